Source: an optimization exercise on an open RTL-to-GDS flow (aim: small area). Production flows keep margins and buffers that such runs may drop. At most, simulation tests tie the RTL to the original design; equivalence was not proved. Runs are listed by start time; runs that overlapped did not see each other's results, and the first one shown may already differ from the original design. Not every run is shown, and edits may drop behaviour that the tests do not exercise. The RTL of runs 5 and 6 was laid out without a check of its function. No driver is modelled on the clock port, so clocking that relies on it looks cheaper here than on a real chip. Power and IR drop assume default switching activity.

`flow/design.v`:
```
module axi_stream_insert_header #(
    parameter DATA_WD = 32,
    parameter DATA_BYTE_WD = DATA_WD / 8,
    parameter BYTE_CNT_WD = $clog2(DATA_BYTE_WD)
) (
    input clk,
    input rst_n,
    input valid_in,
    input [DATA_WD-1 : 0] data_in,
    input [DATA_BYTE_WD-1 : 0] keep_in,
    input last_in,
    output ready_in,
    output valid_out,
    output [DATA_WD-1 : 0] data_out,
    output [DATA_BYTE_WD-1 : 0] keep_out,
    output last_out,
    input ready_out,
    input valid_insert,
    input [DATA_WD-1 : 0] header_insert,
    input [DATA_BYTE_WD-1 : 0] keep_insert,
    input [BYTE_CNT_WD : 0] byte_insert_cnt,
    output ready_insert
);
function [BYTE_CNT_WD:0]count_1;
    input [DATA_BYTE_WD-1:0] data_in;
    reg [BYTE_CNT_WD:0]cnt,n;
begin
    cnt=0;
    for (n=0;n<DATA_BYTE_WD; n=n+1) begin
        if(data_in[n])
            cnt = cnt+1'b1; 
            count_1 =cnt;
    end
end
endfunction
localparam IDEL = 4'b0001;
localparam HAEDER_INSERT = 4'b0010;
localparam WAIT = 4'b0100;
localparam IN_OUT = 4'b1000;
reg [3:0] current_state;
reg [3:0] next_state;
reg [BYTE_CNT_WD : 0] byte_insert_cnt_temp;
reg [DATA_BYTE_WD-1 : 0] keep_insert_temp;
reg [DATA_WD-1:0] mem [0:4];
reg [1:0] addr_in;
reg [1:0] addr_out;
reg[4:0] cnt_temp;
reg [DATA_BYTE_WD-1 : 0] keepin_last;
wire [BYTE_CNT_WD:0] keepin_last_count;
wire [4:0] out_cnt ;
reg [2*DATA_WD-1 : 0] data_out_reg;
reg [2*DATA_BYTE_WD-1 : 0] keep_out_reg;
reg last_out_reg;
reg [4:0]cnt_out_temp;
    assign keepin_last_count = count_1(keepin_last); 
    assign ready_in = (current_state == HAEDER_INSERT || current_state==IN_OUT)?1'b1:1'b0;
    assign ready_insert = (current_state == IDEL)?1'b1:1'b0;
    assign valid_out = (current_state == IN_OUT)?1'b1:1'b0;
    assign out_cnt = (keepin_last_count+byte_insert_cnt_temp>DATA_BYTE_WD)?cnt_temp+1'b1:cnt_temp; 
    always @(posedge clk or negedge rst_n) begin
        if(!rst_n)begin
            current_state <= IDEL;
        end else begin
            current_state <= next_state;
        end
    end
    always @(*) begin
        next_state = IDEL;
        case (current_state)
            IDEL:begin
                if(valid_insert && ready_insert) 
                    next_state = HAEDER_INSERT;
                else 
                    next_state = IDEL;     
            end
            HAEDER_INSERT:begin
                if(ready_out && addr_in == 2'd3) 
                    next_state = IN_OUT;
                else if(addr_in == 2'd3)
                    next_state = WAIT; 
                else
                    next_state = HAEDER_INSERT;     
            end
            WAIT:begin
                if(valid_in && ready_out) 
                    next_state = IN_OUT;
                else 
                    next_state = WAIT;     
            end
            IN_OUT:begin
                if(last_out) 
                    next_state = IDEL;
                else 
                    next_state = IN_OUT;     
            end
            default: next_state = IDEL;
        endcase    
    end
    always @(posedge clk or negedge rst_n) begin
        if(!rst_n)begin
            byte_insert_cnt_temp <= 'b0;
            keep_insert_temp <= 'b0;
        end else if(valid_insert && ready_insert) begin
            byte_insert_cnt_temp <= byte_insert_cnt; 
            keep_insert_temp <= keep_insert;
        end else begin
            byte_insert_cnt_temp <= byte_insert_cnt_temp;
            keep_insert_temp <= keep_insert_temp;
        end
    end
    integer k;
    always @(posedge clk or negedge rst_n) begin
        if(!rst_n)begin
            addr_in <= 2'd0;
            cnt_temp <= 5'b0;
            keepin_last <= 'b0; 
            for(k=0;k<=4;k=k+1) 
               mem[k] <= 32'b0;        
        end else if(valid_insert && ready_insert && addr_in==2'd0) begin 
            addr_in <= addr_in + 1'b1;
            mem[addr_in] <= header_insert;
            cnt_temp <= 5'b0;
            keepin_last <= 'b0;
        end else if (valid_in && ready_in && last_in) begin 
            addr_in <= addr_in + 1'b1;
            mem[addr_in] <= data_in;
            cnt_temp <= cnt_temp + 1'b1;
            keepin_last <= keep_in;
        end else if (valid_in && ready_in) begin 
            addr_in <= addr_in + 1'b1;
            mem[addr_in] <= data_in;
            cnt_temp <= cnt_temp + 1'b1;
            keepin_last <= keepin_last;
        end else begin
            addr_in <= addr_in;
            cnt_temp <= cnt_temp;
            keepin_last <= keepin_last;
        end
    end
    always @(posedge clk or negedge rst_n) begin
        if(!rst_n)begin
            data_out_reg <= 'b0;
            keep_out_reg <= 'b0;
            last_out_reg <= 1'b0;
            addr_out <= 'b0;
            cnt_out_temp <= 'b0;
        end else if((current_state==HAEDER_INSERT || current_state==WAIT) && next_state == IN_OUT) begin 
            data_out_reg <= {mem[addr_out],mem[addr_out+1]} << (DATA_BYTE_WD - byte_insert_cnt)*8;
            keep_out_reg <= {DATA_BYTE_WD{1'b1}};
            last_out_reg <= 1'b0;
            addr_out <= addr_out + 1'b1;
            cnt_out_temp <= cnt_out_temp+1'b1;
        end else if (valid_out && ready_out) begin
            data_out_reg <= {mem[addr_out],mem[addr_out+1]} << (DATA_BYTE_WD - byte_insert_cnt)*8; 
            addr_out <= addr_out + 1'b1;
            cnt_out_temp <= cnt_out_temp+1'b1;
            if (cnt_out_temp == out_cnt-1'b1) begin
            last_out_reg <= 1'b1;
            keep_out_reg <= {keep_insert_temp,keepin_last} << (DATA_BYTE_WD - byte_insert_cnt);            
            end else begin                                                                                                                                           
            last_out_reg <= 1'b0;
            keep_out_reg <= {DATA_BYTE_WD{1'b1}};               
            end
        end else begin
            data_out_reg <= data_out_reg;
            keep_out_reg <= keep_out_reg;
            last_out_reg <= 1'b0;
            addr_out <= 'b0;
            cnt_out_temp <= 'b0;
        end
    end
    assign data_out = data_out_reg[2*DATA_WD-1:DATA_WD];
    assign keep_out = (out_cnt == cnt_temp)?keep_out_reg[2*DATA_BYTE_WD-1:DATA_BYTE_WD]:keep_out_reg[DATA_BYTE_WD-1:0];
    assign last_out = last_out_reg;
endmodule
```
`flow/config.mk`:
```
export PLATFORM = sky130hd
export DESIGN_NAME = axi_stream_insert_header
export DESIGN_NICKNAME = axi_stream_insert_header
export VERILOG_FILES = /design/flow/design.v
export SDC_FILE = /design/flow/constraint.sdc
export NUM_CORES = 4
export LEC_CHECK = 0
export CAP_MARGIN = 20
export CORE_MARGIN = 2
export CORE_UTILIZATION = 40
export PLACE_DENSITY = 0.6
export SLEW_MARGIN = 20
```
`flow/constraint.sdc`:
```
create_clock -name core_clock -period 5.5 [get_ports {clk}]
set_input_delay 1.1000 -clock core_clock [delete_from_list [all_inputs] [get_ports {clk}]]
set_output_delay 1.1000 -clock core_clock [all_outputs]
set_load 0.01 [all_outputs]
```
`flow/run.sh`:
```
#!/bin/bash
# synth_recipe.tcl (not shown) runs the flow's synth.tcl, then flattens the netlist and writes it again
# the make line also repeats each setting of config.mk as NAME=value (left out here)
make -C /OpenROAD-flow-scripts/flow DESIGN_CONFIG=/design/flow/config.mk WORK_HOME=/design/flow/orfs CLKGATE_MAP_FILE= SYNTH_SCRIPT=/design/flow/synth_recipe.tcl finish
```
==> summary.txt, run 1 <==
worst-skew pair later-pin latency = 0.45 ns
Post-synth ARST share = 100%
die area = 31100 um^2
max-slew violations = 0
Clock Skew = 0.0176 ns
synth warn = 2
per-cell routed wire length = 21.5 um
row cnt = 63
fin crit period = 5.32 ns
#FFs+latches synth = 198
Max-cap violations = 0
critical path type = reg2out
Post-CTS Setup Repair Bufs = 0
number of port buffers = 120
Seq pwr share = 38.2%
TritonCTS clock tree = yes
hpwl dp = 26500 um
count of cell types in the netlist = 82
Post-Route WL = 38700 um
DP Worst Slack = 0.608 ns
Final Hold Viols = 0
RePlAce Congestion = 0.925
commonest cells after routing, fill and taps aside = nand2_1 (238), dfrtp_1 (197), o21ai_0 (175)
share of cells above drive strength 1 = 8.23%
core box area = 29500 um^2
hold_buf cts = 0
CTS resizes = 0
CTS Buf Count = 17
CP Capture Type = primary output
top cells by area, synth = dfrtp_1 (41%), nand2_1 (7.6%), o21ai_0 (7.4%)
Initial Utilization = 40.3%
Clk pwr share = 18.4%
antenna violations before repair = 0
maximum number of pins on one net before global-route repair = 109
Worst-path clk slew = 0.08 ns
clk buf depth = 2
# DRC = 0
# diodes = 0
Net Sw Frac = 41.8%
width of the die = 176 um
H-tree lvl count = 4
Peak VDD IR = 0.000258 V
Syn Nets = 1447
startpoint types = flop
vias after detailed routing = 10900
all-layer global routing usage = 25.0%
clk root buf = clkbuf_16
Cells after Synth = 1345
Avg Vias per Cell = 6.05
Total Power = 7.01 mW
Placed Area = 13300 um^2
Post-synth EDFFs = 0
Synth Flop Type = dfrtp_1
drt pass-1 iters = 6
syn_area_per_cell = 8.84 um^2
Critical Path RT = 4.40 ns
Leakage = 5.70 nW
class of the worst hold path = reg2reg
Yosys top cell by area = dfrtp_1
maximum clock frequency = 188 MHz
PnR worst setup slack = 0.180 ns
Die Y-Extent = 176 um
final setup violation count = 0
combinational share of power = 43.4%
Area Overhead vs Synth = 17.2%
clk sink count = 198
grt total ovfl = 0
I/O Pins = 121
Int Pwr = 4.08 mW
vias in the first global route = 10300
mapped cell area = 11900 um^2
Setup Total Neg Slack = 0 ns
Yosys top cell area share = 41.4%
DRT iter0 DRCs = 1462
crit path DAT = 4.22 ns
pwr dens = 503 nW/um^2
fin nets = 1499
Routed Antenna Nets = 0
sequential area share after synthesis = 41.7%
Final period util = 96.7%
max FFs per register = 128
fin area = 13900 um^2
most common cell after layout, fill and taps aside = nand2_1
Slew HR = 19.6%
first-pass GRT wire length = 59900 um
Critical Path Fanout Max = 8
Net Sw Power = 2.93 mW
outcome = complete, no violations
worst slew pin tran = 1.20 ns
==> stage by stage <==
step	hold WS (ns)	instances	util, %
floorplan	0.450	1345	-
global placement	0.465	1768	45.2
detailed placement	0.474	1768	45.2
CTS	0.492	1800	47.3
global route	0.524	1800	47.3
finish	0.493	1800	47.3
==> power groups by stage <==
stage                     clock (mW)  sequential, mW  combinational, mW
after global routing            1.37            2.77               3.36
after CTS                       1.32            2.67               2.98
after detailed placement           0            2.70               2.97
after global placement             0            2.67               2.90
final                           1.29            2.68               3.04
after floorplan                    0            2.52               1.94
==> cells by family (layout without fill, tap and decap cells) <==
| kind of cell | count (synthesis) | count (layout) | synth area share, % |
|---|---|---|---|
| xor+xnor | 15 | 15 | 1.10 |
| fa+ha+maj | 21 | 21 | 2.27 |
| buf+inv | 141 | 206 | 5.20 |
| compound gates | 471 | 471 | 27.1 |
| flops | 198 | 198 | 41.7 |
| simple gates | 426 | 426 | 15.7 |
| mux | 73 | 73 | 6.96 |
==> worst max-delay path: stages, from the launching register on <==
cell and delay (ns):
dfrtp_1 0.51, inv_1 0.08, ha_1 0.33, xor2_1 0.23
xor2_1 0.22, ha_1 0.21, inv_1 0.06, fa_1 0.50
or2b_2 0.35, a221oi_4 0.42, mux2_2 0.39, clkdlybuf4s50_1 0.48
==> worst paths after layout <==
| check | endpoint | cells after the start | start | slack, ns |
|---|---|---|---|---|
| worst max-delay path | keep_out[3] | 11 | keepin_last[0]$_DFFE_PN0P_ | 0.18 |
| worst min-delay path | data_out_reg[38]$_DFFE_PN0P_ | 2 | data_out_reg[38]$_DFFE_PN0P_ | 0.49 |
| worst max register to register | keep_out_reg[6]$_DFFE_PN0P_ | 14 | keepin_last[0]$_DFFE_PN0P_ | 1.10 |
| worst min register to register | data_out_reg[38]$_DFFE_PN0P_ | 2 | data_out_reg[38]$_DFFE_PN0P_ | 0.49 |
| max in group asynchronous | mem[0][6]$_DFFE_PN0P_ | 2 | rst_n | 3.51 |
| min in group asynchronous | cnt_temp[1]$_DFFE_PN0P_ | 1 | rst_n | 0.73 |
==> cell type report <==
cell class	count	area (um^2)
inverters	26	97.6
well taps	390	488
flip-flops and latches	198	4960
clock inverters	14	176
clock buffers	18	439
multi-input cells	1006	6380
repair buffers	148	1410
fillers	2861	15500
==> per-layer routing <==
metal | global-route usage (%) | vias to the layer above | wire length (um)
li1 | - | 5095 | -
met2 | 37.8 | 500 | 17000
met1 | 34.7 | 5197 | 17100
met5 | 0.321 | - | 0
met3 | 5.04 | 95 | 2950
met4 | 11.2 | 0 | 1620
==> cells in the mapped netlist, types with 20 or more instances <==
cell type / instances
a21oi_1: 67
buf_2: 20
mux2i_1: 49
nand3_1: 23
nor2_1: 77
a222oi_1: 62
inv_1: 24
nand2_1: 242
nor2b_1: 22
ha_1: 20
clkbuf_1: 78
dfrtp_1: 197
o21ai_0: 175
==> inputs of run 2 (changes only) <==
==> flow/design.v (replaced) <==
module axi_stream_insert_header #(
    parameter DATA_WD = 32,
    parameter DATA_BYTE_WD = DATA_WD / 8,
    parameter BYTE_CNT_WD = $clog2(DATA_BYTE_WD)
) (
    input clk,
    input rst_n,
    input valid_in,
    input [DATA_WD-1 : 0] data_in,
    input [DATA_BYTE_WD-1 : 0] keep_in,
    input last_in,
    output ready_in,
    output valid_out,
    output [DATA_WD-1 : 0] data_out,
    output [DATA_BYTE_WD-1 : 0] keep_out,
    output last_out,
    input ready_out,
    input valid_insert,
    input [DATA_WD-1 : 0] header_insert,
    input [DATA_BYTE_WD-1 : 0] keep_insert,
    input [BYTE_CNT_WD : 0] byte_insert_cnt,
    output ready_insert
);
reg  [1:0] st;
wire s_idle = ~st[1] & ~st[0];
wire s_hdr  = ~st[1] &  st[0];
wire s_io   =  st[1] &  st[0];
wire s_wait =  st[1] & ~st[0];
reg  [1:0] addr_in;
reg        v3;
reg  [31:0] mem0, mem1, mem2, mem3;
reg  [4:0] cnt_in;
reg  [4:0] cnt_out;
reg  [2:0] bict;
reg  [3:0] kit;
reg  [3:0] kl;
reg  [31:0] dreg;
reg  [7:0] kreg;
reg        lreg;
assign ready_in     = st[0];
assign ready_insert = s_idle;
assign valid_out    = s_io;
assign data_out     = dreg;
assign last_out     = lreg;
wire ain0 = (addr_in == 2'd0);
wire ain3 = (addr_in == 2'd3);
wire hacc = valid_insert & s_idle;
wire hs   = hacc & ain0;
wire we   = valid_in & st[0];
wire load = ready_out & (s_io | (s_hdr & ain3) | (s_wait & valid_in));
wire [2:0] klc = {1'b0, kl[0]} + {1'b0, kl[1]} + {1'b0, kl[2]} + {1'b0, kl[3]};
wire [3:0] ksum = {1'b0, klc} + {1'b0, bict};
wire inc = ksum > 4'd4;
wire [4:0] cnt_out_p1 = cnt_out + 5'd1;
wire match = inc ? (cnt_out == cnt_in) : (cnt_out_p1 == cnt_in);
wire last_nx = s_io & ready_out & match;
wire [2:0] s = byte_insert_cnt;
wire s_big = s[2] & (s[1] | s[0]);
reg  [7:0] kshift;
always @(*) begin
    case (s)
        3'd0: kshift = {kl, 4'b0000};
        3'd1: kshift = {kit[0], kl, 3'b000};
        3'd2: kshift = {kit[1:0], kl, 2'b00};
        3'd3: kshift = {kit[2:0], kl, 1'b0};
        3'd4: kshift = {kit, kl};
        default: kshift = 8'h00;
    endcase
end
assign keep_out = inc ? kreg[3:0] : kreg[7:4];
wire [1:0] a = cnt_out[1:0];
wire sz = (s == 3'd0);
wire [2:0] q = {1'b0, a} + {2'b00, sz};
wire [1:0] r = {s[1] ^ s[0], s[0]};
wire q0 = (q == 3'd0);
wire q1 = (q == 3'd1);
wire q2 = (q == 3'd2);
wire q3 = (q == 3'd3);
wire [31:0] wlo = ({32{q0}} & mem0) | ({32{q1}} & mem1) | ({32{q2}} & mem2) | ({32{q3}} & mem3);
wire [23:0] whi = ({24{q0}} & mem1[31:8]) | ({24{q1}} & mem2[31:8]) | ({24{~q0 & ~q1}} & mem3[31:8]);
wire vlo = ~s_big & (q0 | q1 | q2 | (q3 & v3));
wire vhi = ~s_big & (q0 | q1 | (q2 & v3));
wire [55:0] t = {wlo, whi};
wire [3:0] rs = {r == 2'd3, r == 2'd2, r == 2'd1, r == 2'd0};
reg  [31:0] dnx;
integer i, k;
always @(*) begin
    for (i = 0; i < 4; i = i + 1) begin
        dnx[31-8*i -: 8] = {8{~load}} & dreg[31-8*i -: 8];
        for (k = 0; k < 4; k = k + 1)
            dnx[31-8*i -: 8] = dnx[31-8*i -: 8] |
                ({8{load & rs[k] & ((i + k < 4) ? vlo : vhi)}} & t[55-8*(i+k) -: 8]);
    end
end
always @(posedge clk or negedge rst_n) begin
    if (!rst_n) begin
        st <= 2'b00;
        addr_in <= 2'd0;
        v3 <= 1'b0;
    end else begin
        case (st)
            2'b00: st <= valid_insert ? 2'b01 : 2'b00;
            2'b01: st <= ain3 ? (ready_out ? 2'b11 : 2'b10) : 2'b01;
            2'b10: st <= (valid_in & ready_out) ? 2'b11 : 2'b10;
            default: st <= lreg ? 2'b00 : 2'b11;
        endcase
        if (hs | we)
            addr_in <= addr_in + 2'd1;
        if (we & ain3)
            v3 <= 1'b1;
    end
end
always @(posedge clk) begin
    if (hs)
        mem0 <= header_insert;
    else if (we & ain0)
        mem0 <= data_in;
    if (we & (addr_in == 2'd1))
        mem1 <= data_in;
    if (we & (addr_in == 2'd2))
        mem2 <= data_in;
    if (we & ain3)
        mem3 <= data_in;
    if (hs)
        cnt_in <= 5'd0;
    else if (we)
        cnt_in <= cnt_in + 5'd1;
    if (hs)
        kl <= 4'd0;
    else if (we & last_in)
        kl <= keep_in;
    if (hacc) begin
        bict <= byte_insert_cnt;
        kit <= keep_insert;
    end
    cnt_out <= load ? cnt_out_p1 : 5'd0;
    lreg <= last_nx;
    dreg <= dnx;
    if (load)
        kreg <= last_nx ? kshift : 8'h0F;
end
endmodule
==> summary.txt, run 2 <==
first-pass GRT wire length = 36800 um (-39%)
commonest cells after routing, fill and taps aside = edfxtp_1 (143), clkdlybuf4s50_1 (120), nand2_1 (89)
Initial Utilization = 40.5% (+0.19 points)
critical path type = reg2out
Worst path slowest cell = o22ai_1
per-cell routed wire length = 21.3 um (-0.92%)
grt total ovfl = 0 (unchanged)
RePlAce Congestion = 0.841 (-9.1%)
CP max stage delay = 0.63 ns (+0.12 ns)
die area = 24100 um^2 (-23%)
max-slew violations = 0 (unchanged)
row cnt = 55 (-13%)
DRT iter0 DRCs = 652 (-55%)
Leakage = 3.86 nW (-32%)
setup slack, reg-to-reg = 1.36 ns (+0.26 ns)
synth warn = 1 (-1)
startpoint types = flop
class of the worst hold path = reg2reg
Syn Nets = 804 (-44%)
core box area = 22600 um^2 (-23%)
Final period util = 91.7% (-5.1 points)
# DRC = 0 (unchanged)
maximum clock frequency = 198 MHz (+5.5%)
top cells by area, synth = edfxtp_1 (47%), dfxtp_1 (10%), mux4_2 (5.9%)
outcome = complete, no violations
Avg Vias per Cell = 5.72 (-5.4%)
most common cell in the netlist = edfxtp_1
TritonCTS clock tree = yes
Synth Flop Type = edfxtp_1
maximum number of pins on one net before global-route repair = 47 (-57%)
CP Depth = 8 (-3)
vias after detailed routing = 6387 (-41%)
CP top delay family = adder cells
RSZ-0062 raised after global routing = false
CTS resizes = 0 (unchanged)
hpwl dp = 16000 um (-40%)
worst slew pin tran = 1.04 ns (-0.155 ns)
Slew HR = 30.6% (+11 points)
# diodes = 0 (unchanged)
Post-synth EDFFs = 143 (+143)
RR Endpoint = kreg[2]$_SDFFCE_PN1P_
CTS Buf Count = 17 (unchanged)
mapped cell area = 9150 um^2 (-23%)
CP bufs+invs = 2 (-1)
WHS Endpoint = dreg[5]$_DFF_P_
R2R depth = 10 (-4)
vias in the first global route = 6418 (-38%)
Max-cap violations = 0 (unchanged)
fin crit period = 5.04 ns (-0.278 ns)
all-layer global routing usage = 20.1% (-4.9 points)
Post-synth ARST share = 2.56% (-97 points)
Cells after Synth = 712 (-47%)
Post-Route WL = 23800 um (-39%)
Total Power = 5.44 mW (-22%)
antenna violations before repair = 0 (unchanged)
CP dominant cell by count = fa_1
fin area = 11100 um^2 (-20%)
crit path DAT = 3.94 ns (-0.28 ns)
Clock Skew = 0.00756 ns (-0.0100 ns)
clk root buf = clkbuf_16
post-layout util = 49.4% (+2.1 points)
Worst Hold Launch = dreg[5]$_DFF_P_
Synth top cells by count = edfxtp_1 (143), nand2_1 (89), dfxtp_1 (47), nand3_1 (39), mux2_2 (38)
hold_buf cts = 0 (unchanged)
#FFs+latches synth = 195 (-1.5%)
Critical Path Fanout Max = 7 (-1)
count of cell types in the netlist = 57 (-30%)
most common cell after layout, fill and taps aside = edfxtp_1
Critical Path RT = 4.40 ns (about the same)
width of the die = 155 um (-12%)
number of port buffers = 120 (unchanged)
Post-CTS Setup Repair Bufs = 0 (unchanged)
Final Hold Viols = 0 (unchanged)
Area Overhead vs Synth = 21.8%
crit path cell chain = fa_1, fa_1, inv_1, fa_1, nor2b_1, o22ai_1, mux2_2, clkdlybuf4s50_1
sequential area share after synthesis = 58.6% (+17 points)
Yosys top cell by area = edfxtp_1
share of cells above drive strength 1 = 14.9% (+6.7 points)
drt pass-1 iters = 5 (-1)
Min Hold Slack = 0.496 ns (+0.00228 ns)
worst-skew pair later-pin latency = 0.43 ns (-0.02 ns)
Yosys top cell area share = 46.9% (+5.5 points)
clk sink count = 195 (-1.5%)
Setup Total Neg Slack = 0 ns (unchanged)
I/O Pins = 121 (unchanged)
pwr dens = 488 nW/um^2 (-3.0%)
CP Capture Type = primary output
reg-to-reg startpoint = kl[0]$_SDFFE_PP0P_
fin nets = 910 (-39%)
H-tree lvl count = 4 (unchanged)
Worst-path clk slew = 0.07 ns (about the same)
Peak VDD IR = 0.000193 V (-25%)
Routed Antenna Nets = 0 (unchanged)
Die Y-Extent = 155 um (-12%)
clk buf depth = 2 (unchanged)
final setup violation count = 0 (unchanged)
syn_area_per_cell = 12.9 um^2 (+45%)
hold depth = 2 (unchanged)
Placed Area = 10600 um^2 (-20%)
==> run 2: cell count changes in the layout (fill, tap and decap cells not counted), sizes merged, moves of 19 or more <==
| cell | change |
|---|---|
| mux2 | +20 |
| o21ai | -167 |
| a22oi | +32 |
| a222oi | -59 |
| a21oi | -61 |
| mux2i | -26 |
| dfrtp | -192 |
| dfxtp | +47 |
| mux4 | +19 |
| nand2 | -152 |
| edfxtp | +143 |
| nor2 | -46 |
==> run 2: report_power, final <==
part	internal, mW	total (mW)	leakage, nW	switching, mW
sequential	1.94	2.18	1.74	0.243
combinational	0.978	2.09	1.85	1.11
clock	0.593	1.17	0.274	0.573
==> run 2: cell families (layout without fill, tap and decap cells) <==
| group | count (synthesis) | in the layout | synth area share, % |
|---|---|---|---|
| AND/OR/NAND/NOR | 218 | 218 | 11.3 |
| flip-flops | 195 | 195 | 58.6 |
| adder cells (fa/ha/maj) | 11 | 11 | 1.75 |
| multiplexers | 86 | 86 | 13.4 |
| AO/OA/AOI/OAI | 132 | 132 | 10.8 |
| buffers and inverters | 55 | 174 | 2.72 |
| XOR/XNOR | 15 | 15 | 1.44 |
==> run 2: metal layers <==
metal,wire length (um),vias to the layer above,part of all wire [%],global-route usage [%]
li1,-,2947,-,-
met1,10300,3152,44,26.9
met2,11500,253,48,32.9
met3,1220,35,5.1,2.98
met4,711,0,3.0,8.74
met5,0,-,0,0
==> run 2: per-stage QoR <==
stage	std cells	setup slack, ns
6_report	1116	0.458
5_1_grt	1116	0.241
4_1_cts	1116	0.439
3_5_place_dp	1084	0.820
3_3_place_gp	1084	0.975
2_1_floorplan	712	1.68
==> run 2: how the worst max path moves through the flow <==
stage	from	end	slack (ns)
2_1_floorplan	bict[0]$_DFFE_PP_	keep_out[0]	1.68
3_3_place_gp	kl[0]$_SDFFE_PP0P_	keep_out[2]	0.98
3_5_place_dp	byte_insert_cnt[1]	dreg[22]$_DFF_P_	0.82
4_1_cts	kl[0]$_SDFFE_PP0P_	keep_out[2]	0.44
5_1_grt	kl[0]$_SDFFE_PP0P_	keep_out[2]	0.24
6_report	kl[0]$_SDFFE_PP0P_	keep_out[2]	0.46
==> run 2: area by class of cell <==
type	instances	area (um^2)
timing repair buffer	131	1280
inverter	11	41.3
tap	285	357
multi-input combinational	462	3560
clock inverter	15	123
fill	1983	11400
clock buffer	17	425
sequential	195	5360
==> run 2: worst reg2reg max path, stage by stage (launching register included) <==
cell	delay [ns]
dfxtp_1	0.48
fa_1	0.48
fa_1	0.40
inv_1	0.09
fa_1	0.41
nor2b_1	0.14
o22ai_1	0.63
mux2i_1	0.31
xnor2_1	0.10
nor4_2	0.66
o211ai_1	0.16
==> inputs of run 3 (changes only) <==
--- a/flow/design.v
+++ b/flow/design.v
@@ -76,22 +76,42 @@
 wire q1 = (q == 3'd1);
 wire q2 = (q == 3'd2);
 wire q3 = (q == 3'd3);
-wire [31:0] wlo = ({32{q0}} & mem0) | ({32{q1}} & mem1) | ({32{q2}} & mem2) | ({32{q3}} & mem3);
-wire [23:0] whi = ({24{q0}} & mem1[31:8]) | ({24{q1}} & mem2[31:8]) | ({24{~q0 & ~q1}} & mem3[31:8]);
 wire vlo = ~s_big & (q0 | q1 | q2 | (q3 & v3));
 wire vhi = ~s_big & (q0 | q1 | (q2 & v3));
+wire [3:0] rs = {r == 2'd3, r == 2'd2, r == 2'd1, r == 2'd0};
+wire [31:0] wlo;
+wire [23:0] whi;
 wire [55:0] t = {wlo, whi};
-wire [3:0] rs = {r == 2'd3, r == 2'd2, r == 2'd1, r == 2'd0};
-reg  [31:0] dnx;
-integer i, k;
-always @(*) begin
-    for (i = 0; i < 4; i = i + 1) begin
-        dnx[31-8*i -: 8] = {8{~load}} & dreg[31-8*i -: 8];
-        for (k = 0; k < 4; k = k + 1)
-            dnx[31-8*i -: 8] = dnx[31-8*i -: 8] |
-                ({8{load & rs[k] & ((i + k < 4) ? vlo : vhi)}} & t[55-8*(i+k) -: 8]);
+wire [31:0] dnx;
+wire we0 = we & ain0;
+wire we1 = we & (addr_in == 2'd1);
+wire we2 = we & (addr_in == 2'd2);
+wire we3 = we & ain3;
+wire [31:0] mem0_d, mem1_d, mem2_d, mem3_d;
+genvar b, i, k;
+generate
+    for (b = 0; b < 32; b = b + 1) begin : g_bit
+        aoi_sel4 u_lo (.e({q3, q2, q1, q0}), .d({mem3[b], mem2[b], mem1[b], mem0[b]}), .y(wlo[b]));
+        aoi_sel3 u_w0 (.e({hs, we0, ~(hs | we0)}), .d({header_insert[b], data_in[b], mem0[b]}), .y(mem0_d[b]));
+        aoi_sel2 u_w1 (.e({we1, ~we1}), .d({data_in[b], mem1[b]}), .y(mem1_d[b]));
+        aoi_sel2 u_w2 (.e({we2, ~we2}), .d({data_in[b], mem2[b]}), .y(mem2_d[b]));
+        aoi_sel2 u_w3 (.e({we3, ~we3}), .d({data_in[b], mem3[b]}), .y(mem3_d[b]));
     end
-end
+    for (b = 8; b < 32; b = b + 1) begin : g_hi
+        aoi_sel3 u_hi (.e({~q0 & ~q1, q1, q0}), .d({mem3[b], mem2[b], mem1[b]}), .y(whi[b-8]));
+    end
+    for (i = 0; i < 4; i = i + 1) begin : g_out
+        wire [3:0] e;
+        for (k = 0; k < 4; k = k + 1) begin : g_sel
+            assign e[k] = load & rs[k] & ((i + k < 4) ? vlo : vhi);
+        end
+        for (b = 0; b < 8; b = b + 1) begin : g_ob
+            aoi_sel5 u_o (.e({~load, e}),
+                          .d({dreg[31-8*i-b], t[55-8*(i+3)-b], t[55-8*(i+2)-b], t[55-8*(i+1)-b], t[55-8*i-b]}),
+                          .y(dnx[31-8*i-b]));
+        end
+    end
+endgenerate
 always @(posedge clk or negedge rst_n) begin
     if (!rst_n) begin
         st <= 2'b00;
@@ -111,16 +131,10 @@
     end
 end
 always @(posedge clk) begin
-    if (hs)
-        mem0 <= header_insert;
-    else if (we & ain0)
-        mem0 <= data_in;
-    if (we & (addr_in == 2'd1))
-        mem1 <= data_in;
-    if (we & (addr_in == 2'd2))
-        mem2 <= data_in;
-    if (we & ain3)
-        mem3 <= data_in;
+    mem0 <= mem0_d;
+    mem1 <= mem1_d;
+    mem2 <= mem2_d;
+    mem3 <= mem3_d;
     if (hs)
         cnt_in <= 5'd0;
     else if (we)
@@ -140,3 +154,15 @@
         kreg <= last_nx ? kshift : 8'h0F;
 end
 endmodule
+module aoi_sel2 (input [1:0] e, input [1:0] d, output y);
+    assign y = |(e & d);
+endmodule
+module aoi_sel3 (input [2:0] e, input [2:0] d, output y);
+    assign y = |(e & d);
+endmodule
+module aoi_sel4 (input [3:0] e, input [3:0] d, output y);
+    assign y = |(e & d);
+endmodule
+module aoi_sel5 (input [4:0] e, input [4:0] d, output y);
+    assign y = |(e & d);
+endmodule
--- a/flow/config.mk
+++ b/flow/config.mk
@@ -10,3 +10,5 @@
 export CORE_UTILIZATION = 40
 export PLACE_DENSITY = 0.6
 export SLEW_MARGIN = 20
+export SYNTH_HIERARCHICAL = 1
+export SYNTH_MINIMUM_KEEP_SIZE = 0
==> summary.txt, run 3 <==
outcome = complete, no violations
Initial Utilization = 40.7% (+0.20 points)
CP dominant cell by count = fa_1
Net Sw Power = 2.48 mW (+29%)
die area = 21800 um^2 (-9.7%)
Post-synth ARST share = 2.56% (unchanged)
hpwl dp = 16000 um (-0.34%)
Net Sw Frac = 38.4% (+3.0 points)
Post-Route WL = 26000 um (+9.3%)
hold_buf cts = 0 (unchanged)
crit path cell chain = fa_1, fa_1, inv_1, fa_1, nor2b_1, o22ai_1, nand2_1, nand2_1, clkdlybuf4s50_1
grt total ovfl = 0 (unchanged)
Slew HR = 46.5% (+16 points)
Most Used Layer, Global Route = met2
Synth Flop Type = dfxtp_1
startpoint types = flop
I/O Pins = 121 (unchanged)
max-slew violations = 0 (unchanged)
CTS resizes = 0 (unchanged)
fin area = 10600 um^2 (-5.4%)
Avg Vias per Cell = 6.15 (+7.4%)
Worst-path clk slew = 0.07 ns (about the same)
count of cell types in the netlist = 46 (-19%)
Yosys top cell by area = dfxtp_1
DP Worst Slack = 0.986 ns (+0.166 ns)
Die Y-Extent = 148 um (-5.0%)
Post-CTS Setup Repair Bufs = 0 (unchanged)
Setup Total Neg Slack = 0 ns (unchanged)
Placed Area = 9980 um^2 (-5.8%)
CTS Buf Count = 17 (unchanged)
Critical Path RT = 4.40 ns (about the same)
vias after detailed routing = 7573 (+19%)
fin crit period = 4.59 ns (-0.451 ns)
most common cell after layout, fill and taps aside = dfxtp_1
Int Pwr = 3.97 mW (+13%)
class of the worst hold path = reg2reg
top cells by area, synth = dfxtp_1 (43%), a222oi_1 (11%), a22o_1 (10%)
core box area = 20200 um^2 (-10%)
Max-cap violations = 0 (unchanged)
number of port buffers = 120 (unchanged)
clk buf depth = 2 (unchanged)
all-layer global routing usage = 23.8% (+3.6 points)
share of cells above drive strength 1 = 7.69% (-7.2 points)
post-layout util = 52.1% (+2.7 points)
drt pass-1 iters = 7 (+2)
row cnt = 52 (-5.5%)
commonest cells after routing, fill and taps aside = dfxtp_1 (175), clkdlybuf4s50_1 (120), a22oi_1 (99)
crit path DAT = 3.49 ns (-0.45 ns)
sequential area share after synthesis = 49.5% (-9.1 points)
Critical Path Fanout Max = 7 (unchanged)
setup slack, reg-to-reg = 2.12 ns (+0.76 ns)
TritonCTS clock tree = yes
most common cell in the netlist = dfxtp_1
met3 usage = 4.41% (+1.4 points)
combinational share of power = 41.4% (+3.0 points)
synth warn = 7 (+6)
mapped cell area = 8240 um^2 (-9.9%)
Worst path slowest cell = clkdlybuf4s50_1
clk root buf = clkbuf_16
CP Capture Type = primary output
Final Hold Viols = 0 (unchanged)
met2 Usage GRT = 39.2% (+6.3 points)
H-tree lvl count = 4 (unchanged)
clk sink count = 195 (unchanged)
width of the die = 148 um (-5.0%)
Clk pwr share = 19.0% (-2.4 points)
Cells after Synth = 796 (+12%)
fin nets = 1043 (+15%)
Leakage = 4.42 nW (+14%)
Routed Antenna Nets = 0 (unchanged)
syn_area_per_cell = 10.4 um^2 (-19%)
vias in the first global route = 7220 (+12%)
maximum number of pins on one net before global-route repair = 43 (-8.5%)
RSZ-0062 raised after global routing = false
#FFs+latches synth = 195 (unchanged)
RePlAce Congestion = 0.838 (-0.30%)
DRT iter0 DRCs = 999 (+53%)
Area Overhead vs Synth = 28.0%
first-pass GRT wire length = 40700 um (+11%)
Seq pwr share = 39.6% (-0.6 points)
critical path type = reg2out
maximum clock frequency = 218 MHz (+9.8%)
pwr dens = 612 nW/um^2 (+25%)
CP max stage delay = 0.53 ns (-0.10 ns)
Final period util = 83.5% (-8.2 points)
antenna violations before repair = 0 (unchanged)
PnR worst setup slack = 0.909 ns (+0.451 ns)
worst-skew pair later-pin latency = 0.44 ns (about the same)
Synth top cells by count = dfxtp_1 (175), a22oi_1 (99), a22o_1 (97), nand2_1 (97), a222oi_1 (88)
met1 Usage GRT = 31.5% (+4.6 points)
Post-synth EDFFs = 15 (-90%)
Clock Skew = 0.0116 ns (+0.00399 ns)
per-cell routed wire length = 21.1 um (-1.0%)
# DRC = 0 (unchanged)
# diodes = 0 (unchanged)
Peak VDD IR = 0.000294 V (+53%)
Min Hold Slack = 0.456 ns (-0.0392 ns)
final setup violation count = 0 (unchanged)
Yosys top cell area share = 42.5% (-4.4 points)
worst slew pin tran = 0.801 ns (-0.241 ns)
Syn Nets = 889 (+11%)
-- run 3: changes by cell type in the layout (fill, tap and decap cells not counted), sizes merged, moves of 14 or more --
cell,before,now
a222oi,3,88
edfxtp,143,15
nand3,39,9
a2bb2oi,18,0
buf,11,25
inv,18,75
a22oi,36,99
mux2,38,1
mux2i,23,7
o211ai,18,0
mux4,25,0
dfxtp,47,175
a22o,1,97
-- run 3: worst paths after layout --
kind | start | cells past startpoint | endpoint
worst max-delay path | kl[0]$_SDFFE_PP0P_ | 9 | keep_out[3]
worst min-delay path | lreg$_DFF_P_ | 1 | st[1]$_DFF_PN0_
worst max register to register | kl[0]$_SDFFE_PP0P_ | 9 | kreg[2]$_SDFFCE_PN1P_
worst min register to register | lreg$_DFF_P_ | 1 | st[1]$_DFF_PN0_
max in group asynchronous | rst_n | 1 | v3$_DFFE_PN0P_
min in group asynchronous | rst_n | 1 | st[1]$_DFF_PN0_
-- run 3: power by group through the flow --
stage          sequential [mW]  combinational (mW)  clock, mW
2_1_floorplan             2.45                1.71          0
3_3_place_gp              2.58                2.61          0
3_5_place_dp              2.56                2.65          0
4_1_cts                   2.55                2.66       1.25
5_1_grt                   2.63                2.93       1.30
6_report                  2.56                2.67       1.22
-- run 3: per-layer routing --
layer  vias to the layer above  part of all wire, %
met5                         -                    0
met3                        33                  7.3
met1                      3681                   44
met2                       351                   47
met4                         0                  1.8
li1                       3508                    -
-- run 3: worst max-delay path, delay by kind of cell (launching register included) --
family	cells	cell delay (ns)
compound gates	1	0.36
fa+ha+maj	3	1.26
buf+inv	2	0.61
flops	1	0.49
simple gates	3	0.33
-- run 3: stage by stage --
step                cells  power [mW]
floorplan             796        4.17
global placement     1201        5.19
detailed placement   1201        5.22
CTS                  1232        6.45
global route         1232        6.85
finish               1232        6.46
-- run 3: modules after synthesis, one instance, submodules excluded --
module / cell area, um^2 / cells inside / copies in the design
axi_stream_insert_header: 5350 / 396 / 1
aoi_sel5: 21.3 / 3 / 32
aoi_sel4: 18.8 / 3 / 32
aoi_sel3: 13.8 / 2 / 56
aoi_sel2: 8.76 / 1 / 96
-- run 3: cell families (layout without fill, tap and decap cells) --
family	count (synthesis)	in the layout	synth area share, %
mux	8	8	0.987
xor+xnor	15	15	1.85
fa+ha+maj	12	12	2.09
flops	195	195	49.5
simple gates	173	173	9.26
buf+inv	77	243	3.67
compound gates	316	316	32.7
-- run 3: area by class of cell --
cell class	instances	area, um^2
Clock inverter	14	141
Fill cell	1870	9680
Tap cell	270	338
Sequential cell	195	4080
Clock buffer	17	425
Multi-Input combinational cell	524	3910
Inverter	67	251
Timing Repair Buffer	145	1400
==> inputs of run 4 (changes only) <==
==> flow/flow/run.sh (new file) <==
#!/bin/bash
# Standard ORFS layout, with plain buf_1 cells on the ports and no CTS dummy loads.
set -uo pipefail
export BUFFER_PORTS_ARGS="-buffer_cell sky130_fd_sc_hd__buf_1"
export CTS_ARGS="-sink_clustering_enable -repair_clock_nets -dont_use_dummy_load"
bash standard.sh finish > flow.log 2>&1
==> flow/standard.sh (new file) <==
#!/bin/bash
# synth_recipe.tcl (not shown) runs the flow's synth.tcl, then flattens the netlist and writes it again
# the make line also repeats each setting of config.mk as NAME=value (left out here)
make -C /OpenROAD-flow-scripts/flow DESIGN_CONFIG=/design/flow/config.mk WORK_HOME=/design/flow/orfs CLKGATE_MAP_FILE= SYNTH_SCRIPT=/design/flow/synth_recipe.tcl "${@:-finish}"
removed: flow/run.sh
==> summary.txt, run 4 <==
outcome = complete, no violations
per-cell routed wire length = 21.0 um (-0.23%)
die area = 21800 um^2 (unchanged)
setup slack, reg-to-reg = 2.11 ns (about the same)
Worst-path clk slew = 0.06 ns (about the same)
Yosys top cell area share = 42.5% (unchanged)
CTS resizes = 0 (unchanged)
share of cells above drive strength 1 = 6.23% (-1.5 points)
# DRC = 0 (unchanged)
Cells after Synth = 796 (unchanged)
CP Capture Type = primary output
pwr dens = 627 nW/um^2 (+2.5%)
number of port buffers = 120 (unchanged)
Final period util = 76.9% (-6.5 points)
Critical Path RT = 4.40 ns (about the same)
Avg Vias per Cell = 6.14 (about the same)
fin nets = 1042 (-0.096%)
maximum clock frequency = 236 MHz (+8.5%)
Min Hold Slack = 0.456 ns (+0.0000220 ns)
RSZ-0062 raised after global routing = false
maximum number of pins on one net before global-route repair = 43 (unchanged)
Initial Utilization = 40.7% (unchanged)
syn_area_per_cell = 10.4 um^2 (unchanged)
fin crit period = 4.23 ns (-0.360 ns)
RePlAce Congestion = 0.816 (-2.6%)
worst-skew pair later-pin latency = 0.44 ns (about the same)
most common cell in the netlist = dfxtp_1
Post-CTS Setup Repair Bufs = 0 (unchanged)
all-layer global routing usage = 23.5% (-0.31 points)
grt total ovfl = 0 (unchanged)
final setup violation count = 0 (unchanged)
Post-Route WL = 25600 um (-1.4%)
Setup Total Neg Slack = 0 ns (unchanged)
class of the worst hold path = reg2reg
Max-cap violations = 0 (unchanged)
hpwl dp = 16000 um (+0.39%)
#FFs+latches synth = 195 (unchanged)
Synth top cells by count = dfxtp_1 (175), a22oi_1 (99), a22o_1 (97), nand2_1 (97), a222oi_1 (88)
top cells by area, synth = dfxtp_1 (43%), a222oi_1 (11%), a22o_1 (10%)
Slew HR = 35.8% (-11 points)
most common cell after layout, fill and taps aside = dfxtp_1
Clock Skew = 0.0317 ns (+0.0201 ns)
mapped cell area = 8240 um^2 (unchanged)
synth warn = 7 (unchanged)
commonest cells after routing, fill and taps aside = dfxtp_1 (175), buf_1 (120), a22oi_1 (99)
critical path type = reg2out
vias in the first global route = 7166 (-0.75%)
R2R depth = 9 (unchanged)
Post-synth ARST share = 2.56% (unchanged)
TritonCTS clock tree = yes
Placed Area = 9210 um^2 (-7.7%)
RR Endpoint = kreg[2]$_SDFFCE_PN1P_
reg-to-reg startpoint = kl[0]$_SDFFE_PP0P_
H-tree lvl count = 4 (unchanged)
clk buf depth = 2 (unchanged)
# diodes = 0 (unchanged)
max-slew violations = 0 (unchanged)
drt pass-1 iters = 10 (+3)
count of cell types in the netlist = 46 (unchanged)
Syn Nets = 889 (unchanged)
Die Y-Extent = 148 um (unchanged)
Synth Flop Type = dfxtp_1
crit path DAT = 3.13 ns (-0.36 ns)
WHS Endpoint = st[1]$_DFF_PN0_
antenna violations before repair = 0 (unchanged)
Routed Antenna Nets = 0 (unchanged)
CTS Buf Count = 17 (unchanged)
Final Hold Viols = 0 (unchanged)
clk root buf = clkbuf_16
Leakage = 4.03 nW (-8.8%)
I/O Pins = 121 (unchanged)
Total Power = 6.04 mW (-6.4%)
DRT iter0 DRCs = 966 (-3.3%)
hold depth = 1 (unchanged)
Critical Path Fanout Max = 7 (unchanged)
worst slew pin tran = 0.960 ns (+0.159 ns)
Area Overhead vs Synth = 16.9%
core box area = 20200 um^2 (unchanged)
hold_buf cts = 0 (unchanged)
startpoint types = flop
Yosys top cell by area = dfxtp_1
fin area = 9640 um^2 (-8.6%)
width of the die = 148 um (unchanged)
first-pass GRT wire length = 40200 um (-1.3%)
vias after detailed routing = 7474 (-1.3%)
Post-synth EDFFs = 15 (unchanged)
sequential area share after synthesis = 49.5% (unchanged)
row cnt = 52 (unchanged)
clk sink count = 195 (unchanged)
Peak VDD IR = 0.000269 V (-8.5%)
Worst Hold Launch = lreg$_DFF_P_
## run 4: cell count changes in the layout (fill, tap and decap cells not counted)
| cell | delta |
|---|---|
| buf_1 | +120 |
| buf_12 | -1 |
| bufinv_16 | -1 |
| clkdlybuf4s50_1 | -120 |
| clkinv_2 | -1 |
| clkinv_4 | -1 |
| clkinvlp_4 | -3 |
| inv_6 | -6 |
| inv_8 | -2 |
## run 4: per-module statistics from Yosys (local to each module, per instance)
module | copies in the design | cells
axi_stream_insert_header | 1 | 396
aoi_sel3 | 56 | 2
aoi_sel2 | 96 | 1
aoi_sel5 | 32 | 3
aoi_sel4 | 32 | 3
## run 4: per-stage QoR
step / util, % / instances / setup WS (ns)
global placement: 45.5 / 1200 / 1.24
floorplan: - / 796 / 0.278
finish: 47.6 / 1217 / 1.27
global route: 47.6 / 1217 / 1.10
CTS: 47.6 / 1217 / 1.23
detailed placement: 45.5 / 1200 / 1.12
## run 4: worst max path at each step
| stage | startpoint | end | cells past startpoint |
|---|---|---|---|
| finish | kl[0]$_SDFFE_PP0P_ | keep_out[0] | 9 |
| global route | kl[0]$_SDFFE_PP0P_ | keep_out[0] | 9 |
| CTS | kl[0]$_SDFFE_PP0P_ | keep_out[0] | 9 |
| detailed placement | byte_insert_cnt[2] | dreg[7]$_DFF_P_ | 11 |
| global placement | byte_insert_cnt[2] | dreg[7]$_DFF_P_ | 11 |
| floorplan | byte_insert_cnt[1] | dreg[0]$_DFF_P_ | 11 |
## run 4: kinds of logic after synthesis
group	after synthesis	synth area share, %
AO/OA/AOI/OAI	316	32.7
flip-flops	195	49.5
AND/OR/NAND/NOR	173	9.26
buffers and inverters	77	3.67
XOR/XNOR	15	1.85
adder cells (fa/ha/maj)	12	2.09
multiplexers	8	0.987
## run 4: cell type report
class	instances	area [um^2]
Sequential cell	195	4080
Multi-Input combinational cell	524	3910
Fill cell	2003	10600
Timing Repair Buffer	144	631
Clock buffer	17	425
Inverter	67	251
Tap cell	270	338
## run 4: power breakdown
| group | internal [mW] | leakage [nW] | switching [mW] |
|---|---|---|---|
| Sequential | 2.07 | 1.64 | 0.513 |
| Combinational | 1.05 | 2.17 | 1.39 |
| Clock | 0.538 | 0.209 | 0.485 |
| Total | 3.66 | 4.03 | 2.39 |
## run 4: worst max-delay path: stages, from the launching register on
cell     delay (ns)
dfxtp_1        0.49
fa_1           0.49
fa_1           0.39
inv_1          0.08
fa_1           0.40
nor2b_1        0.16
o22ai_1        0.36
nand2_1        0.11
nand2_1        0.08
buf_1          0.14
## run 4: layer usage
metal | track usage (%) | share of wire [%] | up-vias | routed length (um)
li1 | - | - | 3496 | -
met1 | 31.4 | 44 | 3628 | 11200
met2 | 38.7 | 47 | 325 | 12100
met3 | 4.75 | 7.6 | 25 | 1950
met4 | 6.44 | 1.3 | 0 | 339
met5 | 0 | 0 | - | 0
==> inputs of run 5 (changes only) <==
--- a/flow/design.v
+++ b/flow/design.v
@@ -35,7 +35,7 @@
 reg  [3:0] kit;
 reg  [3:0] kl;
 reg  [31:0] dreg;
-reg  [7:0] kreg;
+reg  [3:0] kreg;
 reg        lreg;
 assign ready_in     = st[0];
 assign ready_insert = s_idle;
@@ -67,7 +67,10 @@
         default: kshift = 8'h00;
     endcase
 end
-assign keep_out = inc ? kreg[3:0] : kreg[7:4];
+wire [3:0] kl_nx = (we & last_in) ? keep_in : kl;
+wire [2:0] klc_nx = {1'b0, kl_nx[0]} + {1'b0, kl_nx[1]} + {1'b0, kl_nx[2]} + {1'b0, kl_nx[3]};
+wire inc_nx = ({1'b0, klc_nx} + {1'b0, bict}) > 4'd4;
+assign keep_out = lreg ? kreg : {4{inc}};
 wire [1:0] a = cnt_out[1:0];
 wire sz = (s == 3'd0);
 wire [2:0] q = {1'b0, a} + {2'b00, sz};
@@ -150,8 +153,8 @@
     cnt_out <= load ? cnt_out_p1 : 5'd0;
     lreg <= last_nx;
     dreg <= dnx;
-    if (load)
-        kreg <= last_nx ? kshift : 8'h0F;
+    if (last_nx)
+        kreg <= inc_nx ? kshift[3:0] : kshift[7:4];
 end
 endmodule
 module aoi_sel2 (input [1:0] e, input [1:0] d, output y);
==> flow/run.sh (new file) <==
#!/bin/bash
# synth_recipe.tcl (not shown) runs the flow's synth.tcl, then flattens the netlist and writes it again
# the make line also repeats each setting of config.mk as NAME=value (left out here)
make -C /OpenROAD-flow-scripts/flow DESIGN_CONFIG=/design/flow/config.mk WORK_HOME=/design/flow/orfs CLKGATE_MAP_FILE= SYNTH_SCRIPT=/design/flow/synth_recipe.tcl finish
--- a/flow/config.mk
+++ b/flow/config.mk
@@ -5,10 +5,11 @@
 export SDC_FILE = /design/flow/constraint.sdc
 export NUM_CORES = 4
 export LEC_CHECK = 0
-export CAP_MARGIN = 20
+export CAP_MARGIN = 0
 export CORE_MARGIN = 2
 export CORE_UTILIZATION = 40
+export CTS_BUF_LIST = sky130_fd_sc_hd__clkbuf_8
 export PLACE_DENSITY = 0.6
-export SLEW_MARGIN = 20
+export SLEW_MARGIN = 0
 export SYNTH_HIERARCHICAL = 1
 export SYNTH_MINIMUM_KEEP_SIZE = 0
removed: flow/flow/run.sh
removed: flow/standard.sh
==> summary.txt, run 5 <==
outcome = complete, no violations
Peak VDD IR = 0.000296 V (+10%)
hpwl dp = 15500 um (-3.6%)
# DRC = 0 (unchanged)
Setup Total Neg Slack = 0 ns (unchanged)
max-slew violations = 0 (unchanged)
drt pass-1 iters = 6 (-4)
CP max stage delay = 0.55 ns (+0.06 ns)
clk root buf = clkbuf_8
row cnt = 52 (unchanged)
crit path cell chain = fa_1, fa_1, inv_1, fa_1, inv_1, o22ai_1, o22ai_1, nor2_1, a21oi_1, clkdlybuf4s50_1
CP top delay family = adder cells
antenna violations before repair = 0 (unchanged)
Post-CTS Setup Repair Bufs = 0 (unchanged)
most common cell after layout, fill and taps aside = dfxtp_1
placed insts = 1189 (-0.92%)
met3 WL = 2050 um (+5.0%)
CTS Buf Count = 17 (unchanged)
# diodes = 0 (unchanged)
Post-synth EDFFs = 11 (-4)
per-cell routed wire length = 21.0 um (-0.11%)
TritonCTS clock tree = yes
clk buf depth = 2 (unchanged)
number of port buffers = 120 (unchanged)
final setup violation count = 0 (unchanged)
most common cell in the netlist = dfxtp_1
Die Y-Extent = 147 um (-0.40%)
Yosys top cell area share = 42.9% (+0.35 points)
final cell count without fillers = 1220 (+0.25%)
DP Worst Slack = 0.637 ns (-0.487 ns)
Initial Utilization = 40.5% (-0.20 points)
Critical Path RT = 4.40 ns (about the same)
Synth Flop Type = dfxtp_1
fin crit period = 4.62 ns (+0.394 ns)
Avg Vias per Cell = 6.04 (-1.7%)
clk sink count = 191 (-2.1%)
critical path type = reg2out
crit path DAT = 3.52 ns (+0.39 ns)
hold_buf cts = 0 (unchanged)
first-pass GRT wire length = 40400 um (+0.58%)
I/O Pins = 121 (unchanged)
synth warn = 7 (unchanged)
Final period util = 84.1% (+7.2 points)
Post-Route WL = 25600 um (+0.14%)
mapped cell area = 8180 um^2 (-0.82%)
all-layer global routing usage = 23.8% (+0.34 points)
H-tree lvl count = 4 (unchanged)
worst slew pin tran = 0.863 ns (-0.0970 ns)
sequential area share after synthesis = 48.4% (-1.1 points)
CP bufs+invs = 3 (+1)
RePlAce Congestion = 0.791 (-3.0%)
CP Capture Type = primary output
count of cell types in the netlist = 54 (+17%)
Worst-path clk slew = 0.10 ns (+0.04 ns)
Routed Antenna Nets = 0 (unchanged)
Synth top cells by count = dfxtp_1 (175), a22oi_1 (97), a22o_1 (96), a222oi_1 (88)
Post-synth ARST share = 2.62% (+0.054 points)
met2 WL = 11800 um (-2.4%)
maximum number of pins on one net before global-route repair = 57 (+33%)
top cells by area, synth = dfxtp_1 (43%), a222oi_1 (11%), a22o_1 (10%)
DRT iter0 DRCs = 860 (-11%)
Worst path slowest cell = clkdlybuf4s50_1
PnR worst setup slack = 0.875 ns (-0.394 ns)
die area = 21600 um^2 (-0.80%)
Final Hold Viols = 0 (unchanged)
pwr dens = 614 nW/um^2 (-2.1%)
vias after detailed routing = 7365 (-1.5%)
share of cells above drive strength 1 = 8.11% (+1.9 points)
routed length on met1 = 11600 um (+3.1%)
fin nets = 1035 (-0.67%)
syn_area_per_cell = 10.4 um^2 (+0.70%)
RSZ-0062 raised after global routing = false
Total Power = 6.33 mW (+4.7%)
width of the die = 147 um (-0.40%)
CTS resizes = 0 (unchanged)
Syn Nets = 881 (-0.90%)
Max-cap violations = 0 (unchanged)
top routing layer in use = met4
commonest cells after routing, fill and taps aside = dfxtp_1 (175), clkdlybuf4s50_1 (120), a22oi_1 (97)
Area Overhead vs Synth = 26.0%
maximum clock frequency = 216 MHz (-8.5%)
core box area = 20200 um^2 (-0.32%)
startpoint types = flop
vias in the first global route = 7047 (-1.7%)
Cells after Synth = 784 (-1.5%)
CP dominant cell by count = fa_1
Clock Skew = 0.0138 ns (-0.0179 ns)
Leakage = 4.37 nW (+8.6%)
Critical Path Fanout Max = 7 (unchanged)
grt total ovfl = 0 (unchanged)
Slew HR = 42.4% (+6.6 points)
Yosys top cell by area = dfxtp_1
worst-skew pair later-pin latency = 0.48 ns (+0.04 ns)
#FFs+latches synth = 191 (-2.1%)
class of the worst hold path = reg2reg
run 5: cell types whose count changed after synthesis, moves of 3 or more:
cell	previous run	this run
o22a_1	4	0
nor3_1	9	5
o21ai_0	6	3
nand2_1	97	79
xnor2_1	5	8
mux2_2	1	4
nand3_1	8	2
fa_1	3	6
a21boi_0	0	3
buf_4	1	4
edfxtp_1	15	11
inv_1	67	79
nor2b_1	11	2
run 5: per-layer routing:
layer | vias to the layer above | GRT usage, %
met5 | - | 0
met4 | 0 | 5.53
met3 | 21 | 5.22
met2 | 307 | 37.3
met1 | 3569 | 33.8
li1 | 3468 | -
run 5: area by class of cell:
type	instances	area, um^2
well taps	270	338
repair buffers	145	1400
fillers	1878	9860
clock inverters	12	138
multi-input cells	504	3910
clock buffers	19	262
flip-flops and latches	191	3960
inverters	79	297
run 5: worst reg2reg max path, stage by stage (launching register included):
cell and delay (ns):
dfrtp_1 0.53, and2_1 0.25, nand2_4 0.09, mux2i_1 0.15, fa_1 0.52, inv_1 0.05, fa_1 0.39, inv_1 0.08
fa_1 0.45, nand2b_4 0.10, a221oi_2 0.06, o2bb2ai_2 0.34, mux2_4 0.33, a31o_1 0.21
run 5: cells by family after synthesis:
kind of cell | share of synthesized area, %
compound gates | 33.3
flops | 48.4
simple gates | 7.73
buf+inv | 4.30
fa+ha+maj | 3.00
xor+xnor | 1.61
mux | 1.59
run 5: through the flow:
stage	area [um^2]	hold WS [ns]	utilization [%]
floorplan	8180	0.450	-
global placement	9910	0.462	49.1
detailed placement	9910	0.464	49.1
CTS	10300	0.489	51.1
global route	10300	0.509	51.1
finish	10300	0.484	51.1
run 5: per-module statistics from Yosys (local to each module, per instance):
| module | cells | flip-flops and latches | cell area, um^2 | copies in the design |
|---|---|---|---|---|
| axi_stream_insert_header | 384 | 191 | 5280 | 1 |
| aoi_sel5 | 3 | 0 | 21.3 | 32 |
| aoi_sel4 | 3 | 0 | 18.8 | 32 |
| aoi_sel3 | 2 | 0 | 13.8 | 56 |
| aoi_sel2 | 1 | 0 | 8.76 | 96 |
run 5: path summary, 6_finish.rpt:
| check | from | end | slack, ns | cells past startpoint |
|---|---|---|---|---|
| max in group asynchronous | rst_n | addr_in[0]$_DFFE_PN0P_ | 4.42 | 1 |
| worst min register to register | dreg[4]$_DFF_P_ | dreg[4]$_DFF_P_ | 0.48 | 2 |
| worst max register to register | st[0]$_DFF_PN0_ | kreg[0]$_DFFE_PP_ | 1.71 | 13 |
| worst max-delay path | kl[0]$_SDFF_PP0_ | keep_out[0] | 0.88 | 10 |
| min in group asynchronous | rst_n | v3$_DFFE_PN0P_ | 0.86 | 1 |
| worst min-delay path | dreg[4]$_DFF_P_ | dreg[4]$_DFF_P_ | 0.48 | 2 |
run 5: where the power goes:
part	internal [mW]	switching (mW)	total, mW
combinational	1.38	1.51	2.89
sequential	2.01	0.476	2.49
clock	0.430	0.515	0.945
total	3.83	2.50	6.33
==> inputs of run 6 (changes only) <==
==> flow/flow/run.sh (new file) <==
#!/bin/bash
# Standard ORFS layout, with plain buf_1 cells on the ports and no CTS dummy loads.
set -uo pipefail
export BUFFER_PORTS_ARGS="-buffer_cell sky130_fd_sc_hd__buf_1"
export CTS_ARGS="-sink_clustering_enable -repair_clock_nets -dont_use_dummy_load"
bash standard.sh finish > flow.log 2>&1
==> flow/standard.sh (new file) <==
#!/bin/bash
# synth_recipe.tcl (not shown) runs the flow's synth.tcl, then flattens the netlist and writes it again
# the make line also repeats each setting of config.mk as NAME=value (left out here)
make -C /OpenROAD-flow-scripts/flow DESIGN_CONFIG=/design/flow/config.mk WORK_HOME=/design/flow/orfs CLKGATE_MAP_FILE= SYNTH_SCRIPT=/design/flow/synth_recipe.tcl "${@:-finish}"
--- a/flow/config.mk
+++ b/flow/config.mk
@@ -7,9 +7,9 @@
 export LEC_CHECK = 0
 export CAP_MARGIN = 0
 export CORE_MARGIN = 2
-export CORE_UTILIZATION = 40
+export CORE_UTILIZATION = 65
 export CTS_BUF_LIST = sky130_fd_sc_hd__clkbuf_8
-export PLACE_DENSITY = 0.6
+export PLACE_DENSITY = 0.8
 export SLEW_MARGIN = 0
 export SYNTH_HIERARCHICAL = 1
 export SYNTH_MINIMUM_KEEP_SIZE = 0
removed: flow/run.sh
==> summary.txt, run 6 <==
sequential area share after synthesis = 48.4% (unchanged)
Post-synth EDFFs = 11 (unchanged)
DRT iter0 DRCs = 1547 (+80%)
RePlAce Congestion = 0.868 (+9.7%)
fin nets = 1031 (-0.39%)
reg-to-reg startpoint = st[0]$_DFF_PN0_
Slew HR = 19.9% (-23 points)
Die Y-Extent = 116 um (-21%)
Avg Vias per Cell = 7.17 (+19%)
Post-CTS Setup Repair Bufs = 0 (unchanged)
share of cells above drive strength 1 = 6.44% (-1.7 points)
Worst Hold Launch = mem2[1]$_DFF_P_
#FFs+latches synth = 191 (unchanged)
outcome = complete, no violations
Syn Nets = 881 (unchanged)
count of cell types in the netlist = 54 (unchanged)
# diodes = 0 (unchanged)
width of the die = 116 um (-21%)
fin crit period = 4.42 ns (-0.207 ns)
vias in the first global route = 7583 (+7.6%)
Critical Path Fanout Max = 10 (+3)
DP Worst Slack = 0.688 ns (+0.0512 ns)
Leakage = 4.04 nW (-7.6%)
Total Power = 6.24 mW (-1.4%)
grt total ovfl = 0 (unchanged)
die area = 13500 um^2 (-38%)
hold_buf cts = 0 (unchanged)
Post-synth ARST share = 2.62% (unchanged)
number of port buffers = 120 (unchanged)
Critical Path RT = 5.67 ns (+1.27 ns)
class of the worst hold path = reg2reg
fin area = 9410 um^2 (-8.7%)
synth warn = 7 (unchanged)
maximum clock frequency = 226 MHz (+4.7%)
Final Hold Viols = 0 (unchanged)
worst-skew pair later-pin latency = 0.43 ns (-0.05 ns)
all-layer global routing usage = 37.3% (+14 points)
maximum number of pins on one net before global-route repair = 57 (unchanged)
Yosys top cell area share = 42.9% (unchanged)
clk root buf = clkbuf_16
antenna violations before repair = 0 (unchanged)
Synth Flop Type = dfxtp_1
final setup violation count = 0 (unchanged)
R2R depth = 13 (unchanged)
pwr dens = 663 nW/um^2 (+8.0%)
TritonCTS clock tree = yes
clk buf depth = 2 (unchanged)
drt pass-1 iters = 10 (+4)
Max-cap violations = 0 (unchanged)
Post-Route WL = 25200 um (-1.7%)
worst slew pin tran = 1.20 ns (+0.337 ns)
vias after detailed routing = 7892 (+7.2%)
crit path DAT = 4.58 ns (+1.06 ns)
Worst-path clk slew = 0.06 ns (-0.04 ns)
mapped cell area = 8180 um^2 (unchanged)
Synth top cells by count = dfxtp_1 (175), a22oi_1 (97), a22o_1 (96), a222oi_1 (88)
Worst setup startpoint = valid_in
CTS resizes = 0 (unchanged)
Setup Total Neg Slack = 0 ns (unchanged)
clk sink count = 191 (unchanged)
top cells by area, synth = dfxtp_1 (43%), a222oi_1 (11%), a22o_1 (10%)
PnR worst setup slack = 1.08 ns (+0.207 ns)
hpwl dp = 14800 um (-4.1%)
Area Overhead vs Synth = 15.1%
Yosys top cell by area = dfxtp_1
Clock Skew = 0.0193 ns (+0.00549 ns)
I/O Pins = 121 (unchanged)
commonest cells after routing, fill and taps aside = dfxtp_1 (175), buf_1 (120), a22oi_1 (97)
Final period util = 80.3% (-3.8 points)
Cells after Synth = 784 (unchanged)
H-tree lvl count = 4 (unchanged)
RSZ-0062 raised after global routing = false
core box area = 12200 um^2 (-40%)
Routed Antenna Nets = 0 (unchanged)
max-slew violations = 0 (unchanged)
CP Capture Type = flop
hold depth = 1 (-1)
CTS Buf Count = 17 (unchanged)
critical path type = in2reg
per-cell routed wire length = 22.9 um (+9.1%)
most common cell after layout, fill and taps aside = dfxtp_1
# DRC = 0 (unchanged)
Peak VDD IR = 0.000356 V (+20%)
startpoint types = input pin
most common cell in the netlist = dfxtp_1
syn_area_per_cell = 10.4 um^2 (unchanged)
Initial Utilization = 67.2% (+27 points)
Placed Area = 8980 um^2 (-9.3%)
first-pass GRT wire length = 38700 um (-4.1%)
row cnt = 40 (-23%)
[run 6: cell counts after synthesis]
Identical to the previous run, type by type.
[run 6: logic make-up after synthesis]
group           after synthesis  synth area share (%)
compound gates              321                  33.3
flops                       191                  48.4
simple gates                140                  7.73
buf+inv                      89                  4.30
fa+ha+maj                    16                  3.00
xor+xnor                     15                  1.61
mux                          12                  1.59
[run 6: per-layer routing]
metal,vias to the layer above,track usage [%],part of all wire [%],wire length [um]
met5,-,0,0,0
met4,0,16.8,3.5,875
met3,96,8.87,12,3130
met2,611,62.1,47,11800
met1,3738,46.3,37,9340
li1,3447,-,-,-
[run 6: critical path: stages]
cell       delay (ns)
buf_1            0.14
and2_1           0.43
nand2_4          0.13
mux2i_1          0.18
fa_1             0.52
inv_1            0.05
fa_1             0.39
inv_1            0.09
fa_1             0.45
nand2b_4         0.11
a221oi_2         0.06
o2bb2ai_2        0.37
mux2_4           0.34
a31o_1           0.22
[run 6: path summary, 6_finish.rpt]
path,to,slack (ns)
max in group asynchronous,st[1]$_DFF_PN0_,4.72
worst min register to register,mem2[1]$_DFF_P_,0.48
worst max-delay path,kreg[0]$_DFFE_PP_,1.08
worst max register to register,kreg[0]$_DFFE_PP_,1.35
min in group asynchronous,addr_in[1]$_DFFE_PN0P_,0.53
worst min-delay path,mem2[1]$_DFF_P_,0.48
[run 6: area by class of cell]
cell class                      instances  area [um^2]
Inverter                               79          297
Timing Repair Buffer                  141          608
Clock buffer                           17          425
Multi-Input combinational cell        504         3910
Sequential cell                       191         3960
Fill cell                             867         2750
Tap cell                              168          210
[run 6: per-module statistics from Yosys (local to each module, per instance)]
| module | area, um^2 | copies in the design | cells inside | flops+latches |
|---|---|---|---|---|
| axi_stream_insert_header | 5280 | 1 | 384 | 191 |
| aoi_sel3 | 13.8 | 56 | 2 | 0 |
| aoi_sel2 | 8.76 | 96 | 1 | 0 |
| aoi_sel5 | 21.3 | 32 | 3 | 0 |
| aoi_sel4 | 18.8 | 32 | 3 | 0 |
[run 6: stage by stage]
| step | hold WS (ns) | cells | util [%] |
|---|---|---|---|
| 3_5_place_dp | 0.461 | 1083 | 73.9 |
| 2_1_floorplan | 0.450 | 784 | - |
| 5_1_grt | 0.492 | 1100 | 77.4 |
| 3_3_place_gp | 0.451 | 1083 | 73.9 |
| 6_report | 0.482 | 1100 | 77.4 |
| 4_1_cts | 0.480 | 1100 | 77.4 |
[run 6: power by group]
part	internal [mW]	switching, mW	total [mW]
Sequential	2.02	0.471	2.49
Clock	0.537	0.456	0.993
Combinational	1.16	1.60	2.76
Total	3.72	2.52	6.24
==> inputs of run 7 (changes only) <==
--- a/flow/design.v
+++ b/flow/design.v
@@ -48,40 +48,53 @@
 wire hs   = hacc & ain0;
 wire we   = valid_in & st[0];
 wire load = ready_out & (s_io | (s_hdr & ain3) | (s_wait & valid_in));
-wire [2:0] klc = {1'b0, kl[0]} + {1'b0, kl[1]} + {1'b0, kl[2]} + {1'b0, kl[3]};
-wire [3:0] ksum = {1'b0, klc} + {1'b0, bict};
-wire inc = ksum > 4'd4;
+function incf;
+    input [3:0] k;
+    input [2:0] c;
+    reg t1, t2, t3, t4;
+begin
+    t1 = k[0] | k[1] | k[2] | k[3];
+    t2 = (k[0] & (k[1] | k[2] | k[3])) | (k[1] & (k[2] | k[3])) | (k[2] & k[3]);
+    t3 = (k[0] & k[1] & (k[2] | k[3])) | (k[2] & k[3] & (k[0] | k[1]));
+    t4 = k[0] & k[1] & k[2] & k[3];
+    case (c)
+        3'd0: incf = 1'b0;
+        3'd1: incf = t4;
+        3'd2: incf = t3;
+        3'd3: incf = t2;
+        3'd4: incf = t1;
+        default: incf = 1'b1;
+    endcase
+end
+endfunction
+wire inc = incf(kl, bict);
 wire [4:0] cnt_out_p1 = cnt_out + 5'd1;
 wire match = inc ? (cnt_out == cnt_in) : (cnt_out_p1 == cnt_in);
 wire last_nx = s_io & ready_out & match;
 wire [2:0] s = byte_insert_cnt;
-wire s_big = s[2] & (s[1] | s[0]);
-reg  [7:0] kshift;
-always @(*) begin
-    case (s)
-        3'd0: kshift = {kl, 4'b0000};
-        3'd1: kshift = {kit[0], kl, 3'b000};
-        3'd2: kshift = {kit[1:0], kl, 2'b00};
-        3'd3: kshift = {kit[2:0], kl, 1'b0};
-        3'd4: kshift = {kit, kl};
-        default: kshift = 8'h00;
-    endcase
-end
+wire [4:0] sd = {s == 3'd4, s == 3'd3, s == 3'd2, s == 3'd1, s == 3'd0};
+wire s_big = ~|sd;
 wire [3:0] kl_nx = (we & last_in) ? keep_in : kl;
-wire [2:0] klc_nx = {1'b0, kl_nx[0]} + {1'b0, kl_nx[1]} + {1'b0, kl_nx[2]} + {1'b0, kl_nx[3]};
-wire inc_nx = ({1'b0, klc_nx} + {1'b0, bict}) > 4'd4;
+wire inc_nx = incf(kl_nx, bict);
+wire [7:0] kw = inc_nx ? {kl, 4'b0000} : {kit, kl};
+wire [3:0] kwin;
+genvar b, i, k;
+generate
+    for (b = 0; b < 4; b = b + 1) begin : g_kw
+        aoi_sel5 u_kw (.e(sd), .d(kw[b+4:b]), .y(kwin[b]));
+    end
+endgenerate
 assign keep_out = lreg ? kreg : {4{inc}};
 wire [1:0] a = cnt_out[1:0];
-wire sz = (s == 3'd0);
+wire sz = sd[0];
 wire [2:0] q = {1'b0, a} + {2'b00, sz};
-wire [1:0] r = {s[1] ^ s[0], s[0]};
 wire q0 = (q == 3'd0);
 wire q1 = (q == 3'd1);
 wire q2 = (q == 3'd2);
 wire q3 = (q == 3'd3);
 wire vlo = ~s_big & (q0 | q1 | q2 | (q3 & v3));
 wire vhi = ~s_big & (q0 | q1 | (q2 & v3));
-wire [3:0] rs = {r == 2'd3, r == 2'd2, r == 2'd1, r == 2'd0};
+wire [3:0] rs = {sd[1], sd[2], sd[3], sd[0] | sd[4]};
 wire [31:0] wlo;
 wire [23:0] whi;
 wire [55:0] t = {wlo, whi};
@@ -91,7 +104,6 @@
 wire we2 = we & (addr_in == 2'd2);
 wire we3 = we & ain3;
 wire [31:0] mem0_d, mem1_d, mem2_d, mem3_d;
-genvar b, i, k;
 generate
     for (b = 0; b < 32; b = b + 1) begin : g_bit
         aoi_sel4 u_lo (.e({q3, q2, q1, q0}), .d({mem3[b], mem2[b], mem1[b], mem0[b]}), .y(wlo[b]));
@@ -154,7 +166,7 @@
     lreg <= last_nx;
     dreg <= dnx;
     if (last_nx)
-        kreg <= inc_nx ? kshift[3:0] : kshift[7:4];
+        kreg <= kwin;
 end
 endmodule
 module aoi_sel2 (input [1:0] e, input [1:0] d, output y);
==> flow/flow/run.sh (replaced) <==
#!/bin/bash
# Standard ORFS layout, with plain buf_1 cells on the ports, no CTS dummy
# loads, and a power-recovery resize after CTS (downsizes cells with slack).
set -uo pipefail
here=$(pwd)
export BUFFER_PORTS_ARGS="-buffer_cell sky130_fd_sc_hd__buf_1"
export CTS_ARGS="-sink_clustering_enable -repair_clock_nets -dont_use_dummy_load"
export POST_CTS_TCL="$here/flow/post_cts.tcl"
bash standard.sh finish > flow.log 2>&1
==> flow/flow/post_cts.tcl (new file) <==
# Downsize cells that have timing slack to spare, then re-legalize.
log_cmd repair_timing -recover_power 100 -verbose
log_cmd detailed_placement
check_placement -verbose
--- a/flow/config.mk
+++ b/flow/config.mk
@@ -7,9 +7,9 @@
 export LEC_CHECK = 0
 export CAP_MARGIN = 0
 export CORE_MARGIN = 2
-export CORE_UTILIZATION = 65
+export CORE_UTILIZATION = 50
 export CTS_BUF_LIST = sky130_fd_sc_hd__clkbuf_8
-export PLACE_DENSITY = 0.8
+export PLACE_DENSITY = 0.65
 export SLEW_MARGIN = 0
 export SYNTH_HIERARCHICAL = 1
 export SYNTH_MINIMUM_KEEP_SIZE = 0
==> summary.txt, run 7 <==
Setup Total Neg Slack = 0 ns (unchanged)
final setup violation count = 0 (unchanged)
commonest cells after routing, fill and taps aside = dfxtp_1 (175), buf_1 (116), a22oi_1 (100)
largest family of logic cells by synthesized area = compound AO/OA/AOI/OAI gates
Post-Synth Simple-Gate Area = 9.33% (+1.6 points)
Slew HR = 3.68% (-16 points)
class of the worst hold path = reg2reg
CP bufs+invs = 3 (unchanged)
drt pass-1 iters = 9 (-1)
Final Hold Viols = 0 (unchanged)
Cells after Synth = 791 (+0.89%)
crit path cell chain = buf_1, and2_0, nand2_2, inv_1, clkbuf_1, a22o_1
Worst path slowest cell = clkbuf_1
CP Capture Type = flop
per-cell routed wire length = 22.3 um (-2.4%)
crit path DAT = 4.56 ns (-0.02 ns)
mux cell area share after synthesis = 1.48% (-0.12 points)
Synth Flop Type = dfxtp_1
first-pass GRT wire length = 40800 um (+5.2%)
DRT iter0 DRCs = 916 (-41%)
most common cell in the netlist = dfxtp_1
final cell count without fillers = 1152 (+4.7%)
row cnt = 46 (+15%)
hpwl dp = 15800 um (+6.9%)
die area = 17300 um^2 (+28%)
Post-Route WL = 25700 um (+2.2%)
top cells by area, synth = dfxtp_1 (43%), a222oi_1 (11%), a22o_1 (10%)
Initial Utilization = 51.2% (-16 points)
RePlAce Congestion = 0.859 (-1.1%)
Synth top cells by count = dfxtp_1 (175), a22oi_1 (100), a22o_1 (97), nand2_1 (97), a222oi_1 (92)
antenna violations before repair = 0 (unchanged)
count of cell types in the netlist = 52 (-3.7%)
Routed Antenna Nets = 0 (unchanged)
all-layer global routing usage = 29.5% (-7.8 points)
Area Overhead vs Synth = 15.3%
Post-synth EDFFs = 11 (unchanged)
mapped cell area = 8140 um^2 (-0.44%)
critical path type = in2reg
max-slew violations = 0 (unchanged)
number of port buffers = 120 (unchanged)
maximum number of pins on one net before global-route repair = 57 (unchanged)
Syn Nets = 880 (-0.11%)
pwr dens = 626 nW/um^2 (-5.6%)
CP top delay family = buffers and inverters
syn_area_per_cell = 10.3 um^2 (-1.3%)
Max-cap violations = 0 (unchanged)
clk sink count = 191 (unchanged)
grt total ovfl = 0 (unchanged)
fin nets = 1027 (-0.39%)
#FFs+latches synth = 191 (unchanged)
sequential area share after synthesis = 48.6% (+0.22 points)
Post-synth ARST share = 2.62% (unchanged)
fin crit period = 4.20 ns (-0.220 ns)
width of the die = 132 um (+13%)
Worst-path clk slew = 0.06 ns (about the same)
TritonCTS clock tree = yes
I/O Pins = 121 (unchanged)
Critical Path RT = 5.86 ns (+0.19 ns)
outcome = complete, no violations
RSZ-0062 raised after global routing = false
Final period util = 76.3% (-4.0 points)
Die Y-Extent = 132 um (+13%)
# diodes = 0 (unchanged)
synth warn = 7 (unchanged)
CP max stage delay = 1.11 ns (+0.59 ns)
vias in the first global route = 7545 (-0.50%)
vias after detailed routing = 7665 (-2.9%)
# DRC = 0 (unchanged)
Peak VDD IR = 0.000294 V (-18%)
placed insts = 1134 (+4.7%)
core box area = 15900 um^2 (+31%)
worst-skew pair later-pin latency = 0.44 ns (about the same)
Yosys top cell by area = dfxtp_1
Total Power = 5.87 mW (-5.9%)
Synth Area in Compound Gates = 33.9% (+0.53 points)
maximum clock frequency = 238 MHz (+5.2%)
post-synthesis xor/xnor area fraction = 1.58% (-0.024 points)
worst slew pin tran = 1.44 ns (+0.244 ns)
Yosys top cell area share = 43.0% (+0.19 points)
Leakage = 3.97 nW (-1.6%)
Critical Path Fanout Max = 33 (+23)
Clock Skew = 0.0260 ns (+0.00667 ns)
startpoint types = input pin
most common cell after layout, fill and taps aside = dfxtp_1
Synth Area in Adders = 1.35% (-1.6 points)
share of cells above drive strength 1 = 6.41% (-0.028 points)
Avg Vias per Cell = 6.65 (-7.3%)
-- run 7: Yosys stat by module (local to each module, per instance) --
module / area [um^2] / copies in the design / flip-flops and latches / cells
axi_stream_insert_header: 5160 / 1 / 191 / 379
aoi_sel5: 21.3 / 36 / 0 / 3
aoi_sel4: 18.8 / 32 / 0 / 3
aoi_sel2: 8.76 / 96 / 0 / 1
aoi_sel3: 13.8 / 56 / 0 / 2
-- run 7: worst min-delay path, delay by kind of cell, from the launching register on --
family / cells / cell delay (ns)
simple gates: 1 / 0.05
compound gates: 1 / 0.06
flops: 1 / 0.33
-- run 7: cells by family (layout without fill, tap and decap cells) --
logic type	count (synthesis)	count (layout)
buf+inv	77	222
xor+xnor	13	13
simple gates	169	169
mux	11	11
flops	191	191
compound gates	321	321
fa+ha+maj	9	9
-- run 7: final cells by class --
| type | instances | area [um^2] |
|---|---|---|
| fill | 1434 | 6500 |
| sequential | 191 | 3960 |
| multi-input combinational | 523 | 3890 |
| timing repair buffer | 140 | 599 |
| clock buffer | 17 | 425 |
| tap | 216 | 270 |
| inverter | 65 | 244 |
-- run 7: metal layers --
metal	vias up	global-route usage, %	share of wire (%)
li1	3495	-	-
met1	3685	38.1	41
met2	418	48.4	48
met3	67	6.52	8.8
met4	0	10.9	2.7
met5	-	0	0
-- run 7: power by group --
part	switching [mW]	total, mW	internal, mW
Clock	0.461	0.999	0.538
Sequential	0.506	2.54	2.03
Combinational	1.33	2.34	1.00
Total	2.30	5.87	3.57
-- run 7: final timing paths --
path / slack [ns] / startpoint / end / cells after the start
max in group asynchronous: 4.69 / rst_n / v3$_DFFE_PN0P_ / 1
worst max register to register: 1.61 / st[0]$_DFF_PN0_ / mem2[27]$_DFF_P_ / 5
worst min-delay path: 0.48 / dreg[7]$_DFF_P_ / dreg[7]$_DFF_P_ / 2
worst max-delay path: 1.30 / valid_in / mem2[27]$_DFF_P_ / 6
worst min register to register: 0.48 / dreg[7]$_DFF_P_ / dreg[7]$_DFF_P_ / 2
min in group asynchronous: 0.54 / rst_n / st[0]$_DFF_PN0_ / 1
-- run 7: metrics by stage --
step	area [um^2]	util, %	setup WS (ns)	hold WS (ns)
global route	9390	59.1	1.13	0.494
detailed placement	8980	56.5	0.993	0.462
floorplan	8140	-	0.306	0.450
global placement	8980	56.5	1.18	0.463
finish	9390	59.1	1.30	0.477
==> inputs of run 8 (changes only) <==
==> flow/flow/run.sh (replaced) <==
#!/bin/bash
# Standard ORFS layout (standard.sh, standard synthesis) with:
#  - plain buf_1 cells as the port buffers,
#  - CTS with clkbuf_8 and no dummy loads,
#  - a power-recovery resize after CTS (downsizes cells that have slack).
set -uo pipefail
here=$(pwd)
export BUFFER_PORTS_ARGS="-buffer_cell sky130_fd_sc_hd__buf_1"
export CTS_ARGS="-sink_clustering_enable -repair_clock_nets -dont_use_dummy_load -buf_list sky130_fd_sc_hd__clkbuf_8"
export POST_CTS_TCL="$here/flow/post_cts.tcl"
bash standard.sh finish > flow.log 2>&1
--- a/flow/config.mk
+++ b/flow/config.mk
@@ -8,7 +8,6 @@
 export CAP_MARGIN = 0
 export CORE_MARGIN = 2
 export CORE_UTILIZATION = 50
-export CTS_BUF_LIST = sky130_fd_sc_hd__clkbuf_8
 export PLACE_DENSITY = 0.65
 export SLEW_MARGIN = 0
 export SYNTH_HIERARCHICAL = 1
==> summary.txt, run 8 <==
outcome = complete, no violations
vias in the first global route = 7533 (-0.16%)
sequential area share after synthesis = 48.6% (unchanged)
DP Worst Slack = 0.993 ns (unchanged)
all-layer global routing usage = 29.3% (-0.24 points)
clk sink count = 191 (unchanged)
Seq pwr share = 45.4% (+2.2 points)
Worst Hold Launch = dreg[7]$_DFF_P_
hpwl dp = 15800 um (unchanged)
max-slew violations = 0 (unchanged)
Max-cap violations = 0 (unchanged)
Net Sw Power = 2.26 mW (-1.6%)
number of port buffers = 120 (unchanged)
Synth top cells by count = dfxtp_1 (175), a22oi_1 (100), a22o_1 (97), nand2_1 (97), a222oi_1 (92)
per-cell routed wire length = 22.4 um (+0.17%)
Area Overhead vs Synth = 13.0%
Yosys top cell area share = 43.0% (unchanged)
count of cell types in the netlist = 52 (unchanged)
Critical Path Fanout Max = 27 (-18%)
vias after detailed routing = 7751 (+1.1%)
Critical Path RT = 5.81 ns (-0.05 ns)
Avg Vias per Cell = 6.73 (+1.1%)
maximum clock frequency = 238 MHz (+0.12%)
Synth Area in Compound Gates = 33.9% (unchanged)
Min Hold Slack = 0.486 ns (+0.00899 ns)
CP top delay family = simple AND/OR/NAND/NOR gates
Synth Flop Type = dfxtp_1
Die Y-Extent = 132 um (unchanged)
reg-to-reg startpoint = addr_in[0]$_DFFE_PN0P_
share of cells above drive strength 1 = 6.52% (+0.11 points)
Peak VDD IR = 0.000243 V (-17%)
RSZ-0062 raised after global routing = false
fin crit period = 4.19 ns (-0.00523 ns)
drt pass-1 iters = 9 (unchanged)
most common cell after layout, fill and taps aside = dfxtp_1
Post-Synth Simple-Gate Area = 9.33% (unchanged)
Final Hold Viols = 0 (unchanged)
placed insts = 1134 (unchanged)
CP Capture Type = flop
Post-synth EDFFs = 11 (unchanged)
Slew HR = 20.1% (+16 points)
class of the worst hold path = reg2reg
Leakage = 3.89 nW (-2.1%)
grt total ovfl = 0 (unchanged)
crit path DAT = 4.50 ns (-0.06 ns)
maximum number of pins on one net before global-route repair = 57 (unchanged)
post-synthesis xor/xnor area fraction = 1.58% (unchanged)
RePlAce Congestion = 0.859 (unchanged)
Int Pwr = 3.31 mW (-7.4%)
top cells by area, synth = dfxtp_1 (43%), a222oi_1 (11%), a22o_1 (10%)
# diodes = 0 (unchanged)
Routed Antenna Nets = 0 (unchanged)
width of the die = 132 um (unchanged)
Worst-path clk slew = 0.08 ns (+0.02 ns)
synth warn = 7 (unchanged)
Post-Route WL = 25800 um (+0.17%)
Synth Area in Adders = 1.35% (unchanged)
row cnt = 46 (unchanged)
final cell count without fillers = 1152 (unchanged)
mux cell area share after synthesis = 1.48% (unchanged)
core box area = 15900 um^2 (unchanged)
Total Power = 5.57 mW (-5.1%)
PnR worst setup slack = 1.31 ns (+0.00523 ns)
Clock Skew = 0.0438 ns (+0.0178 ns)
TritonCTS clock tree = yes
Net Sw Frac = 40.7% (+1.5 points)
combinational share of power = 42.0% (+2.2 points)
Worst path slowest cell = or2_2
critical path type = in2reg
crit path cell chain = clkbuf_1, nor3_1, ha_1, ha_1, or2_2, nor2_4, buf_4, a222oi_1, inv_1, a222oi_1, nand2_1
#FFs+latches synth = 191 (unchanged)
startpoint types = input pin
Initial Utilization = 51.2% (unchanged)
Final period util = 76.2% (-0.095 points)
Worst setup startpoint = byte_insert_cnt[1]
commonest cells after routing, fill and taps aside = dfxtp_1 (175), buf_1 (116), a22oi_1 (100)
Syn Nets = 880 (unchanged)
CP bufs+invs = 3 (unchanged)
antenna violations before repair = 0 (unchanged)
DRT iter0 DRCs = 948 (+3.5%)
worst-skew pair later-pin latency = 0.47 ns (+0.03 ns)
mapped cell area = 8140 um^2 (unchanged)
die area = 17300 um^2 (unchanged)
Post-synth ARST share = 2.62% (unchanged)
worst slew pin tran = 1.20 ns (-0.249 ns)
I/O Pins = 121 (unchanged)
Yosys top cell by area = dfxtp_1
first-pass GRT wire length = 40500 um (-0.63%)
Setup Total Neg Slack = 0 ns (unchanged)
pwr dens = 606 nW/um^2 (-3.2%)
# DRC = 0 (unchanged)
CP max stage delay = 0.66 ns (-0.45 ns)
fin nets = 1027 (unchanged)
Clk pwr share = 12.6% (-4.4 points)
largest family of logic cells by synthesized area = compound AO/OA/AOI/OAI gates
Cells after Synth = 791 (unchanged)
most common cell in the netlist = dfxtp_1
final setup violation count = 0 (unchanged)
syn_area_per_cell = 10.3 um^2 (unchanged)
[run 8: modules after synthesis (local to each module, per instance)]
module,flops+latches,area (um^2),cells inside,times used
axi_stream_insert_header,191,5160,379,1
aoi_sel5,0,21.3,3,36
aoi_sel4,0,18.8,3,32
aoi_sel3,0,13.8,2,56
aoi_sel2,0,8.76,1,96
[run 8: cell type report]
type	instances	area, um^2
fillers	1465	6690
flip-flops and latches	191	3960
well taps	216	270
clock buffers	17	234
inverters	65	244
multi-input cells	523	3890
repair buffers	140	603
[run 8: per-layer routing]
metal / track usage, % / part of all wire, % / vias up
met1: 37.7 / 40 / 3741
met5: 0 / 0 / -
li1: - / - / 3489
met3: 5.59 / 9.7 / 52
met4: 11.5 / 2.4 / 0
met2: 48.5 / 48 / 469
[run 8: cells by family (layout without fill, tap and decap cells)]
kind of cell	after synthesis	after routing
AO/OA/AOI/OAI	321	321
flip-flops	191	191
AND/OR/NAND/NOR	169	169
buffers and inverters	77	222
XOR/XNOR	13	13
multiplexers	11	11
adder cells (fa/ha/maj)	9	9
[run 8: tightest hold or removal path: stages (launching register included)]
cell and delay, ns:
dfxtp_1 0.34, a222oi_1 0.06, nand2_1 0.05
[run 8: through the flow]
stage,area [um^2],util (%)
2_1_floorplan,8140,-
3_3_place_gp,8980,56.5
3_5_place_dp,8980,56.5
5_1_grt,9200,57.9
6_report,9200,57.9
[run 8: worst paths after layout]
path	end	depth (start not counted)	slack, ns
setup / recovery	dreg[18]$_DFF_P_	11	1.31
hold / removal	dreg[7]$_DFF_P_	2	0.49
setup reg to reg	dreg[19]$_DFF_P_	10	1.87
hold reg to reg	dreg[7]$_DFF_P_	2	0.49
max in group asynchronous	v3$_DFFE_PN0P_	1	4.71
min in group asynchronous	st[0]$_DFF_PN0_	1	0.52
[run 8: power by group through the flow]
stage | Sequential [mW] | Clock (mW) | Combinational (mW)
5_1_grt | 2.60 | 0.757 | 2.57
3_3_place_gp | 2.52 | 0 | 2.23
2_1_floorplan | 2.40 | 0 | 1.66
3_5_place_dp | 2.54 | 0 | 2.32
6_report | 2.53 | 0.700 | 2.34
==> inputs of run 9 (changes only) <==
--- a/flow/design.v
+++ b/flow/design.v
@@ -74,13 +74,14 @@
 wire [2:0] s = byte_insert_cnt;
 wire [4:0] sd = {s == 3'd4, s == 3'd3, s == 3'd2, s == 3'd1, s == 3'd0};
 wire s_big = ~|sd;
-wire [3:0] kl_nx = (we & last_in) ? keep_in : kl;
-wire inc_nx = incf(kl_nx, bict);
-wire [7:0] kw = inc_nx ? {kl, 4'b0000} : {kit, kl};
+wire inc_nx = (we & last_in) ? incf(keep_in, bict) : inc;
+wire [7:0] kw;
+assign kw[3:0] = kl & {4{~inc_nx}};
 wire [3:0] kwin;
 genvar b, i, k;
 generate
     for (b = 0; b < 4; b = b + 1) begin : g_kw
+        aoi_sel2 u_kh (.e({inc_nx, ~inc_nx}), .d({kl[b], kit[b]}), .y(kw[b+4]));
         aoi_sel5 u_kw (.e(sd), .d(kw[b+4:b]), .y(kwin[b]));
     end
 endgenerate
--- a/flow/flow/run.sh
+++ b/flow/flow/run.sh
@@ -6,6 +6,6 @@
 set -uo pipefail
 here=$(pwd)
 export BUFFER_PORTS_ARGS="-buffer_cell sky130_fd_sc_hd__buf_1"
-export CTS_ARGS="-sink_clustering_enable -repair_clock_nets -dont_use_dummy_load -buf_list sky130_fd_sc_hd__clkbuf_8"
+export CTS_ARGS="-sink_clustering_enable -repair_clock_nets -dont_use_dummy_load -buf_list sky130_fd_sc_hd__clkbuf_8 -sink_clustering_size 24 -sink_clustering_max_diameter 100"
 export POST_CTS_TCL="$here/flow/post_cts.tcl"
 bash standard.sh finish > flow.log 2>&1
--- a/flow/config.mk
+++ b/flow/config.mk
@@ -7,8 +7,8 @@
 export LEC_CHECK = 0
 export CAP_MARGIN = 0
 export CORE_MARGIN = 2
-export CORE_UTILIZATION = 50
-export PLACE_DENSITY = 0.65
+export CORE_UTILIZATION = 40
+export PLACE_DENSITY = 0.6
 export SLEW_MARGIN = 0
 export SYNTH_HIERARCHICAL = 1
 export SYNTH_MINIMUM_KEEP_SIZE = 0
==> summary.txt, run 9 <==
outcome = complete, no violations
Critical Path RT = 5.84 ns (+0.03 ns)
Worst setup startpoint = byte_insert_cnt[1]
Area Overhead vs Synth = 14.8%
RR Endpoint = dreg[18]$_DFF_P_
pwr dens = 601 nW/um^2 (-0.71%)
Worst Hold Launch = dreg[22]$_DFF_P_
antenna violations before repair = 1 (+1)
R2R depth = 9 (-1)
critical path type = in2reg
Synth Flop Type = dfxtp_1
drt pass-1 iters = 9 (unchanged)
CP bufs+invs = 3 (unchanged)
Syn Nets = 861 (-2.2%)
RSZ-0062 raised after global routing = false
per-cell routed wire length = 21.2 um (-5.4%)
row cnt = 51 (+11%)
Initial Utilization = 40.9% (-10 points)
worst-skew pair later-pin latency = 0.48 ns (about the same)
Leakage = 3.88 nW (-0.37%)
startpoint types = input pin
Placed Area = 8940 um^2 (-0.49%)
DP Worst Slack = 1.21 ns (+0.213 ns)
Worst path slowest cell = clkbuf_2
first-pass GRT wire length = 39900 um (-1.4%)
maximum clock frequency = 225 MHz (-5.8%)
#FFs+latches synth = 191 (unchanged)
die area = 21100 um^2 (+22%)
sequential area share after synthesis = 49.6% (+0.95 points)
max-slew violations = 0 (unchanged)
I/O Pins = 121 (unchanged)
Peak VDD IR = 0.000422 V (+74%)
top cells by area, synth = dfxtp_1 (44%), a222oi_1 (12%), a22o_1 (11%)
setup slack, reg-to-reg = 1.97 ns (+0.10 ns)
final cell count without fillers = 1190 (+3.3%)
syn_area_per_cell = 10.3 um^2 (+0.51%)
Worst-path clk slew = 0.08 ns (about the same)
fin nets = 1016 (-1.1%)
vias in the first global route = 7078 (-6.0%)
maximum number of pins on one net before global-route repair = 57 (unchanged)
synth warn = 7 (unchanged)
most common cell in the netlist = dfxtp_1
TritonCTS clock tree = yes
number of fill cells = 1955 (+33%)
clk sink count = 191 (unchanged)
all-layer global routing usage = 23.7% (-5.5 points)
commonest cells after routing, fill and taps aside = dfxtp_1 (175), buf_1 (117), a22oi_1 (100), a22o_1 (100), nand2_1 (93)
grt total ovfl = 0 (unchanged)
CP Depth = 11 (unchanged)
class of the worst hold path = reg2reg
Die Y-Extent = 145 um (+10%)
Post-synth EDFFs = 11 (unchanged)
crit path DAT = 4.79 ns (+0.29 ns)
width of the die = 145 um (+10%)
number of port buffers = 120 (unchanged)
area of the multi-input gates = 3780 um^2 (-2.7%)
placed insts = 1172 (+3.4%)
Clock Skew = 0.0258 ns (-0.0180 ns)
RePlAce Congestion = 0.796 (-7.4%)
vias after detailed routing = 7430 (-4.1%)
Setup Total Neg Slack = 0 ns (unchanged)
fin crit period = 4.45 ns (+0.260 ns)
reg-to-reg startpoint = cnt_out[0]$_SDFF_PN0_
Total Power = 5.51 mW (-1.1%)
Avg Vias per Cell = 6.24 (-7.2%)
Final Hold Viols = 0 (unchanged)
Final period util = 81.0% (+4.7 points)
Min Hold Slack = 0.480 ns (-0.00694 ns)
hpwl dp = 14900 um (-6.1%)
# diodes = 0 (unchanged)
Slew HR = 11.6% (-8.5 points)
Worst setup endpoint = dreg[18]$_DFF_P_
Yosys top cell area share = 43.9% (+0.84 points)
Max-cap violations = 0 (unchanged)
final setup violation count = 0 (unchanged)
PnR worst setup slack = 1.05 ns (-0.260 ns)
core box area = 19500 um^2 (+23%)
Routed Antenna Nets = 0 (unchanged)
Post-synth ARST share = 2.62% (unchanged)
count of cell types in the netlist = 47 (-9.6%)
post-layout util = 46.9% (-11 points)
CP max stage delay = 0.74 ns (+0.08 ns)
Critical Path Fanout Max = 56 (+110%)
mapped cell area = 7980 um^2 (-1.9%)
Yosys top cell by area = dfxtp_1
Synth top cells by count = dfxtp_1 (175), a22o_1 (100), a22oi_1 (100), nand2_1 (93), a222oi_1 (92)
worst slew pin tran = 1.33 ns (+0.130 ns)
crit path cell chain = clkbuf_1, nor3_1, ha_1, ha_1, or2_2, nor2_4, clkbuf_2, a222oi_1, inv_1, a222oi_1, nand2_1
DRT iter0 DRCs = 1043 (+10%)
most common cell after layout, fill and taps aside = dfxtp_1
Cells after Synth = 772 (-2.4%)
share of cells above drive strength 1 = 5.73% (-0.79 points)
# DRC = 0 (unchanged)
CP top delay family = simple AND/OR/NAND/NOR gates
total area of sequential cells = 3960 um^2 (unchanged)
Post-Route WL = 25200 um (-2.3%)
fin area = 9160 um^2 (-0.39%)
CP Capture Type = flop
run 9: per-module statistics from Yosys, one instance, submodules excluded:
module	flops+latches	area, um^2	cells	times used
aoi_sel2	0	8.76	1	100
aoi_sel5	0	21.3	3	36
axi_stream_insert_header	191	4970	356	1
aoi_sel4	0	18.8	3	32
aoi_sel3	0	13.8	2	56
run 9: how the worst min path moves through the flow:
stage / depth (start not counted) / slack (ns) / end
final: 2 / 0.48 / dreg[22]$_DFF_P_
after floorplan: 1 / 0.45 / mem2[0]$_DFF_P_
after global placement: 2 / 0.46 / dreg[30]$_DFF_P_
after global routing: 1 / 0.50 / v3$_DFFE_PN0P_
after detailed placement: 2 / 0.46 / dreg[22]$_DFF_P_
run 9: power breakdown:
group          switching (mW)  internal, mW
logic                    1.33          1.00
registers               0.463          2.01
clock network           0.437         0.274
total                    2.23          3.28
run 9: cell families after synthesis:
family	share of synthesized area (%)
buffers and inverters	3.39
adder cells (fa/ha/maj)	1.65
multiplexers	0.266
flip-flops	49.6
AO/OA/AOI/OAI	34.4
XOR/XNOR	1.87
AND/OR/NAND/NOR	8.89
run 9: per-layer routing:
metal  share of wire (%)  routed length (um)  global-route usage (%)  vias up
met5               0.052                  13                       0        -
met4                 1.6                 391                    6.86        2
met3                 7.6                1920                    4.03       32
met2                  46               11700                    37.5      344
met1                  44               11200                    33.4     3617
li1                    -                   -                       -     3435
run 9: cell type report:
cell class,count,area share [%]
Multi-Input combinational cell,509,41.3
Timing Repair Buffer,142,6.62
Sequential cell,191,43.2
Clock buffer,17,2.55
Tap cell,265,3.62
Inverter,66,2.70
run 9: worst reg2reg max path, stage by stage, from the launching register on:
cell	delay (ns)
dfxtp_1	0.46
ha_1	0.19
ha_1	0.23
or2_2	0.68
nor2_4	0.02
clkbuf_2	0.74
a222oi_1	0.58
inv_1	0.12
a222oi_1	0.32
nand2_1	0.08
==> inputs of run 10 (changes only) <==
==> flow/flow/run.sh (replaced) <==
#!/bin/bash
# Standard ORFS layout (standard.sh, standard synthesis) with:
#  - plain buf_1 cells as the port buffers,
#  - CTS with clkbuf_8 and no dummy loads,
#  - a power-recovery resize after CTS (downsizes cells that have slack).
set -uo pipefail
here=$(pwd)
export BUFFER_PORTS_ARGS="-buffer_cell sky130_fd_sc_hd__buf_1"
export CTS_ARGS="-sink_clustering_enable -repair_clock_nets -dont_use_dummy_load -buf_list sky130_fd_sc_hd__clkbuf_8"
export POST_CTS_TCL="$here/flow/post_cts.tcl"
bash standard.sh finish > flow.log 2>&1
==> summary.txt, run 10 <==
Final period util = 81.0% (unchanged)
Post-Route WL = 25200 um (unchanged)
width of the die = 145 um (unchanged)
Peak VDD IR = 0.000422 V (unchanged)
Yosys top cell by area = dfxtp_1
Avg Vias per Cell = 6.24 (unchanged)
grt total ovfl = 0 (unchanged)
PnR worst setup slack = 1.05 ns (unchanged)
final setup violation count = 0 (unchanged)
Critical Path RT = 5.84 ns (about the same)
Final Hold Viols = 0 (unchanged)
outcome = complete, no violations
DP Worst Slack = 1.21 ns (unchanged)
TritonCTS clock tree = yes
maximum number of pins on one net before global-route repair = 57 (unchanged)
first-pass GRT wire length = 39900 um (unchanged)
critical path type = in2reg
Area Overhead vs Synth = 14.8% (unchanged)
area of the multi-input gates = 3780 um^2 (unchanged)
commonest cells after routing, fill and taps aside = dfxtp_1 (175), buf_1 (117), a22oi_1 (100), a22o_1 (100), nand2_1 (93)
hpwl dp = 14900 um (unchanged)
vias in the first global route = 7078 (unchanged)
number of fill cells = 1955 (unchanged)
count of cell types in the netlist = 47 (unchanged)
all-layer global routing usage = 23.7% (unchanged)
Synth top cells by count = dfxtp_1 (175), a22o_1 (100), a22oi_1 (100), nand2_1 (93), a222oi_1 (92)
Critical Path Fanout Max = 56 (unchanged)
Worst-path clk slew = 0.08 ns (about the same)
Initial Utilization = 40.9% (unchanged)
fin nets = 1016 (unchanged)
Max-cap violations = 0 (unchanged)
DRT iter0 DRCs = 1043 (unchanged)
top cells by area, synth = dfxtp_1 (44%), a222oi_1 (12%), a22o_1 (11%)
per-cell routed wire length = 21.2 um (unchanged)
RePlAce Congestion = 0.796 (unchanged)
worst-skew pair later-pin latency = 0.48 ns (about the same)
#FFs+latches synth = 191 (unchanged)
crit path DAT = 4.79 ns (about the same)
vias after detailed routing = 7430 (unchanged)
total area of sequential cells = 3960 um^2 (unchanged)
antenna violations before repair = 1 (unchanged)
most common cell after layout, fill and taps aside = dfxtp_1
Slew HR = 11.6% (unchanged)
sequential area share after synthesis = 49.6% (unchanged)
pwr dens = 601 nW/um^2 (unchanged)
drt pass-1 iters = 9 (unchanged)
Yosys top cell area share = 43.9% (unchanged)
synth warn = 7 (unchanged)
startpoint types = input pin
Cells after Synth = 772 (unchanged)
Die Y-Extent = 145 um (unchanged)
class of the worst hold path = reg2reg
clk sink count = 191 (unchanged)
I/O Pins = 121 (unchanged)
Syn Nets = 861 (unchanged)
syn_area_per_cell = 10.3 um^2 (unchanged)
Leakage = 3.88 nW (unchanged)
worst slew pin tran = 1.33 ns (unchanged)
share of cells above drive strength 1 = 5.73% (unchanged)
Clock Skew = 0.0258 ns (unchanged)
RSZ-0062 raised after global routing = false
fin crit period = 4.45 ns (unchanged)
maximum clock frequency = 225 MHz (unchanged)
Post-synth EDFFs = 11 (unchanged)
Synth Flop Type = dfxtp_1
number of port buffers = 120 (unchanged)
Post-synth ARST share = 2.62% (unchanged)
most common cell in the netlist = dfxtp_1
core box area = 19500 um^2 (unchanged)
CP Capture Type = flop
mapped cell area = 7980 um^2 (unchanged)
Setup Total Neg Slack = 0 ns (unchanged)
Min Hold Slack = 0.480 ns (unchanged)
post-layout util = 46.9% (unchanged)
die area = 21100 um^2 (unchanged)
max-slew violations = 0 (unchanged)
Routed Antenna Nets = 0 (unchanged)
row cnt = 51 (unchanged)
# DRC = 0 (unchanged)
# diodes = 0 (unchanged)
## run 10: cell counts after synthesis
No cell type changed its count.
## run 10: report_power, final
group	switching (mW)	internal [mW]	leakage (nW)
sequential	0.463	2.01	1.62
clock	0.437	0.274	0.122
combinational	1.33	1.00	2.14
## run 10: layer usage
layer  part of all wire [%]  track usage, %  up-vias  wire (um)
met5                  0.052               0        -         13
met4                    1.6            6.86        2        391
met3                    7.6            4.03       32       1920
met2                     46            37.5      344      11700
met1                     44            33.4     3617      11200
li1                       -               -     3435          -
## run 10: kinds of logic (layout without fill, tap and decap cells)
kind of cell,Yosys count,in the layout,share of synthesized area (%)
AO/OA/AOI/OAI,321,321,34.4
AND/OR/NAND/NOR,158,158,8.89
buffers and inverters,72,225,3.39
multiplexers,2,2,0.266
XOR/XNOR,17,17,1.87
flip-flops,191,191,49.6
adder cells (fa/ha/maj),11,11,1.65
## run 10: path summary, 6_finish.rpt
check	from	endpoint	slack [ns]	depth (start not counted)
setup / recovery	byte_insert_cnt[1]	dreg[18]$_DFF_P_	1.05	11
hold / removal	dreg[22]$_DFF_P_	dreg[22]$_DFF_P_	0.48	2
setup reg to reg	cnt_out[0]$_SDFF_PN0_	dreg[18]$_DFF_P_	1.97	9
hold reg to reg	dreg[22]$_DFF_P_	dreg[22]$_DFF_P_	0.48	2
max in group asynchronous	rst_n	addr_in[1]$_DFFE_PN0P_	4.77	1
min in group asynchronous	rst_n	v3$_DFFE_PN0P_	0.50	1
## run 10: Yosys stat by module (local to each module, per instance)
module                    cells inside  flops+latches  cell area, um^2
axi_stream_insert_header           356            191             4970
aoi_sel5                             3              0             21.3
aoi_sel4                             3              0             18.8
aoi_sel3                             2              0             13.8
aoi_sel2                             1              0             8.76
## run 10: cell type report
class	count	area share [%]
Tap cell	265	3.62
Inverter	66	2.70
Clock buffer	17	2.55
Sequential cell	191	43.2
Timing Repair Buffer	142	6.62
Multi-Input combinational cell	509	41.3
## run 10: per-stage QoR
stage	power, mW	instance area, um^2	std cells
after floorplan	4.04	7980	772
after global placement	4.78	8940	1172
after detailed placement	4.80	8940	1172
after global routing	5.91	9160	1190
final	5.51	9160	1190
## run 10: critical path: stages
cell,delay [ns]
clkbuf_1,0.16
nor3_1,0.52
ha_1,0.26
ha_1,0.23
or2_2,0.68
nor2_4,0.01
clkbuf_2,0.74
a222oi_1,0.57
inv_1,0.12
a222oi_1,0.32
nand2_1,0.08
==> inputs of run 11 (changes only) <==
--- a/flow/design.v
+++ b/flow/design.v
@@ -26,10 +26,11 @@
 wire s_hdr  = ~st[1] &  st[0];
 wire s_io   =  st[1] &  st[0];
 wire s_wait =  st[1] & ~st[0];
-reg  [1:0] addr_in;
 reg        v3;
 reg  [31:0] mem0, mem1, mem2, mem3;
-reg  [4:0] cnt_in;
+reg  [1:0] cnt_lo;
+reg  [2:0] cnt_hi;
+wire [4:0] cnt_in = {cnt_hi, cnt_lo};
 reg  [4:0] cnt_out;
 reg  [2:0] bict;
 reg  [3:0] kit;
@@ -42,8 +43,10 @@
 assign valid_out    = s_io;
 assign data_out     = dreg;
 assign last_out     = lreg;
-wire ain0 = (addr_in == 2'd0);
-wire ain3 = (addr_in == 2'd3);
+wire ain0 = (cnt_lo == 2'd3);
+wire ain1 = (cnt_lo == 2'd0);
+wire ain2 = (cnt_lo == 2'd1);
+wire ain3 = (cnt_lo == 2'd2);
 wire hacc = valid_insert & s_idle;
 wire hs   = hacc & ain0;
 wire we   = valid_in & st[0];
@@ -101,8 +104,8 @@
 wire [55:0] t = {wlo, whi};
 wire [31:0] dnx;
 wire we0 = we & ain0;
-wire we1 = we & (addr_in == 2'd1);
-wire we2 = we & (addr_in == 2'd2);
+wire we1 = we & ain1;
+wire we2 = we & ain2;
 wire we3 = we & ain3;
 wire [31:0] mem0_d, mem1_d, mem2_d, mem3_d;
 generate
@@ -131,7 +134,7 @@
 always @(posedge clk or negedge rst_n) begin
     if (!rst_n) begin
         st <= 2'b00;
-        addr_in <= 2'd0;
+        cnt_lo <= 2'b11;
         v3 <= 1'b0;
     end else begin
         case (st)
@@ -140,8 +143,10 @@
             2'b10: st <= (valid_in & ready_out) ? 2'b11 : 2'b10;
             default: st <= lreg ? 2'b00 : 2'b11;
         endcase
-        if (hs | we)
-            addr_in <= addr_in + 2'd1;
+        if (hs)
+            cnt_lo <= 2'd0;
+        else if (we)
+            cnt_lo <= cnt_lo + 2'd1;
         if (we & ain3)
             v3 <= 1'b1;
     end
@@ -152,9 +157,9 @@
     mem2 <= mem2_d;
     mem3 <= mem3_d;
     if (hs)
-        cnt_in <= 5'd0;
-    else if (we)
-        cnt_in <= cnt_in + 5'd1;
+        cnt_hi <= 3'd0;
+    else if (we & (cnt_lo == 2'd3))
+        cnt_hi <= cnt_hi + 3'd1;
     if (hs)
         kl <= 4'd0;
     else if (we & last_in)
==> summary.txt, run 11 <==
outcome = complete, no violations
CP Capture Type = flop
Slew HR = 16.6% (+5.0 points)
maximum clock frequency = 249 MHz (+11%)
# diodes = 0 (unchanged)
Initial Utilization = 40.8% (-0.14 points)
mapped cell area = 7910 um^2 (-0.99%)
Final Hold Viols = 0 (unchanged)
syn_area_per_cell = 10.5 um^2 (+1.2%)
TritonCTS clock tree = yes
most common cell in the netlist = dfxtp_1
worst slew pin tran = 1.25 ns (-0.0744 ns)
DP Worst Slack = 1.10 ns (-0.107 ns)
first-pass GRT wire length = 38000 um (-4.7%)
Clock Skew = 0.0437 ns (+0.0179 ns)
all-layer global routing usage = 23.9% (+0.12 points)
Yosys top cell by area = dfxtp_1
Critical Path RT = 5.84 ns (about the same)
Cells after Synth = 755 (-2.2%)
Die Y-Extent = 145 um (-0.48%)
#FFs+latches synth = 189 (-1.0%)
Syn Nets = 844 (-2.0%)
Worst-path clk slew = 0.09 ns (about the same)
post-layout util = 46.9% (-0.059 points)
Post-synth EDFFs = 11 (unchanged)
reg-to-reg startpoint = cnt_lo[0]$_DFFE_PN1P_
per-cell routed wire length = 21.2 um (about the same)
number of port buffers = 120 (unchanged)
total area of sequential cells = 3920 um^2 (-0.95%)
synth warn = 7 (unchanged)
most common cell after layout, fill and taps aside = dfxtp_1
Worst setup startpoint = byte_insert_cnt[1]
fin area = 9090 um^2 (-0.78%)
Peak VDD IR = 0.000254 V (-40%)
vias after detailed routing = 7287 (-1.9%)
max-slew violations = 0 (unchanged)
clk sink count = 189 (-1.0%)
fin nets = 1000 (-1.6%)
number of fill cells = 1895 (-3.1%)
drt pass-1 iters = 9 (unchanged)
fin crit period = 4.01 ns (-0.439 ns)
Post-Route WL = 24900 um (-1.3%)
Routed Antenna Nets = 0 (unchanged)
width of the die = 145 um (-0.48%)
Avg Vias per Cell = 6.21 (-0.59%)
RePlAce Congestion = 0.855 (+7.4%)
worst-skew pair later-pin latency = 0.48 ns (about the same)
top cells by area, synth = dfxtp_1 (44%), a222oi_1 (12%), a22o_1 (11%)
I/O Pins = 121 (unchanged)
pwr dens = 613 nW/um^2 (+2.0%)
Yosys top cell area share = 43.8% (-0.069 points)
Critical Path Fanout Max = 35 (-38%)
area of the multi-input gates = 3720 um^2 (-1.6%)
Max-cap violations = 0 (unchanged)
antenna violations before repair = 0 (-1)
grt total ovfl = 0 (unchanged)
critical path type = in2reg
row cnt = 51 (unchanged)
count of cell types in the netlist = 47 (unchanged)
DRT iter0 DRCs = 1022 (-2.0%)
crit path DAT = 4.35 ns (-0.44 ns)
sequential area share after synthesis = 49.6% (about the same)
Final period util = 73.0% (-8.0 points)
PnR worst setup slack = 1.49 ns (+0.439 ns)
vias in the first global route = 6737 (-4.8%)
Setup Total Neg Slack = 0 ns (unchanged)
commonest cells after routing, fill and taps aside = dfxtp_1 (173), buf_1 (116), a22oi_1 (100), a22o_1 (100), a222oi_1 (92)
maximum number of pins on one net before global-route repair = 46 (-19%)
# DRC = 0 (unchanged)
Leakage = 3.86 nW (-0.38%)
startpoint types = input pin
final setup violation count = 0 (unchanged)
Area Overhead vs Synth = 15.0%
Synth Flop Type = dfxtp_1
class of the worst hold path = reg2reg
die area = 20900 um^2 (-0.96%)
Synth top cells by count = dfxtp_1 (173), a22o_1 (100), a22oi_1 (100), a222oi_1 (92), nand2_1 (79)
RSZ-0062 raised after global routing = false
core box area = 19400 um^2 (-0.65%)
Worst Hold Launch = dreg[27]$_DFF_P_
hpwl dp = 15100 um (+1.5%)
share of cells above drive strength 1 = 5.72% (-0.0092 points)
Post-synth ARST share = 2.65% (+0.028 points)
Placed Area = 8870 um^2 (-0.73%)
==> run 11: worst paths after layout <==
check,slack (ns),cells after the start,to
worst max register to register,1.97,7,mem3[5]$_DFF_P_
worst min-delay path,0.48,2,dreg[27]$_DFF_P_
worst min register to register,0.48,2,dreg[27]$_DFF_P_
min in group asynchronous,0.53,1,v3$_DFFE_PN0P_
max in group asynchronous,4.64,1,cnt_lo[1]$_DFFE_PN1P_
worst max-delay path,1.49,11,dreg[21]$_DFF_P_
==> run 11: final cells by class <==
type                    count  area share [%]
clock buffers              17            2.57
repair buffers            142            6.94
well taps                 265            3.65
multi-input cells         494            40.9
inverters                  67            2.77
flip-flops and latches    189            43.1
==> run 11: critical path, stage by stage <==
cell      delay [ns]
clkbuf_1        0.15
nor3_1          0.52
ha_1            0.25
ha_1            0.23
or2_2           0.67
nor2_4          0.27
buf_12          0.26
a222oi_1        0.36
inv_1           0.12
a222oi_1        0.31
nand2_1         0.08
==> run 11: routing by layer <==
metal,track usage [%],share of wire [%]
met1,33.5,45
met2,37.1,45
met3,5.50,8.6
met4,6.23,1.2
met5,0,0
==> run 11: cells by family after synthesis <==
group	after synthesis	synth area share [%]
xor gates and xnor gates	15	1.66
DFF	189	49.6
muxes	7	0.902
buffers and inverters	72	3.61
adders and majority gates	9	1.39
and+or+nand+nor	146	8.33
AOI/OAI and AO/OA	317	34.5
==> run 11: power breakdown <==
group / leakage [nW] / switching (mW) / internal, mW
combinational: 2.15 / 1.35 / 1.03
sequential: 1.59 / 0.479 / 2.02
clock: 0.122 / 0.427 / 0.274
total: 3.86 / 2.25 / 3.32
==> run 11: through the flow <==
step                total power [mW]  instances  hold slack [ns]
floorplan                       4.05        755            0.450
global placement                4.85       1156            0.462
detailed placement              4.88       1156            0.462
global route                    5.98       1174            0.507
finish                          5.57       1174            0.477
==> run 11: per-module statistics from Yosys (local to each module, per instance) <==
module / cells inside / times used
aoi_sel2: 1 / 100
aoi_sel5: 3 / 36
aoi_sel4: 3 / 32
axi_stream_insert_header: 339 / 1
aoi_sel3: 2 / 56
==> inputs of run 12 (changes only) <==
--- a/flow/flow/run.sh
+++ b/flow/flow/run.sh
@@ -6,6 +6,6 @@
 set -uo pipefail
 here=$(pwd)
 export BUFFER_PORTS_ARGS="-buffer_cell sky130_fd_sc_hd__buf_1"
-export CTS_ARGS="-sink_clustering_enable -repair_clock_nets -dont_use_dummy_load -buf_list sky130_fd_sc_hd__clkbuf_8"
+export CTS_ARGS="-sink_clustering_enable -repair_clock_nets -dont_use_dummy_load -buf_list \"sky130_fd_sc_hd__clkbuf_4 sky130_fd_sc_hd__clkbuf_8\""
 export POST_CTS_TCL="$here/flow/post_cts.tcl"
 bash standard.sh finish > flow.log 2>&1
==> summary.txt, run 12 <==
max-slew violations = 0 (unchanged)
# diodes = 0 (unchanged)
number of port buffers = 120 (unchanged)
Leakage = 3.86 nW (unchanged)
RePlAce Congestion = 0.855 (unchanged)
I/O Pins = 121 (unchanged)
fin crit period = 4.01 ns (unchanged)
Peak VDD IR = 0.000254 V (unchanged)
Final period util = 73.0% (unchanged)
Slew HR = 16.6% (unchanged)
per-cell routed wire length = 21.2 um (unchanged)
met3 WL = 2130 um (unchanged)
sequential area share after synthesis = 49.6% (unchanged)
routed length on met1 = 11300 um (unchanged)
Area Overhead vs Synth = 15.0% (unchanged)
number of fill cells = 1895 (unchanged)
Initial Utilization = 40.8% (unchanged)
worst-skew pair later-pin latency = 0.48 ns (about the same)
Post-synth EDFFs = 11 (unchanged)
outcome = complete, no violations
clk sink count = 189 (unchanged)
first-pass GRT wire length = 38000 um (unchanged)
antenna violations before repair = 0 (unchanged)
DRT iter0 DRCs = 1022 (unchanged)
Worst-path clk slew = 0.09 ns (about the same)
Avg Vias per Cell = 6.21 (unchanged)
met2 WL = 11200 um (unchanged)
Syn Nets = 844 (unchanged)
Cells after Synth = 755 (unchanged)
Post-synth ARST share = 2.65% (unchanged)
Synth Flop Type = dfxtp_1
all-layer global routing usage = 23.9% (unchanged)
crit path DAT = 4.35 ns (about the same)
top cells by area, synth = dfxtp_1 (44%), a222oi_1 (12%), a22o_1 (11%)
Routed Antenna Nets = 0 (unchanged)
TritonCTS clock tree = yes
critical path type = in2reg
Post-Route WL = 24900 um (unchanged)
top routing layer in use = met4
syn_area_per_cell = 10.5 um^2 (unchanged)
most common cell after layout, fill and taps aside = dfxtp_1
placed insts = 1156 (unchanged)
count of cell types in the netlist = 47 (unchanged)
fin nets = 1000 (unchanged)
Yosys top cell area share = 43.8% (unchanged)
Critical Path RT = 5.84 ns (about the same)
Die Y-Extent = 145 um (unchanged)
Synth top cells by count = dfxtp_1 (173), a22o_1 (100), a22oi_1 (100), a222oi_1 (92), nand2_1 (79)
final cell count without fillers = 1174 (unchanged)
vias after detailed routing = 7287 (unchanged)
drt pass-1 iters = 9 (unchanged)
post-layout util = 46.9% (unchanged)
Setup Total Neg Slack = 0 ns (unchanged)
Final Hold Viols = 0 (unchanged)
final setup violation count = 0 (unchanged)
#FFs+latches synth = 189 (unchanged)
synth warn = 7 (unchanged)
core box area = 19400 um^2 (unchanged)
pwr dens = 613 nW/um^2 (unchanged)
Max-cap violations = 0 (unchanged)
# DRC = 0 (unchanged)
hpwl dp = 15100 um (unchanged)
row cnt = 51 (unchanged)
class of the worst hold path = reg2reg
most common cell in the netlist = dfxtp_1
Yosys top cell by area = dfxtp_1
mapped cell area = 7910 um^2 (unchanged)
width of the die = 145 um (unchanged)
commonest cells after routing, fill and taps aside = dfxtp_1 (173), buf_1 (116), a22oi_1 (100), a22o_1 (100), a222oi_1 (92)
RSZ-0062 raised after global routing = false
vias in the first global route = 6737 (unchanged)
worst slew pin tran = 1.25 ns (unchanged)
grt total ovfl = 0 (unchanged)
Clock Skew = 0.0437 ns (unchanged)
maximum clock frequency = 249 MHz (unchanged)
Critical Path Fanout Max = 35 (unchanged)
die area = 20900 um^2 (unchanged)
share of cells above drive strength 1 = 5.72% (unchanged)
maximum number of pins on one net before global-route repair = 46 (unchanged)
CP Capture Type = flop
startpoint types = input pin
==> run 12: cell counts after synthesis <==
Identical to the previous run, type by type.
==> run 12: worst max-delay path, stage by stage <==
cell and delay (ns):
clkbuf_1 0.15, nor3_1 0.52, ha_1 0.25, ha_1 0.23
or2_2 0.67, nor2_4 0.27, buf_12 0.26, a222oi_1 0.36
inv_1 0.12, a222oi_1 0.31, nand2_1 0.08
==> run 12: worst paths after layout <==
path / start / endpoint / slack, ns / cells past startpoint
min: dreg[27]$_DFF_P_ / dreg[27]$_DFF_P_ / 0.48 / 2
min reg2reg: dreg[27]$_DFF_P_ / dreg[27]$_DFF_P_ / 0.48 / 2
min in group asynchronous: rst_n / v3$_DFFE_PN0P_ / 0.53 / 1
max: byte_insert_cnt[1] / dreg[21]$_DFF_P_ / 1.49 / 11
max reg2reg: cnt_lo[0]$_DFFE_PN1P_ / mem3[5]$_DFF_P_ / 1.97 / 7
max in group asynchronous: rst_n / cnt_lo[1]$_DFFE_PN1P_ / 4.64 / 1
==> run 12: per-stage QoR <==
stage | power, mW | area, um^2 | worst slack [ns] | hold slack (ns)
2_1_floorplan | 4.05 | 7910 | 0.321 | 0.450
3_3_place_gp | 4.85 | 8870 | 1.20 | 0.462
3_5_place_dp | 4.88 | 8870 | 1.10 | 0.462
5_1_grt | 5.98 | 9090 | 1.26 | 0.507
6_report | 5.57 | 9090 | 1.49 | 0.477
==> run 12: layout make-up <==
type | instances | area [um^2] | share of cell area, %
flip-flops and latches | 189 | 3920 | 43.1
well taps | 265 | 332 | 3.65
clock buffers | 17 | 234 | 2.57
inverters | 67 | 251 | 2.77
multi-input cells | 494 | 3720 | 40.9
repair buffers | 142 | 631 | 6.94
==> run 12: routing by layer <==
layer	vias to the layer above	track usage (%)
met5	-	0
li1	3385	-
met4	0	6.23
met3	18	5.50
met2	327	37.1
met1	3557	33.5
==> run 12: cell families (layout without fill, tap and decap cells) <==
family	count (synthesis)	after routing	share of synthesized area, %
muxes	7	7	0.902
xor gates and xnor gates	15	15	1.66
adders and majority gates	9	9	1.39
and+or+nand+nor	146	146	8.33
AOI/OAI and AO/OA	317	317	34.5
buffers and inverters	72	226	3.61
DFF	189	189	49.6
==> run 12: per-module statistics from Yosys (local to each module, per instance) <==
module / flops+latches / cells inside / area [um^2]
aoi_sel5: 0 / 3 / 21.3
aoi_sel3: 0 / 2 / 13.8
aoi_sel4: 0 / 3 / 18.8
aoi_sel2: 0 / 1 / 8.76
axi_stream_insert_header: 189 / 339 / 4890
==> run 12: power breakdown <==
group / switching, mW / internal (mW)
clock: 0.427 / 0.274
sequential: 0.479 / 2.02
combinational: 1.35 / 1.03
==> inputs of run 13 (changes only) <==
--- a/flow/flow/run.sh
+++ b/flow/flow/run.sh
@@ -6,6 +6,6 @@
 set -uo pipefail
 here=$(pwd)
 export BUFFER_PORTS_ARGS="-buffer_cell sky130_fd_sc_hd__buf_1"
-export CTS_ARGS="-sink_clustering_enable -repair_clock_nets -dont_use_dummy_load -buf_list \"sky130_fd_sc_hd__clkbuf_4 sky130_fd_sc_hd__clkbuf_8\""
+export CTS_ARGS="-sink_clustering_enable -repair_clock_nets -dont_use_dummy_load -buf_list sky130_fd_sc_hd__clkbuf_8"
 export POST_CTS_TCL="$here/flow/post_cts.tcl"
 bash standard.sh finish > flow.log 2>&1
--- a/flow/config.mk
+++ b/flow/config.mk
@@ -8,7 +8,8 @@
 export CAP_MARGIN = 0
 export CORE_MARGIN = 2
 export CORE_UTILIZATION = 40
-export PLACE_DENSITY = 0.6
+export GPL_ROUTABILITY_DRIVEN = 0
+export PLACE_DENSITY = 0.8
 export SLEW_MARGIN = 0
 export SYNTH_HIERARCHICAL = 1
 export SYNTH_MINIMUM_KEEP_SIZE = 0
==> summary.txt, run 13 <==
antenna violations before repair = 2 (+2)
worst-skew pair later-pin latency = 0.48 ns (about the same)
first-pass GRT wire length = 38400 um (+0.84%)
Avg Vias per Cell = 6.39 (+3.0%)
vias in the first global route = 7032 (+4.4%)
outcome = complete, no violations
grt total ovfl = 0 (unchanged)
all-layer global routing usage = 23.7% (-0.21 points)
Max-cap violations = 0 (unchanged)
Cells after Synth = 755 (unchanged)
worst slew pin tran = 1.32 ns (+0.0673 ns)
die area = 20900 um^2 (unchanged)
top cells by area, synth = dfxtp_1 (44%), a222oi_1 (12%), a22o_1 (11%)
count of cell types in the netlist = 47 (unchanged)
maximum clock frequency = 224 MHz (-10%)
hpwl dp = 15300 um (+1.5%)
fin crit period = 4.46 ns (+0.448 ns)
RSZ-0062 raised after global routing = false
Slew HR = 11.8% (-4.8 points)
Post-synth EDFFs = 11 (unchanged)
fin area = 9050 um^2 (-0.44%)
pwr dens = 613 nW/um^2 (about the same)
post-layout util = 46.7% (-0.21 points)
Setup Total Neg Slack = 0 ns (unchanged)
PnR worst setup slack = 1.04 ns (-0.448 ns)
DP Worst Slack = 1.12 ns (+0.0253 ns)
most common cell in the netlist = dfxtp_1
Placed Area = 8830 um^2 (-0.45%)
Syn Nets = 844 (unchanged)
final setup violation count = 0 (unchanged)
# DRC = 0 (unchanged)
max-slew violations = 0 (unchanged)
share of cells above drive strength 1 = 5.07% (-0.65 points)
maximum number of pins on one net before global-route repair = 57 (+24%)
Peak VDD IR = 0.000304 V (+19%)
Synth top cells by count = dfxtp_1 (173), a22o_1 (100), a22oi_1 (100), a222oi_1 (92), nand2_1 (79)
Yosys top cell by area = dfxtp_1
width of the die = 145 um (unchanged)
Final Hold Viols = 0 (unchanged)
synth warn = 7 (unchanged)
Leakage = 3.84 nW (-0.66%)
crit path DAT = 4.80 ns (+0.45 ns)
Worst-path clk slew = 0.07 ns (-0.02 ns)
I/O Pins = 121 (unchanged)
Yosys top cell area share = 43.8% (unchanged)
row cnt = 51 (unchanged)
core box area = 19400 um^2 (unchanged)
TritonCTS clock tree = yes
#FFs+latches synth = 189 (unchanged)
Critical Path Fanout Max = 56 (+60%)
Critical Path RT = 5.84 ns (about the same)
Area Overhead vs Synth = 14.5%
Final period util = 81.1% (+8.1 points)
most common cell after layout, fill and taps aside = dfxtp_1
vias after detailed routing = 7503 (+3.0%)
number of port buffers = 120 (unchanged)
Post-synth ARST share = 2.65% (unchanged)
per-cell routed wire length = 20.7 um (-2.4%)
Die Y-Extent = 145 um (unchanged)
Initial Utilization = 40.8% (unchanged)
sequential area share after synthesis = 49.6% (unchanged)
fin nets = 998 (-0.20%)
critical path type = in2reg
drt pass-1 iters = 8 (-1)
Clock Skew = 0.0379 ns (-0.00580 ns)
Total Power = 5.55 mW (-0.39%)
Synth Flop Type = dfxtp_1
startpoint types = input pin
Post-Route WL = 24300 um (-2.4%)
class of the worst hold path = reg2reg
Routed Antenna Nets = 0 (unchanged)
mapped cell area = 7910 um^2 (unchanged)
CP Capture Type = flop
DRT iter0 DRCs = 1221 (+19%)
clk sink count = 189 (unchanged)
commonest cells after routing, fill and taps aside = dfxtp_1 (173), buf_1 (116), a22oi_1 (100), a22o_1 (100), a222oi_1 (92)
syn_area_per_cell = 10.5 um^2 (unchanged)
-- run 13: cell counts after synthesis --
No cell type changed its count.
-- run 13: area by class of cell --
type / count / area, um^2
Fill cell: 1854 / 10300
Sequential cell: 189 / 3920
Multi-Input combinational cell: 494 / 3720
Timing Repair Buffer: 140 / 583
Tap cell: 265 / 332
Inverter: 67 / 251
Clock buffer: 17 / 234
Antenna cell: 2 / 5.00
-- run 13: cells by family after synthesis --
| group | Yosys count | share of synthesized area, % |
|---|---|---|
| and+or+nand+nor | 146 | 8.33 |
| AOI/OAI and AO/OA | 317 | 34.5 |
| muxes | 7 | 0.902 |
| xor gates and xnor gates | 15 | 1.66 |
| adders and majority gates | 9 | 1.39 |
| DFF | 189 | 49.6 |
| buffers and inverters | 72 | 3.61 |
-- run 13: Yosys stat by module, one instance, submodules excluded --
module / cells / times used / flip-flops and latches
axi_stream_insert_header: 339 / 1 / 189
aoi_sel2: 1 / 100 / 0
aoi_sel3: 2 / 56 / 0
aoi_sel5: 3 / 36 / 0
aoi_sel4: 3 / 32 / 0
-- run 13: path summary, 6_finish.rpt --
| check | from | endpoint | slack, ns | cells past startpoint |
|---|---|---|---|---|
| worst max-delay path | byte_insert_cnt[1] | dreg[18]$_DFF_P_ | 1.04 | 11 |
| worst min-delay path | mem2[4]$_DFF_P_ | mem2[4]$_DFF_P_ | 0.48 | 1 |
| worst max register to register | st[0]$_DFF_PN0_ | mem0[13]$_DFF_P_ | 1.77 | 8 |
| worst min register to register | mem2[4]$_DFF_P_ | mem2[4]$_DFF_P_ | 0.48 | 1 |
| max in group asynchronous | rst_n | cnt_lo[1]$_DFFE_PN1P_ | 4.70 | 1 |
| min in group asynchronous | rst_n | st[1]$_DFF_PN0_ | 0.51 | 1 |
-- run 13: metal layers --
metal	part of all wire, %	global-route usage [%]
met1	41	32.2
met2	46	37.0
met3	12	5.56
met4	1.9	7.92
met5	0	0
-- run 13: critical path, stage by stage --
cell and delay (ns):
clkbuf_1 0.16, nor3_1 0.54, ha_1 0.26, ha_1 0.27, or2_2 0.65, nor2_4 0.02
clkbuf_2 0.65, a222oi_1 0.58, inv_1 0.14, a222oi_1 0.30, nand2_1 0.08
-- run 13: power by group --
group / leakage [nW] / internal [mW] / switching, mW / total, mW
clock: 0.122 / 0.274 / 0.426 / 0.700
sequential: 1.59 / 2.02 / 0.494 / 2.51
combinational: 2.12 / 1.01 / 1.34 / 2.34
-- run 13: per-stage QoR --
stage          instances  hold WS (ns)
5_1_grt             1173         0.502
6_report            1174         0.483
2_1_floorplan        755         0.450
3_5_place_dp        1154         0.464
3_3_place_gp        1154         0.462
==> inputs of run 14 (changes only) <==
--- a/flow/config.mk
+++ b/flow/config.mk
@@ -9,7 +9,7 @@
 export CORE_MARGIN = 2
 export CORE_UTILIZATION = 40
 export GPL_ROUTABILITY_DRIVEN = 0
-export PLACE_DENSITY = 0.8
+export PLACE_DENSITY = 0.92
 export SLEW_MARGIN = 0
 export SYNTH_HIERARCHICAL = 1
 export SYNTH_MINIMUM_KEEP_SIZE = 0
==> summary.txt, run 14 <==
worst-skew pair later-pin latency = 0.48 ns (about the same)
first-pass GRT wire length = 38400 um (about the same)
Worst-path clk slew = 0.09 ns (+0.02 ns)
Final Hold Viols = 0 (unchanged)
Post-synth EDFFs = 11 (unchanged)
Critical Path RT = 5.82 ns (-0.02 ns)
Synth Flop Type = dfxtp_1
row cnt = 51 (unchanged)
Slew HR = 5.11% (-6.6 points)
vias after detailed routing = 7689 (+2.5%)
Yosys top cell area share = 43.8% (unchanged)
Post-Route WL = 24900 um (+2.6%)
most common cell after layout, fill and taps aside = dfxtp_1
startpoint types = input pin
Setup Total Neg Slack = 0 ns (unchanged)
Avg Vias per Cell = 6.54 (+2.4%)
Initial Utilization = 40.8% (unchanged)
commonest cells after routing, fill and taps aside = dfxtp_1 (173), buf_1 (116), a22oi_1 (100), a22o_1 (100), a222oi_1 (92)
clk sink count = 189 (unchanged)
Leakage = 3.85 nW (+0.46%)
I/O Pins = 121 (unchanged)
Max-cap violations = 0 (unchanged)
fin area = 9070 um^2 (+0.25%)
fin nets = 1000 (+0.20%)
antenna violations before repair = 2 (unchanged)
outcome = complete, no violations
most common cell in the netlist = dfxtp_1
Synth top cells by count = dfxtp_1 (173), a22o_1 (100), a22oi_1 (100), a222oi_1 (92), nand2_1 (79)
width of the die = 145 um (unchanged)
Peak VDD IR = 0.000332 V (+9.4%)
Syn Nets = 844 (unchanged)
max-slew violations = 0 (unchanged)
TritonCTS clock tree = yes
drt pass-1 iters = 11 (+3)
Min Hold Slack = 0.479 ns (-0.00398 ns)
crit path DAT = 4.38 ns (-0.42 ns)
#FFs+latches synth = 189 (unchanged)
placed insts = 1155 (+0.087%)
synth warn = 7 (unchanged)
Final period util = 73.8% (-7.3 points)
Die Y-Extent = 145 um (unchanged)
post-layout util = 46.8% (+0.12 points)
class of the worst hold path = reg2reg
Post-synth ARST share = 2.65% (unchanged)
syn_area_per_cell = 10.5 um^2 (unchanged)
final setup violation count = 0 (unchanged)
CP Capture Type = flop
share of cells above drive strength 1 = 5.72% (+0.65 points)
mapped cell area = 7910 um^2 (unchanged)
Yosys top cell by area = dfxtp_1
top cells by area, synth = dfxtp_1 (44%), a222oi_1 (12%), a22o_1 (11%)
hpwl dp = 15700 um (+2.6%)
maximum number of pins on one net before global-route repair = 43 (-25%)
DRT iter0 DRCs = 1408 (+15%)
Critical Path Fanout Max = 29 (-48%)
final cell count without fillers = 1175 (+0.085%)
RSZ-0062 raised after global routing = false
maximum clock frequency = 246 MHz (+9.9%)
vias in the first global route = 7250 (+3.1%)
Area Overhead vs Synth = 14.8%
number of port buffers = 120 (unchanged)
die area = 20900 um^2 (unchanged)
worst slew pin tran = 1.42 ns (+0.0993 ns)
Clock Skew = 0.0379 ns (+0.0000623 ns)
count of cell types in the netlist = 47 (unchanged)
grt total ovfl = 0 (unchanged)
all-layer global routing usage = 23.7% (+0.094 points)
fin crit period = 4.06 ns (-0.403 ns)
# DRC = 0 (unchanged)
pwr dens = 618 nW/um^2 (+0.68%)
sequential area share after synthesis = 49.6% (unchanged)
Placed Area = 8840 um^2 (about the same)
Routed Antenna Nets = 0 (unchanged)
Cells after Synth = 755 (unchanged)
critical path type = in2reg
per-cell routed wire length = 21.2 um (+2.5%)
core box area = 19400 um^2 (unchanged)
[run 14: path summary, 6_finish.rpt]
path | start | to | slack [ns] | depth (start not counted)
max | byte_insert_cnt[1] | dreg[12]$_DFF_P_ | 1.44 | 11
min | dreg[30]$_DFF_P_ | dreg[30]$_DFF_P_ | 0.48 | 2
max reg2reg | cnt_lo[1]$_DFFE_PN1P_ | dreg[24]$_DFF_P_ | 1.80 | 9
min reg2reg | dreg[30]$_DFF_P_ | dreg[30]$_DFF_P_ | 0.48 | 2
max in group asynchronous | rst_n | cnt_lo[1]$_DFFE_PN1P_ | 4.69 | 1
min in group asynchronous | rst_n | v3$_DFFE_PN0P_ | 0.49 | 1
[run 14: report_power, final]
part	internal (mW)	total [mW]	switching, mW
Sequential	2.02	2.50	0.489
Combinational	1.02	2.40	1.38
Clock	0.273	0.697	0.424
Total	3.31	5.60	2.30
[run 14: area by class of cell]
class / count / area, um^2
Timing Repair Buffer: 142 / 608
Clock buffer: 17 / 234
Inverter: 67 / 251
Tap cell: 265 / 332
Antenna cell: 1 / 2.50
Multi-Input combinational cell: 494 / 3720
Sequential cell: 189 / 3920
Fill cell: 1808 / 10300
[run 14: through the flow]
| step | power, mW | worst slack, ns |
|---|---|---|
| after floorplan | 4.05 | 0.321 |
| after global placement | 4.73 | 1.25 |
| after detailed placement | 4.85 | 1.03 |
| after global routing | 5.92 | 1.19 |
| final | 5.60 | 1.44 |
[run 14: logic make-up (layout without fill, tap and decap cells)]
logic type | Yosys count | count (layout) | share of synthesized area [%]
AO/OA/AOI/OAI | 317 | 317 | 34.5
XOR/XNOR | 15 | 15 | 1.66
adder cells (fa/ha/maj) | 9 | 9 | 1.39
buffers and inverters | 72 | 226 | 3.61
flip-flops | 189 | 189 | 49.6
multiplexers | 7 | 7 | 0.902
other | 0 | 1 | 0
AND/OR/NAND/NOR | 146 | 146 | 8.33
[run 14: routing by layer]
metal  track usage, %  vias to the layer above  part of all wire (%)  routed length (um)
li1                 -                     3385                     -                   -
met1             30.3                     3635                    38                9400
met2             37.0                      573                    45               11300
met3             6.62                       94                    14                3370
met4             11.8                        2                   3.6                 887
met5                0                        -                 0.040                  10
[run 14: per-module statistics from Yosys (local to each module, per instance)]
module / copies in the design / cells
aoi_sel4: 32 / 3
axi_stream_insert_header: 1 / 339
aoi_sel5: 36 / 3
aoi_sel2: 100 / 1
aoi_sel3: 56 / 2
[run 14: worst max-delay path, stage by stage]
cell and delay (ns):
clkbuf_1 0.16, nor3_1 0.52, ha_1 0.26, ha_1 0.23, or2_2 0.64, nor2_4 0.30, buf_4 0.29, a222oi_1 0.33
inv_1 0.10, a222oi_1 0.33, nand2_1 0.10
==> inputs of run 15 (changes only) <==
--- a/flow/config.mk
+++ b/flow/config.mk
@@ -8,8 +8,7 @@
 export CAP_MARGIN = 0
 export CORE_MARGIN = 2
 export CORE_UTILIZATION = 40
-export GPL_ROUTABILITY_DRIVEN = 0
-export PLACE_DENSITY = 0.92
+export PLACE_DENSITY = 0.8
 export SLEW_MARGIN = 0
 export SYNTH_HIERARCHICAL = 1
 export SYNTH_MINIMUM_KEEP_SIZE = 0
==> summary.txt, run 15 <==
outcome = complete, no violations
hpwl dp = 15300 um (-2.6%)
CP top delay family = simple AND/OR/NAND/NOR gates
core box area = 19400 um^2 (unchanged)
syn_area_per_cell = 10.5 um^2 (unchanged)
Net Sw Power = 2.26 mW (-1.7%)
Critical Path RT = 5.84 ns (+0.02 ns)
count of cell types in the netlist = 47 (unchanged)
fin area = 9050 um^2 (-0.25%)
mux cell area share after synthesis = 0.902% (unchanged)
Yosys top cell area share = 43.8% (unchanged)
Synth Area in Compound Gates = 34.5% (unchanged)
fin crit period = 4.46 ns (+0.403 ns)
RePlAce Congestion = 0.825
Worst path slowest cell = or2_2
worst-skew pair later-pin latency = 0.48 ns (about the same)
WHS Endpoint = mem2[4]$_DFF_P_
Synth Flop Type = dfxtp_1
vias after detailed routing = 7503 (-2.4%)
# DRC = 0 (unchanged)
Syn Nets = 844 (unchanged)
all-layer global routing usage = 23.7% (-0.094 points)
I/O Pins = 121 (unchanged)
final setup violation count = 0 (unchanged)
Synth Area in Adders = 1.39% (unchanged)
Routed Antenna Nets = 0 (unchanged)
RSZ-0062 raised after global routing = false
Critical Path Fanout Max = 56 (+93%)
Yosys top cell by area = dfxtp_1
Worst Hold Launch = mem2[4]$_DFF_P_
die area = 20900 um^2 (unchanged)
share of cells above drive strength 1 = 5.07% (-0.65 points)
CP Capture Type = flop
drt pass-1 iters = 8 (-3)
class of the worst hold path = reg2reg
Post-synth ARST share = 2.65% (unchanged)
combinational share of power = 42.2% (-0.7 points)
per-cell routed wire length = 20.7 um (-2.4%)
Area Overhead vs Synth = 14.5%
antenna violations before repair = 2 (unchanged)
Leakage = 3.84 nW (-0.46%)
worst slew pin tran = 1.32 ns (-0.0993 ns)
critical path type = in2reg
synth warn = 7 (unchanged)
max-slew violations = 0 (unchanged)
Int Pwr = 3.30 mW (-0.38%)
post-synthesis xor/xnor area fraction = 1.66% (unchanged)
row cnt = 51 (unchanged)
Max-cap violations = 0 (unchanged)
number of port buffers = 120 (unchanged)
Setup Total Neg Slack = 0 ns (unchanged)
vias in the first global route = 7032 (-3.0%)
Cells after Synth = 755 (unchanged)
TritonCTS clock tree = yes
Peak VDD IR = 0.000304 V (-8.6%)
clk sink count = 189 (unchanged)
Post-synth EDFFs = 11 (unchanged)
sequential area share after synthesis = 49.6% (unchanged)
crit path cell chain = clkbuf_1, nor3_1, ha_1, ha_1, or2_2, nor2_4, clkbuf_2, a222oi_1, inv_1, a222oi_1, nand2_1
width of the die = 145 um (unchanged)
#FFs+latches synth = 189 (unchanged)
CP bufs+invs = 3 (unchanged)
Worst-path clk slew = 0.07 ns (-0.02 ns)
setup slack, reg-to-reg = 1.77 ns (-0.03 ns)
Clk pwr share = 12.6% (+0.2 points)
maximum clock frequency = 224 MHz (-9.0%)
mapped cell area = 7910 um^2 (unchanged)
most common cell after layout, fill and taps aside = dfxtp_1
hold depth = 1 (-1)
Final period util = 81.1% (+7.3 points)
Slew HR = 11.8% (+6.6 points)
largest family of logic cells by synthesized area = compound AO/OA/AOI/OAI gates
Post-Route WL = 24300 um (-2.5%)
Avg Vias per Cell = 6.39 (-2.3%)
Net Sw Frac = 40.7% (-0.32 points)
crit path DAT = 4.80 ns (+0.42 ns)
first-pass GRT wire length = 38400 um (about the same)
maximum number of pins on one net before global-route repair = 57 (+33%)
R2R depth = 8 (-1)
commonest cells after routing, fill and taps aside = dfxtp_1 (173), buf_1 (116), a22oi_1 (100), a22o_1 (100), a222oi_1 (92)
Seq pwr share = 45.2% (+0.5 points)
Die Y-Extent = 145 um (unchanged)
startpoint types = input pin
CP max stage delay = 0.65 ns (about the same)
Clock Skew = 0.0379 ns (-0.0000623 ns)
RR Endpoint = mem0[13]$_DFF_P_
Post-Synth Simple-Gate Area = 8.33% (unchanged)
DRT iter0 DRCs = 1221 (-13%)
grt total ovfl = 0 (unchanged)
Final Hold Viols = 0 (unchanged)
Synth top cells by count = dfxtp_1 (173), a22o_1 (100), a22oi_1 (100), a222oi_1 (92), nand2_1 (79)
reg-to-reg startpoint = st[0]$_DFF_PN0_
most common cell in the netlist = dfxtp_1
Placed Area = 8830 um^2 (about the same)
fin nets = 998 (-0.20%)
top cells by area, synth = dfxtp_1 (44%), a222oi_1 (12%), a22o_1 (11%)
Initial Utilization = 40.8% (unchanged)
pwr dens = 613 nW/um^2 (-0.68%)
run 15: final cells by class:
type                       instances  area [um^2]
tap                              265          332
clock buffer                      17          234
inverter                          67          251
fill                            1854        10300
sequential                       189         3920
multi-input combinational        494         3720
antenna                            2         5.00
timing repair buffer             140          583
run 15: cell families (layout without fill, tap and decap cells):
kind of cell,count (synthesis),count (layout)
other,0,2
AO/OA/AOI/OAI,317,317
AND/OR/NAND/NOR,146,146
adder cells (fa/ha/maj),9,9
buffers and inverters,72,224
flip-flops,189,189
multiplexers,7,7
XOR/XNOR,15,15
run 15: per-stage QoR:
| stage | util, % | hold slack [ns] | instances | total power, mW | worst slack (ns) |
|---|---|---|---|---|---|
| 3_5_place_dp | 45.5 | 0.464 | 1154 | 4.83 | 1.12 |
| 5_1_grt | 46.6 | 0.502 | 1173 | 5.93 | 0.826 |
| 3_3_place_gp | 45.5 | 0.462 | 1154 | 4.75 | 1.32 |
| 6_report | 46.7 | 0.483 | 1174 | 5.55 | 1.04 |
| 2_1_floorplan | - | 0.450 | 755 | 4.05 | 0.321 |
run 15: per-layer routing:
layer	track usage (%)	part of all wire (%)
met4	7.92	1.9
met2	37.0	46
met5	0	0
met1	32.2	41
met3	5.56	12
run 15: power groups by stage:
| stage | Combinational (mW) | Clock (mW) | Sequential (mW) |
|---|---|---|---|
| 3_5_place_dp | 2.31 | 0 | 2.52 |
| 2_1_floorplan | 1.65 | 0 | 2.41 |
| 3_3_place_gp | 2.24 | 0 | 2.51 |
| 5_1_grt | 2.59 | 0.769 | 2.57 |
| 6_report | 2.34 | 0.700 | 2.51 |
run 15: worst max path at each step:
stage	start	end	slack, ns	depth (start not counted)
after floorplan	byte_insert_cnt[2]	dreg[0]$_DFF_P_	0.32	8
after global placement	byte_insert_cnt[1]	dreg[29]$_DFF_P_	1.32	11
after detailed placement	byte_insert_cnt[1]	dreg[21]$_DFF_P_	1.12	11
after global routing	byte_insert_cnt[1]	dreg[8]$_DFF_P_	0.83	11
final	byte_insert_cnt[1]	dreg[18]$_DFF_P_	1.04	11
run 15: worst register-to-register path, cell delays in order, from the launching register on:
cell      delay [ns]
dfrtp_1         0.64
nor2_1          0.12
and3_2          0.23
clkbuf_2        0.27
buf_12          0.25
nor2_1          1.01
clkbuf_1        0.80
a222oi_1        0.27
inv_1           0.09
run 15: per-module statistics from Yosys (local to each module, per instance):
| module | cell area, um^2 | cells | copies in the design |
|---|---|---|---|
| axi_stream_insert_header | 4890 | 339 | 1 |
| aoi_sel2 | 8.76 | 1 | 100 |
| aoi_sel3 | 13.8 | 2 | 56 |
| aoi_sel4 | 18.8 | 3 | 32 |
| aoi_sel5 | 21.3 | 3 | 36 |
==> inputs of run 16 (changes only) <==
--- a/flow/config.mk
+++ b/flow/config.mk
@@ -8,7 +8,8 @@
 export CAP_MARGIN = 0
 export CORE_MARGIN = 2
 export CORE_UTILIZATION = 40
-export PLACE_DENSITY = 0.8
+export GPL_ROUTABILITY_DRIVEN = 0
+export PLACE_DENSITY = 0.7
 export SLEW_MARGIN = 0
 export SYNTH_HIERARCHICAL = 1
 export SYNTH_MINIMUM_KEEP_SIZE = 0
==> summary.txt, run 16 <==
Final period util = 71.6% (-9.6 points)
Routed Antenna Nets = 0 (unchanged)
combinational share of power = 42.8% (+0.6 points)
#FFs+latches synth = 189 (unchanged)
TritonCTS clock tree = yes
hpwl dp = 15200 um (-1.1%)
top cells by area, synth = dfxtp_1 (44%), a222oi_1 (12%), a22o_1 (11%)
Initial Utilization = 40.8% (unchanged)
total area of sequential cells = 3920 um^2 (unchanged)
DRT iter0 DRCs = 1105 (-9.5%)
max-slew violations = 0 (unchanged)
Most Used Layer, Global Route = met2
Setup Total Neg Slack = 0 ns (unchanged)
maximum clock frequency = 254 MHz (+13%)
Post-Route WL = 24500 um (+1.1%)
Peak VDD IR = 0.000303 V (-0.30%)
Yosys top cell area share = 43.8% (unchanged)
count of cell types in the netlist = 47 (unchanged)
most common cell in the netlist = dfxtp_1
worst-skew pair later-pin latency = 0.47 ns (about the same)
width of the die = 145 um (unchanged)
met3 usage = 4.44% (-1.1 points)
number of fill cells = 1900 (+2.5%)
Syn Nets = 844 (unchanged)
worst slew pin tran = 1.41 ns (+0.0911 ns)
number of port buffers = 120 (unchanged)
Synth Area in Compound Gates = 34.5% (unchanged)
Synth Flop Type = dfxtp_1
crit path cell chain = clkbuf_1, nor3_1, ha_1, ha_1, or2_2, nor2_4, buf_12, a222oi_1, inv_1, a222oi_1, nand2_1
setup slack, reg-to-reg = 1.95 ns (+0.18 ns)
outcome = complete, no violations
grt total ovfl = 0 (unchanged)
class of the worst hold path = reg2reg
Worst Hold Launch = mem2[3]$_DFF_P_
pwr dens = 613 nW/um^2 (about the same)
I/O Pins = 121 (unchanged)
Net Sw Frac = 40.5% (-0.16 points)
drt pass-1 iters = 8 (unchanged)
placed insts = 1156 (+0.17%)
core box area = 19400 um^2 (unchanged)
Area Overhead vs Synth = 14.9%
Post-Synth Simple-Gate Area = 8.33% (unchanged)
Slew HR = 6.00% (-5.7 points)
CP bufs+invs = 3 (unchanged)
per-cell routed wire length = 20.9 um (+1.1%)
met2 Usage GRT = 37.2% (+0.12 points)
Post-synth ARST share = 2.65% (unchanged)
Post-synth EDFFs = 11 (unchanged)
fin crit period = 3.94 ns (-0.526 ns)
syn_area_per_cell = 10.5 um^2 (unchanged)
Avg Vias per Cell = 6.24 (-2.3%)
Synth top cells by count = dfxtp_1 (173), a22o_1 (100), a22oi_1 (100), a222oi_1 (92), nand2_1 (79)
Worst path slowest cell = or2_2
RR Endpoint = dreg[13]$_DFF_P_
maximum number of pins on one net before global-route repair = 57 (unchanged)
Int Pwr = 3.31 mW (+0.54%)
final cell count without fillers = 1174 (unchanged)
Critical Path Fanout Max = 27 (-52%)
WHS Endpoint = mem2[3]$_DFF_P_
synth warn = 7 (unchanged)
# diodes = 0 (-2)
mapped cell area = 7910 um^2 (unchanged)
Leakage = 3.86 nW (+0.52%)
Clk pwr share = 12.7% (about the same)
# DRC = 0 (unchanged)
hold depth = 1 (unchanged)
startpoint types = input pin
row cnt = 51 (unchanged)
crit path DAT = 4.27 ns (-0.53 ns)
RSZ-0062 raised after global routing = false
vias in the first global route = 6813 (-3.1%)
commonest cells after routing, fill and taps aside = dfxtp_1 (173), buf_1 (116), a22oi_1 (100), a22o_1 (100), a222oi_1 (92)
CP Depth = 11 (unchanged)
Net Sw Power = 2.25 mW (-0.12%)
sequential area share after synthesis = 49.6% (unchanged)
mux cell area share after synthesis = 0.902% (unchanged)
Worst-path clk slew = 0.07 ns (about the same)
critical path type = in2reg
most common cell after layout, fill and taps aside = dfxtp_1
Synth Area in Adders = 1.39% (unchanged)
all-layer global routing usage = 23.4% (-0.29 points)
CP Capture Type = flop
CP top delay family = simple AND/OR/NAND/NOR gates
die area = 20900 um^2 (unchanged)
Final Hold Viols = 0 (unchanged)
first-pass GRT wire length = 37600 um (-1.9%)
largest family of logic cells by synthesized area = compound AO/OA/AOI/OAI gates
area of the multi-input gates = 3720 um^2 (about the same)
Max-cap violations = 0 (unchanged)
met1 Usage GRT = 32.3% (+0.12 points)
fin nets = 1000 (+0.20%)
Seq pwr share = 44.6% (-0.6 points)
Critical Path RT = 5.84 ns (about the same)
Die Y-Extent = 145 um (unchanged)
Yosys top cell by area = dfxtp_1
Clock Skew = 0.0269 ns (-0.0110 ns)
reg-to-reg startpoint = cnt_lo[0]$_DFFE_PN1P_
clk sink count = 189 (unchanged)
CP max stage delay = 0.67 ns (+0.02 ns)
Cells after Synth = 755 (unchanged)
antenna violations before repair = 0 (-2)
share of cells above drive strength 1 = 5.39% (+0.32 points)
R2R depth = 11 (+3)
vias after detailed routing = 7331 (-2.3%)
final setup violation count = 0 (unchanged)
post-synthesis xor/xnor area fraction = 1.66% (unchanged)
-- run 16: cell counts after synthesis --
Identical to the previous run, type by type.
-- run 16: layout make-up --
class	count	area share (%)
well taps	265	3.65
repair buffers	142	6.85
multi-input cells	494	41.0
inverters	67	2.77
flip-flops and latches	189	43.2
clock buffers	17	2.58
-- run 16: worst max-delay path by stage --
stage	start	endpoint	slack, ns
2_1_floorplan	byte_insert_cnt[2]	dreg[0]$_DFF_P_	0.32
3_3_place_gp	byte_insert_cnt[1]	dreg[17]$_DFF_P_	1.26
3_5_place_dp	byte_insert_cnt[1]	dreg[22]$_DFF_P_	1.12
5_1_grt	byte_insert_cnt[2]	dreg[10]$_DFF_P_	1.27
6_report	byte_insert_cnt[1]	dreg[21]$_DFF_P_	1.56
-- run 16: logic make-up after synthesis --
logic type / Yosys count
xor gates and xnor gates: 15
and+or+nand+nor: 146
adders and majority gates: 9
buffers and inverters: 72
DFF: 189
muxes: 7
AOI/OAI and AO/OA: 317
-- run 16: Yosys stat by module, one instance, submodules excluded --
module	cells	area, um^2
aoi_sel2	1	8.76
aoi_sel4	3	18.8
axi_stream_insert_header	339	4890
aoi_sel5	3	21.3
aoi_sel3	2	13.8
-- run 16: metal layers --
layer  vias to the layer above  part of all wire [%]
li1                       3390                     -
met1                      3558                    44
met2                       353                    46
met3                        30                   8.5
met4                         0                   1.9
met5                         -                     0
-- run 16: per-stage QoR --
| stage | hold slack [ns] | power, mW | setup slack [ns] | area (um^2) | util (%) |
|---|---|---|---|---|---|
| finish | 0.480 | 5.57 | 1.56 | 9080 | 46.8 |
| global route | 0.489 | 5.95 | 1.27 | 9080 | 46.8 |
| detailed placement | 0.461 | 4.85 | 1.12 | 8860 | 45.7 |
| global placement | 0.452 | 4.79 | 1.26 | 8860 | 45.7 |
| floorplan | 0.450 | 4.05 | 0.321 | 7910 | - |
-- run 16: power by group through the flow --
| stage | logic (mW) | registers, mW | clock network (mW) |
|---|---|---|---|
| 2_1_floorplan | 1.65 | 2.41 | 0 |
| 3_3_place_gp | 2.29 | 2.50 | 0 |
| 3_5_place_dp | 2.36 | 2.49 | 0 |
| 5_1_grt | 2.62 | 2.56 | 0.768 |
| 6_report | 2.38 | 2.48 | 0.704 |
==> inputs of run 17 (changes only) <==
==> flow/flow/run.sh (replaced) <==
#!/bin/bash
# Standard ORFS layout (standard.sh, standard synthesis) with:
#  - plain buf_1 cells as the port buffers,
#  - CTS with clkbuf_8 and no dummy loads,
#  - a power-recovery resize after CTS and after global routing (downsizes
#    cells that have slack).
set -uo pipefail
here=$(pwd)
export BUFFER_PORTS_ARGS="-buffer_cell sky130_fd_sc_hd__buf_1"
export CTS_ARGS="-sink_clustering_enable -repair_clock_nets -dont_use_dummy_load -buf_list sky130_fd_sc_hd__clkbuf_8"
export POST_CTS_TCL="$here/flow/post_cts.tcl"
export RECOVER_POWER=100
bash standard.sh finish > flow.log 2>&1
--- a/flow/config.mk
+++ b/flow/config.mk
@@ -9,7 +9,7 @@
 export CORE_MARGIN = 2
 export CORE_UTILIZATION = 40
 export GPL_ROUTABILITY_DRIVEN = 0
-export PLACE_DENSITY = 0.7
+export PLACE_DENSITY = 0.8
 export SLEW_MARGIN = 0
 export SYNTH_HIERARCHICAL = 1
 export SYNTH_MINIMUM_KEEP_SIZE = 0
==> summary.txt, run 17 <==
outcome = complete, but fails checks
SO Viols = capacitance limit, slew limit
Placed Area = 8830 um^2 (-0.34%)
pwr dens = 615 nW/um^2 (+0.38%)
maximum number of pins on one net before global-route repair = 57 (unchanged)
total area of sequential cells = 3920 um^2 (unchanged)
Syn Nets = 844 (unchanged)
width of the die = 145 um (unchanged)
die area = 20900 um^2 (unchanged)
#FFs+latches synth = 189 (unchanged)
RSZ-0062 raised after global routing = false
number of port buffers = 120 (unchanged)
number of fill cells = 1861 (-2.1%)
commonest cells after routing, fill and taps aside = dfxtp_1 (173), buf_1 (116), a22oi_1 (100), a22o_1 (100), a222oi_1 (92)
top cells by area, synth = dfxtp_1 (44%), a222oi_1 (12%), a22o_1 (11%)
vias in the first global route = 7032 (+3.2%)
max-slew violations = 173 (+173)
I/O Pins = 121 (unchanged)
area of the multi-input gates = 3720 um^2 (about the same)
class of the worst hold path = reg2reg
worst slew pin tran = 2.09 ns (+0.677 ns)
Setup Total Neg Slack = 0 ns (unchanged)
Critical Path RT = 5.84 ns (about the same)
# DRC = 0 (unchanged)
Leakage = 3.81 nW (-1.1%)
Post-synth EDFFs = 11 (unchanged)
critical path type = in2reg
most common cell after layout, fill and taps aside = dfxtp_1
drt pass-1 iters = 9 (+1)
Peak VDD IR = 0.000302 V (about the same)
setup slack, reg-to-reg = 0.75 ns (-1.20 ns)
fin crit period = 4.84 ns (+0.907 ns)
TritonCTS clock tree = yes
row cnt = 51 (unchanged)
synth warn = 7 (unchanged)
Total Power = 5.56 mW (-0.22%)
hpwl dp = 15300 um (+1.1%)
Die Y-Extent = 145 um (unchanged)
post-layout util = 46.5% (-0.28 points)
worst-skew pair later-pin latency = 0.48 ns (about the same)
DRT iter0 DRCs = 1184 (+7.1%)
Routed Antenna Nets = 0 (unchanged)
sequential area share after synthesis = 49.6% (unchanged)
per-cell routed wire length = 20.7 um (-0.89%)
most common cell in the netlist = dfxtp_1
Final Hold Viols = 0 (unchanged)
Final period util = 88.1% (+16 points)
share of cells above drive strength 1 = 4.19% (-1.2 points)
final setup violation count = 0 (unchanged)
Worst-path clk slew = 0.08 ns (about the same)
antenna violations before repair = 2 (+2)
PnR worst setup slack = 0.656 ns (-0.907 ns)
Critical Path Fanout Max = 56 (+110%)
mapped cell area = 7910 um^2 (unchanged)
CP Capture Type = flop
startpoint types = input pin
grt total ovfl = 0 (unchanged)
crit path DAT = 5.18 ns (+0.91 ns)
clk sink count = 189 (unchanged)
Avg Vias per Cell = 6.39 (+2.4%)
Area Overhead vs Synth = 14.2%
vias after detailed routing = 7506 (+2.4%)
Max-cap violations = 5 (+5)
Clock Skew = 0.0371 ns (+0.0102 ns)
all-layer global routing usage = 23.7% (+0.29 points)
fin area = 9030 um^2 (-0.59%)
first-pass GRT wire length = 38400 um (+1.9%)
Yosys top cell area share = 43.8% (unchanged)
syn_area_per_cell = 10.5 um^2 (unchanged)
Synth Flop Type = dfxtp_1
Cells after Synth = 755 (unchanged)
Post-synth ARST share = 2.65% (unchanged)
Synth top cells by count = dfxtp_1 (173), a22o_1 (100), a22oi_1 (100), a222oi_1 (92), nand2_1 (79)
Yosys top cell by area = dfxtp_1
count of cell types in the netlist = 47 (unchanged)
core box area = 19400 um^2 (unchanged)
Post-Route WL = 24300 um (-0.89%)
Initial Utilization = 40.8% (unchanged)
maximum clock frequency = 206 MHz (-19%)
DP Worst Slack = 1.12 ns (+0.00488 ns)
Slew HR = -39.1% (-45 points)
fin nets = 998 (-0.20%)
## run 17: cell count changes in the layout (fill, tap and decap cells not counted), moves of 2 or more
cell	delta
diode_2	+2
clkbuf_1	+7
buf_4	-2
clkbuf_2	-5
## run 17: power by group
part           switching [mW]  internal (mW)
clock                   0.425          0.274
combinational            1.34           1.01
sequential              0.494           2.01
## run 17: metrics by stage
| stage | hold slack (ns) | instances |
|---|---|---|
| floorplan | 0.450 | 755 |
| global placement | 0.462 | 1154 |
| detailed placement | 0.464 | 1154 |
| global route | 0.502 | 1173 |
| finish | 0.486 | 1174 |
## run 17: kinds of logic after synthesis
group / Yosys count / synth area share, %
AO/OA/AOI/OAI: 317 / 34.5
buffers and inverters: 72 / 3.61
AND/OR/NAND/NOR: 146 / 8.33
flip-flops: 189 / 49.6
adder cells (fa/ha/maj): 9 / 1.39
multiplexers: 7 / 0.902
XOR/XNOR: 15 / 1.66
## run 17: final timing paths
| path | from | to | depth (start not counted) |
|---|---|---|---|
| worst max register to register | cnt_lo[1]$_DFFE_PN1P_ | mem0[13]$_DFF_P_ | 8 |
| worst max-delay path | byte_insert_cnt[1] | dreg[18]$_DFF_P_ | 11 |
| max in group asynchronous | rst_n | cnt_lo[1]$_DFFE_PN1P_ | 1 |
| worst min-delay path | mem2[4]$_DFF_P_ | mem2[4]$_DFF_P_ | 1 |
| min in group asynchronous | rst_n | st[1]$_DFF_PN0_ | 1 |
| worst min register to register | mem2[4]$_DFF_P_ | mem2[4]$_DFF_P_ | 1 |
## run 17: area by class of cell
cell class,instances,share of cell area [%]
Clock buffer,17,2.59
Timing Repair Buffer,140,6.21
Inverter,67,2.79
Tap cell,265,3.67
Antenna cell,2,0.0554
Sequential cell,189,43.4
Multi-Input combinational cell,494,41.3
## run 17: modules after synthesis (local to each module, per instance)
module,flip-flops and latches,copies in the design
axi_stream_insert_header,189,1
aoi_sel5,0,36
aoi_sel4,0,32
aoi_sel3,0,56
aoi_sel2,0,100
## run 17: per-layer routing
metal  vias up  global-route usage (%)  share of wire, %
li1       3383                       -                 -
met4         0                    7.92               2.3
met1      3621                    32.2                41
met5         -                       0                 0
met2       460                    37.0                46
met3        42                    5.56                11
## run 17: critical path, stage by stage
cell and delay (ns):
clkbuf_1 0.16, nor3_1 0.53, ha_1 0.26, ha_1 0.27
or2_1 1.05, nor2_4 -0.03, clkbuf_2 0.70, a222oi_1 0.58
inv_1 0.14, a222oi_1 0.32, nand2_1 0.08
==> inputs of run 18 (changes only) <==
--- a/flow/design.v
+++ b/flow/design.v
@@ -33,10 +33,9 @@
 wire [4:0] cnt_in = {cnt_hi, cnt_lo};
 reg  [4:0] cnt_out;
 reg  [2:0] bict;
-reg  [3:0] kit;
 reg  [3:0] kl;
 reg  [31:0] dreg;
-reg  [3:0] kreg;
+reg  [3:0] kk;
 reg        lreg;
 assign ready_in     = st[0];
 assign ready_insert = s_idle;
@@ -84,11 +83,11 @@
 genvar b, i, k;
 generate
     for (b = 0; b < 4; b = b + 1) begin : g_kw
-        aoi_sel2 u_kh (.e({inc_nx, ~inc_nx}), .d({kl[b], kit[b]}), .y(kw[b+4]));
+        aoi_sel2 u_kh (.e({inc_nx, ~inc_nx}), .d({kl[b], kk[b]}), .y(kw[b+4]));
         aoi_sel5 u_kw (.e(sd), .d(kw[b+4:b]), .y(kwin[b]));
     end
 endgenerate
-assign keep_out = lreg ? kreg : {4{inc}};
+assign keep_out = lreg ? kk : {4{inc}};
 wire [1:0] a = cnt_out[1:0];
 wire sz = sd[0];
 wire [2:0] q = {1'b0, a} + {2'b00, sz};
@@ -164,15 +163,15 @@
         kl <= 4'd0;
     else if (we & last_in)
         kl <= keep_in;
-    if (hacc) begin
+    if (hacc)
         bict <= byte_insert_cnt;
-        kit <= keep_insert;
-    end
     cnt_out <= load ? cnt_out_p1 : 5'd0;
     lreg <= last_nx;
     dreg <= dnx;
-    if (last_nx)
-        kreg <= kwin;
+    if (hacc)
+        kk <= keep_insert;
+    else if (last_nx)
+        kk <= kwin;
 end
 endmodule
 module aoi_sel2 (input [1:0] e, input [1:0] d, output y);
==> flow/flow/run.sh (replaced) <==
#!/bin/bash
# Standard ORFS layout (standard.sh, standard synthesis) with:
#  - plain buf_1 cells as the port buffers,
#  - CTS with clkbuf_8 and no dummy loads,
#  - a power-recovery resize after CTS (downsizes cells that have slack).
set -uo pipefail
here=$(pwd)
export BUFFER_PORTS_ARGS="-buffer_cell sky130_fd_sc_hd__buf_1"
export CTS_ARGS="-sink_clustering_enable -repair_clock_nets -dont_use_dummy_load -buf_list sky130_fd_sc_hd__clkbuf_8"
export POST_CTS_TCL="$here/flow/post_cts.tcl"
bash standard.sh finish > flow.log 2>&1
==> summary.txt, run 18 <==
hpwl dp = 15500 um (+1.0%)
setup slack, reg-to-reg = 1.89 ns (+1.14 ns)
Yosys top cell by area = dfxtp_1
commonest cells after routing, fill and taps aside = dfxtp_1 (173), buf_1 (116), a22oi_1 (100), a22o_1 (100), a222oi_1 (92)
DRT iter0 DRCs = 1207 (+1.9%)
CP max stage delay = 0.99 ns (-0.06 ns)
RSZ-0062 raised after global routing = false
syn_area_per_cell = 10.2 um^2 (-2.8%)
Clk pwr share = 12.9% (+0.3 points)
Post-Route WL = 24200 um (-0.32%)
Peak VDD IR = 0.000280 V (-7.4%)
WHS Endpoint = dreg[28]$_DFF_P_
Most Used Layer, Global Route = met2
fin nets = 1012 (+1.4%)
maximum clock frequency = 239 MHz (+16%)
row cnt = 51 (unchanged)
PnR worst setup slack = 1.31 ns (+0.656 ns)
RR Endpoint = dreg[3]$_DFF_P_
Final period util = 76.1% (-12 points)
max-slew violations = 0 (-100%)
worst slew pin tran = 1.34 ns (-0.747 ns)
most common cell in the netlist = dfxtp_1
most common cell after layout, fill and taps aside = dfxtp_1
Max-cap violations = 0 (-5)
synth warn = 7 (unchanged)
I/O Pins = 121 (unchanged)
Setup Total Neg Slack = 0 ns (unchanged)
worst-skew pair later-pin latency = 0.47 ns (about the same)
R2R depth = 11 (+3)
startpoint types = input pin
DP Worst Slack = 1.00 ns (-0.120 ns)
crit path cell chain = clkbuf_1, nor3_1, ha_1, ha_1, or2_2, nand2_1, nand4_1, nor2_2, a222oi_1, nand2_1
met1 Usage GRT = 31.6% (-0.64 points)
Syn Nets = 862 (+2.1%)
Critical Path RT = 5.90 ns (+0.06 ns)
all-layer global routing usage = 23.1% (-0.51 points)
vias in the first global route = 7029 (-0.043%)
fin area = 8980 um^2 (-0.53%)
critical path type = in2reg
die area = 20800 um^2 (-0.48%)
sequential area share after synthesis = 48.3% (-1.3 points)
reg-to-reg startpoint = cnt_lo[0]$_DFFE_PN1P_
vias after detailed routing = 7649 (+1.9%)
CP bufs+invs = 1 (-2)
Avg Vias per Cell = 6.45 (+0.87%)
crit path DAT = 4.58 ns (-0.60 ns)
core box area = 19400 um^2 (unchanged)
class of the worst hold path = reg2reg
fin crit period = 4.19 ns (-0.656 ns)
final setup violation count = 0 (unchanged)
first-pass GRT wire length = 37600 um (-1.9%)
# diodes = 0 (-2)
count of cell types in the netlist = 48 (+2.1%)
# DRC = 0 (unchanged)
drt pass-1 iters = 8 (-1)
#FFs+latches synth = 185 (-2.1%)
Final Hold Viols = 0 (unchanged)
CP Capture Type = flop
Post-synth ARST share = 2.70% (+0.057 points)
met2 Usage GRT = 36.4% (-0.60 points)
Yosys top cell area share = 44.0% (+0.22 points)
combinational share of power = 41.3% (-1.0 points)
Synth Flop Type = dfxtp_1
share of cells above drive strength 1 = 5.43% (+1.2 points)
Synth top cells by count = dfxtp_1 (173), a22o_1 (100), a22oi_1 (100), a222oi_1 (92), nand2_1 (91)
Die Y-Extent = 144 um (-0.24%)
Clock Skew = 0.0324 ns (-0.00472 ns)
Total Power = 5.35 mW (-3.8%)
CP top delay family = simple AND/OR/NAND/NOR gates
Initial Utilization = 40.6% (-0.20 points)
width of the die = 144 um (-0.24%)
TritonCTS clock tree = yes
Area Overhead vs Synth = 14.2% (about the same)
maximum number of pins on one net before global-route repair = 57 (unchanged)
Placed Area = 8790 um^2 (-0.51%)
Net Sw Power = 2.14 mW (-5.3%)
mapped cell area = 7870 um^2 (-0.49%)
Worst-path clk slew = 0.10 ns (+0.02 ns)
grt total ovfl = 0 (unchanged)
antenna violations before repair = 0 (-2)
post-layout util = 46.3% (-0.25 points)
Critical Path Fanout Max = 27 (-52%)
per-cell routed wire length = 20.4 um (-1.3%)
Net Sw Frac = 40.0% (-0.63 points)
Routed Antenna Nets = 0 (unchanged)
Leakage = 3.82 nW (about the same)
top cells by area, synth = dfxtp_1 (44%), a222oi_1 (12%), a22o_1 (11%)
outcome = complete, no violations
Post-synth EDFFs = 7 (-4)
Int Pwr = 3.21 mW (-2.7%)
Worst Hold Launch = dreg[28]$_DFF_P_
met3 usage = 4.60% (-0.96 points)
hold depth = 2 (+1)
clk sink count = 185 (-2.1%)
number of port buffers = 120 (unchanged)
Worst path slowest cell = nor2_2
Seq pwr share = 45.7% (+0.6 points)
Slew HR = 10.7% (+50 points)
Cells after Synth = 773 (+2.4%)
pwr dens = 595 nW/um^2 (-3.2%)
-- run 18: area by class of cell --
class	instances	area, um^2
fillers	1897	10400
inverters	71	267
repair buffers	136	547
clock buffers	17	234
flip-flops and latches	185	3800
multi-input cells	512	3800
well taps	265	332
-- run 18: per-layer routing --
layer | routed length, um | vias up | part of all wire [%]
li1 | - | 3441 | -
met1 | 9850 | 3676 | 41
met2 | 11200 | 483 | 46
met3 | 2700 | 49 | 11
met4 | 530 | 0 | 2.2
met5 | 0 | - | 0
-- run 18: cells by family after synthesis --
family          share of synthesized area [%]
xor+xnor                                 1.00
flops                                    48.3
mux                                     0.970
fa+ha+maj                                1.56
buf+inv                                  3.64
simple gates                             9.02
compound gates                           35.5
-- run 18: tightest hold or removal path: cells and delay by family, from the launching register on --
family           cells  cell delay (ns)
AND/OR/NAND/NOR      1             0.06
AO/OA/AOI/OAI        1             0.06
flip-flops           1             0.34
-- run 18: through the flow --
stage	hold WS, ns	cells
2_1_floorplan	0.450	773
5_1_grt	0.503	1186
6_report	0.478	1186
3_5_place_dp	0.461	1169
3_3_place_gp	0.457	1169
-- run 18: per-module statistics from Yosys (local to each module, per instance) --
module	times used	cells	area [um^2]
axi_stream_insert_header	1	357	4850
aoi_sel2	100	1	8.76
aoi_sel4	32	3	18.8
aoi_sel5	36	3	21.3
aoi_sel3	56	2	13.8
-- run 18: how the worst max path moves through the flow --
| stage | end | from | cells after the start |
|---|---|---|---|
| 3_5_place_dp | dreg[11]$_DFF_P_ | byte_insert_cnt[1] | 10 |
| 2_1_floorplan | dreg[0]$_DFF_P_ | byte_insert_cnt[2] | 9 |
| 3_3_place_gp | dreg[2]$_DFF_P_ | byte_insert_cnt[1] | 10 |
| 6_report | dreg[3]$_DFF_P_ | byte_insert_cnt[1] | 10 |
| 5_1_grt | dreg[15]$_DFF_P_ | byte_insert_cnt[2] | 11 |
-- run 18: power by group through the flow --
stage | combinational [mW] | clock, mW | sequential [mW]
3_5_place_dp | 2.19 | 0 | 2.46
5_1_grt | 2.43 | 0.754 | 2.52
2_1_floorplan | 1.57 | 0 | 2.35
3_3_place_gp | 2.11 | 0 | 2.45
6_report | 2.21 | 0.692 | 2.45
==> inputs of run 19 (changes only) <==
--- a/flow/design.v
+++ b/flow/design.v
@@ -71,7 +71,8 @@
 endfunction
 wire inc = incf(kl, bict);
 wire [4:0] cnt_out_p1 = cnt_out + 5'd1;
-wire match = inc ? (cnt_out == cnt_in) : (cnt_out_p1 == cnt_in);
+wire [4:0] dif = cnt_in - cnt_out;
+wire match = inc ? (dif == 5'd0) : (dif == 5'd1);
 wire last_nx = s_io & ready_out & match;
 wire [2:0] s = byte_insert_cnt;
 wire [4:0] sd = {s == 3'd4, s == 3'd3, s == 3'd2, s == 3'd1, s == 3'd0};
==> summary.txt, run 19 <==
outcome = complete, no violations
commonest cells after routing, fill and taps aside = dfxtp_1 (173), buf_1 (116), a22oi_1 (100), a22o_1 (100), a222oi_1 (92)
Worst path slowest cell = or2_2
setup slack, reg-to-reg = 1.94 ns (+0.05 ns)
Critical Path Fanout Max = 48 (+78%)
class of the worst hold path = reg2reg
mux cell area share after synthesis = 0.969% (-0.0014 points)
Cells after Synth = 769 (-0.52%)
Synth top cells by count = dfxtp_1 (173), a22o_1 (100), a22oi_1 (100), a222oi_1 (92), nand2_1 (88)
syn_area_per_cell = 10.2 um^2 (+0.66%)
Avg Vias per Cell = 6.32 (-2.0%)
Post-synth EDFFs = 7 (unchanged)
Post-synth ARST share = 2.70% (unchanged)
Clock Skew = 0.0287 ns (-0.00365 ns)
DRT iter0 DRCs = 1167 (-3.3%)
Setup Total Neg Slack = 0 ns (unchanged)
top routing layer in use = met4
sequential area share after synthesis = 48.3% (-0.069 points)
reg-to-reg startpoint = cnt_lo[1]$_DFFE_PN1P_
Peak VDD IR = 0.000292 V (+4.4%)
# DRC = 0 (unchanged)
I/O Pins = 121 (unchanged)
grt total ovfl = 0 (unchanged)
top cells by area, synth = dfxtp_1 (44%), a222oi_1 (12%), a22o_1 (11%)
routed length on met1 = 10200 um (+3.3%)
most common cell after layout, fill and taps aside = dfxtp_1
post-layout util = 46.4% (+0.12 points)
post-synthesis xor/xnor area fraction = 1.22% (+0.22 points)
Synth Area in Compound Gates = 35.0% (-0.53 points)
Leakage = 3.82 nW (+0.17%)
hpwl dp = 15400 um (-0.31%)
Yosys top cell by area = dfxtp_1
Worst-path clk slew = 0.09 ns (about the same)
first-pass GRT wire length = 37600 um (-0.18%)
drt pass-1 iters = 7 (-1)
width of the die = 144 um (about the same)
WHS Endpoint = dreg[3]$_DFF_P_
startpoint types = input pin
Slew HR = 10.1% (-0.64 points)
#FFs+latches synth = 185 (unchanged)
all-layer global routing usage = 23.0% (-0.12 points)
Worst Hold Launch = dreg[3]$_DFF_P_
row cnt = 51 (unchanged)
Initial Utilization = 40.6% (+0.058 points)
pwr dens = 606 nW/um^2 (+1.8%)
Worst setup startpoint = byte_insert_cnt[1]
TritonCTS clock tree = yes
Yosys top cell area share = 44.0% (-0.063 points)
worst-skew pair later-pin latency = 0.47 ns (about the same)
crit path DAT = 4.39 ns (-0.19 ns)
largest family of logic cells by synthesized area = compound AO/OA/AOI/OAI gates
number of port buffers = 120 (unchanged)
Min Hold Slack = 0.478 ns (+0.0000860 ns)
Die Y-Extent = 144 um (about the same)
clk sink count = 185 (unchanged)
maximum number of pins on one net before global-route repair = 57 (unchanged)
share of cells above drive strength 1 = 5.66% (+0.24 points)
CP bufs+invs = 3 (+2)
vias in the first global route = 7056 (+0.38%)
mapped cell area = 7880 um^2 (+0.14%)
RR Endpoint = dreg[1]$_DFF_P_
worst slew pin tran = 1.35 ns (+0.00955 ns)
met3 WL = 2580 um (-4.5%)
Synth Flop Type = dfxtp_1
synth warn = 7 (unchanged)
# diodes = 0 (unchanged)
CP max stage delay = 0.66 ns (-0.33 ns)
fin crit period = 4.05 ns (-0.143 ns)
count of cell types in the netlist = 48 (unchanged)
number of fill cells = 1897 (unchanged)
core box area = 19400 um^2 (unchanged)
Post-Synth Simple-Gate Area = 8.12% (-0.90 points)
hold depth = 2 (unchanged)
Final Hold Viols = 0 (unchanged)
R2R depth = 10 (-1)
max-slew violations = 0 (unchanged)
critical path type = in2reg
antenna violations before repair = 0 (unchanged)
fin nets = 1014 (+0.20%)
Post-Route WL = 24300 um (+0.17%)
Final period util = 73.6% (-2.6 points)
per-cell routed wire length = 20.5 um (+0.43%)
crit path cell chain = clkbuf_1, nor3_1, ha_1, ha_1, or2_2, nor2_4, buf_4, a222oi_1, inv_1, a222oi_1, nand2_1
die area = 20800 um^2 (+0.14%)
most common cell in the netlist = dfxtp_1
CP top delay family = simple AND/OR/NAND/NOR gates
vias after detailed routing = 7474 (-2.3%)
Max-cap violations = 0 (unchanged)
maximum clock frequency = 247 MHz (+3.5%)
final setup violation count = 0 (unchanged)
Routed Antenna Nets = 0 (unchanged)
Synth Area in Adders = 2.41% (+0.86 points)
Syn Nets = 863 (+0.12%)
RSZ-0062 raised after global routing = false
Critical Path RT = 5.85 ns (-0.05 ns)
met2 WL = 11100 um (-0.19%)
Area Overhead vs Synth = 14.3%
CP Capture Type = flop
## run 19: modules after synthesis (local to each module, per instance)
module / cell area [um^2] / copies in the design / flip-flops and latches
aoi_sel4: 18.8 / 32 / 0
aoi_sel3: 13.8 / 56 / 0
axi_stream_insert_header: 4860 / 1 / 185
aoi_sel2: 8.76 / 100 / 0
aoi_sel5: 21.3 / 36 / 0
## run 19: stage by stage
stage | cell area, um^2 | worst slack (ns) | std cells | power (mW)
final | 9000 | 1.45 | 1183 | 5.46
after floorplan | 7880 | 0.306 | 769 | 4.00
after global placement | 8800 | 1.23 | 1165 | 4.67
after detailed placement | 8800 | 1.10 | 1165 | 4.76
after global routing | 9000 | 1.22 | 1183 | 5.82
## run 19: area by class of cell
type                            instances  area, um^2  share of cell area, %
Clock buffer                           17         234                   2.60
Timing Repair Buffer                  139         579                   6.43
Tap cell                              265         332                   3.68
Multi-Input combinational cell        501        3770                   41.9
Inverter                               76         285                   3.17
Sequential cell                       185        3800                   42.2
## run 19: kinds of logic (layout without fill, tap and decap cells)
logic type	count (synthesis)	count (layout)
adder cells (fa/ha/maj)	15	15
buffers and inverters	83	232
flip-flops	185	185
XOR/XNOR	11	11
AO/OA/AOI/OAI	324	324
AND/OR/NAND/NOR	144	144
multiplexers	7	7
## run 19: worst max-delay path by stage
stage	cells past startpoint	to
after floorplan	9	dreg[0]$_DFF_P_
after detailed placement	11	dreg[18]$_DFF_P_
after global routing	11	dreg[20]$_DFF_P_
final	11	dreg[20]$_DFF_P_
after global placement	11	dreg[20]$_DFF_P_
## run 19: layer usage
layer  global-route usage, %  vias to the layer above
met5                       0                        -
met4                    6.69                        0
met3                    5.20                       39
met2                    37.1                      423
met1                    31.0                     3599
li1                        -                     3413
## run 19: where the power goes
| group | total, mW | switching, mW | leakage (nW) | internal, mW |
|---|---|---|---|---|
| sequential | 2.46 | 0.479 | 1.56 | 1.98 |
| clock | 0.689 | 0.415 | 0.122 | 0.274 |
| combinational | 2.31 | 1.31 | 2.14 | 1.00 |
## run 19: worst reg2reg max path: stages (launching register included)
cell	delay, ns
dfstp_2	0.61
ha_1	0.24
nand2_1	0.09
nand2_1	0.16
nand2_1	0.07
clkbuf_2	0.51
or3_1	0.60
nor3_1	0.19
clkbuf_2	0.63
a222oi_1	0.29
nand2_1	0.11

-- what the ideal ports hide --
Ports are ideal in the flow. The routed layouts listed here were re-timed in OpenROAD.
Step 1 sets driving cells, clkbuf_16 on the clock port and buf_2 on the other inputs (assumed; they add their load-dependent delay and slew).
Step 2, shift: input delay + t, output delay - t, t = (earliest + latest rising clock arrival at the registers) / 2. This alone moves slack from input paths to output paths.
Three values: ideal ports, drivers, drivers and shift; two values: the first two.
run | t (ns) | slack for setup (ns) | latest minus earliest clock arrival (ns) | worst register clock-pin slew, ns
run 1 | 0.494 | 0.180 / 0.129 / 0.623 | 0.018 / 0.018 | 0.09 / 0.09
run 2 | 0.471 | 0.458 / 0.412 / 0.752 | 0.009 / 0.010 | 0.07 / 0.07
run 3 | 0.479 | 0.909 / 0.864 / 0.885 | 0.013 / 0.013 | 0.08 / 0.08
run 4 | 0.474 | 1.270 / 1.223 / 1.079 | 0.033 / 0.033 | 0.08 / 0.08
run 5 | 0.512 | 0.875 / 0.832 / 0.629 | 0.017 / 0.017 | 0.10 / 0.10
run 6 | 0.467 | 1.082 / 1.102 / 0.635 | 0.023 / 0.022 | 0.07 / 0.07
run 7 | 0.469 | 1.302 / 1.319 / 0.850 | 0.027 / 0.026 | 0.07 / 0.07
run 8 | 0.488 | 1.307 / 1.318 / 0.830 | 0.046 / 0.046 | 0.11 / 0.11
run 9 | 0.499 | 1.047 / 1.059 / 0.560 | 0.033 / 0.033 | 0.10 / 0.10
run 10 | 0.499 | 1.047 / 1.059 / 0.560 | 0.033 / 0.033 | 0.10 / 0.10
run 11 | 0.494 | 1.486 / 1.509 / 1.016 | 0.053 / 0.053 | 0.12 / 0.12
run 12 | 0.494 | 1.486 / 1.509 / 1.016 | 0.053 / 0.053 | 0.12 / 0.12
run 13 | 0.500 | 1.038 / 1.053 / 0.553 | 0.038 / 0.038 | 0.11 / 0.11
run 14 | 0.503 | 1.441 / 1.457 / 0.954 | 0.038 / 0.038 | 0.10 / 0.10
run 15 | 0.500 | 1.038 / 1.053 / 0.553 | 0.038 / 0.038 | 0.11 / 0.11
run 16 | 0.491 | 1.564 / 1.574 / 1.083 | 0.039 / 0.038 | 0.10 / 0.10
run 17 | 0.499 | 0.656 / 0.672 / 0.173 | 0.038 / 0.038 | 0.11 / 0.11
run 18 | 0.488 | 1.312 / 1.334 / 0.845 | 0.039 / 0.039 | 0.10 / 0.10
run 19 | 0.491 | 1.455 / 1.468 / 0.977 | 0.038 / 0.038 | 0.10 / 0.10
